What follows belongs to an exercise in optimizing a design on an open flow for small area and a short achievable clock period; a production flow would make more cautious choices.
In this exercise RTL edits were held to simulation tests only and were not proved equivalent to the original.
The runs stand in the order in which they began. Some may have run side by side, so a run need not build on the results above it, and the first need not be the original design.
Not every run is shown, and edits may drop behaviour that the tests do not exercise.
The clock port is modelled as an ideal driver; clocking choices that lean on that would not hold on a real chip.
Power figures rest on the tool's default switching activity, not on a simulated workload.

<file path="flow/design.v">
module PC(pcout,pcin,clk, rst);
	input [6:0]pcin;
	input clk, rst;
	output reg [6:0] pcout;
	always@(posedge clk) begin
		if(rst) pcout <= 0;
		else pcout <= pcin;
	end
endmodule
module pcplus1(pcout,pcin);
	input[6:0] pcin;
	output [6:0] pcout;
	assign pcout = pcin + 7'b1;
endmodule
module loadWord();
endmodule
module storeWord();
endmodule
module jump(nextAddr,jumpAddr, jump,pc);
	output reg [6:0] nextAddr;
	input[25:0] jumpAddr;
	input jump;
	input [6:0] pc;
	always@(*)
	if(jump) nextAddr =  jumpAddr[6:0] ; 
	else nextAddr = pc;
endmodule 
module jumpRegister(nextAddr,s,jr,pc);
	output reg [6:0] nextAddr;
	input[31:0] s;
	input jr;
	input [6:0]pc;
	always@(*)
	if(jr) nextAddr =  s[6:0];
	else nextAddr = pc;
endmodule 
module BGT(nextAddr,offset,pc,bgt);
	output reg[6:0] nextAddr;
	input [15:0]offset;
	input bgt;
	input [6:0] pc;		
	always@(*)begin
	if (bgt) begin
		nextAddr = offset[6:0];
	end
	else nextAddr = pc;
	end
endmodule
module adderCLA32(sum, cout, overf, zerof, negf, a, b);
	output [31:0] sum;
	output cout, overf, zerof, negf;
	input [31:0] a, b;
	wire [7:0]temp;
	genvar i;
	generate
		for (i = 0; i < 8; i = i + 1)
		begin: adder
			if (i == 0)
				CLA_4bit a0(sum[3:0], temp[0], a[3:0], b[3:0], 1'b0);
			else
				CLA_4bit a1(sum[((i * 4) + 3): (i * 4)], temp[i], a[((i * 4) + 3): (i * 4)], b[((i * 4) + 3): (i * 4)], temp[i - 1]);
		end
	endgenerate
	assign cout = temp[7];
	assign overf = (a[31] == b[31]) && (sum[31] != a[31]);
	assign zerof = !overf && ((sum == 0) && !cout);
	assign negf = !overf && (cout || (!cout && sum[31]));
endmodule
module CLA_4bit(sum, cout, a, b, cin);
    output [3:0] sum;
    output cout;
    input [3:0] a, b;
    input cin;
    wire [3:0] g, p, c;
    assign g = a & b;  
    assign p = a ^ b;  
    assign c[0] = cin;
    assign c[1] = g[0] | (p[0] & c[0]);
    assign c[2] = g[1] | (p[1] & g[0]) | (p[1] & p[0] & c[0]);
    assign c[3] = g[2] | (p[2] & g[1]) | (p[2] & p[1] & g[0]) | (p[2] & p[1] & p[0] & c[0]);
    assign cout = g[3] | (p[3] & g[2]) | (p[3] & p[2] & g[1]) | (p[3] & p[2] & p[1] & g[0]) |(p[3] & p[2] & p[1] & p[0] & c[0]);
    assign sum = p ^ c;
endmodule
module subtractorRTL(diff, bout, overf, zerof, negf, a, b);
	output [31:0] diff;
	output bout, overf, zerof, negf;
	input [31:0] a, b;
	adderCLA32 sub(diff, bout, overf, zerof, negf, a, (~b + 32'b1));
endmodule
module shiftRTL(in, amount, dataOut, zeroFlag, overflowFlag, carryoutFlag, negativeFlag);
	input [31:0] in;
	input [1:0] amount;
	output [31:0] dataOut;
	output zeroFlag, overflowFlag, carryoutFlag, negativeFlag;
	assign overflowFlag = 1'b0;
	assign carryoutFlag = (amount == 2'b00) ? 1'b0 : in[31];
	assign dataOut = (amount == 2'b00) ? in : (amount == 2'b01) ? in << 1 : (amount == 2'b10) ? in << 2 : in << 3;
	assign negativeFlag = dataOut[31];
	assign zeroFlag = (dataOut == 0) ? 1'b1 : 1'b0;
endmodule
module compareRTL(busA, busB, dataOut, zeroFlag, overflowFlag, carryoutFlag, negativeFlag);
	input [31:0] busA, busB;
	output [31:0] dataOut;
	output  zeroFlag, overflowFlag, carryoutFlag, negativeFlag;
	assign zeroFlag = 0;
	assign overflowFlag = 0;
	assign carryoutFlag = 0;
	assign negativeFlag = 0;
	assign dataOut = (busA < busB) ? 1 : 0;
endmodule
module xorRTL(a,b,out,zerof,negf,overf,carry);
	input [31:0] a, b;
	output [31:0] out;
	output zerof,negf,overf,carry;
	genvar i;
	generate
		for (i = 0; i < 32; i = i + 1)
		begin: xorLogic
			xor1 o(a[i],b[i],out[i]);
		end
	endgenerate
	assign zerof = (out == 0);
	assign negf = 0;
	assign overf = 0;
	assign carry = 0;
endmodule
module xor1(a,b,out);
	input a,b;
	output  out;
	assign out = a^b;
endmodule	
module andRTL(a,b,out,zerof,negf,overf,carry);
	input  [31:0] a, b;
	output  [31:0] out;
	output  zerof,negf,overf,carry;
	genvar i;
	generate
		for (i = 0; i < 32; i = i + 1)
		begin: andLogic
			and1 o(a[i],b[i],out[i]);
		end
	endgenerate
	assign zerof = (out ==  32'b0);
	assign negf = 0;
	assign overf = 0;
	assign carry = 0;
endmodule
module and1(a,b,out);
	input a,b;
	output  out;
	assign out = a*b;
endmodule
module orRTL(a,b,out,zerof,negf,overf,carry);
	input  [31:0] a, b;
	output  [31:0] out;
	output  zerof,negf,overf,carry;
	wire zerof;
	genvar i;
	generate
		for (i = 0; i < 32; i = i + 1)
		begin: orLogic
			or1 o(a[i],b[i],out[i]);
		end
	endgenerate
	assign zerof = (out == 0);
	assign negf = 0;
	assign overf = 0;
	assign carry = 0;
endmodule
module or1(a,b,out);
	input a,b;
	output  out;
	assign out = a||b;
endmodule 
module alu(dataOut, zeroFlag, overflowFlag, carryoutFlag, negativeFlag, busA, busB, control);
	output [31:0] dataOut;
	output zeroFlag, overflowFlag, carryoutFlag, negativeFlag;
	input [31:0]busA, busB;
	input [2:0] control;
	wire [31:0] dataOut8 [7:0];
	wire [7:0] zeroFlag8, overflowFlag8, carryoutFlag8, negativeFlag8;
	assign dataOut8[0] = 32'b0;
	assign zeroFlag8[0] = 1'b0;  
	assign overflowFlag8[0] = 1'b0;
	assign carryoutFlag8[0] = 1'b0;
	assign negativeFlag8[0] = 1'b0;
	adderCLA32 adder(dataOut8[1], carryoutFlag8[1], overflowFlag8[1], zeroFlag8[1], negativeFlag8[1], busA, busB);
	subtractorRTL subtractor(dataOut8[2], carryoutFlag8[2], overflowFlag8[2], zeroFlag8[2], negativeFlag8[2], busA, busB);
	andRTL ander(busA, busB,dataOut8[3],zeroFlag8[3], negativeFlag8[3], overflowFlag8[3],carryoutFlag8[3] );
	orRTL orer(busA, busB,dataOut8[4],zeroFlag8[4], negativeFlag8[4], overflowFlag8[4],carryoutFlag8[4] );
	xorRTL xorer(busA, busB,dataOut8[5],zeroFlag8[5], negativeFlag8[5], overflowFlag8[5],carryoutFlag8[5] );
	compareRTL comparer(busA, busB,dataOut8[6], zeroFlag8[6], overflowFlag8[6], carryoutFlag8[6], negativeFlag8[6]);
	shiftRTL shifter(busA, busB[1:0],dataOut8[7], zeroFlag8[7], overflowFlag8[7], carryoutFlag8[7], negativeFlag8[7]);
	mux32_8 selDataOut(dataOut, dataOut8[0], dataOut8[1], dataOut8[2], dataOut8[3], dataOut8[4], dataOut8[5], dataOut8[6], dataOut8[7], control);
	mux1_8 selZero(zeroFlag, zeroFlag8, control);
	mux1_8 selOverf(overflowFlag, overflowFlag8, control);
	mux1_8 selCarry(carryoutFlag, carryoutFlag8, control);
	mux1_8 selNeg(negativeFlag, negativeFlag8, control);
endmodule
module mux32_8 (D0, i0,
					i1,
					i2,
					i3,
					i4,
					i5,
					i6,
					i7, sel);
	output [31:0] D0;
	input [31:0] i0, i1, i2, i3, i4, i5, i6, i7;
	input[2:0] sel;
	wire [31:0] v [1:0];
	mux32_4 m0(v[0], i0,  i1,  i2,  i3,  sel[0], sel[1]);
	mux32_4 m1(v[1], i4,  i5,  i6,  i7,  sel[0], sel[1]);
	mux32_2 m10(D0, v[0], v[1], sel[2]);
endmodule
module mux32_4(D0, in0, in1, in2, in3, sel0, sel1);
	output [31:0] D0;
	input [31:0] in0, in1, in2, in3; 
	input sel0, sel1;
	wire [31:0] q0, q1;
	mux32_2 m0(q0, in0, in1, sel0);
	mux32_2 m1(q1, in2, in3, sel0);
	mux32_2 m (D0, q0, q1, sel1);
endmodule
module mux32_2(D0, in0, in1, sel0);
	output [31:0] D0;
	input  [31:0] in0, in1;
	input sel0;
	wire nSel;
	wire [31:0] q0, q1;
	not(nSel, sel0);
	genvar i;
	generate
	for (i = 0; i < 32; i = i + 1)
	begin: ands
		and(q0[i], in1[i], sel0);
		and(q1[i], in0[i], nSel);
	end
	endgenerate
	genvar j;
	generate
	for (j = 0; j < 32; j = j + 1)
	begin: ors
		or(D0[j], q0[j], q1[j]);
	end
	endgenerate
endmodule
module mux1_8 (D0, i, sel);
	output D0;
	input [7:0] i;
	input[2:0] sel;
	wire v [1:0];
	mux1_4 m0(v[0], i[0],  i[1],  i[2],  i[3],  sel[0], sel[1]);
	mux1_4 m1(v[1], i[4],  i[5],  i[6],  i[7],  sel[0], sel[1]);
	mux1_2 m10(D0, v[0], v[1], sel[2]);
endmodule
module mux1_4(D0, in0, in1, in2, in3, sel0, sel1);
	output D0;
	input in0, in1, in2, in3; 
	input sel0, sel1;
	wire q0, q1;
	mux1_2 m0(q0, in0, in1, sel0);
	mux1_2 m1(q1, in2, in3, sel0);
	mux1_2 m (D0, q0, q1, sel1);
endmodule
module mux1_2(D0, in0, in1, sel0);
	output D0;
	input in0, in1;
	input sel0;
	wire nSel;
	wire q0, q1;
	not(nSel, sel0);
	and(q0, in1, sel0);
	and(q1, in0, nSel);
	or(D0, q0, q1);
endmodule
module registerFile (readOut_1, readOut_2, readSel_1, readSel_2, writeSel, data, we, rst, clock);
	output [31:0] readOut_1, readOut_2;
	input [4:0] readSel_1, readSel_2, writeSel;
	input [31:0] data;
	input we, rst, clock;
	reg [31:0] memory [31:0];  
	mux32 ma0(readOut_1, memory[0],
						memory[1],
						memory[2],
						memory[3],
						memory[4],
						memory[5],
						memory[6],
						memory[7],
						memory[8],
						memory[9],
						memory[10],
						memory[11],
						memory[12],
						memory[13],
						memory[14],
						memory[15],
						memory[16],
						memory[17],
						memory[18],
						memory[19],
						memory[20],
						memory[21],
						memory[22],
						memory[23],
						memory[24],
						memory[25],
						memory[26],
						memory[27],
						memory[28],
						memory[29],
						memory[30],
						memory[31], readSel_1);
	mux32 ma1(readOut_2, memory[0],
						memory[1],
						memory[2],
						memory[3],
						memory[4],
						memory[5],
						memory[6],
						memory[7],
						memory[8],
						memory[9],
						memory[10],
						memory[11],
						memory[12],
						memory[13],
						memory[14],
						memory[15],
						memory[16],
						memory[17],
						memory[18],
						memory[19],
						memory[20],
						memory[21],
						memory[22],
						memory[23],
						memory[24],
						memory[25],
						memory[26],
						memory[27],
						memory[28],
						memory[29],
						memory[30],
						memory[31], readSel_2);
	wire [31:0] writeDec, enWriteDec;
	decoder dec0(writeDec, writeSel);  
	and a0 (enWriteDec[0],  writeDec[0],  we);
	and a1 (enWriteDec[1],  writeDec[1],  we);
	and a2 (enWriteDec[2],  writeDec[2],  we);
	and a3 (enWriteDec[3],  writeDec[3],  we);
	and a4 (enWriteDec[4],  writeDec[4],  we);
	and a5 (enWriteDec[5],  writeDec[5],  we);
	and a6 (enWriteDec[6],  writeDec[6],  we);
	and a7 (enWriteDec[7],  writeDec[7],  we);
	and a8 (enWriteDec[8],  writeDec[8],  we);
	and a9 (enWriteDec[9],  writeDec[9],  we);
	and a10(enWriteDec[10], writeDec[10], we);
	and a11(enWriteDec[11], writeDec[11], we);
	and a12(enWriteDec[12], writeDec[12], we);
	and a13(enWriteDec[13], writeDec[13], we);
	and a14(enWriteDec[14], writeDec[14], we);
	and a15(enWriteDec[15], writeDec[15], we);
	and a16(enWriteDec[16], writeDec[16], we);
	and a17(enWriteDec[17], writeDec[17], we);
	and a18(enWriteDec[18], writeDec[18], we);
	and a19(enWriteDec[19], writeDec[19], we);
	and a20(enWriteDec[20], writeDec[20], we);
	and a21(enWriteDec[21], writeDec[21], we);
	and a22(enWriteDec[22], writeDec[22], we);
	and a23(enWriteDec[23], writeDec[23], we);
	and a24(enWriteDec[24], writeDec[24], we);
	and a25(enWriteDec[25], writeDec[25], we);
	and a26(enWriteDec[26], writeDec[26], we);
	and a27(enWriteDec[27], writeDec[27], we);
	and a28(enWriteDec[28], writeDec[28], we);
	and a29(enWriteDec[29], writeDec[29], we);
	and a30(enWriteDec[30], writeDec[30], we);
	and a31(enWriteDec[31], writeDec[31], we);
	integer k;
	always @(posedge clock)
	begin
		if (rst)
		begin
			for (k = 1; k < 32; k = k + 1)
				memory[k] <= 32'b0;
		end
		else
		begin
			for (k = 1; k < 32; k = k + 1)
			begin
				if (enWriteDec[k])
				begin
					memory[k][31:0] <= data[31:0];
				end
			end
		end
		memory[0] <= 32'b0;
	end
endmodule
module decoder(decode, select);
	output [31:0] decode;
	input [4:0] select;
	wire [4:0] nSelect;
	not n0(nSelect[0], select[0]);
	not n1(nSelect[1], select[1]);
	not n2(nSelect[2], select[2]);
	not n3(nSelect[3], select[3]);
	not n4(nSelect[4], select[4]);
	and a0 (decode[0],  nSelect[4], nSelect[3], nSelect[2], nSelect[1], nSelect[0]);
	and a1 (decode[1],  nSelect[4], nSelect[3], nSelect[2], nSelect[1],  select[0]);
	and a2 (decode[2],  nSelect[4], nSelect[3], nSelect[2],  select[1], nSelect[0]);
	and a3 (decode[3],  nSelect[4], nSelect[3], nSelect[2],  select[1],  select[0]);
	and a4 (decode[4],  nSelect[4], nSelect[3],  select[2], nSelect[1], nSelect[0]);
	and a5 (decode[5],  nSelect[4], nSelect[3],  select[2], nSelect[1],  select[0]);
	and a6 (decode[6],  nSelect[4], nSelect[3],  select[2],  select[1], nSelect[0]);
	and a7 (decode[7],  nSelect[4], nSelect[3],  select[2],  select[1],  select[0]);
	and a8 (decode[8],  nSelect[4],  select[3], nSelect[2], nSelect[1], nSelect[0]);
	and a9 (decode[9],  nSelect[4],  select[3], nSelect[2], nSelect[1],  select[0]);
	and a10(decode[10], nSelect[4],  select[3], nSelect[2],  select[1], nSelect[0]);
	and a11(decode[11], nSelect[4],  select[3], nSelect[2],  select[1],  select[0]);
	and a12(decode[12], nSelect[4],  select[3],  select[2], nSelect[1], nSelect[0]);
	and a13(decode[13], nSelect[4],  select[3],  select[2], nSelect[1],  select[0]);
	and a14(decode[14], nSelect[4],  select[3],  select[2],  select[1], nSelect[0]);
	and a15(decode[15], nSelect[4],  select[3],  select[2],  select[1],  select[0]);
	and a16(decode[16],  select[4], nSelect[3], nSelect[2], nSelect[1], nSelect[0]);
	and a17(decode[17],  select[4], nSelect[3], nSelect[2], nSelect[1],  select[0]);
	and a18(decode[18],  select[4], nSelect[3], nSelect[2],  select[1], nSelect[0]);
	and a19(decode[19],  select[4], nSelect[3], nSelect[2],  select[1],  select[0]);
	and a20(decode[20],  select[4], nSelect[3],  select[2], nSelect[1], nSelect[0]);
	and a21(decode[21],  select[4], nSelect[3],  select[2], nSelect[1],  select[0]);
	and a22(decode[22],  select[4], nSelect[3],  select[2],  select[1], nSelect[0]);
	and a23(decode[23],  select[4], nSelect[3],  select[2],  select[1],  select[0]);
	and a24(decode[24],  select[4],  select[3], nSelect[2], nSelect[1], nSelect[0]);
	and a25(decode[25],  select[4],  select[3], nSelect[2], nSelect[1],  select[0]);
	and a26(decode[26],  select[4],  select[3], nSelect[2],  select[1], nSelect[0]);
	and a27(decode[27],  select[4],  select[3], nSelect[2],  select[1],  select[0]);
	and a28(decode[28],  select[4],  select[3],  select[2], nSelect[1], nSelect[0]);
	and a29(decode[29],  select[4],  select[3],  select[2], nSelect[1],  select[0]);
	and a30(decode[30],  select[4],  select[3],  select[2],  select[1], nSelect[0]);
	and a31(decode[31],  select[4],  select[3],  select[2],  select[1],  select[0]);
endmodule
module mux2(D0, in0, in1, sel0);
	output [31:0] D0;
	input  [31:0] in0, in1;
	input sel0;
	wire nSel;
	wire [31:0] q0, q1;
	not(nSel, sel0);
	and(q0[0], in1[0], sel0);
	and(q0[1], in1[1], sel0);
	and(q0[2], in1[2], sel0);
	and(q0[3], in1[3], sel0);
	and(q0[4], in1[4], sel0);
	and(q0[5], in1[5], sel0);
	and(q0[6], in1[6], sel0);
	and(q0[7], in1[7], sel0);
	and(q0[8], in1[8], sel0);
	and(q0[9], in1[9], sel0);
	and(q0[10], in1[10], sel0);
	and(q0[11], in1[11], sel0);
	and(q0[12], in1[12], sel0);
	and(q0[13], in1[13], sel0);
	and(q0[14], in1[14], sel0);
	and(q0[15], in1[15], sel0);
	and(q0[16], in1[16], sel0);
	and(q0[17], in1[17], sel0);
	and(q0[18], in1[18], sel0);
	and(q0[19], in1[19], sel0);
	and(q0[20], in1[20], sel0);
	and(q0[21], in1[21], sel0);
	and(q0[22], in1[22], sel0);
	and(q0[23], in1[23], sel0);
	and(q0[24], in1[24], sel0);
	and(q0[25], in1[25], sel0);
	and(q0[26], in1[26], sel0);
	and(q0[27], in1[27], sel0);
	and(q0[28], in1[28], sel0);
	and(q0[29], in1[29], sel0);
	and(q0[30], in1[30], sel0);
	and(q0[31], in1[31], sel0);
	and(q1[0], in0[0], nSel);
	and(q1[1], in0[1], nSel);
	and(q1[2], in0[2], nSel);
	and(q1[3], in0[3], nSel);
	and(q1[4], in0[4], nSel);
	and(q1[5], in0[5], nSel);
	and(q1[6], in0[6], nSel);
	and(q1[7], in0[7], nSel);
	and(q1[8], in0[8], nSel);
	and(q1[9], in0[9], nSel);
	and(q1[10], in0[10], nSel);
	and(q1[11], in0[11], nSel);
	and(q1[12], in0[12], nSel);
	and(q1[13], in0[13], nSel);
	and(q1[14], in0[14], nSel);
	and(q1[15], in0[15], nSel);
	and(q1[16], in0[16], nSel);
	and(q1[17], in0[17], nSel);
	and(q1[18], in0[18], nSel);
	and(q1[19], in0[19], nSel);
	and(q1[20], in0[20], nSel);
	and(q1[21], in0[21], nSel);
	and(q1[22], in0[22], nSel);
	and(q1[23], in0[23], nSel);
	and(q1[24], in0[24], nSel);
	and(q1[25], in0[25], nSel);
	and(q1[26], in0[26], nSel);
	and(q1[27], in0[27], nSel);
	and(q1[28], in0[28], nSel);
	and(q1[29], in0[29], nSel);
	and(q1[30], in0[30], nSel);
	and(q1[31], in0[31], nSel);
	or(D0[0], q0[0], q1[0]);
	or(D0[1], q0[1], q1[1]);
	or(D0[2], q0[2], q1[2]);
	or(D0[3], q0[3], q1[3]);
	or(D0[4], q0[4], q1[4]);
	or(D0[5], q0[5], q1[5]);
	or(D0[6], q0[6], q1[6]);
	or(D0[7], q0[7], q1[7]);
	or(D0[8], q0[8], q1[8]);
	or(D0[9], q0[9], q1[9]);
	or(D0[10], q0[10], q1[10]);
	or(D0[11], q0[11], q1[11]);
	or(D0[12], q0[12], q1[12]);
	or(D0[13], q0[13], q1[13]);
	or(D0[14], q0[14], q1[14]);
	or(D0[15], q0[15], q1[15]);
	or(D0[16], q0[16], q1[16]);
	or(D0[17], q0[17], q1[17]);
	or(D0[18], q0[18], q1[18]);
	or(D0[19], q0[19], q1[19]);
	or(D0[20], q0[20], q1[20]);
	or(D0[21], q0[21], q1[21]);
	or(D0[22], q0[22], q1[22]);
	or(D0[23], q0[23], q1[23]);
	or(D0[24], q0[24], q1[24]);
	or(D0[25], q0[25], q1[25]);
	or(D0[26], q0[26], q1[26]);
	or(D0[27], q0[27], q1[27]);
	or(D0[28], q0[28], q1[28]);
	or(D0[29], q0[29], q1[29]);
	or(D0[30], q0[30], q1[30]);
	or(D0[31], q0[31], q1[31]);
endmodule
module mux4(D0, in0, in1, in2, in3, sel0, sel1);
	output [31:0] D0;
	input [31:0] in0, in1, in2, in3; 
	input sel0, sel1;
	wire [31:0] q0, q1;
	mux2 m0(q0, in0, in1, sel0);
	mux2 m1(q1, in2, in3, sel0);
	mux2 m (D0, q0, q1, sel1);
endmodule
module mux32 (D0, i0,
						i1,
						i2,
						i3,
						i4,
						i5,
						i6,
						i7,
						i8,
						i9,
						i10,
						i11,
						i12,
						i13,
						i14,
						i15,
						i16,
						i17,
						i18,
						i19,
						i20,
						i21,
						i22,
						i23,
						i24,
						i25,
						i26,
						i27,
						i28,
						i29,
						i30,
						i31, sel);
	output [31:0] D0;
	input [31:0] i0, i1, i2, i3, i4, i5, i6, i7, i8, i9, i10, i11, i12, i13, i14, i15, i16, i17, i18, i19, i20, i21, i22, i23, i24, i25, i26, i27, i28, i29, i30, i31;
	input[4:0] sel;
	wire [31:0] v [9:0];
	mux4 m0(v[0], i0,  i1,  i2,  i3,  sel[0], sel[1]);
	mux4 m1(v[1], i4,  i5,  i6,  i7,  sel[0], sel[1]);
	mux4 m2(v[2], i8,  i9,  i10, i11, sel[0], sel[1]);
	mux4 m3(v[3], i12, i13, i14, i15, sel[0], sel[1]);
	mux4 m4(v[4], i16, i17, i18, i19, sel[0], sel[1]);
	mux4 m5(v[5], i20, i21, i22, i23, sel[0], sel[1]);
	mux4 m6(v[6], i24, i25, i26, i27, sel[0], sel[1]);
	mux4 m7(v[7], i28, i29, i30, i31, sel[0], sel[1]);
	mux4 m8(v[8], v[0], v[1], v[2], v[3], sel[2], sel[3]);
	mux4 m9(v[9], v[4], v[5], v[6], v[7], sel[2], sel[3]);
	mux2 m10(D0, v[8], v[9], sel[4]);
endmodule
module instructiondec(instructionOut,clk,rst,instruction,pc,dmemAddr,dmemWriteData,dmemWrite,dmemRead,dmemReadData);
	input [31:0] instruction;
	input [6:0] pc;
	input clk, rst;
	output [4:0] dmemAddr;
	output [31:0] dmemWriteData;
	output dmemWrite, dmemRead;
	input [31:0] dmemReadData;
	output [6:0]instructionOut;
	 wire regDst,branch,memRead,memtoReg,memWrite,ALUSrc, regWrite,j,jr;
	 wire [2:0]ALUOp;
	 controlunit c1(regDst,branch,memRead,memtoReg,memWrite,ALUSrc, regWrite,ALUOp,j,jr,instruction[31:26]);
	wire [4:0] writereg;
	wire[31:0] readdata1,readdata2;
	wire [31:0]data;
	assign writereg = (regDst)? instruction[15:11]:instruction[20:16];
	registerFile reg1(readdata1,readdata2,instruction[25:21],instruction[20:16],writereg,data,regWrite,rst,clk);
	wire [31:0]ins32bit;
	signextend s1(ins32bit,instruction[15:0]);
	wire [31:0] busB;
	assign busB = (ALUSrc)? ins32bit:readdata2;
	wire [2:0] control;
	ALUcontrol alu1(control,instruction[5:0],ALUOp);
	wire [31:0] aluresult;
	wire zerof,overf,carryf,negf;
	alu alu2(aluresult,zerof,overf,carryf,negf,readdata1,busB,control);
	wire [31:0] readdata;  
	assign dmemAddr = aluresult[4:0];
	assign dmemWriteData = readdata2;
	assign dmemWrite = memWrite;
	assign dmemRead = memRead;
	assign readdata = dmemReadData;
	assign data = (memtoReg)? readdata:aluresult;
	wire [6:0]out1;
	jump j1(out1,instruction[25:0],j,pc);
	wire [6:0]out2;
	jumpRegister jr1(out2,readdata1,jr,out1);
	wire bgt;
	assign bgt = branch && (~negf);
	BGT b10(instructionOut, instruction[15:0], out2, bgt);
endmodule
module controlunit(regDst,branch,memRead,memtoReg,memWrite,ALUSrc, regWrite,ALUOp,j, jr, instruction);
	input[5:0] instruction;
	output reg regDst,branch,memRead,memtoReg,memWrite,ALUSrc, regWrite, j, jr;
	output reg [2:0]ALUOp;
	parameter [5:0]
	NOP =	6'b0,
	AND =	6'b100100,
	ANDI =6'b1100,
	OR =	6'b100101,
	ORI =	6'b001101,
	XOR =	6'b100110,
	XORI =6'b1110,
	ADD =	6'b100000,
	ADDI =6'b1000,
	SUB = 6'b100010,
	SLT =	6'b101010,
	SLL =	6'b1,
	J =	6'b10,
	JR =	6'b1001,
	BGT =	6'b111,
	LW = 	6'b100011,
	SW = 	6'b101011;
	always@(*) begin
		case(instruction)
			NOP: begin
					regDst=1;
					ALUSrc=0;
					memtoReg = 0;
					regWrite=1;
					memRead = 0;
					memWrite =0;
					branch = 0;
					ALUOp=3'b010;
					j=0;
					jr=0;
				end
			AND: begin
					regDst=1;
					ALUSrc=0;
					memtoReg = 0;
					regWrite=1;
					memRead = 0;
					memWrite =0;
					branch = 0;
					ALUOp=3'b010;
					j=0;
					jr=0;
				end
			ANDI: begin
					regDst=1;
					ALUSrc=1;
					memtoReg = 0;
					regWrite=1;
					memRead = 0;
					memWrite =0;
					branch = 0;
					ALUOp=3'b011;
					j=0;
					jr=0;
				end
			OR: begin
					regDst=1;
					ALUSrc=0;
					memtoReg = 0;
					regWrite=1;
					memRead = 0;
					memWrite =0;
					branch = 0;
					ALUOp=3'b010;
					j=0;
					jr=0;
				end
			ORI: begin
					regDst=1;
					ALUSrc=1;
					memtoReg = 0;
					regWrite=1;
					memRead = 0;
					memWrite =0;
					branch = 0;
					ALUOp=3'b101;
					j=0;
					jr=0;
				end
			XOR: begin
					regDst=1;
					ALUSrc=0;
					memtoReg = 0;
					regWrite=1;
					memRead = 0;
					memWrite =0;
					branch = 0;
					ALUOp=3'b010;
					j=0;
					jr=0;
				end
			XORI: begin
					regDst=1;
					ALUSrc=1;
					memtoReg = 0;
					regWrite=1;
					memRead = 0;
					memWrite =0;
					branch = 0;
					ALUOp=3'b100;
					j=0;
					jr=0;
				end
			ADD: begin
					regDst=1;
					ALUSrc=0;
					memtoReg = 0;
					regWrite=1;
					memRead = 0;
					memWrite =0;
					branch = 0;
					ALUOp=3'b010;
					j=0;
					jr=0;
				end
			ADDI: begin
					regDst=1;
					ALUSrc=1;
					memtoReg = 0;
					regWrite=1;
					memRead = 0;
					memWrite =0;
					branch = 0;
					ALUOp=3'b0;
					j=0;
					jr=0;
				end
			SUB: begin
					regDst=1;
					ALUSrc=0;
					memtoReg = 0;
					regWrite=1;
					memRead = 0;
					memWrite =0;
					branch = 0;
					ALUOp=3'b010;
					j=0;
					jr=0;
				end
			SLT: begin
					regDst=1;
					ALUSrc=0;
					memtoReg = 0;
					regWrite=1;
					memRead = 0;
					memWrite =0;
					branch = 0;
					ALUOp=3'b010;
					j=0;
					jr=0;
				end
			SLL: begin
					regDst=1;
					ALUSrc=0;
					memtoReg = 0;
					regWrite=1;
					memRead = 0;
					memWrite =0;
					branch = 0;
					ALUOp=3'b010;
					j=0;
					jr=0;
				end
			J: begin
					regDst=1;
					ALUSrc=0;
					memtoReg = 0;
					regWrite=1;
					memRead = 0;
					memWrite =0;
					branch = 0;
					ALUOp=3'b010;
					j=1;
					jr=0;
				end
			JR: begin
					regDst=1;
					ALUSrc=0;
					memtoReg = 0;
					regWrite=1;
					memRead = 0;
					memWrite =0;
					branch = 0;
					ALUOp=3'b010;
					j=0;
					jr=1;
				end
			BGT: begin
					regDst=1'bx;
					ALUSrc=0;
					memtoReg = 1'bx;
					regWrite=0;
					memRead = 0;
					memWrite =0;
					branch = 1;
					ALUOp=3'b001;
					j=0;
					jr=0;
				end
			LW: begin
					regDst=0;
					ALUSrc=1;
					memtoReg = 1;
					regWrite=1;
					memRead = 1;
					memWrite =0;
					branch = 0;
					ALUOp=3'b0;
					j=0;
					jr=0;
				end
			SW: begin
					regDst= 1'bx;
					ALUSrc=1;
					memtoReg = 1'bx;
					regWrite = 0;
					memRead = 0;
					memWrite = 1;
					branch = 0;
					ALUOp = 3'b0;
					j=0;
					jr=0;
				end
			default: begin  
					regDst=1;
					ALUSrc=0;
					memtoReg = 0;
					regWrite=1;
					memRead = 0;
					memWrite =0;
					branch = 0;
					ALUOp=2'b10;
					j=0;
					jr=0;
					end
		endcase
	end
endmodule 
module ALUcontrol (control,instruction,ALUOp);
	input [5:0] instruction;
	input [2:0] ALUOp;
	output reg [2:0] control;
	always@(*)begin
		case(ALUOp)
			3'b0: control = 3'b001;
			3'b001: control = 3'b010;
			3'b010: begin 
				if (instruction == 6'b0) control = 3'b0;
				else if (instruction == 6'b100000) control = 3'b001; 
				else if (instruction == 6'b100010) control = 3'b010; 
				else if (instruction == 6'b100100) control = 3'b011; 
				else if (instruction == 6'b100101) control = 3'b100; 
				else if (instruction == 6'b100110) control = 3'b101; 
				else if (instruction == 6'b101010) control = 3'b110; 
				else if (instruction == 6'b000001) control = 3'b111; 
				else control =3'b0;
			end
			3'b011: control = 3'b011; 
			3'b100: control = 3'b101; 
			3'b101: control = 3'b100; 
			default: control =3'b0;
			endcase
	end
endmodule
module signextend(instruction32bit,instruction);
	input[15:0] instruction;
	output [31:0] instruction32bit;
	assign instruction32bit = (instruction[15]) ? {15'b1, instruction[15:0]} : {15'b0,instruction[15:0]};
endmodule
module cpu(clk, rst, imem_addr, imem_data, dmem_addr, dmem_wdata, dmem_we, dmem_re, dmem_rdata);
	input clk;
	input rst;
	output [6:0] imem_addr;
	input [31:0] imem_data;
	output [4:0] dmem_addr;
	output [31:0] dmem_wdata;
	output dmem_we;
	output dmem_re;
	input [31:0] dmem_rdata;
	wire[6:0] programcounter,pcout,instructionOut;
	PC p1(programcounter,instructionOut,clk,rst);
	pcplus1 pc2(pcout,programcounter);
	assign imem_addr = programcounter;
	instructiondec in2(instructionOut,clk,rst,imem_data,pcout,dmem_addr,dmem_wdata,dmem_we,dmem_re,dmem_rdata);
endmodule
</file>
<file path="flow/run.sh">
#!/bin/bash
# synth_recipe.tcl (not shown) runs the flow's synth.tcl, then flattens the netlist and writes it again
# the make line also repeats each setting of config.mk as NAME=value (left out here)
make -C /OpenROAD-flow-scripts/flow DESIGN_CONFIG=/design/flow/config.mk WORK_HOME=/design/flow/orfs CLKGATE_MAP_FILE= SYNTH_SCRIPT=/design/flow/synth_recipe.tcl finish
</file>
<file path="flow/config.mk">
export PLATFORM = sky130hd
export DESIGN_NAME = cpu
export DESIGN_NICKNAME = cpu
export VERILOG_FILES = /design/flow/design.v
export SDC_FILE = /design/flow/constraint.sdc
export NUM_CORES = 4
export LEC_CHECK = 0
export CAP_MARGIN = 20
export CORE_MARGIN = 2
export CORE_UTILIZATION = 40
export PLACE_DENSITY = 0.6
export SLEW_MARGIN = 20
</file>
<file path="flow/constraint.sdc">
create_clock -name core_clock -period 12.0 [get_ports {clk}]
set_input_delay 2.4000 -clock core_clock [delete_from_list [all_inputs] [get_ports {clk}]]
set_output_delay 2.4000 -clock core_clock [all_outputs]
set_load 0.01 [all_outputs]
</file>
==> results of run 1 <==
==> critical path, cell delays in order <==
cell             delay [ns]
buf_8                  0.55
buf_12                 0.46
mux4_1                 0.62
mux4_2                 0.47
mux2i_1                0.76
inv_1                  0.24
ha_1                   0.49
nand4b_1               0.14
or4b_2                 0.71
nor3_1                 0.26
nor2b_1                0.19
a2111oi_0              0.09
o221ai_1               0.12
a31oi_1                0.11
a2bb2oi_2              0.18
clkdlybuf4s50_1        0.50
==> layout by cell type, fill, tap and decap left out, types with 39 or more instances in the layout <==
cell type        count
a211oi_1            43
a21o_1              47
a21oi_1            430
a221oi_1            46
a22oi_1             39
a31oi_1            144
and3_1              42
buf_4              211
clkbuf_16          105
clkdlybuf4s50_1    102
dfxtp_1            999
ha_1               136
inv_1              110
mux2_2              82
mux2i_1            200
mux4_2             422
nand2_1            410
nand2b_1            40
nand3_1            492
nor2_1             253
nor2b_1             39
o21ai_0            813
o21ai_1             55
o22ai_1             45
o31ai_1             95
xnor2_1             52
==> cell families (layout without fill, tap and decap cells) <==
group | count (synthesis) | in the layout | synth area share
AOI/OAI and AO/OA | 1979 | 1979 | 0.202
xor gates and xnor gates | 69 | 69 | 0.0104
adders and majority gates | 152 | 152 | 0.0347
buffers and inverters | 784 | 648 | 0.0663
DFF | 999 | 999 | 0.343
muxes | 743 | 743 | 0.227
other | 0 | 8 | 0
and+or+nand+nor | 1463 | 1463 | 0.117
==> registers in the layout (all words and copies together), names as in the netlist <==
signal and count:
in2.reg1.memory 992, p1.pcout 7
==> power groups by stage <==
| stage | Sequential [uW] | Combinational (uW) | Clock, uW |
|---|---|---|---|
| 3_3_place_gp | 3480 | 1390 | 0 |
| 2_1_floorplan | 3470 | 892 | 0 |
| 4_1_cts | 3410 | 1390 | 3470 |
| 3_5_place_dp | 3490 | 1390 | 0 |
| 5_1_grt | 3420 | 1500 | 3610 |
| 6_report | 3410 | 1440 | 3440 |
==> final cells by class <==
type / count / area share
diodes: 8 / 0.000311
clock buffers: 151 / 0.0473
clock inverters: 40 / 0.00909
inverters: 120 / 0.00712
multi-input cells: 4406 / 0.541
flip-flops and latches: 999 / 0.310
well taps: 1917 / 0.0372
repair buffers: 337 / 0.0472
==> per-stage QoR <==
step | area, sq um | setup slack, ns | util | std cells
4_1_cts | 64400 | 1.24 | 0.444 | 7970
3_5_place_dp | 60800 | 1.27 | 0.419 | 7779
6_report | 64400 | 1.20 | 0.444 | 7978
2_1_floorplan | 58400 | 2.59 | - | 6189
5_1_grt | 64400 | 0.950 | 0.444 | 7971
3_3_place_gp | 60800 | 1.33 | 0.418 | 7778
==> routing by layer <==
layer,up-vias,part of all wire
met4,12,0.059
met5,-,0.00028
met1,25900,0.39
met2,3368,0.44
met3,675,0.11
li1,22700,-
==> path summary, 6_finish.rpt <==
path | from | endpoint | cells past startpoint
max | imem_data[21] | dmem_addr[0] | 16
min | in2.reg1.memory[11][10] | in2.reg1.memory[11][10] | 2
max reg2reg | in2.reg1.memory[11][0] | in2.reg1.memory[13][28] | 27
min reg2reg | in2.reg1.memory[11][10] | in2.reg1.memory[11][10] | 2
==> qor.csv, run 1 <==
metric,value,unit
Die X,386,um
crit end category,output pin,
Pleak,0.0240,uW
CTS tree,yes,
hold crit path type,register to register,
worst-margin pin slew,1.21,ns
fill count,13800,
met1 Track Usage GR,0.420,
Port Buffers,111,
clock latency (worst-skew pair),0.78,ns
Synth Instances,6189,
vias in the first global route,49100,
internal power,5790,uW
DP Wirelength,158,mm
Hold Buf Count CTS,0,
Vias/cell,6.61,
antenna violations before repair,15,
RD Place Congestion,0.970,
RSZ-0062 raised after global routing,false,
setup tns final,0,ns
register area share after synthesis,0.343,
CP Max Fanout,61,
f_max,92.6,MHz
FP Rows,140,
GR Util All Layers,0.317,
Pwr Total,8300,uW
Synth area leaders,"dfxtp_1 (34%), mux4_2 (16%), o21ai_0 (7.0%)",
clk root buf,clkbuf_16,
startpoint types,input pin,
Max-slew headroom,0.191,
DR iter-0 viols,7283,
post-CTS setup repair buffer count,0,
Post-synth top cells,"dfxtp_1 (999), o21ai_0 (818), nand3_1 (493), a21oi_1 (431), mux4_2 (422)",
Mapped Area,0.0584,sq mm
Mapped Nets,6407,
max-cap violation count,0,
final wirelength,242,mm
"count leader, synth",dfxtp_1,
clk buf depth,3,
multi-input logic area,0.0349,sq mm
final hold vios,0,
Routed Antenna Nets,0,
WL per Instance,30.4,um
worst setup path class,input pin to output pin,
Yosys warning count,13,
Unique masters post-synth,106,
Critical Path RT,9.60,ns
sw frac,0.302,
PD cells,129,mW/mm^2
status,no timing/DRC/antenna violations,
die height,386,um
grt peak-use layer,met2,
met3 usage,0.0713,
register area,0.0200,sq mm
Vias,52700,
clock-pin slew on the worst setup and hold paths,0.06,ns
GR Overflow Total,0,
share of layout cells above drive strength 1,0.176,
Psw,2500,uW
H-tree Lvls,3,
largest net degree at the start of global routing,216,
flop2flop setup slack,4.19,ns
Final setup viols,0,
Post-synth ARST share,0,
DRT Pass-1 Iters,6,
Gate power share,0.174,
Synth Register Bits,999,
total CTS buffers,105,
max-slew violations,0,
VDD IR-drop max,0.000112,V
Synth top area share,0.343,
clock share of power,0.415,
first-pass GRT wire length,349,mm
core area,0.145,sq mm
Syn Area/Cell,9.43,sq um
die area,0.149,sq mm
predominant post-synthesis flop cell,dfxtp_1,
sequential share of power,0.411,
area growth from synthesis to layout,10.4,%
Layout Nets,6187,
number of gates resized after cts,0,
clock skew,0.0780,ns
clock sinks,999,
dominant cell type by area after synthesis,dfxtp_1,
starting density of the core,0.402,
Final Cycle Share,0.900,
detailed-route DRC error count,0,
WP data arrival,8.40,ns
"EDFF count, synth",0,
met2 Track Usage GR,0.482,
min Tclk post-route,10.80,ns
io pins,112,
Hold WS,0.467,ns
==> inputs of run 2 (changes only) <==
==> flow/design.v (replaced) <==
module rdport(input [991:0] d, input [4:0] sel, output [31:0] q);
	wire [31:1] oh;
	genvar k, i;
	generate
		for (k = 1; k < 32; k = k + 1) begin : g_dec
			assign oh[k] = (sel == k);
		end
		for (i = 0; i < 32; i = i + 1) begin : g_bit
			wire [9:0] y;
			wire n31, n0, n1, n2;
			for (k = 0; k < 10; k = k + 1) begin : g_grp
				aoi222 u(.a1(oh[3*k+1]), .b1(d[(3*k)*32+i]), .a2(oh[3*k+2]), .b2(d[(3*k+1)*32+i]), .a3(oh[3*k+3]), .b3(d[(3*k+2)*32+i]), .y(y[k]));
			end
			nd2 u31(.a(oh[31]), .b(d[30*32+i]), .y(n31));
			nd4 u0(.a(y[0]), .b(y[1]), .c(y[2]), .d(y[3]), .y(n0));
			nd4 u1(.a(y[4]), .b(y[5]), .c(y[6]), .d(y[7]), .y(n1));
			nd3 u2(.a(y[8]), .b(y[9]), .c(n31), .y(n2));
			or3 u3(.a(n0), .b(n1), .c(n2), .y(q[i]));
		end
	endgenerate
endmodule
module aoi222(input a1, b1, a2, b2, a3, b3, output y);
	assign y = ~((a1 & b1) | (a2 & b2) | (a3 & b3));
endmodule
module nd2(input a, b, output y);
	assign y = ~(a & b);
endmodule
module nd3(input a, b, c, output y);
	assign y = ~(a & b & c);
endmodule
module nd4(input a, b, c, d, output y);
	assign y = ~(a & b & c & d);
endmodule
module or3(input a, b, c, output y);
	assign y = a | b | c;
endmodule
module cpu(clk, rst, imem_addr, imem_data, dmem_addr, dmem_wdata, dmem_we, dmem_re, dmem_rdata);
	input clk;
	input rst;
	output [6:0] imem_addr;
	input [31:0] imem_data;
	output [4:0] dmem_addr;
	output [31:0] dmem_wdata;
	output dmem_we;
	output dmem_re;
	input [31:0] dmem_rdata;
	wire [5:0] op = imem_data[31:26];
	wire [4:0] rs = imem_data[25:21];
	wire [4:0] rt = imem_data[20:16];
	wire [4:0] rd = imem_data[15:11];
	wire [5:0] fn = imem_data[5:0];
	wire [15:0] imm = imem_data[15:0];
	wire is_addi = (op == 6'h08);
	wire is_andi = (op == 6'h0c);
	wire is_ori  = (op == 6'h0d);
	wire is_xori = (op == 6'h0e);
	wire is_lw   = (op == 6'h23);
	wire is_sw   = (op == 6'h2b);
	wire is_bgt  = (op == 6'h07);
	wire is_j    = (op == 6'h02);
	wire is_jr   = (op == 6'h09);
	wire is_imm  = is_addi | is_andi | is_ori | is_xori | is_lw | is_sw;
	wire rtype   = ~(is_imm | is_bgt);
	wire f_add = rtype & (fn == 6'h20);
	wire f_sub = rtype & (fn == 6'h22);
	wire f_and = rtype & (fn == 6'h24);
	wire f_or  = rtype & (fn == 6'h25);
	wire f_xor = rtype & (fn == 6'h26);
	wire f_slt = rtype & (fn == 6'h2a);
	wire f_shl = rtype & (fn == 6'h01);
	wire op_add = is_addi | is_lw | is_sw | f_add;
	wire op_sub = f_sub;
	wire op_and = is_andi | f_and;
	wire op_or  = is_ori | f_or;
	wire op_xor = is_xori | f_xor;
	reg [31:0] rf [1:31];
	wire [31:0] ra, rb;
	integer k;
	genvar gk;
	wire [991:0] rflat;
	generate
		for (gk = 1; gk < 32; gk = gk + 1) begin : g_flat
			assign rflat[gk*32-32 +: 32] = rf[gk];
		end
	endgenerate
	rdport port_a(.d(rflat), .sel(rs), .q(ra));
	rdport port_b(.d(rflat), .sel(rt), .q(rb));
	wire [31:0] A = ra;
	wire [31:0] ext = {15'b0, imm[15], imm};
	wire [31:0] B = is_imm ? ext : rb;
	wire [31:0] sum = A + B;
	wire [32:0] dif = {1'b0, A} + {1'b0, ~rb} + 33'd1;
	wire [31:0] diff = dif[31:0];
	wire cs = dif[32];
	wire [31:0] shl = A << rb[1:0];
	wire [31:0] result =
		({32{op_add}} & sum) |
		({32{op_sub}} & diff) |
		({32{op_and}} & (A & B)) |
		({32{op_or}}  & (A | B)) |
		({32{op_xor}} & (A ^ B)) |
		({32{f_slt}}  & {31'b0, ~cs}) |
		({32{f_shl}}  & shl);
	wire nb31  = ~rb[31] ^ (rb[30:0] == 31'b0);
	wire carry = cs & (rb != 32'b0);
	wire ovf   = (A[31] == nb31) & (diff[31] != A[31]);
	wire neg   = ~ovf & (carry | diff[31]);
	wire taken = is_bgt & ~neg;
	reg [6:0] pc;
	wire [6:0] pc1 = pc + 7'd1;
	wire [6:0] npc = (taken | is_j) ? imem_data[6:0] : is_jr ? A[6:0] : pc1;
	always @(posedge clk) begin
		if (rst) pc <= 7'd0;
		else pc <= npc;
	end
	wire we = ~(is_bgt | is_sw);
	wire [4:0] wsel = is_lw ? rt : rd;
	wire [31:0] wdata = is_lw ? dmem_rdata : result;
	wire [31:0] wd = wdata & {32{~rst}};
	always @(posedge clk) begin
		for (k = 1; k < 32; k = k + 1) begin
			if (rst | (we & (wsel == k))) rf[k] <= wd;
		end
	end
	assign imem_addr = pc;
	assign dmem_addr = A[4:0] + imm[4:0];
	assign dmem_wdata = rb;
	assign dmem_we = is_sw;
	assign dmem_re = is_lw;
endmodule
--- a/flow/config.mk
+++ b/flow/config.mk
@@ -9,4 +9,8 @@
 export CORE_MARGIN = 2
-export CORE_UTILIZATION = 40
+export CORE_UTILIZATION = 45
 export PLACE_DENSITY = 0.6
+export SETUP_SLACK_MARGIN = 5
 export SLEW_MARGIN = 20
+export SYNTH_HIERARCHICAL = 1
+export SYNTH_MINIMUM_KEEP_SIZE = 0
+export TNS_END_PERCENT = 0
==> run 2 against run 1 <==
Setup slack improved by 2.9 ns. Critical path depth is 2 higher. Flip-flop and latch count did not move. Maximum frequency grew 36%. Final area down 12%. Combinational power up about 40%. Global-route usage up 8.1 points. Via count decreased by 25%. Synthesized area shrank 21%. Core utilization grew 11 points. Hold slack improved by 0.21 ns. Largest cell class is now registers.
==> qor.csv, run 2 <==
metric,value,unit
status,no timing/DRC/antenna violations,
clk root buf,clkbuf_16,
Critical Path Sink,rf[10][31],
clock skew,0.0522,ns
io pins,112,
Die X,325,um
Final setup viols,0,
Mapped Area,0.0464,sq mm
FP Rows,117,
Routed Antenna Nets,0,
WP depth,18,
antenna violations before repair,18,
critical path's top delay family,simple AND/OR/NAND/NOR gates,
"commonest non-fill, non-tap cells in the layout","edfxtp_1 (992), a222oi_1 (640), buf_4 (218)",
Synth Register Bits,999,
worst setup path class,input pin to register,
RD Place Congestion,0.968,
clock sinks,999,
dominant cell type by area after synthesis,edfxtp_1,
Max-slew headroom,0.191,
CTS tree,yes,
reg2reg path depth,13,
"count leader, synth",edfxtp_1,
Synth top area share,0.643,
Unique masters post-synth,86,
share of layout cells above drive strength 1,0.186,
min Tclk post-route,7.94,ns
area growth from synthesis to layout,22.5,%
WP data arrival,8.40,ns
H-tree Lvls,3,
critical path's largest stage delay,0.72,ns
Yosys warning count,8,
die area,0.106,sq mm
f_max,126,MHz
vias in the first global route,37000,
Reg-to-Reg End,rf[10][31],
"Critical Path, Cell by Cell",buf_6 -> nand2b_4 -> nor2_4 -> buf_12 -> buf_4 -> a222oi_1 -> nand4_1 -> or3_1 -> ha_1 -> and3_1 -> and4_1 -> nand2_1 -> nor2_1 -> a211oi_4 -> o211ai_2 -> nand3_1 -> a311oi_4 -> buf_4,
Post-synth top cells,"edfxtp_1 (992), a222oi_1 (640), nor2_1 (181), nand2_1 (176), nand4_1 (136)",
WL per Instance,42.2,um
worst-margin pin slew,1.21,ns
max-slew violations,0,
Syn Area/Cell,14.2,sq um
Pleak,0.0200,uW
"commonest non-fill, non-tap cell in the layout",edfxtp_1,
Final Cycle Share,0.662,
Synth Instances,3254,
clk buf depth,3,
max-cap violation count,0,
Port Buffers,111,
DP Wirelength,138,mm
first-pass GRT wire length,296,mm
Vias,39600,
starting density of the core,0.454,
largest net degree at the start of global routing,52,
most frequent CP cell,buf_4,
setup tns final,0,ns
PD cells,171,mW/mm^2
Hold Crit Start,pc[0],
flop2flop setup slack,6.19,ns
hold crit path type,register to register,
DR iter-0 viols,10100,
CP Max Fanout,31,
biggest regs,"rf: 992 flops, pc: 7 flops",
VDD IR-drop max,0.000122,V
final hold vios,0,
critical path's slowest cell,or3_1,
die height,325,um
Min-Delay Path Depth,3,
crit end category,register,
startpoint types,input pin,
Critical Path RT,12.46,ns
reg2reg start,rf[10][14],
GR Util All Layers,0.398,
largest register by flop count,rf,
clock-pin slew on the worst setup and hold paths,0.06,ns
Post-synth ARST share,0,
predominant post-synthesis flop cell,edfxtp_1,
Synth area leaders,"edfxtp_1 (64%), a222oi_1 (14%), ha_1 (2.8%)",
Vias/cell,7.69,
utilization after layout,0.557,
RSZ-0062 raised after global routing,true,
GR Overflow Total,0,
"EDFF count, synth",992,
total CTS buffers,103,
max reg flops,992,
final wirelength,217,mm
register area share after synthesis,0.646,
detailed-route DRC error count,0,
Buf/Inv on CP,4,
Layout Nets,3853,
Mapped Nets,3425,
DRT Pass-1 Iters,15,
fill count,8309,
clock latency (worst-skew pair),0.74,ns
CP Launch Point,imem_data[25],
core area,0.102,sq mm
[run 2: metal layers]
metal,GRT usage,routed length [um],vias to the layer above
li1,-,-,15500
met1,0.526,78000,19800
met2,0.579,91800,3625
met3,0.133,32900,600
met4,0.215,14600,18
met5,0,114,-
[run 2: power breakdown]
part | internal (uW) | leakage [uW] | switching [uW] | total (uW)
combinational | 629 | 0.00805 | 1390 | 2020
sequential | 4290 | 0.0103 | 189 | 4480
clock | 1780 | 0.00159 | 1420 | 3200
[run 2: how the worst min path moves through the flow]
stage and endpoint:
3_3_place_gp pc[0], 3_5_place_dp pc[0], 5_1_grt pc[0], 2_1_floorplan pc[0], 4_1_cts pc[0], 6_report pc[0]
[run 2: kinds of logic (layout without fill, tap and decap cells)]
kind of cell             after synthesis  in the layout  share of synthesized area
buffers and inverters                208            712                     0.0177
multiplexers                          36             36                    0.00812
AO/OA/AOI/OAI                       1069           1069                      0.205
other                                  0             14                          0
flip-flops                           999            999                      0.646
AND/OR/NAND/NOR                      789            794                     0.0856
adder cells (fa/ha/maj)              107            107                     0.0293
XOR/XNOR                              46             46                    0.00869
[run 2: worst min-delay path: cells and delay by family (launching register included)]
kind	cells	cell delay [ns]
AOI/OAI and AO/OA	2	0.15
DFF	1	0.39
and+or+nand+nor	1	0.08
[run 2: timing repair]
| action | 4_1_cts | 5_1_grt |
|---|---|---|
| setup endpoints to repair | 1037 | 789 |
| hold buffers | 0 | 0 |
| endpoints found under the hold margin | 0 | 0 |
| pin swaps | 106 | 16 |
| cloned | 13 | 0 |
| resized for setup | 239 | 12 |
| setup buffers | 128 | 5 |
[run 2: area by class of cell]
cell class	count	area [sq um]	share of cell area
diodes	14	35.0	0.000617
clock buffers	129	2680	0.0471
clock inverters	57	656	0.0115
inverters	131	495	0.00872
multi-input cells	2052	17300	0.305
flip-flops and latches	999	29900	0.527
well taps	1368	1710	0.0301
repair buffers	395	3990	0.0703
[run 2: Yosys stat by module, one instance, submodules excluded]
module | cells | times used | cell area, sq um
or3 | 1 | 64 | 6.26
nd3 | 1 | 64 | 5.00
rdport | 46 | 2 | 218
cpu | 2202 | 1 | 37800
nd4 | 1 | 128 | 6.26
nd2 | 1 | 64 | 3.75
aoi222 | 1 | 640 | 10.0
[run 2: stage by stage]
stage / hold slack (ns) / cell area, sq um / power [uW] / worst slack, ns / cells
3_5_place_dp: 0.652 / 51100 / 6350 / 1.81 / 4798
6_report: 0.674 / 56800 / 9700 / 4.06 / 5145
2_1_floorplan: 0.650 / 47200 / 5490 / 4.59 / 3254
3_3_place_gp: 0.645 / 51100 / 6330 / 1.93 / 4794
5_1_grt: 0.712 / 56800 / 9930 / 4.15 / 5136
4_1_cts: 0.659 / 56600 / 9600 / 4.32 / 5125
==> inputs of run 3 (changes only) <==
--- a/flow/design.v
+++ b/flow/design.v
@@ -1,2 +1,92 @@
-module rdport(input [991:0] d, input [4:0] sel, output [31:0] q);
+module add32(input [31:0] a, input [31:0] b, input ci, output [31:0] s, output co,
+		output [31:0] g, output [31:0] t, output [31:0] p);
+	wire [32:0] c;
+	genvar i;
+	generate
+		for (i = 0; i < 32; i = i + 1) begin : g_bit
+			gt ugt(.a(a[i]), .b(b[i]), .g(g[i]), .t(t[i]));
+			x2 up(.a(a[i]), .b(b[i]), .y(p[i]));
+			x2 us(.a(p[i]), .b(c[i]), .y(s[i]));
+		end
+	endgenerate
+	carry32 uc(.g(g), .t(t), .ci(ci), .c(c));
+	assign co = c[32];
+endmodule
+module gt(input a, b, output g, t);
+	assign g = a & b;
+	assign t = a | b;
+endmodule
+module carry32(input [31:0] g, input [31:0] t, input ci, output [32:0] c);
+	reg [32:0] G [0:5];
+	reg [32:0] T [0:5];
+	integer l, i;
+	always @(*) begin
+		G[0] = {g, ci};
+		T[0] = {t, 1'b0};
+		for (l = 0; l < 5; l = l + 1) begin
+			for (i = 0; i < 33; i = i + 1) begin
+				if (((i >> l) & 1) == 1) begin
+					G[l+1][i] = G[l][i] | (T[l][i] & G[l][((i >> l) << l) - 1]);
+					T[l+1][i] = T[l][i] & T[l][((i >> l) << l) - 1];
+				end else begin
+					G[l+1][i] = G[l][i];
+					T[l+1][i] = T[l][i];
+				end
+			end
+		end
+	end
+	genvar k;
+	generate
+		for (k = 0; k < 32; k = k + 1) begin : g_c
+			assign c[k] = G[5][k];
+		end
+	endgenerate
+	assign c[32] = G[5][32] | (T[5][32] & G[5][31]);
+endmodule
+module agen(input [14:0] lo, input [4:0] m, output [4:0] s);
+	wire [4:0] g, t, p;
+	wire [4:1] c;
+	genvar i;
+	generate
+		for (i = 0; i < 5; i = i + 1) begin : g_gt
+			gt3 u(.n0(lo[i]), .n1(lo[5+i]), .n2(lo[10+i]), .m(m[i]), .g(g[i]), .t(t[i]));
+			xo3 up(.n0(lo[i]), .n1(lo[5+i]), .n2(lo[10+i]), .m(m[i]), .y(p[i]));
+		end
+		for (i = 1; i < 5; i = i + 1) begin : g_s
+			x2 us(.a(p[i]), .b(c[i]), .y(s[i]));
+		end
+	endgenerate
+	assign s[0] = p[0];
+	assign c[1] = g[0];
+	cy2 u2(.g(g[1:0]), .t(t[1]), .c(c[2]));
+	cy3 u3(.g(g[2:0]), .t(t[2:1]), .c(c[3]));
+	cy4 u4(.g(g[3:0]), .t(t[3:1]), .c(c[4]));
+endmodule
+module gt3(input n0, n1, n2, m, output g, t);
+	assign g = (n0 | n1 | n2) & m;
+	assign t = n0 | n1 | n2 | m;
+endmodule
+module xo3(input n0, n1, n2, m, output y);
+	assign y = (n0 | n1 | n2) ^ m;
+endmodule
+module cy2(input [1:0] g, input [1:1] t, output c);
+	assign c = g[1] | (t[1] & g[0]);
+endmodule
+module cy3(input [2:0] g, input [2:1] t, output c);
+	assign c = g[2] | (t[2] & g[1]) | (t[2] & t[1] & g[0]);
+endmodule
+module cy4(input [3:0] g, input [3:1] t, output c);
+	assign c = g[3] | (t[3] & g[2]) | (t[3] & t[2] & g[1]) | (t[3] & t[2] & t[1] & g[0]);
+endmodule
+module x2(input a, b, output y);
+	assign y = a ^ b;
+endmodule
+module xn2(input a, b, output y);
+	assign y = ~(a ^ b);
+endmodule
+module memdec(input [5:0] op, output we, output re);
+	assign we = (op == 6'h2b);
+	assign re = (op == 6'h23);
+endmodule
+module rdport(input [991:0] d, input [4:0] sel, output [31:0] qn, output [14:0] lo);
 	wire [31:1] oh;
@@ -17,3 +107,8 @@
 			nd3 u2(.a(y[8]), .b(y[9]), .c(n31), .y(n2));
-			or3 u3(.a(n0), .b(n1), .c(n2), .y(q[i]));
+			nr3 u3(.a(n0), .b(n1), .c(n2), .y(qn[i]));
+			if (i < 5) begin : g_lo
+				assign lo[i] = n0;
+				assign lo[5+i] = n1;
+				assign lo[10+i] = n2;
+			end
 		end
@@ -33,4 +128,15 @@
 endmodule
-module or3(input a, b, c, output y);
-	assign y = a | b | c;
+module nr3(input a, b, c, output y);
+	assign y = ~(a | b | c);
+endmodule
+module holdrow(input en, input enb, input [31:0] d, input [31:0] q, output [31:0] y);
+	genvar i;
+	generate
+		for (i = 0; i < 32; i = i + 1) begin : g_b
+			ao22 u(.a1(en), .b1(d[i]), .a2(enb), .b2(q[i]), .y(y[i]));
+		end
+	endgenerate
+endmodule
+module ao22(input a1, b1, a2, b2, output y);
+	assign y = (a1 & b1) | (a2 & b2);
 endmodule
@@ -85,4 +191,8 @@
 	endgenerate
-	rdport port_a(.d(rflat), .sel(rs), .q(ra));
-	rdport port_b(.d(rflat), .sel(rt), .q(rb));
+	wire [31:0] ran, rbn;
+	wire [14:0] ralo;
+	rdport port_a(.d(rflat), .sel(rs), .qn(ran), .lo(ralo));
+	rdport port_b(.d(rflat), .sel(rt), .qn(rbn), .lo());
+	assign ra = ~ran;
+	assign rb = ~rbn;
 	wire [31:0] A = ra;
@@ -90,13 +200,15 @@
 	wire [31:0] B = is_imm ? ext : rb;
-	wire [31:0] sum = A + B;
-	wire [32:0] dif = {1'b0, A} + {1'b0, ~rb} + 33'd1;
-	wire [31:0] diff = dif[31:0];
-	wire cs = dif[32];
+	wire sm = is_bgt | f_sub | f_slt;
+	wire [31:0] Bx = is_imm ? ext : (sm ? rbn : rb);
+	wire [31:0] sum;
+	wire cs;
+	wire [31:0] a_and, a_or, a_xor;
+	add32 u_add(.a(A), .b(Bx), .ci(sm), .s(sum), .co(cs), .g(a_and), .t(a_or), .p(a_xor));
+	wire [31:0] diff = sum;
 	wire [31:0] shl = A << rb[1:0];
 	wire [31:0] result =
-		({32{op_add}} & sum) |
-		({32{op_sub}} & diff) |
-		({32{op_and}} & (A & B)) |
-		({32{op_or}}  & (A | B)) |
-		({32{op_xor}} & (A ^ B)) |
+		({32{op_add | op_sub}} & sum) |
+		({32{op_and}} & a_and) |
+		({32{op_or}}  & a_or) |
+		({32{op_xor}} & a_xor) |
 		({32{f_slt}}  & {31'b0, ~cs}) |
@@ -119,5 +231,13 @@
 	wire [31:0] wd = wdata & {32{~rst}};
+	wire [31:1] ld;
+	wire [991:0] nxt;
+	generate
+		for (gk = 1; gk < 32; gk = gk + 1) begin : g_wr
+			assign ld[gk] = rst | (we & (wsel == gk));
+			holdrow hr(.en(ld[gk]), .enb(~ld[gk]), .d(wd), .q(rf[gk]), .y(nxt[gk*32-32 +: 32]));
+		end
+	endgenerate
 	always @(posedge clk) begin
 		for (k = 1; k < 32; k = k + 1) begin
-			if (rst | (we & (wsel == k))) rf[k] <= wd;
+			rf[k] <= nxt[k*32-32 +: 32];
 		end
@@ -125,6 +245,5 @@
 	assign imem_addr = pc;
-	assign dmem_addr = A[4:0] + imm[4:0];
+	agen ag(.lo(ralo), .m(imm[4:0]), .s(dmem_addr));
 	assign dmem_wdata = rb;
-	assign dmem_we = is_sw;
-	assign dmem_re = is_lw;
-endmodule
+	memdec md(.op(op), .we(dmem_we), .re(dmem_re));
+endmodule
==> flow/flow/run.sh (new file) <==
#!/bin/bash
set -euo pipefail
bash standard.sh "BUFFER_PORTS_ARGS=-buffer_cell sky130_fd_sc_hd__buf_2" finish > standard_flow.log 2>&1
==> flow/standard.sh (new file) <==
#!/bin/bash
# synth_recipe.tcl (not shown) runs the flow's synth.tcl, then flattens the netlist and writes it again
# the make line also repeats each setting of config.mk as NAME=value (left out here)
make -C /OpenROAD-flow-scripts/flow DESIGN_CONFIG=/design/flow/config.mk WORK_HOME=/design/flow/orfs CLKGATE_MAP_FILE= SYNTH_SCRIPT=/design/flow/synth_recipe.tcl "${@:-finish}"
--- a/flow/config.mk
+++ b/flow/config.mk
@@ -9,4 +9,7 @@
 export CORE_MARGIN = 2
-export CORE_UTILIZATION = 45
-export PLACE_DENSITY = 0.6
+export CORE_UTILIZATION = 55
+export CTS_BUF_LIST = sky130_fd_sc_hd__clkbuf_16
+export CTS_CLUSTER_DIAMETER = 80
+export CTS_CLUSTER_SIZE = 30
+export PLACE_DENSITY = 0.7
 export SETUP_SLACK_MARGIN = 5
removed: flow/run.sh
==> run 3 against run 2 <==
Still clean. First-iteration DRC count rose by 27%. Clock skew rose by 0.010 ns. Critical path depth rose by 2. Critical path type unchanged.
==> qor.csv, run 3 <==
metric,value,unit
status,no timing/DRC/antenna violations,
clock-pin slew on the worst setup and hold paths,0.11,ns
placed cell area,0.0480,sq mm
max-slew violations,0,
critical path's top delay family,simple AND/OR/NAND/NOR gates,
GR Util All Layers,0.501,
Buf/Inv on CP,6,
critical path's slowest cell,nor3_2,
PD cells,117,mW/mm^2
GR Overflow Total,0,
io pins,112,
"Critical Path, Cell by Cell",buf_6 -> or3b_4 -> nor2_4 -> bufbuf_16 -> buf_4 -> a222oi_1 -> nand4_1 -> nor3_2 -> inv_1 -> or2_1 -> and4_2 -> and2_2 -> o311ai_4 -> buf_4 -> nand2_1 -> xor2_1 -> a221oi_2 -> a211oi_4 -> buf_4 -> a22o_1,
starting density of the core,0.554,
hold crit path type,register to register,
largest register by flop count,rf,
fill count,6238,
Mapped Nets,4025,
H-tree Lvls,2,
antenna violations before repair,7,
Pleak,0.0200,uW
Max-slew headroom,0.124,
min Tclk post-route,7.73,ns
critical path's largest stage delay,0.80,ns
Mapped Area,0.0444,sq mm
final hold vios,0,
die area,0.0830,sq mm
first-pass GRT wire length,304,mm
clock sinks,999,
share of layout cells above drive strength 1,0.210,
area growth from synthesis to layout,18.4,%
Final Cycle Share,0.644,
most frequent CP cell,buf_4,
Yosys warning count,12,
biggest regs,"rf: 992 flops, pc: 7 flops",
clk root buf,clkbuf_16,
"commonest non-fill, non-tap cells in the layout","dfxtp_1 (999), a22o_1 (993), a222oi_1 (640)",
core area,0.0802,sq mm
total CTS buffers,46,
largest net degree at the start of global routing,70,
max-cap violation count,0,
Critical Path RT,12.57,ns
VDD IR-drop max,0.000160,V
Port Buffers,111,
startpoint types,input pin,
Syn Area/Cell,11.2,sq um
DRT Pass-1 Iters,19,
Vias/cell,8.49,
Synth Instances,3958,
Routed Antenna Nets,0,
worst setup path class,input pin to register,
FP Rows,104,
worst-margin pin slew,1.31,ns
RD Place Congestion,0.980,
die height,288,um
Die X,288,um
Vias,46800,
CTS tree,yes,
Final setup viols,0,
max reg flops,992,
DR iter-0 viols,12800,
post-route cell area,0.0526,sq mm
setup tns final,0,ns
WP data arrival,8.29,ns
"commonest non-fill, non-tap cell in the layout",dfxtp_1,
clock latency (worst-skew pair),0.69,ns
final wirelength,219,mm
clk buf depth,3,
WL per Instance,39.7,um
CP Max Fanout,31,
detailed-route DRC error count,0,
Layout Nets,4481,
DP Wirelength,118,mm
RSZ-0062 raised after global routing,true,
clock skew,0.0622,ns
vias in the first global route,42100,
f_max,129,MHz
crit end category,register,
[run 3: through the flow]
| stage | utilization | instances | hold WS, ns | power [uW] | worst slack, ns |
|---|---|---|---|---|---|
| floorplan | - | 3958 | 0.460 | 3790 | 4.97 |
| global placement | 0.597 | 5171 | 0.472 | 4040 | 3.16 |
| detailed placement | 0.598 | 5175 | 0.477 | 4050 | 3.04 |
| CTS | 0.646 | 5445 | 0.504 | 6040 | 4.78 |
| global route | 0.656 | 5503 | 0.521 | 6230 | 4.37 |
| finish | 0.656 | 5508 | 0.506 | 6140 | 4.27 |
[run 3: what timing repair did]
| action | CTS | global route |
|---|---|---|
| gates cloned | 43 | 1 |
| hold buffers | 0 | 0 |
| pin swaps | 115 | 29 |
| gates resized for setup | 120 | 39 |
| endpoints found under the setup margin | 974 | 881 |
| buffers inserted | 152 | 50 |
[run 3: routing by layer]
metal	routed length [um]	track usage
met5	521	0.0432
met4	20000	0.346
met3	40700	0.256
met2	83700	0.671
met1	73800	0.616
[run 3: power by group]
group          switching, uW  internal, uW  total [uW]
registers               50.6          3380        3430
clock network           1220           804        2020
logic                    497           192         690
[run 3: worst paths after layout]
| check | from | to | slack [ns] | depth (start not counted) |
|---|---|---|---|---|
| setup / recovery | imem_data[21] | rf[17][27] | 4.27 | 20 |
| hold / removal | rf[29][5] | rf[29][5] | 0.51 | 1 |
| setup reg to reg | rf[1][15] | rf[2][22] | 6.53 | 18 |
| hold reg to reg | rf[29][5] | rf[29][5] | 0.51 | 1 |
[run 3: final cells by class]
class | count | area (sq um) | share of cell area
Inverter | 76 | 293 | 0.00557
Tap cell | 1060 | 1330 | 0.0252
Multi-Input combinational cell | 2835 | 25300 | 0.481
Timing Repair Buffer | 456 | 4090 | 0.0779
Clock inverter | 28 | 375 | 0.00714
Antenna cell | 7 | 17.5 | 0.000333
Sequential cell | 999 | 20000 | 0.380
Clock buffer | 47 | 1180 | 0.0224
==> inputs of run 4 (changes only) <==
==> flow/run.sh (new file) <==
#!/bin/bash
# synth_recipe.tcl (not shown) runs the flow's synth.tcl, then flattens the netlist and writes it again
# the make line also repeats each setting of config.mk as NAME=value (left out here)
make -C /OpenROAD-flow-scripts/flow DESIGN_CONFIG=/design/flow/config.mk WORK_HOME=/design/flow/orfs CLKGATE_MAP_FILE= SYNTH_SCRIPT=/design/flow/synth_recipe.tcl finish
--- a/flow/config.mk
+++ b/flow/config.mk
@@ -9,3 +9,3 @@
 export CORE_MARGIN = 2
-export CORE_UTILIZATION = 55
+export CORE_UTILIZATION = 45
 export CTS_BUF_LIST = sky130_fd_sc_hd__clkbuf_16
@@ -13,3 +13,3 @@
 export CTS_CLUSTER_SIZE = 30
-export PLACE_DENSITY = 0.7
+export PLACE_DENSITY = 0.6
 export SETUP_SLACK_MARGIN = 5
removed: flow/flow/run.sh
removed: flow/standard.sh
==> run 4 against run 3 <==
Still clean. Die area rose by 22%. Flip-flop and latch count did not move. Non-clock buffer count rose by 107. Synthesized area did not move. Global-route usage fell by 8.2 points. Total power rose by 1.6%. Setup slack got worse by 0.077 ns. Maximum frequency fell by 0.99%. Largest cell class unchanged. Highest routed layer unchanged.
==> qor.csv, run 4 <==
metric,value,unit
antenna violations before repair,4,
detailed-route DRC error count,0,
Port Buffers,111,
GR Overflow Total,0,
Final setup viols,0,
reg2reg path depth,30,
biggest regs,"rf: 992 flops, pc: 7 flops",
utilization after layout,0.557,
die area,0.101,sq mm
f_max,128,MHz
RSZ-0062 raised after global routing,true,
Mapped Area,0.0444,sq mm
clk buf depth,3,
FP Rows,115,
starting density of the core,0.452,
min Tclk post-route,7.80,ns
placed cell area,0.0488,sq mm
DR iter-0 viols,10400,
CP Max Fanout,16,
area growth from synthesis to layout,23.2,%
DRT Pass-1 Iters,15,
Syn Area/Cell,11.2,sq um
io pins,112,
final hold vios,0,
H-tree Lvls,2,
worst setup path class,input pin to output pin,
clock skew,0.0651,ns
Min-Delay Path Depth,1,
clock-pin slew on the worst setup and hold paths,0.08,ns
share of layout cells above drive strength 1,0.212,
Final Cycle Share,0.650,
vias in the first global route,42000,
"commonest non-fill, non-tap cell in the layout",dfxtp_1,
hold crit path type,register to register,
WP data arrival,5.40,ns
Max-slew headroom,0.126,
clock latency (worst-skew pair),0.72,ns
Synth Instances,3958,
Critical Path RT,9.60,ns
Layout Nets,4584,
Pleak,0.0206,uW
status,no timing/DRC/antenna violations,
Die X,318,um
Vias,46200,
Hold Buf Count CTS,0,
Layout Cells excl Fill,5837,
Vias/cell,7.92,
final wirelength,228,mm
total CTS buffers,46,
post-route cell area,0.0547,sq mm
largest register by flop count,rf,
WL per Instance,39.0,um
GR Util All Layers,0.419,
Mapped Nets,4025,
max-slew violations,0,
Cells after DPL,5407,
max reg flops,992,
max-cap violation count,0,
VDD IR-drop max,0.000105,V
clk root buf,clkbuf_16,
setup tns final,0,ns
"commonest non-fill, non-tap cells in the layout","dfxtp_1 (999), a22o_1 (993), a222oi_1 (640)",
startpoint types,input pin,
CTS tree,yes,
core area,0.0981,sq mm
crit end category,output pin,
clock sinks,999,
Yosys warning count,12,
die height,318,um
Routed Antenna Nets,0,
largest net degree at the start of global routing,62,
DP Wirelength,124,mm
PD cells,114,mW/mm^2
RD Place Congestion,0.934,
worst-margin pin slew,1.31,ns
first-pass GRT wire length,313,mm
## run 4: cell count changes in the layout (fill, tap and decap cells not counted), moves of 6 or more
cell | before | now
buf_12 | 32 | 57
buf_2 | 99 | 3
buf_4 | 275 | 346
clkbuf_16 | 48 | 59
clkdlybuf4s50_1 | 0 | 66
dlygate4sd2_1 | 0 | 24
inv_1 | 73 | 59
inv_2 | 4 | 18
nor3_2 | 57 | 51
nor3_4 | 14 | 20
## run 4: per-stage QoR
step / setup slack, ns / power [uW] / hold slack (ns)
floorplan: 4.97 / 3790 / 0.460
global route: 4.48 / 6350 / 0.518
CTS: 4.71 / 6160 / 0.506
finish: 4.20 / 6230 / 0.506
global placement: 2.74 / 4070 / 0.472
detailed placement: 2.71 / 4080 / 0.477
## run 4: where the power goes
part | internal, uW | switching [uW]
combinational | 218 | 499
clock | 869 | 1220
sequential | 3380 | 50.4
total | 4460 | 1770
## run 4: area by class of cell
type / instances / area [sq um]
antenna: 2 / 5.00
clock buffer: 47 / 1180
clock inverter: 32 / 467
fill: 8328 / 43400
inverter: 76 / 290
multi-input combinational: 2831 / 25300
sequential: 999 / 20000
tap: 1287 / 1610
timing repair buffer: 563 / 5800
## run 4: critical path, cell delays in order
cell and delay (ns):
buf_12 0.13, nand3b_1 0.17, buf_12 0.15, nor2_4 0.06, buf_4 0.14, buf_12 0.17, a222oi_1 0.48, nand4_1 0.85
nor3_4 0.52, inv_2 0.11, buf_4 0.17
## run 4: worst paths after layout
path / endpoint / start / slack (ns)
worst min-delay path: rf[29][9] / rf[29][9] / 0.51
worst max-delay path: dmem_wdata[14] / imem_data[17] / 4.20
worst min register to register: rf[29][9] / rf[29][9] / 0.51
worst max register to register: pc[1] / rf[1][22] / 6.48
## run 4: repair_timing
action / CTS / global route
buffers inserted: 234 / 60
resized for setup: 251 / 75
pin swaps: 174 / 76
endpoints found under the setup margin: 1036 / 790
cloned: 40 / 10
## run 4: per-layer routing
layer | global-route usage | vias to the layer above | wire, um
li1 | - | 18700 | -
met5 | 0.0128 | - | 197
met2 | 0.583 | 3965 | 89300
met1 | 0.530 | 22700 | 82300
met4 | 0.278 | 8 | 19000
met3 | 0.171 | 884 | 36900
==> inputs of run 5 (changes only) <==
==> flow/flow/run.sh (new file) <==
#!/bin/bash
set -euo pipefail
bash standard.sh "BUFFER_PORTS_ARGS=-buffer_cell sky130_fd_sc_hd__buf_2" \
  "POST_CTS_TCL=$(pwd)/flow/post_cts.tcl" finish > standard_flow.log 2>&1
==> flow/flow/post_cts.tcl (new file) <==
# Extra setup repair after CTS: resize and swap pins only, toward the same
# margin as the flow's own repair, over every violating endpoint.
estimate_parasitics -placement
repair_timing -setup -setup_margin $::env(SETUP_SLACK_MARGIN) -repair_tns 100 \
  -sequence "sizeup,swap" -skip_last_gasp -verbose
detailed_placement
check_placement -verbose
estimate_parasitics -placement
report_worst_slack
report_design_area
==> flow/standard.sh (new file) <==
#!/bin/bash
# synth_recipe.tcl (not shown) runs the flow's synth.tcl, then flattens the netlist and writes it again
# the make line also repeats each setting of config.mk as NAME=value (left out here)
make -C /OpenROAD-flow-scripts/flow DESIGN_CONFIG=/design/flow/config.mk WORK_HOME=/design/flow/orfs CLKGATE_MAP_FILE= SYNTH_SCRIPT=/design/flow/synth_recipe.tcl "${@:-finish}"
removed: flow/run.sh
==> run 5 against run 4 <==
Highest routed layer unchanged. Still clean. Total power shrank 0.20%. Register-to-register slack gained 0.12 ns. Clock power is essentially flat. Largest cell class unchanged. Combinational power shrank 2.9%. Critical path depth grew 10.
==> qor.csv, run 5 <==
metric,value,unit
status,no timing/DRC/antenna violations,
PD cells,116,mW/mm^2
crit end category,register,
WL per Instance,39.6,um
Critical Path RT,12.60,ns
Vias/cell,8.02,
max-slew violations,0,
RD Place Congestion,0.973,
Syn Area/Cell,11.2,sq um
die area,0.101,sq mm
Yosys warning count,12,
critical path's top delay family,simple AND/OR/NAND/NOR gates,
largest register by flop count,rf,
Final setup viols,0,
worst setup path class,input pin to register,
clock latency (worst-skew pair),0.72,ns
Psw,1790,uW
FP Rows,115,
DR iter-0 viols,10800,
CP Max Fanout,31,
critical path's slowest cell,nand4_1,
share of layout cells above drive strength 1,0.219,
f_max,131,MHz
Synth Instances,3958,
max-cap violation count,0,
core area,0.0981,sq mm
sw frac,0.287,
first-pass GRT wire length,314,mm
"Critical Path, Cell by Cell",buf_12 -> nand2b_4 -> buf_12 -> buf_4 -> buf_4 -> nor2_2 -> a222oi_1 -> nand4_1 -> nor3_4 -> inv_1 -> or2_1 -> a21oi_1 -> o21a_2 -> or3b_1 -> o31ai_2 -> a21oi_1 -> xor2_1 -> a221oi_2 -> a211oi_4 -> buf_6 -> a22o_1,
final wirelength,227,mm
Vias,46000,
clock skew,0.0680,ns
internal power,4430,uW
WP data arrival,8.20,ns
hold crit path type,register to register,
GR Util All Layers,0.422,
antenna violations before repair,7,
Max-slew headroom,0.148,
starting density of the core,0.452,
clock-pin slew on the worst setup and hold paths,0.10,ns
area growth from synthesis to layout,20.4,%
Die X,318,um
DRT Pass-1 Iters,19,
VDD IR-drop max,0.000110,V
DP Wirelength,126,mm
placed cell area,0.0483,sq mm
GR Overflow Total,0,
worst-margin pin slew,1.27,ns
Pleak,0.0201,uW
detailed-route DRC error count,0,
setup tns final,0,ns
"commonest non-fill, non-tap cell in the layout",dfxtp_1,
biggest regs,"rf: 992 flops, pc: 7 flops",
largest net degree at the start of global routing,62,
critical path's largest stage delay,0.74,ns
flop2flop setup slack,6.60,ns
max reg flops,992,
Mapped Area,0.0444,sq mm
min Tclk post-route,7.60,ns
startpoint types,input pin,
sequential share of power,0.551,
Layout Nets,4486,
clock sinks,999,
Buf/Inv on CP,6,
post-route cell area,0.0535,sq mm
Routed Antenna Nets,0,
clock share of power,0.337,
Mapped Nets,4025,
Final Cycle Share,0.634,
Gate power share,0.112,
final hold vios,0,
Port Buffers,111,
RSZ-0062 raised after global routing,true,
vias in the first global route,41800,
Pwr Total,6220,uW
"commonest non-fill, non-tap cells in the layout","dfxtp_1 (999), a22o_1 (993), a222oi_1 (640)",
CTS tree,yes,
io pins,112,
die height,318,um
==> run 5: layer usage <==
metal  vias up  wire length (um)  GRT usage
met3       914             36800      0.169
met5         -               728     0.0459
met4        20             19200      0.288
met1     22600             80500      0.528
met2      3993             90200      0.588
li1      18500                 -          -
==> run 5: power groups by stage <==
stage	logic (uW)	registers (uW)	clock network (uW)
final	697	3430	2100
after global routing	698	3430	2210
after detailed placement	566	3500	0
after global placement	557	3500	0
after floorplan	306	3490	0
==> run 5: metrics by stage <==
step / hold WS (ns) / setup WS [ns] / util / cells
2_1_floorplan: 0.460 / 4.97 / - / 3958
3_3_place_gp: 0.473 / 3.36 / 0.491 / 5402
3_5_place_dp: 0.477 / 3.25 / 0.492 / 5405
5_1_grt: 0.515 / 4.44 / 0.545 / 5739
6_report: 0.505 / 4.40 / 0.545 / 5742
==> run 5: layout make-up <==
cell class	instances	area, sq um
sequential	999	20000
clock buffer	46	1150
antenna	4	10.0
tap	1287	1610
clock inverter	34	468
fill	8505	44700
multi-input combinational	2831	25400
timing repair buffer	465	4560
inverter	76	303
==> run 5: worst paths after layout <==
check | startpoint | endpoint | depth (start not counted)
worst max-delay path | imem_data[25] | rf[2][22] | 21
worst min-delay path | rf[23][16] | rf[23][16] | 1
worst max register to register | rf[1][17] | rf[15][25] | 17
worst min register to register | rf[23][16] | rf[23][16] | 1
==> inputs of run 6 (changes only) <==
==> flow/flow/run.sh (replaced) <==
#!/bin/bash
set -euo pipefail
CTS="-sink_clustering_enable -repair_clock_nets -sink_clustering_size 26 -sink_clustering_max_diameter 70 -buf_list sky130_fd_sc_hd__clkbuf_16 -dont_use_dummy_load"
bash standard.sh "BUFFER_PORTS_ARGS=-buffer_cell sky130_fd_sc_hd__buf_2" \
  "CTS_ARGS=$CTS" \
  "POST_CTS_TCL=$(pwd)/flow/post_cts.tcl" \
  "POST_GLOBAL_ROUTE_TCL=$(pwd)/flow/post_grt.tcl" finish > standard_flow.log 2>&1
==> flow/flow/post_grt.tcl (new file) <==
# Extra setup repair after global routing, with global-route parasitics:
# resize and swap pins only, toward the flow's margin, over every violating
# endpoint; then legalize and reroute the changed nets as global_route.tcl does.
estimate_parasitics -global_routing
repair_timing -setup -setup_margin $::env(SETUP_SLACK_MARGIN) -repair_tns 100 \
  -sequence "sizeup,swap" -skip_last_gasp -verbose
global_route -start_incremental
detailed_placement
global_route -end_incremental
check_placement -verbose
estimate_parasitics -global_routing
report_worst_slack
report_design_area
--- a/flow/config.mk
+++ b/flow/config.mk
@@ -11,4 +11,4 @@
 export CTS_BUF_LIST = sky130_fd_sc_hd__clkbuf_16
-export CTS_CLUSTER_DIAMETER = 80
-export CTS_CLUSTER_SIZE = 30
+export CTS_CLUSTER_DIAMETER = 70
+export CTS_CLUSTER_SIZE = 26
 export PLACE_DENSITY = 0.6
==> run 6 against run 5 <==
Count of clock-buffer cells in the layout grew 12. Clock power shrank 4%. Combinational power is essentially flat. Sequential share of layout area is essentially flat. Maximum frequency grew 1.8%. Critical endpoint is now dmem_wdata[20].
==> qor.csv, run 6 <==
metric,value,unit
DR iter-0 viols,10400,
internal power,4430,uW
Layout Nets,4463,
clock latency (worst-skew pair),0.77,ns
antenna violations before repair,7,
critical path's top delay family,simple AND/OR/NAND/NOR gates,
critical path's largest stage delay,0.70,ns
"commonest non-fill, non-tap cell in the layout",dfxtp_1,
Max-slew headroom,0.153,
detailed-route DRC error count,0,
WP data arrival,5.07,ns
DRT Pass-1 Iters,13,
Psw,1700,uW
GR Util All Layers,0.419,
share of layout cells above drive strength 1,0.220,
clock-pin slew on the worst setup and hold paths,0.07,ns
RD Place Congestion,0.973,
hold crit path type,register to register,
Vias/cell,8.07,
CTS tree,yes,
Yosys warning count,12,
Die X,318,um
DP Wirelength,126,mm
Gate power share,0.114,
Routed Antenna Nets,0,
pre-CTS WS,3.25,ns
Port Buffers,111,
die area,0.101,sq mm
worst setup margin,4.53,ns
fill count,8472,
VDD IR-drop max,0.000109,V
register area,0.0200,sq mm
max-slew violations,0,
die height,318,um
post-route cell area,0.0535,sq mm
crit end category,output pin,
vias in the first global route,41700,
setup tns final,0,ns
first-pass GRT wire length,312,mm
multi-input logic area,0.0257,sq mm
max-cap violation count,0,
f_max,134,MHz
area growth from synthesis to layout,20.4,%
largest register by flop count,rf,
Mapped Nets,4025,
worst setup path class,input pin to output pin,
sw frac,0.278,
CP Max Fanout,12,
Vias,45900,
Critical Path RT,9.60,ns
starting density of the core,0.452,
largest net degree at the start of global routing,62,
io pins,112,
sequential share of power,0.559,
min Tclk post-route,7.47,ns
"commonest non-fill, non-tap cells in the layout","dfxtp_1 (999), a22o_1 (993), a222oi_1 (640)",
biggest regs,"rf: 992 flops, pc: 7 flops",
clock skew,0.134,ns
core area,0.0981,sq mm
Pleak,0.0199,uW
Mapped Area,0.0444,sq mm
status,no timing/DRC/antenna violations,
final hold vios,0,
max reg flops,992,
"Critical Path, Cell by Cell",buf_12 -> or3b_4 -> nor2_4 -> buf_6 -> a222oi_1 -> nand4_1 -> nor3_2 -> inv_2 -> buf_2,
PD cells,115,mW/mm^2
Syn Area/Cell,11.2,sq um
Synth Instances,3958,
FP Rows,115,
GR Overflow Total,0,
startpoint types,input pin,
critical path's slowest cell,nand4_1,
placed cell area,0.0483,sq mm
final wirelength,225,mm
Final Cycle Share,0.623,
clock sinks,999,
WL per Instance,39.6,um
Final setup viols,0,
clock share of power,0.327,
worst-margin pin slew,1.27,ns
Buf/Inv on CP,4,
[run 6: area by class of cell]
class                           instances  area share
Antenna cell                            2   0.0000936
Clock buffer                           58      0.0271
Inverter                               76     0.00580
Multi-Input combinational cell       2832       0.481
Sequential cell                       999       0.374
Tap cell                             1287      0.0301
Timing Repair Buffer                  429      0.0819
[run 6: worst paths after layout]
kind	start	end	slack, ns	depth (start not counted)
min	rf[31][3]	rf[31][3]	0.50	1
max	imem_data[18]	dmem_wdata[20]	4.53	9
max reg2reg	rf[1][12]	rf[16][30]	6.74	19
min reg2reg	rf[31][3]	rf[31][3]	0.50	1
[run 6: layer usage]
layer  share of wire  routed length (um)  track usage
met2            0.40               89400        0.592
met1            0.36               80500        0.525
met5          0.0024                 533       0.0213
met4           0.085               19200        0.268
met3            0.16               35500        0.173
[run 6: per-stage QoR]
step | total power (uW) | hold WS, ns | util | instances
floorplan | 3790 | 0.460 | - | 3958
global placement | 4060 | 0.473 | 0.491 | 5402
detailed placement | 4060 | 0.477 | 0.492 | 5405
finish | 6130 | 0.498 | 0.545 | 5683
[run 6: power groups by stage]
stage | Sequential [uW] | Combinational [uW] | Clock [uW]
floorplan | 3490 | 306 | 0
global placement | 3500 | 557 | 0
detailed placement | 3500 | 566 | 0
finish | 3430 | 696 | 2010
==> inputs of run 7 (changes only) <==
--- a/flow/design.v
+++ b/flow/design.v
@@ -65,7 +65,7 @@
 module gt3(input n0, n1, n2, m, output g, t);
-	assign g = (n0 | n1 | n2) & m;
-	assign t = n0 | n1 | n2 | m;
+	assign g = ~(n0 & n1 & n2) & m;
+	assign t = ~(n0 & n1 & n2) | m;
 endmodule
 module xo3(input n0, n1, n2, m, output y);
-	assign y = (n0 | n1 | n2) ^ m;
+	assign y = ~(n0 & n1 & n2) ^ m;
 endmodule
@@ -90,3 +90,3 @@
 endmodule
-module rdport(input [991:0] d, input [4:0] sel, output [31:0] qn, output [14:0] lo);
+module rdport(input [991:0] d, input [4:0] sel, output [31:0] q, output [14:0] lo);
 	wire [31:1] oh;
@@ -104,6 +104,6 @@
 			nd2 u31(.a(oh[31]), .b(d[30*32+i]), .y(n31));
-			nd4 u0(.a(y[0]), .b(y[1]), .c(y[2]), .d(y[3]), .y(n0));
-			nd4 u1(.a(y[4]), .b(y[5]), .c(y[6]), .d(y[7]), .y(n1));
-			nd3 u2(.a(y[8]), .b(y[9]), .c(n31), .y(n2));
-			nr3 u3(.a(n0), .b(n1), .c(n2), .y(qn[i]));
+			an4 u0(.a(y[0]), .b(y[1]), .c(y[2]), .d(y[3]), .y(n0));
+			an4 u1(.a(y[4]), .b(y[5]), .c(y[6]), .d(y[7]), .y(n1));
+			an3 u2(.a(y[8]), .b(y[9]), .c(n31), .y(n2));
+			nd3 u3(.a(n0), .b(n1), .c(n2), .y(q[i]));
 			if (i < 5) begin : g_lo
@@ -125,7 +125,7 @@
 endmodule
-module nd4(input a, b, c, d, output y);
-	assign y = ~(a & b & c & d);
-endmodule
-module nr3(input a, b, c, output y);
-	assign y = ~(a | b | c);
+module an3(input a, b, c, output y);
+	assign y = a & b & c;
+endmodule
+module an4(input a, b, c, d, output y);
+	assign y = a & b & c & d;
 endmodule
@@ -191,8 +191,6 @@
 	endgenerate
-	wire [31:0] ran, rbn;
+	wire [31:0] rbn = ~rb;
 	wire [14:0] ralo;
-	rdport port_a(.d(rflat), .sel(rs), .qn(ran), .lo(ralo));
-	rdport port_b(.d(rflat), .sel(rt), .qn(rbn), .lo());
-	assign ra = ~ran;
-	assign rb = ~rbn;
+	rdport port_a(.d(rflat), .sel(rs), .q(ra), .lo(ralo));
+	rdport port_b(.d(rflat), .sel(rt), .q(rb), .lo());
 	wire [31:0] A = ra;
==> flow/flow/run.sh (replaced) <==
#!/bin/bash
set -euo pipefail
CTS="-sink_clustering_enable -repair_clock_nets -sink_clustering_size 26 -sink_clustering_max_diameter 70 -buf_list sky130_fd_sc_hd__clkbuf_16 -dont_use_dummy_load"
bash standard.sh "BUFFER_PORTS_ARGS=-buffer_cell sky130_fd_sc_hd__buf_2" \
  "CTS_ARGS=$CTS" finish > standard_flow.log 2>&1
removed: flow/flow/post_cts.tcl
removed: flow/flow/post_grt.tcl
==> run 7 against run 6 <==
Still clean on timing, DRC and antenna. Sequential share of layout area increased by 0.49 points. Flip-flop and latch count did not move. Critical path depth is 1 lower. Maximum frequency up 1.7%. Combinational power down 4.6%. Critical path type unchanged. Largest power group unchanged. Highest routed layer unchanged.
==> qor.csv, run 7 <==
metric,value,unit
clk buf depth,3,
Syn Area/Cell,11.2,sq um
setup tns final,0,ns
final wirelength,224,mm
Port Buffers,111,
PD cells,119,mW/mm^2
WL per Instance,39.8,um
Critical Path RT,9.60,ns
fill count,8370,
"commonest non-fill, non-tap cells in the layout","dfxtp_1 (999), a22o_1 (994), a222oi_1 (640)",
final hold vios,0,
die area,0.100,sq mm
largest net degree at the start of global routing,59,
Hold Buf Count CTS,0,
WP data arrival,4.95,ns
max-slew violations,0,
CTS tree,yes,
die height,317,um
GR Overflow Total,0,
FP Rows,114,
clock latency (worst-skew pair),0.71,ns
min Tclk post-route,7.35,ns
"commonest non-fill, non-tap cell in the layout",dfxtp_1,
starting density of the core,0.454,
detailed-route DRC error count,0,
worst setup path class,input pin to output pin,
largest register by flop count,rf,
Max-slew headroom,0.225,
placed cell area,0.0483,sq mm
first-pass GRT wire length,310,mm
clk root buf,clkbuf_16,
f_max,136,MHz
hold crit path type,register to register,
total CTS buffers,67,
area growth from synthesis to layout,20.1,%
CP Max Fanout,12,
DR iter-0 viols,9465,
post-route cell area,0.0528,sq mm
Final setup viols,0,
RSZ-0062 raised after global routing,true,
share of layout cells above drive strength 1,0.193,
RD Place Congestion,0.933,
Yosys warning count,12,
clock skew,0.101,ns
vias in the first global route,41700,
max-cap violation count,0,
clock sinks,999,
Mapped Area,0.0440,sq mm
worst-margin pin slew,1.16,ns
DRT Pass-1 Iters,13,
Die X,317,um
max reg flops,992,
startpoint types,input pin,
Final Cycle Share,0.612,
Cells after DPL,5398,
Pleak,0.0187,uW
crit end category,output pin,
biggest regs,"rf: 992 flops, pc: 7 flops",
DP Wirelength,123,mm
Vias,45900,
Synth Instances,3936,
H-tree Lvls,3,
clock-pin slew on the worst setup and hold paths,0.03,ns
core area,0.0967,sq mm
Layout Nets,4432,
antenna violations before repair,7,
Routed Antenna Nets,0,
Vias/cell,8.13,
GR Util All Layers,0.426,
status,no timing/DRC/antenna violations,
VDD IR-drop max,0.0000865,V
io pins,112,
Layout Cells excl Fill,5642,
Mapped Nets,4003,
## run 7: layer usage
metal / global-route usage / part of all wire
met3: 0.188 / 0.17
met1: 0.538 / 0.36
met5: 0.0232 / 0.0013
met4: 0.283 / 0.083
met2: 0.581 / 0.39
## run 7: stage by stage
| stage | hold slack [ns] | power [uW] | setup slack [ns] | utilization |
|---|---|---|---|---|
| after global placement | 0.473 | 4070 | 3.22 | 0.499 |
| final | 0.497 | 6260 | 4.65 | 0.546 |
| after detailed placement | 0.477 | 4070 | 3.10 | 0.499 |
| after floorplan | 0.460 | 3790 | 4.97 | - |
| after CTS | 0.495 | 6210 | 4.82 | 0.541 |
| after global routing | 0.503 | 6370 | 4.68 | 0.546 |
## run 7: worst max-delay path: stages
cell and delay [ns]:
clkbuf_4 0.24, or3b_4 0.51, buf_4 0.21, nor2_4 0.47, a222oi_1 0.18, and4_2 0.38, nand3_1 0.32, buf_2 0.21
## run 7: where the power goes
part	switching (uW)	internal, uW
Sequential	49.7	3380
Combinational	490	174
Clock	1180	993
Total	1720	4540
## run 7: final cells by class
cell class / count / area [sq um] / area share
diodes: 3 / 7.51 / 0.000142
clock buffers: 67 / 1680 / 0.0318
inverters: 10 / 37.5 / 0.000711
multi-input cells: 2858 / 25600 / 0.486
flip-flops and latches: 999 / 20000 / 0.379
well taps: 1276 / 1600 / 0.0303
repair buffers: 429 / 3800 / 0.0721
## run 7: path summary, 6_finish.rpt
check	start	endpoint	slack, ns	depth (start not counted)
setup / recovery	imem_data[16]	dmem_wdata[20]	4.65	8
hold / removal	rf[29][30]	rf[29][30]	0.50	1
setup reg to reg	rf[16][10]	rf[20][27]	6.99	14
hold reg to reg	rf[29][30]	rf[29][30]	0.50	1
## run 7: repair_timing
item | in CTS | in global routing
gates resized for setup | 170 | 77
pin swaps | 77 | 43
setup endpoints to repair | 991 | 860
endpoints found under the hold margin | 0 | 0
buffers inserted | 137 | 12
cloned | 21 | 2
==> inputs of run 8 (changes only) <==
--- a/flow/design.v
+++ b/flow/design.v
@@ -65,7 +65,7 @@
 module gt3(input n0, n1, n2, m, output g, t);
-	assign g = ~(n0 & n1 & n2) & m;
-	assign t = ~(n0 & n1 & n2) | m;
+	assign g = (n0 | n1 | n2) & m;
+	assign t = n0 | n1 | n2 | m;
 endmodule
 module xo3(input n0, n1, n2, m, output y);
-	assign y = ~(n0 & n1 & n2) ^ m;
+	assign y = (n0 | n1 | n2) ^ m;
 endmodule
@@ -90,3 +90,3 @@
 endmodule
-module rdport(input [991:0] d, input [4:0] sel, output [31:0] q, output [14:0] lo);
+module rdport(input [991:0] d, input [4:0] sel, output [31:0] qn, output [14:0] lo);
 	wire [31:1] oh;
@@ -104,6 +104,6 @@
 			nd2 u31(.a(oh[31]), .b(d[30*32+i]), .y(n31));
-			an4 u0(.a(y[0]), .b(y[1]), .c(y[2]), .d(y[3]), .y(n0));
-			an4 u1(.a(y[4]), .b(y[5]), .c(y[6]), .d(y[7]), .y(n1));
-			an3 u2(.a(y[8]), .b(y[9]), .c(n31), .y(n2));
-			nd3 u3(.a(n0), .b(n1), .c(n2), .y(q[i]));
+			nd4 u0(.a(y[0]), .b(y[1]), .c(y[2]), .d(y[3]), .y(n0));
+			nd4 u1(.a(y[4]), .b(y[5]), .c(y[6]), .d(y[7]), .y(n1));
+			nd3 u2(.a(y[8]), .b(y[9]), .c(n31), .y(n2));
+			nr3 u3(.a(n0), .b(n1), .c(n2), .y(qn[i]));
 			if (i < 5) begin : g_lo
@@ -125,7 +125,7 @@
 endmodule
-module an3(input a, b, c, output y);
-	assign y = a & b & c;
-endmodule
-module an4(input a, b, c, d, output y);
-	assign y = a & b & c & d;
+module nd4(input a, b, c, d, output y);
+	assign y = ~(a & b & c & d);
+endmodule
+module nr3(input a, b, c, output y);
+	assign y = ~(a | b | c);
 endmodule
@@ -191,6 +191,8 @@
 	endgenerate
-	wire [31:0] rbn = ~rb;
+	wire [31:0] ran, rbn;
 	wire [14:0] ralo;
-	rdport port_a(.d(rflat), .sel(rs), .q(ra), .lo(ralo));
-	rdport port_b(.d(rflat), .sel(rt), .q(rb), .lo());
+	rdport port_a(.d(rflat), .sel(rs), .qn(ran), .lo(ralo));
+	rdport port_b(.d(rflat), .sel(rt), .qn(rbn), .lo());
+	assign ra = ~ran;
+	assign rb = ~rbn;
 	wire [31:0] A = ra;
==> run 8 against run 7 <==
Non-clock buffer count is 53 higher. Count of clock-buffer cells in the layout decreased by 9. Die area up 1.0%. Sequential power about the same. Hold slack improved by 0.0020 ns. Flip-flop and latch count unchanged. Core utilization decreased by 0.42 points. Combinational power grew 4.4%. First-iteration DRC count rose by 16%. Synthesized area grew 1.0%. Critical endpoint is now dmem_wdata[31]. Largest cell class unchanged.
==> qor.csv, run 8 <==
metric,value,unit
total CTS buffers,58,
CTS tree,yes,
CP Max Fanout,16,
WL per Instance,39.6,um
detailed-route DRC error count,0,
starting density of the core,0.452,
share of layout cells above drive strength 1,0.216,
clock latency (worst-skew pair),0.77,ns
area growth from synthesis to layout,19.7,%
Die X,318,um
GR Overflow Total,0,
clk root buf,clkbuf_16,
GR Util All Layers,0.419,
Syn Area/Cell,11.2,sq um
Pleak,0.0201,uW
Mapped Area,0.0444,sq mm
clock skew,0.134,ns
Max-slew headroom,0.132,
status,no timing/DRC/antenna violations,
worst setup path class,input pin to output pin,
"commonest non-fill, non-tap cell in the layout",dfxtp_1,
Routed Antenna Nets,0,
PD cells,115,mW/mm^2
max-cap violation count,0,
f_max,131,MHz
min Tclk post-route,7.62,ns
worst-margin pin slew,1.30,ns
clock-pin slew on the worst setup and hold paths,0.05,ns
Final Cycle Share,0.635,
DP Wirelength,126,mm
first-pass GRT wire length,312,mm
largest net degree at the start of global routing,62,
die height,318,um
"commonest non-fill, non-tap cells in the layout","dfxtp_1 (999), a22o_1 (993), a222oi_1 (640)",
post-route cell area,0.0531,sq mm
Critical Path RT,9.60,ns
final hold vios,0,
clock sinks,999,
RSZ-0062 raised after global routing,true,
max reg flops,992,
vias in the first global route,41600,
max-slew violations,0,
crit end category,output pin,
clk buf depth,3,
Pwr Total,6120,uW
Vias/cell,8.06,
Synth Instances,3958,
Mapped Nets,4025,
placed cell area,0.0483,sq mm
Final setup viols,0,
io pins,112,
core area,0.0981,sq mm
Layout Nets,4517,
VDD IR-drop max,0.000111,V
FP Rows,115,
setup tns final,0,ns
DRT Pass-1 Iters,19,
RD Place Congestion,0.973,
WP data arrival,5.22,ns
Vias,46300,
Yosys warning count,12,
biggest regs,"rf: 992 flops, pc: 7 flops",
largest register by flop count,rf,
utilization after layout,0.541,
Port Buffers,111,
hold crit path type,register to register,
DR iter-0 viols,11000,
startpoint types,input pin,
final wirelength,227,mm
H-tree Lvls,2,
die area,0.101,sq mm
antenna violations before repair,7,
==> run 8: path summary, 6_finish.rpt <==
path / from / end / slack, ns / depth (start not counted)
max reg2reg: rf[1][12] / rf[19][29] / 6.54 / 19
min: rf[23][4] / rf[23][4] / 0.50 / 1
min reg2reg: rf[23][4] / rf[23][4] / 0.50 / 1
max: imem_data[16] / dmem_wdata[31] / 4.38 / 10
==> run 8: cell type report <==
class	instances	area (sq um)
antenna	7	17.5
clock buffer	58	1450
fill	8548	45000
inverter	76	295
multi-input combinational	2833	25300
sequential	999	20000
tap	1287	1610
timing repair buffer	482	4470
==> run 8: metal layers <==
metal  wire length, um  GRT usage
met4             19100      0.272
met2             89800      0.588
met5               590     0.0217
met3             35500      0.170
met1             82300      0.527
==> run 8: what timing repair did <==
item / CTS / global route
resized for setup: 148 / 56
hold buffers: 0 / 0
setup buffers: 171 / 54
endpoints found under the setup margin: 974 / 805
pin swaps: 135 / 62
cloned: 38 / 7
==> run 8: worst max-delay path, cell delays in order <==
cell	delay, ns
buf_6	0.18
nand3b_1	0.21
buf_12	0.14
buf_4	0.18
nor2_4	0.15
a222oi_1	0.56
nand4_1	0.65
nor3_4	0.36
inv_1	0.19
buf_2	0.18
==> run 8: through the flow <==
step | hold slack, ns | instances | worst slack (ns)
detailed placement | 0.477 | 5405 | 3.25
finish | 0.499 | 5742 | 4.38
floorplan | 0.460 | 3958 | 4.97
global route | 0.504 | 5736 | 4.54
global placement | 0.473 | 5402 | 3.36
CTS | 0.496 | 5672 | 4.79
==> run 8: power by group <==
| part | internal [uW] | total [uW] | switching, uW | leakage, uW |
|---|---|---|---|---|
| Sequential | 3380 | 3430 | 50.3 | 0.00806 |
| Clock | 853 | 2010 | 1150 | 0.000715 |
| Combinational | 195 | 693 | 498 | 0.0113 |
==> inputs of run 9 (changes only) <==
--- a/flow/design.v
+++ b/flow/design.v
@@ -65,7 +65,7 @@
 module gt3(input n0, n1, n2, m, output g, t);
-	assign g = (n0 | n1 | n2) & m;
-	assign t = n0 | n1 | n2 | m;
+	assign g = ~(n0 & n1 & n2) & m;
+	assign t = ~(n0 & n1 & n2) | m;
 endmodule
 module xo3(input n0, n1, n2, m, output y);
-	assign y = (n0 | n1 | n2) ^ m;
+	assign y = ~(n0 & n1 & n2) ^ m;
 endmodule
@@ -90,3 +90,3 @@
 endmodule
-module rdport(input [991:0] d, input [4:0] sel, output [31:0] qn, output [14:0] lo);
+module rdport(input [991:0] d, input [4:0] sel, output [31:0] q, output [14:0] lo);
 	wire [31:1] oh;
@@ -104,6 +104,6 @@
 			nd2 u31(.a(oh[31]), .b(d[30*32+i]), .y(n31));
-			nd4 u0(.a(y[0]), .b(y[1]), .c(y[2]), .d(y[3]), .y(n0));
-			nd4 u1(.a(y[4]), .b(y[5]), .c(y[6]), .d(y[7]), .y(n1));
-			nd3 u2(.a(y[8]), .b(y[9]), .c(n31), .y(n2));
-			nr3 u3(.a(n0), .b(n1), .c(n2), .y(qn[i]));
+			an4 u0(.a(y[0]), .b(y[1]), .c(y[2]), .d(y[3]), .y(n0));
+			an4 u1(.a(y[4]), .b(y[5]), .c(y[6]), .d(y[7]), .y(n1));
+			an3 u2(.a(y[8]), .b(y[9]), .c(n31), .y(n2));
+			nd3 u3(.a(n0), .b(n1), .c(n2), .y(q[i]));
 			if (i < 5) begin : g_lo
@@ -125,7 +125,7 @@
 endmodule
-module nd4(input a, b, c, d, output y);
-	assign y = ~(a & b & c & d);
-endmodule
-module nr3(input a, b, c, output y);
-	assign y = ~(a | b | c);
+module an3(input a, b, c, output y);
+	assign y = a & b & c;
+endmodule
+module an4(input a, b, c, d, output y);
+	assign y = a & b & c & d;
 endmodule
@@ -191,8 +191,6 @@
 	endgenerate
-	wire [31:0] ran, rbn;
+	wire [31:0] rbn = ~rb;
 	wire [14:0] ralo;
-	rdport port_a(.d(rflat), .sel(rs), .qn(ran), .lo(ralo));
-	rdport port_b(.d(rflat), .sel(rt), .qn(rbn), .lo());
-	assign ra = ~ran;
-	assign rb = ~rbn;
+	rdport port_a(.d(rflat), .sel(rs), .q(ra), .lo(ralo));
+	rdport port_b(.d(rflat), .sel(rt), .q(rb), .lo());
 	wire [31:0] A = ra;
--- a/flow/flow/run.sh
+++ b/flow/flow/run.sh
@@ -4,2 +4,4 @@
 bash standard.sh "BUFFER_PORTS_ARGS=-buffer_cell sky130_fd_sc_hd__buf_2" \
-  "CTS_ARGS=$CTS" finish > standard_flow.log 2>&1
+  "CTS_ARGS=$CTS" \
+  "POST_CTS_TCL=$(pwd)/flow/post_cts.tcl" \
+  "POST_GLOBAL_ROUTE_TCL=$(pwd)/flow/post_grt.tcl" finish > standard_flow.log 2>&1
==> flow/flow/post_cts.tcl (new file) <==
# Extra setup repair after CTS: resize and swap pins only, toward the same
# margin as the flow's own repair, over every violating endpoint.
estimate_parasitics -placement
repair_timing -setup -setup_margin $::env(SETUP_SLACK_MARGIN) -repair_tns 100 \
  -sequence "sizeup,swap" -skip_last_gasp -verbose
detailed_placement
check_placement -verbose
estimate_parasitics -placement
report_worst_slack
report_design_area
==> flow/flow/post_grt.tcl (new file) <==
# Extra setup repair after global routing, with global-route parasitics:
# resize and swap pins only, toward the flow's margin, over every violating
# endpoint; then legalize and reroute the changed nets as global_route.tcl does.
estimate_parasitics -global_routing
repair_timing -setup -setup_margin $::env(SETUP_SLACK_MARGIN) -repair_tns 100 \
  -sequence "sizeup,swap" -skip_last_gasp -verbose
global_route -start_incremental
detailed_placement
global_route -end_incremental
check_placement -verbose
estimate_parasitics -global_routing
report_worst_slack
report_design_area
==> run 9 against run 8 <==
Flip-flop and latch count unchanged. Synthesized area decreased by 1.0%. Synthesized cell count down 0.56%. Final area about the same. Routed wire length decreased by 1.1%. Total power up 2.4%. Largest cell class unchanged. Non-clock buffer count decreased by 52. Still clean on timing, DRC and antenna.
==> qor.csv, run 9 <==
metric,value,unit
final hold vios,0,
antenna violations before repair,4,
internal power,4550,uW
Final Cycle Share,0.600,
Layout Nets,4433,
Port Buffers,111,
DP Wirelength,123,mm
f_max,139,MHz
die height,317,um
Vias/cell,8.10,
Min-Delay Path Depth,1,
FP Rows,114,
Routed Antenna Nets,0,
Synth Instances,3936,
"commonest non-fill, non-tap cell in the layout",dfxtp_1,
clock latency (worst-skew pair),0.71,ns
Reg-to-Reg End,rf[21][28],
VDD IR-drop max,0.0000860,V
Max-slew headroom,0.149,
core area,0.0967,sq mm
PD cells,118,mW/mm^2
starting density of the core,0.454,
GR Overflow Total,0,
clock-pin slew on the worst setup and hold paths,0.06,ns
DRT Pass-1 Iters,13,
hold crit path type,register to register,
Die X,317,um
share of layout cells above drive strength 1,0.201,
largest register by flop count,rf,
CTS tree,yes,
biggest regs,"rf: 992 flops, pc: 7 flops",
Mapped Nets,4003,
critical path's top delay family,simple AND/OR/NAND/NOR gates,
Gate power share,0.107,
detailed-route DRC error count,0,
setup tns final,0,ns
Hold WS,0.497,ns
Critical Path RT,9.60,ns
worst setup margin,4.80,ns
"Critical Path, Cell by Cell",buf_8 -> or3b_4 -> nor2_4 -> buf_12 -> a222oi_1 -> and4_4 -> nand3_2 -> or2_1 -> a21oi_2 -> o21ai_1 -> xor2_1 -> buf_2,
worst setup path class,input pin to output pin,
WP depth,12,
vias in the first global route,41700,
pre-CTS WS,3.10,ns
RD Place Congestion,0.933,
flop2flop setup slack,7.22,ns
Yosys warning count,12,
first-pass GRT wire length,311,mm
reg2reg start,rf[13][4],
area growth from synthesis to layout,21.0,%
critical path's slowest cell,a222oi_1,
largest net degree at the start of global routing,59,
sw frac,0.275,
Vias,45700,
CP Max Fanout,8,
max-slew violations,0,
startpoint types,input pin,
GR Util All Layers,0.427,
Final setup viols,0,
Psw,1720,uW
worst-margin pin slew,1.28,ns
final wirelength,225,mm
Hold Crit Start,rf[20][10],
Pleak,0.0189,uW
Layout Cells excl Fill,5646,
reg2reg path depth,17,
min Tclk post-route,7.20,ns
sequential share of power,0.546,
worst hold endpoint,rf[20][10],
Mapped Area,0.0440,sq mm
Syn Area/Cell,11.2,sq um
max reg flops,992,
utilization after layout,0.550,
die area,0.100,sq mm
Cells after DPL,5398,
crit end category,output pin,
"commonest non-fill, non-tap cells in the layout","dfxtp_1 (999), a22o_1 (994), a222oi_1 (640)",
status,no timing/DRC/antenna violations,
clock skew,0.101,ns
clock share of power,0.347,
DR iter-0 viols,10200,
critical path's largest stage delay,0.48,ns
io pins,112,
max-cap violation count,0,
clock sinks,999,
WP data arrival,4.80,ns
Buf/Inv on CP,3,
WL per Instance,39.8,um
run 9: per-stage QoR:
stage | instance area (sq um) | power (uW)
floorplan | 44800 | 3790
global placement | 48300 | 4070
detailed placement | 48300 | 4070
finish | 53200 | 6270
run 9: worst max path at each step:
stage,slack [ns],end,startpoint
6_report,4.80,dmem_addr[4],imem_data[23]
2_1_floorplan,4.97,rf[10][7],imem_data[20]
3_5_place_dp,3.10,rf[23][31],imem_data[19]
3_3_place_gp,3.22,rf[22][31],imem_data[19]
run 9: area by class of cell:
type	count	area (sq um)
clock buffer	67	1680
tap	1276	1600
inverter	10	37.5
antenna	6	15.0
multi-input combinational	2858	25800
fill	8323	43500
sequential	999	20000
timing repair buffer	430	4030
run 9: power by group through the flow:
stage / logic (uW) / clock network (uW) / registers (uW)
after global placement: 569 / 0 / 3500
after floorplan: 298 / 0 / 3490
after detailed placement: 574 / 0 / 3500
final: 671 / 2170 / 3430
run 9: worst reg2reg max path: cells and delay by family (launching register included):
family,cells,cell delay [ns]
XOR/XNOR,2,0.45
buffers and inverters,2,0.40
AND/OR/NAND/NOR,3,0.99
flip-flops,1,0.34
AO/OA/AOI/OAI,10,2.47
run 9: per-layer routing:
| metal | global-route usage | vias up | part of all wire |
|---|---|---|---|
| met3 | 0.186 | 931 | 0.16 |
| met2 | 0.583 | 4100 | 0.39 |
| met4 | 0.281 | 4 | 0.083 |
| met1 | 0.541 | 22300 | 0.36 |
| met5 | 0.0133 | - | 0.00067 |
| li1 | - | 18400 | - |
==> inputs of run 10 (changes only) <==
--- a/flow/design.v
+++ b/flow/design.v
@@ -91,7 +91,20 @@
 module rdport(input [991:0] d, input [4:0] sel, output [31:0] q, output [14:0] lo);
-	wire [31:1] oh;
+	wire [4:0] seln;
+	wire [3:0] lon;
+	wire [7:0] hin;
+	wire [31:1] oh0, oh1;
 	genvar k, i;
 	generate
+		for (k = 0; k < 5; k = k + 1) begin : g_inv
+			iv ui(.a(sel[k]), .y(seln[k]));
+		end
+		for (k = 0; k < 4; k = k + 1) begin : g_lo
+			nd2 u(.a(k[0] ? sel[0] : seln[0]), .b(k[1] ? sel[1] : seln[1]), .y(lon[k]));
+		end
+		for (k = 0; k < 8; k = k + 1) begin : g_hi
+			nd3 u(.a(k[0] ? sel[2] : seln[2]), .b(k[1] ? sel[3] : seln[3]), .c(k[2] ? sel[4] : seln[4]), .y(hin[k]));
+		end
 		for (k = 1; k < 32; k = k + 1) begin : g_dec
-			assign oh[k] = (sel == k);
+			nr2 u0(.a(lon[k % 4]), .b(hin[k / 4]), .y(oh0[k]));
+			nr2h u1(.a(lon[k % 4]), .b(hin[k / 4]), .y(oh1[k]));
 		end
@@ -100,2 +113,3 @@
 			wire n31, n0, n1, n2;
+			wire [31:1] oh = (i < 16) ? oh0 : oh1;
 			for (k = 0; k < 10; k = k + 1) begin : g_grp
@@ -118,2 +132,11 @@
 	assign y = ~((a1 & b1) | (a2 & b2) | (a3 & b3));
+endmodule
+module iv(input a, output y);
+	assign y = ~a;
+endmodule
+module nr2(input a, b, output y);
+	assign y = ~(a | b);
+endmodule
+module nr2h(input a, b, output y);
+	assign y = ~(a | b);
 endmodule
==> run 10 against run 9 <==
Clock skew decreased by 0.029 ns. Global-route usage fell by 4.0 points. Maximum frequency fell by 2.2%. Final cell count fell by 0.25%. Core utilization down 1.2 points. Critical path type unchanged. Combinational power shrank 4.8%.
==> qor.csv, run 10 <==
metric,value,unit
max-cap violation count,0,
Hold WS,0.498,ns
max-slew violations,0,
Mapped Nets,4069,
share of layout cells above drive strength 1,0.195,
CP Max Fanout,8,
Buf/Inv on CP,4,
PD cells,115,mW/mm^2
critical path's top delay family,simple AND/OR/NAND/NOR gates,
die height,317,um
DRT Pass-1 Iters,12,
Final setup viols,0,
clock-pin slew on the worst setup and hold paths,0.06,ns
worst setup margin,4.64,ns
pre-CTS WS,3.64,ns
die area,0.101,sq mm
Syn Area/Cell,11.0,sq um
Critical Path RT,9.60,ns
hold crit path type,register to register,
CTS tree,yes,
"commonest non-fill, non-tap cells in the layout","dfxtp_1 (999), a22o_1 (994), a222oi_1 (640)",
min Tclk post-route,7.36,ns
"Critical Path, Cell by Cell",buf_12 -> clkinvlp_4 -> nand3_4 -> nor2_2 -> buf_6 -> a222oi_1 -> and4_4 -> nand3_2 -> or2_4 -> a21oi_2 -> nand2_1 -> xor2_1 -> buf_2,
vias in the first global route,40900,
first-pass GRT wire length,290,mm
post-route cell area,0.0522,sq mm
critical path's largest stage delay,0.64,ns
Die X,317,um
VDD IR-drop max,0.000120,V
FP Rows,114,
Max-slew headroom,0.182,
antenna violations before repair,2,
clock sinks,999,
DR iter-0 viols,9598,
largest net degree at the start of global routing,52,
GR Overflow Total,0,
area growth from synthesis to layout,18.3,%
Pleak,0.0183,uW
worst setup path class,input pin to output pin,
RD Place Congestion,0.964,
max reg flops,992,
final wirelength,204,mm
biggest regs,"rf: 992 flops, pc: 7 flops",
critical path's slowest cell,a222oi_1,
fill count,8597,
setup tns final,0,ns
Layout Nets,4424,
crit end category,output pin,
WL per Instance,36.2,um
placed cell area,0.0484,sq mm
core area,0.0970,sq mm
Port Buffers,111,
worst-margin pin slew,1.21,ns
Yosys warning count,12,
utilization after layout,0.538,
Routed Antenna Nets,0,
clock latency (worst-skew pair),0.69,ns
f_max,136,MHz
"commonest non-fill, non-tap cell in the layout",dfxtp_1,
Final Cycle Share,0.614,
Vias/cell,7.94,
detailed-route DRC error count,0,
Synth Instances,4002,
Mapped Area,0.0441,sq mm
GR Util All Layers,0.386,
io pins,112,
starting density of the core,0.455,
final hold vios,0,
Vias,44700,
startpoint types,input pin,
WP data arrival,4.96,ns
clock skew,0.0720,ns
largest register by flop count,rf,
status,no timing/DRC/antenna violations,
DP Wirelength,122,mm
==> run 10: cell type report <==
| cell class | count | area [sq um] | area share |
|---|---|---|---|
| flip-flops and latches | 999 | 20000 | 0.383 |
| diodes | 1 | 2.50 | 0.0000479 |
| inverters | 20 | 105 | 0.00201 |
| multi-input cells | 2915 | 26200 | 0.501 |
| clock buffers | 55 | 1380 | 0.0264 |
| well taps | 1276 | 1600 | 0.0306 |
| repair buffers | 366 | 2940 | 0.0564 |
==> run 10: metal layers <==
layer	track usage	wire (um)
met2	0.554	84900
met5	0	0
met1	0.506	75800
met4	0.296	18600
met3	0.0845	24500
==> run 10: report_power, final <==
| part | switching (uW) | internal, uW | total [uW] |
|---|---|---|---|
| registers | 50.4 | 3380 | 3430 |
| logic | 468 | 171 | 639 |
| clock network | 1120 | 811 | 1930 |
==> run 10: path summary, 6_finish.rpt <==
check                 from           end  slack (ns)  depth (start not counted)
min              rf[29][3]     rf[29][3]        0.50                          1
max reg2reg       rf[4][2]    rf[20][28]        7.14                         16
max          imem_data[24]  dmem_addr[3]        4.64                         13
min reg2reg      rf[29][3]     rf[29][3]        0.50                          1
==> run 10: metrics by stage <==
stage | cells | total power (uW)
finish | 5632 | 5990
detailed placement | 5470 | 4050
global placement | 5467 | 4050
floorplan | 4002 | 3780
==> inputs of run 11 (changes only) <==
--- a/flow/design.v
+++ b/flow/design.v
@@ -45,5 +45,6 @@
 endmodule
-module agen(input [14:0] lo, input [4:0] m, output [4:0] s);
+module agen(input [19:0] lo, input [4:0] m, output [4:0] s);
 	wire [4:0] g, t, p;
 	wire [4:1] c;
+	wire [4:0] mn;
 	genvar i;
@@ -51,4 +52,6 @@
 		for (i = 0; i < 5; i = i + 1) begin : g_gt
-			gt3 u(.n0(lo[i]), .n1(lo[5+i]), .n2(lo[10+i]), .m(m[i]), .g(g[i]), .t(t[i]));
-			xo3 up(.n0(lo[i]), .n1(lo[5+i]), .n2(lo[10+i]), .m(m[i]), .y(p[i]));
+			iv um(.a(m[i]), .y(mn[i]));
+			gen4 ug(.n0(lo[i]), .n1(lo[5+i]), .n2(lo[10+i]), .n3(lo[15+i]), .mn(mn[i]), .g(g[i]));
+			prp4 ut(.n0(lo[i]), .n1(lo[5+i]), .n2(lo[10+i]), .n3(lo[15+i]), .mn(mn[i]), .t(t[i]));
+			xo4 up(.n0(lo[i]), .n1(lo[5+i]), .n2(lo[10+i]), .n3(lo[15+i]), .m(m[i]), .y(p[i]));
 		end
@@ -64,8 +67,10 @@
 endmodule
-module gt3(input n0, n1, n2, m, output g, t);
-	assign g = ~(n0 & n1 & n2) & m;
-	assign t = ~(n0 & n1 & n2) | m;
-endmodule
-module xo3(input n0, n1, n2, m, output y);
-	assign y = ~(n0 & n1 & n2) ^ m;
+module gen4(input n0, n1, n2, n3, mn, output g);
+	assign g = ~((n0 & n1 & n2 & n3) | mn);
+endmodule
+module prp4(input n0, n1, n2, n3, mn, output t);
+	assign t = ~(n0 & n1 & n2 & n3 & mn);
+endmodule
+module xo4(input n0, n1, n2, n3, m, output y);
+	assign y = ~(n0 & n1 & n2 & n3) ^ m;
 endmodule
@@ -90,3 +95,3 @@
 endmodule
-module rdport(input [991:0] d, input [4:0] sel, output [31:0] q, output [14:0] lo);
+module rdport #(parameter FAST = 1) (input [991:0] d, input [4:0] sel, output [31:0] q, output [19:0] lo);
 	wire [4:0] seln;
@@ -110,3 +115,23 @@
 		end
-		for (i = 0; i < 32; i = i + 1) begin : g_bit
+		if (!FAST) begin : g_nolo
+			assign lo = 20'b0;
+		end
+		for (i = 0; i < (FAST ? 5 : 0); i = i + 1) begin : g_fast
+			wire [15:0] y;
+			wire n0, n1, n2, n3;
+			for (k = 0; k < 15; k = k + 1) begin : g_grp
+				aoi22 u(.a1(oh0[2*k+1]), .b1(d[(2*k)*32+i]), .a2(oh0[2*k+2]), .b2(d[(2*k+1)*32+i]), .y(y[k]));
+			end
+			nd2 u31(.a(oh0[31]), .b(d[30*32+i]), .y(y[15]));
+			an4 u0(.a(y[0]), .b(y[1]), .c(y[2]), .d(y[3]), .y(n0));
+			an4 u1(.a(y[4]), .b(y[5]), .c(y[6]), .d(y[7]), .y(n1));
+			an4 u2(.a(y[8]), .b(y[9]), .c(y[10]), .d(y[11]), .y(n2));
+			an4 u3(.a(y[12]), .b(y[13]), .c(y[14]), .d(y[15]), .y(n3));
+			nd4 u4(.a(n0), .b(n1), .c(n2), .d(n3), .y(q[i]));
+			assign lo[i] = n0;
+			assign lo[5+i] = n1;
+			assign lo[10+i] = n2;
+			assign lo[15+i] = n3;
+		end
+		for (i = (FAST ? 5 : 0); i < 32; i = i + 1) begin : g_bit
 			wire [9:0] y;
@@ -122,9 +147,10 @@
 			nd3 u3(.a(n0), .b(n1), .c(n2), .y(q[i]));
-			if (i < 5) begin : g_lo
-				assign lo[i] = n0;
-				assign lo[5+i] = n1;
-				assign lo[10+i] = n2;
-			end
-		end
-	endgenerate
+		end
+	endgenerate
+endmodule
+module aoi22(input a1, b1, a2, b2, output y);
+	assign y = ~((a1 & b1) | (a2 & b2));
+endmodule
+module nd4(input a, b, c, d, output y);
+	assign y = ~(a & b & c & d);
 endmodule
@@ -215,5 +241,5 @@
 	wire [31:0] rbn = ~rb;
-	wire [14:0] ralo;
-	rdport port_a(.d(rflat), .sel(rs), .q(ra), .lo(ralo));
-	rdport port_b(.d(rflat), .sel(rt), .q(rb), .lo());
+	wire [19:0] ralo;
+	rdport #(.FAST(1)) port_a(.d(rflat), .sel(rs), .q(ra), .lo(ralo));
+	rdport #(.FAST(0)) port_b(.d(rflat), .sel(rt), .q(rb), .lo());
 	wire [31:0] A = ra;
==> run 11 against run 10 <==
Still clean. Routed wire length increased by 0.75%. Die area up 1.3%. Sequential share of layout area is 0.76 points lower. Critical path type unchanged. Critical endpoint is now dmem_wdata[25]. Largest power group unchanged.
==> qor.csv, run 11 <==
metric,value,unit
status,no timing/DRC/antenna violations,
largest net degree at the start of global routing,53,
worst hold endpoint,rf[2][20],
Buf/Inv on CP,6,
Pwr Total,6020,uW
biggest regs,"rf: 992 flops, pc: 7 flops",
Hold Crit Start,rf[2][20],
share of layout cells above drive strength 1,0.217,
CP Max Fanout,16,
Port Buffers,111,
RD Place Congestion,0.932,
clock-pin slew on the worst setup and hold paths,0.08,ns
hold crit path type,register to register,
Layout Nets,4515,
final hold vios,0,
Final setup viols,0,
Critical Path RT,9.60,ns
FP Rows,115,
area growth from synthesis to layout,19.2,%
WP data arrival,4.70,ns
reg2reg path depth,18,
die height,319,um
Die X,319,um
VDD IR-drop max,0.000113,V
critical path's slowest cell,a222oi_1,
flop2flop setup slack,7.21,ns
Vias,45000,
DR iter-0 viols,9428,
starting density of the core,0.454,
crit end category,output pin,
GR Util All Layers,0.378,
vias in the first global route,41300,
Reg-to-Reg End,rf[30][23],
reg2reg start,rf[13][1],
PD cells,113,mW/mm^2
core area,0.0984,sq mm
final wirelength,205,mm
min Tclk post-route,7.10,ns
Mapped Area,0.0447,sq mm
multi-input logic area,0.0266,sq mm
largest register by flop count,rf,
Mapped Nets,4107,
DP Wirelength,125,mm
"commonest non-fill, non-tap cell in the layout",dfxtp_1,
clock latency (worst-skew pair),0.71,ns
Synth Instances,4040,
ant diodes,0,
"Critical Path, Cell by Cell",buf_8 -> clkinvlp_4 -> buf_12 -> nand2_8 -> buf_12 -> nor2_1 -> buf_4 -> a222oi_1 -> and4_1 -> nand3_4 -> buf_2,
GR Overflow Total,0,
DRT Pass-1 Iters,13,
max reg flops,992,
"commonest non-fill, non-tap cells in the layout","dfxtp_1 (999), a22o_1 (994), a222oi_1 (590)",
Vias/cell,7.85,
worst setup path class,input pin to output pin,
io pins,112,
die area,0.102,sq mm
worst-margin pin slew,1.18,ns
register area,0.0200,sq mm
clock skew,0.0837,ns
Min-Delay Path Depth,1,
critical path's top delay family,buffers and inverters,
detailed-route DRC error count,0,
critical path's largest stage delay,0.54,ns
setup tns final,0,ns
Yosys warning count,12,
most frequent CP cell,buf_12,
Final Cycle Share,0.591,
Syn Area/Cell,11.1,sq um
clock sinks,999,
Routed Antenna Nets,0,
CTS tree,yes,
antenna violations before repair,2,
f_max,141,MHz
startpoint types,input pin,
first-pass GRT wire length,291,mm
max-slew violations,0,
WL per Instance,35.8,um
max-cap violation count,0,
fill count,8632,
Pleak,0.0186,uW
Max-slew headroom,0.210,
==> run 11: cell count changes in the layout (fill, tap and decap cells not counted), moves of 21 or more <==
cell,change
a222oi_1,-50
a22oi_2,+75
buf_4,+43
nor2_1,-21
nor2_4,+25
==> run 11: final cells by class <==
type / count / area share
well taps: 1287 / 0.0302
clock buffers: 55 / 0.0258
repair buffers: 423 / 0.0657
flip-flops and latches: 999 / 0.376
inverters: 24 / 0.00240
multi-input cells: 2945 / 0.500
==> run 11: where the power goes <==
| part | leakage, uW | internal, uW | total, uW | switching, uW |
|---|---|---|---|---|
| clock network | 0.000678 | 811 | 1940 | 1130 |
| registers | 0.00806 | 3380 | 3430 | 52.5 |
| logic | 0.00988 | 182 | 656 | 475 |
==> run 11: worst max path at each step <==
| stage | from | to | slack (ns) | depth (start not counted) |
|---|---|---|---|---|
| 2_1_floorplan | imem_data[25] | dmem_addr[4] | 5.00 | 11 |
| 6_report | imem_data[17] | dmem_wdata[25] | 4.90 | 11 |
| 3_5_place_dp | imem_data[20] | pc[0] | 3.44 | 21 |
| 3_3_place_gp | imem_data[20] | pc[0] | 3.49 | 21 |
==> run 11: routing by layer <==
| layer | part of all wire | vias to the layer above | GRT usage |
|---|---|---|---|
| met5 | 0.00011 | - | 0 |
| met4 | 0.084 | 4 | 0.269 |
| met3 | 0.12 | 689 | 0.0801 |
| met2 | 0.42 | 3579 | 0.555 |
| met1 | 0.37 | 22100 | 0.494 |
| li1 | - | 18600 | - |
==> run 11: through the flow <==
| step | util | worst slack [ns] | cell area (sq um) | instances | hold slack [ns] |
|---|---|---|---|---|---|
| after global placement | 0.495 | 3.49 | 48700 | 5499 | 0.473 |
| final | 0.541 | 4.90 | 53300 | 5733 | 0.500 |
| after floorplan | - | 5.00 | 45400 | 4040 | 0.460 |
| after detailed placement | 0.496 | 3.44 | 48800 | 5504 | 0.477 |
==> inputs of run 12 (changes only) <==
==> flow/flow/run.sh (replaced) <==
#!/bin/bash
set -euo pipefail
CTS="-sink_clustering_enable -repair_clock_nets -sink_clustering_size 30 -sink_clustering_max_diameter 80 -buf_list sky130_fd_sc_hd__clkbuf_16 -dont_use_dummy_load"
bash standard.sh "BUFFER_PORTS_ARGS=-buffer_cell sky130_fd_sc_hd__buf_2" \
  "CTS_ARGS=$CTS" \
  "POST_CTS_TCL=$(pwd)/flow/post_cts.tcl" \
  "POST_GLOBAL_ROUTE_TCL=$(pwd)/flow/post_grt.tcl" finish > standard_flow.log 2>&1
--- a/flow/config.mk
+++ b/flow/config.mk
@@ -7,3 +7,3 @@
 export LEC_CHECK = 0
-export CAP_MARGIN = 20
+export CAP_MARGIN = 10
 export CORE_MARGIN = 2
@@ -11,7 +11,7 @@
 export CTS_BUF_LIST = sky130_fd_sc_hd__clkbuf_16
-export CTS_CLUSTER_DIAMETER = 70
-export CTS_CLUSTER_SIZE = 26
+export CTS_CLUSTER_DIAMETER = 80
+export CTS_CLUSTER_SIZE = 30
 export PLACE_DENSITY = 0.6
 export SETUP_SLACK_MARGIN = 5
-export SLEW_MARGIN = 20
+export SLEW_MARGIN = 10
 export SYNTH_HIERARCHICAL = 1
==> run 12 against run 11 <==
Final cell count is essentially flat. Non-clock buffer count down 5. Maximum frequency hardly changed. Critical path depth stayed put. Clock power shrank 7%. Total power fell by 2.0%. Routed wire length grew 1.6%. Flip-flop and latch count unchanged. Register-to-register slack got worse by 0.05 ns. Sequential share of layout area hardly changed. Critical endpoint is now dmem_wdata[29]. Highest routed layer unchanged.
==> qor.csv, run 12 <==
metric,value,unit
status,no timing/DRC/antenna violations,
critical path's largest stage delay,0.77,ns
Layout Nets,4510,
CTS tree,yes,
min Tclk post-route,7.10,ns
Mapped Area,0.0447,sq mm
DRT Pass-1 Iters,12,
flop2flop setup slack,7.16,ns
final hold vios,0,
biggest regs,"rf: 992 flops, pc: 7 flops",
CP Max Fanout,8,
Vias/cell,7.89,
Final Cycle Share,0.591,
VDD IR-drop max,0.000124,V
Buf/Inv on CP,6,
largest net degree at the start of global routing,53,
hold crit path type,register to register,
vias in the first global route,41000,
area growth from synthesis to layout,19.3,%
Critical Path RT,9.60,ns
Routed Antenna Nets,0,
Vias,45200,
final wirelength,209,mm
WL per Instance,36.4,um
DR iter-0 viols,9336,
max-cap violation count,0,
max reg flops,992,
antenna violations before repair,5,
critical path's slowest cell,a222oi_1,
worst-margin pin slew,1.29,ns
core area,0.0984,sq mm
met1 Track Usage GR,0.496,
Die X,319,um
setup tns final,0,ns
PD cells,111,mW/mm^2
first-pass GRT wire length,292,mm
"commonest non-fill, non-tap cells in the layout","dfxtp_1 (999), a22o_1 (994), a222oi_1 (590)",
starting density of the core,0.454,
Synth Instances,4040,
Port Buffers,111,
"Critical Path, Cell by Cell",buf_16 -> clkinvlp_4 -> buf_6 -> nand3_4 -> buf_6 -> nor2_4 -> buf_6 -> a222oi_1 -> and4_1 -> nand3_4 -> buf_6,
Max-slew headroom,0.139,
DP Wirelength,125,mm
GR Overflow Total,0,
pre-CTS WS,3.41,ns
crit end category,output pin,
clock sinks,999,
max-slew violations,0,
share of layout cells above drive strength 1,0.220,
worst setup path class,input pin to output pin,
"commonest non-fill, non-tap cell in the layout",dfxtp_1,
grt peak-use layer,met2,
die area,0.102,sq mm
FP Rows,115,
met3 usage,0.0792,
largest register by flop count,rf,
Yosys warning count,12,
io pins,112,
RD Place Congestion,0.932,
startpoint types,input pin,
Syn Area/Cell,11.1,sq um
detailed-route DRC error count,0,
Final setup viols,0,
most frequent CP cell,buf_6,
clock-pin slew on the worst setup and hold paths,0.04,ns
Mapped Nets,4107,
Pleak,0.0185,uW
clock skew,0.107,ns
critical path's top delay family,buffers and inverters,
GR Util All Layers,0.381,
clock latency (worst-skew pair),0.70,ns
WP data arrival,4.70,ns
worst setup margin,4.90,ns
f_max,141,MHz
die height,319,um
met2 Track Usage GR,0.561,
## run 12: through the flow
stage	power (uW)	std cells	cell area, sq um	hold slack, ns	util
after floorplan	3790	4040	45400	0.460	-
after global placement	4050	5499	48700	0.473	0.495
after detailed placement	4050	5499	48700	0.477	0.495
final	5900	5732	53300	0.497	0.542
## run 12: area by class of cell
class	count	area, sq um
Fill cell	8631	45100
Multi-Input combinational cell	2952	26800
Sequential cell	999	20000
Timing Repair Buffer	418	3550
Tap cell	1287	1610
Clock buffer	48	1200
Inverter	24	128
Antenna cell	4	10.0
## run 12: per-layer routing
layer  wire length (um)  part of all wire
met1              77200              0.37
met2              88100              0.42
met3              24900              0.12
met4              18400             0.088
met5                 26           0.00012
## run 12: report_power, final
part           switching [uW]  internal, uW
Clock                    1100           716
Sequential               52.9          3380
Combinational             482           182
Total                    1630          4270
## run 12: final timing paths
| path | endpoint | depth (start not counted) | from |
|---|---|---|---|
| hold reg to reg | rf[29][28] | 1 | rf[29][28] |
| setup reg to reg | rf[30][26] | 18 | rf[13][1] |
| setup / recovery | dmem_wdata[29] | 11 | imem_data[20] |
| hold / removal | rf[29][28] | 1 | rf[29][28] |
==> inputs of run 13 (changes only) <==
--- a/flow/design.v
+++ b/flow/design.v
@@ -99,3 +99,3 @@
 	wire [7:0] hin;
-	wire [31:1] oh0, oh1;
+	wire [31:1] oh0, oh1, oh2, oh3;
 	genvar k, i;
@@ -114,2 +114,4 @@
 			nr2h u1(.a(lon[k % 4]), .b(hin[k / 4]), .y(oh1[k]));
+			nr2i u2(.a(lon[k % 4]), .b(hin[k / 4]), .y(oh2[k]));
+			nr2j u3(.a(lon[k % 4]), .b(hin[k / 4]), .y(oh3[k]));
 		end
@@ -138,3 +140,3 @@
 			wire n31, n0, n1, n2;
-			wire [31:1] oh = (i < 16) ? oh0 : oh1;
+			wire [31:1] oh = (i < 8) ? oh0 : (i < 16) ? oh1 : (i < 24) ? oh2 : oh3;
 			for (k = 0; k < 10; k = k + 1) begin : g_grp
@@ -167,2 +169,8 @@
 	assign y = ~(a | b);
+endmodule
+module nr2i(input a, b, output y);
+	assign y = ~(a | b);
+endmodule
+module nr2j(input a, b, output y);
+	assign y = ~(a | b);
 endmodule
==> flow/flow/run.sh (replaced) <==
#!/bin/bash
set -euo pipefail
CTS="-sink_clustering_enable -repair_clock_nets -sink_clustering_size 26 -sink_clustering_max_diameter 70 -buf_list sky130_fd_sc_hd__clkbuf_16 -dont_use_dummy_load"
bash standard.sh "BUFFER_PORTS_ARGS=-buffer_cell sky130_fd_sc_hd__buf_2" \
  "CTS_ARGS=$CTS" \
  "POST_CTS_TCL=$(pwd)/flow/post_cts.tcl" \
  "POST_GLOBAL_ROUTE_TCL=$(pwd)/flow/post_grt.tcl" finish > standard_flow.log 2>&1
==> flow/flow/post_cts.tcl (replaced) <==
# Extra setup repair after CTS: resize and swap pins only, toward a setup
# margin of 5.5 ns, over every endpoint below it.
estimate_parasitics -placement
repair_timing -setup -setup_margin 5.5 -repair_tns 100 \
  -sequence "sizeup,swap" -skip_last_gasp -verbose
detailed_placement
check_placement -verbose
estimate_parasitics -placement
report_worst_slack
report_design_area
==> flow/flow/post_grt.tcl (replaced) <==
# Extra setup repair after global routing, with global-route parasitics:
# resize and swap pins only, toward a setup margin of 5.5 ns, over every
# endpoint below it; then legalize and reroute the changed nets as
# global_route.tcl does.
estimate_parasitics -global_routing
repair_timing -setup -setup_margin 5.5 -repair_tns 100 \
  -sequence "sizeup,swap" -skip_last_gasp -verbose
global_route -start_incremental
detailed_placement
global_route -end_incremental
check_placement -verbose
estimate_parasitics -global_routing
report_worst_slack
report_design_area
--- a/flow/config.mk
+++ b/flow/config.mk
@@ -7,3 +7,3 @@
 export LEC_CHECK = 0
-export CAP_MARGIN = 10
+export CAP_MARGIN = 20
 export CORE_MARGIN = 2
@@ -11,7 +11,7 @@
 export CTS_BUF_LIST = sky130_fd_sc_hd__clkbuf_16
-export CTS_CLUSTER_DIAMETER = 80
-export CTS_CLUSTER_SIZE = 30
+export CTS_CLUSTER_DIAMETER = 70
+export CTS_CLUSTER_SIZE = 26
 export PLACE_DENSITY = 0.6
 export SETUP_SLACK_MARGIN = 5
-export SLEW_MARGIN = 10
+export SLEW_MARGIN = 20
 export SYNTH_HIERARCHICAL = 1
==> run 13 against run 12 <==
Count of clock-buffer cells in the layout up 10. Sequential power about the same. Global-route usage up 1.7 points. Still clean. Die area up 1.0%. Clock power up 9.9%. Via count up 1.2%. Non-clock buffer count down 142.
==> qor.csv, run 13 <==
metric,value,unit
status,no timing/DRC/antenna violations,
Mapped Nets,4231,
first-pass GRT wire length,303,mm
CP Launch Point,imem_data[16],
register area,0.0200,sq mm
die height,321,um
fill count,8722,
Pwr Total,6140,uW
critical path's slowest cell,a222oi_1,
starting density of the core,0.452,
clock latency (worst-skew pair),0.73,ns
PD cells,114,mW/mm^2
"Critical Path, Cell by Cell",buf_16 -> clkinvlp_4 -> buf_6 -> nand2_8 -> nor2_4 -> a222oi_1 -> and4_4 -> nand3_4 -> buf_12 -> buf_6,
Min-Delay Path Depth,1,
GR Util All Layers,0.399,
RD Place Congestion,0.999,
final wirelength,215,mm
WP depth,10,
FP Rows,116,
Port Buffers,111,
Critical Path RT,9.60,ns
clock sinks,999,
hold crit path type,register to register,
die area,0.103,sq mm
critical path's largest stage delay,0.47,ns
critical path's top delay family,simple AND/OR/NAND/NOR gates,
Final Cycle Share,0.589,
met2 wire length,87.6,mm
Yosys warning count,12,
Layout Nets,4493,
largest net degree at the start of global routing,54,
DP Wirelength,141,mm
Hold Crit Start,rf[20][6],
Buf/Inv on CP,5,
Cells after DPL,5605,
antenna violations before repair,6,
core area,0.0999,sq mm
biggest regs,"rf: 992 flops, pc: 7 flops",
max-cap violation count,0,
reg2reg start,rf[4][0],
Pleak,0.0183,uW
Critical Path Sink,dmem_wdata[1],
highest routed layer,met5,
CP Max Fanout,41,
worst-margin pin slew,1.17,ns
Final setup viols,0,
startpoint types,input pin,
DRT Pass-1 Iters,17,
most frequent CP cell,buf_6,
setup tns final,0,ns
Reg-to-Reg End,rf[21][28],
"commonest non-fill, non-tap cells in the layout","dfxtp_1 (999), a22o_1 (994), a222oi_1 (590)",
min Tclk post-route,7.07,ns
clock-pin slew on the worst setup and hold paths,0.07,ns
Routed Antenna Nets,0,
Routed met1 length,80.9,mm
VDD IR-drop max,0.000125,V
WL per Instance,37.6,um
utilization after layout,0.540,
worst setup path class,input pin to output pin,
Die X,321,um
Vias,45800,
GR Overflow Total,0,
"commonest non-fill, non-tap cell in the layout",dfxtp_1,
Vias/cell,8.00,
largest register by flop count,rf,
DR iter-0 viols,9805,
vias in the first global route,41900,
placed cell area,0.0491,sq mm
multi-input logic area,0.0279,sq mm
met3 routed WL,30.3,mm
crit end category,output pin,
CTS tree,yes,
post-route cell area,0.0540,sq mm
Max-slew headroom,0.223,
max reg flops,992,
Syn Area/Cell,10.8,sq um
Mapped Area,0.0452,sq mm
WP data arrival,4.67,ns
share of layout cells above drive strength 1,0.209,
Synth Instances,4164,
max-slew violations,0,
io pins,112,
area growth from synthesis to layout,19.5,%
reg2reg path depth,17,
flop2flop setup slack,7.26,ns
detailed-route DRC error count,0,
final hold vios,0,
f_max,141,MHz
clock skew,0.0818,ns
Layout Cells excl Fill,5725,
[run 13: cell types whose count changed in the layout (fill, tap and decap cells not counted), sizes merged]
cell and change:
clkinvlp -4, inv +4, diode -1, clkbuf +10
a41oi -3, buf -142, nand3 -1, nor2 +119
[run 13: power breakdown]
group | total [uW] | internal, uW | switching [uW]
Combinational | 726 | 185 | 541
Sequential | 3430 | 3380 | 55.2
Clock | 1990 | 854 | 1130
Total | 6140 | 4410 | 1730
[run 13: worst min-delay path by stage]
stage            endpoint  slack, ns
2_1_floorplan  rf[10][10]       0.46
3_3_place_gp   rf[28][30]       0.47
3_5_place_dp   rf[28][30]       0.48
6_report        rf[20][6]       0.50
[run 13: worst reg2reg max path, stage by stage, from the launching register on]
cell	delay, ns
dfxtp_1	0.35
a222oi_1	0.53
and4_4	0.38
nand3_4	0.10
buf_16	0.20
xnor2_4	0.19
o21ai_2	0.09
or2_1	0.26
a21o_1	0.24
a22oi_4	0.24
o22ai_4	0.18
o311ai_4	0.47
a31oi_1	0.17
xor2_1	0.31
nand2_1	0.32
a41oi_4	0.30
buf_12	0.20
a22o_1	0.17
[run 13: layout make-up]
class,instances,area share
clock buffers,58,0.0269
flip-flops and latches,999,0.371
inverters,24,0.00227
well taps,1298,0.0301
repair buffers,276,0.0537
multi-input cells,3067,0.516
diodes,3,0.000139
[run 13: metal layers]
layer | global-route usage | vias to the layer above
met1 | 0.520 | 22500
met5 | 0 | -
li1 | - | 18800
met4 | 0.256 | 4
met3 | 0.121 | 825
met2 | 0.571 | 3763
[run 13: metrics by stage]
step                      hold WS (ns)  setup slack (ns)
after floorplan                  0.460              4.99
after global placement           0.473              3.27
after detailed placement         0.475              3.22
final                            0.500              4.93
==> inputs of run 14 (changes only) <==
==> flow/flow/post_cts.tcl (replaced) <==
# Extra setup repair after CTS: resize and swap pins only, toward the same
# margin as the flow's own repair, over every violating endpoint.
estimate_parasitics -placement
repair_timing -setup -setup_margin $::env(SETUP_SLACK_MARGIN) -repair_tns 100 \
  -sequence "sizeup,swap" -skip_last_gasp -verbose
detailed_placement
check_placement -verbose
estimate_parasitics -placement
report_worst_slack
report_design_area
==> flow/flow/post_grt.tcl (replaced) <==
# Extra setup repair after global routing, with global-route parasitics:
# resize and swap pins only, toward the flow's margin, over every violating
# endpoint; then legalize and reroute the changed nets as global_route.tcl does.
estimate_parasitics -global_routing
repair_timing -setup -setup_margin $::env(SETUP_SLACK_MARGIN) -repair_tns 100 \
  -sequence "sizeup,swap" -skip_last_gasp -verbose
global_route -start_incremental
detailed_placement
global_route -end_incremental
check_placement -verbose
estimate_parasitics -global_routing
report_worst_slack
report_design_area
==> run 14 against run 13 <==
Final area decreased by 2.2%. Routed wire length decreased by 0.23%. Register-to-register slack got worse by 0.04 ns. Total power decreased by 0.37%. Largest cell class unchanged. Clock power about the same. Final cell count increased by 0.16%. Combinational power decreased by 3.3%. Critical path depth decreased by 1. Still clean. Flip-flop and latch count unchanged.
==> qor.csv, run 14 <==
metric,value,unit
first-pass GRT wire length,302,mm
clock sinks,999,
max reg flops,992,
GR Util All Layers,0.397,
"commonest non-fill, non-tap cell in the layout",dfxtp_1,
largest net degree at the start of global routing,54,
"commonest non-fill, non-tap cells in the layout","dfxtp_1 (999), a22o_1 (994), a222oi_1 (590)",
Syn Area/Cell,10.8,sq um
core area,0.0999,sq mm
WP data arrival,4.73,ns
die height,321,um
status,no timing/DRC/antenna violations,
FP Rows,116,
startpoint types,input pin,
Pleak,0.0180,uW
Hold Crit Start,rf[13][27],
Min-Delay Path Depth,1,
Yosys warning count,12,
Port Buffers,111,
clock skew,0.0843,ns
clock latency (worst-skew pair),0.74,ns
share of layout cells above drive strength 1,0.184,
internal power,4400,uW
RD Place Congestion,0.999,
worst setup path class,input pin to output pin,
WP depth,9,
Mapped Area,0.0452,sq mm
final wirelength,215,mm
Routed Antenna Nets,0,
crit end category,output pin,
vias in the first global route,41600,
largest register by flop count,rf,
Gate power share,0.115,
detailed-route DRC error count,0,
placed cell area,0.0491,sq mm
pre-CTS WS,3.22,ns
reg2reg path depth,18,
DR iter-0 viols,9865,
CTS tree,yes,
sw frac,0.281,
Vias/cell,7.99,
Reg-to-Reg End,rf[3][28],
WL per Instance,37.5,um
DP Wirelength,141,mm
biggest regs,"rf: 992 flops, pc: 7 flops",
min Tclk post-route,7.13,ns
worst hold endpoint,rf[13][27],
Mapped Nets,4231,
io pins,112,
CP Max Fanout,17,
DRT Pass-1 Iters,15,
max-cap violation count,0,
area growth from synthesis to layout,16.8,%
worst setup margin,4.87,ns
f_max,140,MHz
hold crit path type,register to register,
Vias,45800,
critical path's top delay family,simple AND/OR/NAND/NOR gates,
starting density of the core,0.452,
Psw,1720,uW
Final setup viols,0,
antenna violations before repair,10,
final hold vios,0,
Critical Path RT,9.60,ns
Buf/Inv on CP,4,
worst-margin pin slew,1.22,ns
max-slew violations,0,
"Critical Path, Cell by Cell",buf_12 -> clkinvlp_4 -> buf_6 -> nand2_8 -> nor2_1 -> a222oi_1 -> and3_1 -> nand3_4 -> buf_2,
post-route cell area,0.0528,sq mm
clock-pin slew on the worst setup and hold paths,0.06,ns
setup tns final,0,ns
GR Overflow Total,0,
Synth Instances,4164,
VDD IR-drop max,0.000127,V
Layout Nets,4498,
die area,0.103,sq mm
critical path's largest stage delay,0.57,ns
critical path's slowest cell,a222oi_1,
sequential share of power,0.560,
Die X,321,um
Max-slew headroom,0.189,
clock share of power,0.325,
Final Cycle Share,0.595,
PD cells,116,mW/mm^2
reg2reg start,rf[4][0],
flop2flop setup slack,7.22,ns
run 14: cell type report:
| class | count | area [sq um] |
|---|---|---|
| tap | 1298 | 1620 |
| antenna | 7 | 17.5 |
| timing repair buffer | 281 | 2420 |
| inverter | 24 | 123 |
| multi-input combinational | 3067 | 27100 |
| sequential | 999 | 20000 |
| fill | 8889 | 47100 |
| clock buffer | 58 | 1450 |
run 14: worst max path at each step:
stage	startpoint	to	slack, ns
2_1_floorplan	imem_data[20]	rf[10][0]	4.99
3_3_place_gp	imem_data[16]	rf[16][22]	3.27
3_5_place_dp	imem_data[16]	rf[30][22]	3.22
6_report	imem_data[17]	dmem_wdata[29]	4.87
run 14: power groups by stage:
| stage | logic [uW] | clock network [uW] | registers (uW) |
|---|---|---|---|
| global placement | 604 | 0 | 3500 |
| finish | 702 | 1990 | 3430 |
| detailed placement | 607 | 0 | 3500 |
| floorplan | 309 | 0 | 3490 |
run 14: metal layers:
| metal | vias up | share of wire | global-route usage |
|---|---|---|---|
| met5 | - | 0 | 0 |
| met4 | 0 | 0.077 | 0.253 |
| met2 | 3802 | 0.41 | 0.567 |
| met1 | 22500 | 0.38 | 0.524 |
| li1 | 18800 | - | - |
| met3 | 788 | 0.14 | 0.116 |
run 14: through the flow:
step	cells	utilization	hold slack, ns	total power, uW
global placement	5602	0.491	0.473	4110
floorplan	4164	-	0.460	3800
detailed placement	5605	0.492	0.475	4110
finish	5734	0.528	0.496	6120
==> inputs of run 15 (changes only) <==
--- a/flow/config.mk
+++ b/flow/config.mk
@@ -9,3 +9,3 @@
 export CORE_MARGIN = 2
-export CORE_UTILIZATION = 45
+export CORE_UTILIZATION = 50
 export CTS_BUF_LIST = sky130_fd_sc_hd__clkbuf_16
@@ -13,3 +13,3 @@
 export CTS_CLUSTER_SIZE = 26
-export PLACE_DENSITY = 0.6
+export PLACE_DENSITY = 0.65
 export SETUP_SLACK_MARGIN = 5
==> run 15 against run 14 <==
Total power fell by 0.10%. Hold slack improved by 0.0046 ns. Routed wire length fell by 1.1%. Still clean on timing, DRC and antenna. Core utilization rose by 6.2 points. Global-route usage rose by 3.8 points. Sequential power barely moved. Flip-flop and latch count did not move. Combinational power rose by 2%. Critical path depth did not move. Clock power barely moved. Final cell count fell by 1.6%. Highest routed layer is now met5.
==> qor.csv, run 15 <==
metric,value,unit
WP data arrival,4.73,ns
vias in the first global route,42300,
biggest regs,"rf: 992 flops, pc: 7 flops",
die area,0.0927,sq mm
Pleak,0.0182,uW
WL per Instance,37.7,um
antenna violations before repair,8,
share of layout cells above drive strength 1,0.191,
Cells after DPL,5481,
clock latency (worst-skew pair),0.71,ns
worst setup path class,input pin to output pin,
clock skew,0.105,ns
CTS tree,yes,
RD Place Congestion,1.01,
startpoint types,input pin,
max-cap violation count,0,
Routed Antenna Nets,0,
crit end category,output pin,
PD cells,115,mW/mm^2
Critical Path RT,9.60,ns
Syn Area/Cell,10.8,sq um
die height,305,um
Mapped Area,0.0452,sq mm
Vias,46600,
Synth Instances,4164,
starting density of the core,0.503,
final hold vios,0,
first-pass GRT wire length,301,mm
detailed-route DRC error count,0,
DP Wirelength,136,mm
Mapped Nets,4231,
Port Buffers,111,
f_max,140,MHz
io pins,112,
max reg flops,992,
min Tclk post-route,7.13,ns
clock-pin slew on the worst setup and hold paths,0.06,ns
area growth from synthesis to layout,17.4,%
GR Util All Layers,0.435,
largest net degree at the start of global routing,67,
status,no timing/DRC/antenna violations,
DR iter-0 viols,11000,
Final setup viols,0,
Vias/cell,8.26,
DRT Pass-1 Iters,17,
flop2flop setup slack,7.27,ns
Yosys warning count,12,
Layout Cells excl Fill,5644,
Die X,305,um
worst-margin pin slew,1.24,ns
CP Max Fanout,8,
Final Cycle Share,0.594,
clock sinks,999,
max-slew violations,0,
GR Overflow Total,0,
Layout Nets,4530,
Max-slew headroom,0.169,
setup tns final,0,ns
FP Rows,110,
"commonest non-fill, non-tap cell in the layout",dfxtp_1,
core area,0.0897,sq mm
VDD IR-drop max,0.000134,V
"commonest non-fill, non-tap cells in the layout","dfxtp_1 (999), a22o_1 (994), a222oi_1 (590)",
largest register by flop count,rf,
hold crit path type,register to register,
final wirelength,213,mm
[run 15: critical path, stage by stage]
cell	delay (ns)
buf_8	0.17
clkinvlp_4	0.12
buf_8	0.18
nand2_8	0.26
nor2_2	0.16
a222oi_1	0.53
and4_1	0.40
nand3_2	0.23
buf_4	0.25
[run 15: final cells by class]
cell class              count  area [sq um]
repair buffers            309          2720
diodes                      7          17.5
inverters                  24           119
flip-flops and latches    999         20000
clock buffers              58          1450
well taps                1176          1470
fillers                  7486         36700
multi-input cells        3071         27200
[run 15: routing by layer]
metal | GRT usage | share of wire | vias to the layer above
met2 | 0.610 | 0.40 | 4293
met4 | 0.291 | 0.084 | 6
met3 | 0.148 | 0.16 | 932
met1 | 0.564 | 0.36 | 22500
li1 | - | - | 18800
met5 | 0 | 0.00047 | -
[run 15: power breakdown]
group / switching, uW / total (uW) / internal, uW
clock network: 1120 / 1970 / 853
registers: 55.5 / 3430 / 3380
logic: 534 / 714 / 180
total: 1710 / 6110 / 4410
[run 15: per-stage QoR]
stage,cell area (sq um),hold slack [ns],power [uW],worst slack (ns),util
after floorplan,45800,0.460,3800,4.99,-
after global placement,48900,0.473,4100,3.40,0.545
after detailed placement,49000,0.477,4100,3.28,0.546
final,53000,0.501,6110,4.87,0.591
[run 15: path summary, 6_finish.rpt]
check / startpoint / endpoint / cells past startpoint
worst max-delay path: imem_data[16] / dmem_wdata[24] / 9
worst min-delay path: rf[5][19] / rf[5][19] / 1
worst max register to register: rf[4][0] / rf[13][13] / 18
worst min register to register: rf[5][19] / rf[5][19] / 1

[separate check: timing with driven ports]
How much do the figures lean on ideal ports? The routed layouts below were timed once more, with nothing changed but the port constraints.
Step 1, drivers: a clkbuf_16 drives clk and a buf_2 each remaining input, both assumed.
Step 2 adds t to the input delays and takes it off the output delays; t is the mean of the earliest and latest rising clock arrival at the registers after step 1. Input paths then give back, and output paths get back, about the clock's delay inside the block.
Three values: ideal ports, drivers, drivers and shift; two values: the first two.
| run | shift t [ns] | slack for setup (ns) | worst setup path at the end | latest minus earliest clock arrival (ns) | slew at the worst register clock pin (ns) |
|---|---|---|---|---|---|
| run 1 | 0.825 | 1.196 / 1.123 / 1.123 | input to output | 0.078 / 0.078 | 0.07 / 0.07 |
| run 2 | 0.785 | 4.058 / 4.042 / 3.279 | input to register | 0.052 / 0.052 | 0.07 / 0.07 |
| run 3 | 0.731 | 4.273 / 4.145 / 3.460 | input to register | 0.063 / 0.062 | 0.12 / 0.12 |
| run 4 | 0.758 | 4.196 / 3.996 / 3.447 | input to register | 0.065 / 0.065 | 0.12 / 0.12 |
| run 5 | 0.756 | 4.395 / 4.234 / 3.565 | input to register | 0.068 / 0.068 | 0.12 / 0.12 |
| run 6 | 0.780 | 4.527 / 4.400 / 3.818 | input to register | 0.134 / 0.134 | 0.11 / 0.11 |
| run 7 | 0.729 | 4.654 / 4.628 / 4.019 | input to register | 0.100 / 0.101 | 0.10 / 0.10 |
| run 8 | 0.779 | 4.382 / 4.334 / 3.694 | input to register | 0.134 / 0.134 | 0.11 / 0.11 |
| run 9 | 0.729 | 4.796 / 4.711 / 4.255 | input to register | 0.101 / 0.101 | 0.10 / 0.10 |
| run 10 | 0.732 | 4.635 / 4.510 / 4.145 | input to register | 0.072 / 0.072 | 0.11 / 0.11 |
| run 11 | 0.747 | 4.903 / 4.789 / 4.259 | input to register | 0.084 / 0.084 | 0.11 / 0.11 |
| run 12 | 0.721 | 4.904 / 4.788 / 4.192 | input to register | 0.107 / 0.107 | 0.12 / 0.12 |
| run 13 | 0.769 | 4.932 / 4.821 / 4.202 | input to register | 0.082 / 0.082 | 0.11 / 0.11 |
| run 14 | 0.765 | 4.866 / 4.783 / 4.222 | input to register | 0.084 / 0.084 | 0.11 / 0.11 |
| run 15 | 0.736 | 4.870 / 4.780 / 4.274 | input to register | 0.105 / 0.105 | 0.11 / 0.11 |
After both steps every run listed still meets setup and hold. The setup slack of run 5, which loses most, moves by -0.161 ns with the drivers and by -0.830 ns with both steps.
